What follows belongs to an exercise in optimizing a design on an open flow for a short achievable clock period and few clock cycles; a production flow would make more cautious choices.
In this exercise RTL edits were held to simulation tests only and were not proved equivalent to the original.
Runs are listed by start time; runs that overlapped did not see each other's results, and the first one shown may already differ from the original design.
Some runs may be left out. An edit can pass the tests and still lose a function that they never use.
No activity file was given, so power comes from the tool's default toggle rates.

**flow/design.v**
```verilog
module mult_core #(parameter SIGNED = 1) (
    input clk,
    input [31:0] a,
    input [31:0] b,
    output reg [63:0] p
    );
    wire [63:0] ax = SIGNED ? {{32{a[31]}}, a} : {32'b0, a};
    wire [63:0] bx = SIGNED ? {{32{b[31]}}, b} : {32'b0, b};
    always @(posedge clk)
        p <= ax * bx;
endmodule
module mult_gen_0 (input clk, input [31:0] a, input [31:0] b, output [63:0] p);
    mult_core #(.SIGNED(1)) u (.clk(clk), .a(a), .b(b), .p(p));
endmodule
module mult_unsigned (input clk, input [31:0] a, input [31:0] b, output [63:0] p);
    mult_core #(.SIGNED(0)) u (.clk(clk), .a(a), .b(b), .p(p));
endmodule
module div_core #(parameter SIGNED = 1) (
    input clk,
    input divisor_tvalid,
    input [31:0] divisor,
    input dividend_tvalid,
    input [31:0] dividend,
    output reg dout_tvalid,
    output [63:0] dout
    );
    reg        busy;
    reg [5:0]  cnt;
    reg [31:0] rem;
    reg [31:0] quo;
    reg [31:0] dsr;
    reg        neg_q, neg_r;
    wire       dd_neg = SIGNED && dividend[31];
    wire       ds_neg = SIGNED && divisor[31];
    wire [32:0] trial = {rem[31:0], quo[31]} - {1'b0, dsr};
    wire [31:0] q_out = neg_q ? (~quo + 32'd1) : quo;
    wire [31:0] r_out = neg_r ? (~rem + 32'd1) : rem;
    assign dout = {q_out, r_out};
    always @(posedge clk) begin
        dout_tvalid <= 1'b0;
        if (divisor_tvalid && dividend_tvalid) begin
            busy  <= 1'b1;
            cnt   <= 6'd0;
            rem   <= 32'b0;
            quo   <= dd_neg ? (~dividend + 32'd1) : dividend;
            dsr   <= ds_neg ? (~divisor + 32'd1) : divisor;
            neg_q <= dd_neg ^ ds_neg;
            neg_r <= dd_neg;
        end else if (busy) begin
            if (trial[32]) begin
                rem <= {rem[30:0], quo[31]};
                quo <= {quo[30:0], 1'b0};
            end else begin
                rem <= trial[31:0];
                quo <= {quo[30:0], 1'b1};
            end
            cnt <= cnt + 6'd1;
            if (cnt == 6'd31) begin
                busy <= 1'b0;
                dout_tvalid <= 1'b1;
            end
        end
    end
endmodule
module div_gen_0 (input clk, input divisor_tvalid, input [31:0] divisor, input dividend_tvalid,
                  input [31:0] dividend, output dout_tvalid, output [63:0] dout);
    div_core #(.SIGNED(1)) u (.clk(clk), .divisor_tvalid(divisor_tvalid), .divisor(divisor),
        .dividend_tvalid(dividend_tvalid), .dividend(dividend), .dout_tvalid(dout_tvalid), .dout(dout));
endmodule
module div_unsigned (input clk, input divisor_tvalid, input [31:0] divisor, input dividend_tvalid,
                     input [31:0] dividend, output dout_tvalid, output [63:0] dout);
    div_core #(.SIGNED(0)) u (.clk(clk), .divisor_tvalid(divisor_tvalid), .divisor(divisor),
        .dividend_tvalid(dividend_tvalid), .dividend(dividend), .dout_tvalid(dout_tvalid), .dout(dout));
endmodule
`timescale 1ns / 1ps
module ALU_57(
    input [31:0] ind1, ind2,
    input [4:0] aluctr,
    output [31:0] alure,
    output ov_ex
    );
    wire signed [31:0] d1_s = ind1;
    wire signed [31:0] d2_s = ind2;
    wire [32:0] add_re = d1_s+d2_s;
    wire [32:0] sub_re = d1_s-d2_s;
    wire [31:0] da1 = d2_s >>> {27'b0,ind1[4:0]};
    wire [31:0] da2 = d2_s >>> {27'b0,ind1[10:6]};
    assign alure = (aluctr==5'b00100) ? d1_s < d2_s :
                    (aluctr==5'b00101) ? ind1 < ind2 :
                    (aluctr==5'b01010) ? ind1&ind2 :
                    (aluctr==5'b01011) ? {{ind2[15:0]}, {16{1'b0}}} :
                    (aluctr==5'b01100) ? ~(ind1|ind2) :
                    (aluctr==5'b01101) ? ind1|ind2 :
                    (aluctr==5'b01110) ? ind1^ind2 :
                    (aluctr==5'b01111) ? ind2<<ind1[4:0] :   
                    (aluctr==5'b10000) ? ind2<<ind1[10:6] :
                    (aluctr==5'b00000 || aluctr==5'b00001) ? add_re[31:0] :
                    (aluctr==5'b00010 || aluctr==5'b00011) ? sub_re[31:0] :
                    (aluctr==5'b10001) ? da1 :
                    (aluctr==5'b10010) ?  da2 :
                    (aluctr==5'b10011) ? ind2>>ind1[4:0] :
                    (aluctr==5'b10100) ? ind2>>ind1[10:6] : 32'b0;
    assign ov_ex = ((aluctr==5'b00000) && add_re[32]!=add_re[31]) ? 1 :
                   ((aluctr==5'b00010) && sub_re[32]!=sub_re[31]) ? 1 : 0; 
endmodule
`timescale 1ns / 1ps
module ALU_for_mux(
            input [31:0] bus,MEM_data,WB_data,
            input [1:0] alusrc,
            output [31:0] dout
    );
            assign dout = (alusrc == 2'b00)     ?       bus     :
                                   (alusrc == 2'b01)     ?       MEM_data   :    WB_data;
endmodule
`timescale 1ns / 1ps
module ALU_forward(
            input [4:0] rs,rt,
            input [4:0] MEM_wbadd,WB_wbadd,
            input MEM_regwrite,WB_regwrite,
            input jback,
            output [1:0] alusrc1,alusrc2
    );
            assign alusrc1 = ( MEM_wbadd == rs  &&  MEM_regwrite == 1'b1)   ?    2'b01  :
                                      ( WB_wbadd == rs && WB_regwrite == 1'b1)      ?       2'b10   :   2'b00;
            assign alusrc2 = (jback == 1'b1)    ?    2'b00  :
                                      ( MEM_wbadd == rt  &&  MEM_regwrite == 1'b1)   ?    2'b01  :
                                      ( WB_wbadd == rt && WB_regwrite == 1'b1)      ?       2'b10   :   2'b00;
endmodule
`timescale 1ns / 1ps
module ALU_func_mux(
            input [31:0] din,imm,
            input alusrc,
            output [31:0] dout
    );
            assign dout = (alusrc == 1'b1)  ?   din     :       imm;
endmodule
`timescale 1ns / 1ps
module Branch_forward(
            input [4:0] EXwbadd,
            input EXregwrite,
            input [4:0] MEMwbadd,
            input MEMregwrite,
            input [4:0] WBwbadd,
            input WBregwrite,
            input [4:0] rs,rt,
            output reg [1:0] cmpsrc1,cmpsrc2
    );
            always@(*)
            begin
                    if(EXregwrite == 1'b1 && EXwbadd == rs)
                    begin
                            cmpsrc1 = 2'b01;
                    end
                    else if(MEMregwrite == 1'b1 && MEMwbadd == rs)
                    begin
                            cmpsrc1 = 2'b10;
                    end
                    else if(WBregwrite == 1'b1 && WBwbadd == rs)
                    begin
                            cmpsrc1 = 2'b11;
                    end
                    else
                    begin
                            cmpsrc1 = 2'b00;
                    end
            end
            always@(*)
            begin
                    if(EXregwrite == 1'b1 && EXwbadd == rt)
                    begin
                            cmpsrc2 = 2'b01;
                    end
                    else if(MEMregwrite == 1'b1 && MEMwbadd == rt)
                    begin
                            cmpsrc2 = 2'b10;
                    end
                    else if(WBregwrite == 1'b1 && WBwbadd == rt)
                    begin
                            cmpsrc2 = 2'b11;
                    end
                    else
                    begin
                            cmpsrc2 = 2'b00;
                    end
            end
endmodule
`timescale 1ns / 1ps
module CMP(
            input [31:0] din1,din2,
            input [2:0] cmpctr,
            output branch_used
    );
            wire signed [31:0] d1,d2;
            assign d1 = din1;
            assign d2 = din2;
            assign branch_used = (cmpctr == 3'b000)     ?      ( (din1 == din2)      ?       1'b1        :      1'b0)       :
                                               (cmpctr == 3'b001)      ?     (  (din1 == din2)      ?       1'b0        :     1'b1)        :
                                               (cmpctr == 3'b010)      ?     (  (d1 < 0)                ?       1'b0        :      1'b1)        :
                                               (cmpctr == 3'b011)       ?     (  (d1 > 0)               ?       1'b1         :       1'b0)      :
                                               (cmpctr == 3'b100)       ?     (  (d1 >0)                ?       1'b0        :       1'b1)       :
                                               (cmpctr == 3'b101)       ?     (  (d1 < 0)               ?        1'b1        :       1'b0)      :
                                               (cmpctr == 3'b110)       ?     (  (d1 < 0)               ?        1'b0       :       1'b1)       :
                                                                                          (  (d1 < 0)               ?         1'b1       :       1'b0) ;
endmodule
`timescale 1ns / 1ps
module CMP_mux(
            input [31:0] register,
            input [31:0] id_ex,
            input [31:0] ex_mem,
            input [31:0] mem_wb,
            input [1:0] cmpsrc,
            output reg [31:0] dout
    );
            always@(*)
            begin
                    case(cmpsrc)
                            2'b00:
                            begin
                                    dout = register;
                            end
                            2'b01:
                            begin
                                    dout = id_ex;
                            end
                            2'b10:
                            begin
                                    dout = ex_mem;
                            end
                            2'b11:
                            begin
                                    dout = mem_wb;
                            end
                    endcase
            end
endmodule
`timescale 1ns / 1ps
module CP0(
            input clk,reset,
            input write,expwrite,
            input [31:0] din,
            input [4:0] rd,
            input [31:0] in_epc,
            input [31:0] in_badvaddr,
            input [31:0] in_status,
            input [31:0] in_cause,
            output reg [31:0] dout,
            output [31:0] out_epc,
            output [31:0] out_badvaddr,
            output [31:0] out_status,
            output [31:0] out_cause,
            output [36:0] out_temp
    );      
            reg delay;
            reg [31:0] CP0_BadVAddr;
            reg [31:0] CP0_Count;
            reg [31:0] CP0_Status;
            reg [31:0] CP0_Cause;
            reg [31:0] CP0_EPC;
            reg [36:0] CP0_temp;
            always @(posedge clk)
            begin
                    delay <= reset;
            end
            always@(posedge clk)
            begin
                    if( reset ==1'b0)
                    begin
                            CP0_BadVAddr<=32'b0;
                            CP0_Count<=32'b0;
                            CP0_Status<={{9'b0},1'b1,{22'b0}};
                            CP0_Cause<=32'b0;
                            CP0_EPC<=32'b0;
                            CP0_temp <= 32'b0;
                    end
                    else if(write == 1'b1)
                    begin
                            case(rd)
                                5'd8    :   CP0_BadVAddr <= din;
                                5'd9    :   CP0_Count <= din;
                                5'd12   :   CP0_Status <= din;
                                5'd13   :   CP0_Cause <= din;
                                5'd14   :   CP0_EPC <= din;
                            endcase
                    end
                    else if(expwrite == 1'b1)
                    begin
                            CP0_BadVAddr <= in_badvaddr;
                            CP0_Status <= in_status;
                            CP0_Cause <= in_cause;
                            CP0_EPC <= in_epc;
                            CP0_temp <= {in_epc,in_cause[6:2]};
                    end
            end
            always@(*)
            begin
                    case (rd)
                            5'd8    :   dout = CP0_BadVAddr;
                            5'd9    :   dout = CP0_Count;
                            5'd12   :   dout = CP0_Status;
                            5'd13   :   dout = CP0_Cause;
                            5'd14   :   dout = CP0_EPC;
                            default :   dout = 32'b0;
                    endcase
            end
            assign out_epc = CP0_EPC;
            assign out_badvaddr = CP0_BadVAddr;
            assign out_status = CP0_Status;
            assign out_cause = CP0_Cause;
            assign out_temp = CP0_temp;
endmodule
`timescale 1ns / 1ps
module	Center_ctr(
	input			[31:0]			instruct,
	input           [8:0]			IFexcept,
	output	reg						regdes,
	output	reg						jump,
	output	reg						branch,
	output	reg						memread,
	output	reg						memwrite,
	output	reg						alusrc1,
	output	reg						alusrc2,
	output	reg						signextend,
	output	reg						regwrite,
	output	reg		[2:0]			branch_ctr,
	output	reg						jr,
	output	reg						hiread,
	output	reg						hiwrite,
	output	reg						loread,
	output	reg						lowrite,
	output	reg						cp0read,
	output	reg						cp0write,
	output	reg						full,
	output	reg						half,
	output	reg						bt,
	output	reg						signload,
	output	reg		[1:0]			T_rs,
	output	reg		[1:0]			T_rt,
	output	reg		[1:0]			T_new,
	output	reg		[8:0]			except,
	output	reg		[4:0]			aluctr,
	output	reg						jback
);
	wire [5:0] op;
	wire [5:0] func;
	wire [4:0] branch_flag;
	assign op = instruct[31:26];
	assign func = instruct[5:0];
	assign branch_flag = instruct[20:16];
	always@(*)
	begin
		case(op)
		6'b000000	:					 
			begin
				case(func)		
				6'b100000	:			 
					begin
					regdes		=	1;
					jump		=	0;
					branch		=	0;
					memread		=	0;
					memwrite	=	0;
					alusrc1		=	1;
					alusrc2		=	1;
					signextend	=	0;
					regwrite	=	1;
					branch_ctr	=	3'b000;
					jr			=	0;
					hiread		=	0;
					hiwrite		=	0;
					loread		=	0;
					lowrite		=	0;
					cp0read		=	0;
					cp0write	=	0;
					full		=	0;
					half		=	0;
					bt			=	0;
					signload	=	0;
					T_rs		=	2'b01;
					T_rt		=	2'b01;
					T_new		=	2'b10;
					except		=	IFexcept;
					aluctr		=	5'b00000;
					jback		=	0;
					end						
				6'b100001	:			 
					begin
					regdes		=	1;
					jump		=	0;
					branch		=	0;
					memread		=	0;
					memwrite	=	0;
					alusrc1		=	1;
					alusrc2		=	1;
					signextend	=	0;
					regwrite	=	1;
					branch_ctr	=	3'b000;
					jr			=	0;
					hiread		=	0;
					hiwrite		=	0;
					loread		=	0;
					lowrite		=	0;
					cp0read		=	0;
					cp0write	=	0;
					full		=	0;
					half		=	0;
					bt			=	0;
					signload	=	0;
					T_rs		=	2'b01;
					T_rt		=	2'b01;
					T_new		=	2'b10;
					except		=	IFexcept;
					aluctr		=	5'b00001;
					jback		=	0;
					end	
				6'b100010	:			 
					begin
					regdes		=	1;
					jump		=	0;
					branch		=	0;
					memread		=	0;
					memwrite	=	0;
					alusrc1		=	1;
					alusrc2		=	1;
					signextend	=	0;
					regwrite	=	1;
					branch_ctr	=	3'b000;
					jr			=	0;
					hiread		=	0;
					hiwrite		=	0;
					loread		=	0;
					lowrite		=	0;
					cp0read		=	0;
					cp0write	=	0;
					full		=	0;
					half		=	0;
					bt			=	0;
					signload	=	0;
					T_rs		=	2'b01;
					T_rt		=	2'b01;
					T_new		=	2'b10;
					except		=	IFexcept;
					aluctr		=	5'b00010;
					jback		=	0;
					end				
				6'b100011	:			 
					begin
					regdes		=	1;
					jump		=	0;
					branch		=	0;
					memread		=	0;
					memwrite	=	0;
					alusrc1		=	1;
					alusrc2		=	1;
					signextend	=	0;
					regwrite	=	1;
					branch_ctr	=	3'b000;
					jr			=	0;
					hiread		=	0;
					hiwrite		=	0;
					loread		=	0;
					lowrite		=	0;
					cp0read		=	0;
					cp0write	=	0;
					full		=	0;
					half		=	0;
					bt			=	0;
					signload	=	0;
					T_rs		=	2'b01;
					T_rt		=	2'b01;
					T_new		=	2'b10;
					except		=	IFexcept;
					aluctr		=	5'b00011;
					jback		=	0;
					end	
				6'b101010	:			 
					begin
					regdes		=	1;
					jump		=	0;
					branch		=	0;
					memread		=	0;
					memwrite	=	0;
					alusrc1		=	1;
					alusrc2		=	1;
					signextend	=	0;
					regwrite	=	1;
					branch_ctr	=	3'b000;
					jr			=	0;
					hiread		=	0;
					hiwrite		=	0;
					loread		=	0;
					lowrite		=	0;
					cp0read		=	0;
					cp0write	=	0;
					full		=	0;
					half		=	0;
					bt			=	0;
					signload	=	0;
					T_rs		=	2'b01;
					T_rt		=	2'b01;
					T_new		=	2'b10;
					except		=	IFexcept;
					aluctr		=	5'b00100;
					jback		=	0;
					end	
				6'b101011	:			 
					begin
					regdes		=	1;
					jump		=	0;
					branch		=	0;
					memread		=	0;
					memwrite	=	0;
					alusrc1		=	1;
					alusrc2		=	1;
					signextend	=	0;
					regwrite	=	1;
					branch_ctr	=	3'b000;
					jr			=	0;
					hiread		=	0;
					hiwrite		=	0;
					loread		=	0;
					lowrite		=	0;
					cp0read		=	0;
					cp0write	=	0;
					full		=	0;
					half		=	0;
					bt			=	0;
					signload	=	0;
					T_rs		=	2'b01;
					T_rt		=	2'b01;
					T_new		=	2'b10;
					except		=	IFexcept;
					aluctr		=	5'b00101;
					jback		=	0;
					end	
				6'b011010	:			 
					begin
					regdes		=	0;
					jump		=	0;
					branch		=	0;
					memread		=	0;
					memwrite	=	0;
					alusrc1		=	1;
					alusrc2		=	1;
					signextend	=	0;
					regwrite	=	0;
					branch_ctr	=	3'b000;
					jr			=	0;
					hiread		=	0;
					hiwrite		=	1;
					loread		=	0;
					lowrite		=	1;
					cp0read		=	0;
					cp0write	=	0;
					full		=	0;
					half		=	0;
					bt			=	0;
					signload	=	0;
					T_rs		=	2'b01;
					T_rt		=	2'b01;
					T_new		=	2'b10;
					except		=	IFexcept;
					aluctr		=	5'b00110;
					jback		=	0;
					end	
				6'b011011	:			 
					begin
					regdes		=	0;
					jump		=	0;
					branch		=	0;
					memread		=	0;
					memwrite	=	0;
					alusrc1		=	1;
					alusrc2		=	1;
					signextend	=	0;
					regwrite	=	0;
					branch_ctr	=	3'b000;
					jr			=	0;
					hiread		=	0;
					hiwrite		=	1;
					loread		=	0;
					lowrite		=	1;
					cp0read		=	0;
					cp0write	=	0;
					full		=	0;
					half		=	0;
					bt			=	0;
					signload	=	0;
					T_rs		=	2'b01;
					T_rt		=	2'b01;
					T_new		=	2'b10;
					except		=	IFexcept;
					aluctr		=	5'b00111;
					jback		=	0;
					end	
				6'b011000	:			 
					begin
					regdes		=	0;
					jump		=	0;
					branch		=	0;
					memread		=	0;
					memwrite	=	0;
					alusrc1		=	1;
					alusrc2		=	1;
					signextend	=	0;
					regwrite	=	0;
					branch_ctr	=	3'b000;
					jr			=	0;
					hiread		=	0;
					hiwrite		=	1;
					loread		=	0;
					lowrite		=	1;
					cp0read		=	0;
					cp0write	=	0;
					full		=	0;
					half		=	0;
					bt			=	0;
					signload	=	0;
					T_rs		=	2'b01;
					T_rt		=	2'b01;
					T_new		=	2'b10;
					except		=	IFexcept;
					aluctr		=	5'b01000;
					jback		=	0;
					end	
				6'b011001	:			 
					begin
					regdes		=	0;
					jump		=	0;
					branch		=	0;
					memread		=	0;
					memwrite	=	0;
					alusrc1		=	1;
					alusrc2		=	1;
					signextend	=	0;
					regwrite	=	0;
					branch_ctr	=	3'b000;
					jr			=	0;
					hiread		=	0;
					hiwrite		=	1;
					loread		=	0;
					lowrite		=	1;
					cp0read		=	0;
					cp0write	=	0;
					full		=	0;
					half		=	0;
					bt			=	0;
					signload	=	0;
					T_rs		=	2'b01;
					T_rt		=	2'b01;
					T_new		=	2'b10;
					except		=	IFexcept;
					aluctr		=	5'b01001;
					jback		=	0;
					end
				6'b100100	:			 
					begin
					regdes		=	1;
					jump		=	0;
					branch		=	0;
					memread		=	0;
					memwrite	=	0;
					alusrc1		=	1;
					alusrc2		=	1;
					signextend	=	0;
					regwrite	=	1;
					branch_ctr	=	3'b000;
					jr			=	0;
					hiread		=	0;
					hiwrite		=	0;
					loread		=	0;
					lowrite		=	0;
					cp0read		=	0;
					cp0write	=	0;
					full		=	0;
					half		=	0;
					bt			=	0;
					signload	=	0;
					T_rs		=	2'b01;
					T_rt		=	2'b01;
					T_new		=	2'b10;
					except		=	IFexcept;
					aluctr		=	5'b01010;
					jback		=	0;
					end
				6'b100111	:			 
					begin
					regdes		=	1;
					jump		=	0;
					branch		=	0;
					memread		=	0;
					memwrite	=	0;
					alusrc1		=	1;
					alusrc2		=	1;
					signextend	=	0;
					regwrite	=	1;
					branch_ctr	=	3'b000;
					jr			=	0;
					hiread		=	0;
					hiwrite		=	0;
					loread		=	0;
					lowrite		=	0;
					cp0read		=	0;
					cp0write	=	0;
					full		=	0;
					half		=	0;
					bt			=	0;
					signload	=	0;
					T_rs		=	2'b01;
					T_rt		=	2'b01;
					T_new		=	2'b10;
					except		=	IFexcept;
					aluctr		=	5'b01100;
					jback		=	0;
					end
				6'b100101	:			 
					begin
					regdes		=	1;
					jump		=	0;
					branch		=	0;
					memread		=	0;
					memwrite	=	0;
					alusrc1		=	1;
					alusrc2		=	1;
					signextend	=	0;
					regwrite	=	1;
					branch_ctr	=	3'b000;
					jr			=	0;
					hiread		=	0;
					hiwrite		=	0;
					loread		=	0;
					lowrite		=	0;
					cp0read		=	0;
					cp0write	=	0;
					full		=	0;
					half		=	0;
					bt			=	0;
					signload	=	0;
					T_rs		=	2'b01;
					T_rt		=	2'b01;
					T_new		=	2'b10;
					except		=	IFexcept;
					aluctr		=	5'b01101;
					jback		=	0;
					end
				6'b100110	:			 
					begin
					regdes		=	1;
					jump		=	0;
					branch		=	0;
					memread		=	0;
					memwrite	=	0;
					alusrc1		=	1;
					alusrc2		=	1;
					signextend	=	0;
					regwrite	=	1;
					branch_ctr	=	3'b000;
					jr			=	0;
					hiread		=	0;
					hiwrite		=	0;
					loread		=	0;
					lowrite		=	0;
					cp0read		=	0;
					cp0write	=	0;
					full		=	0;
					half		=	0;
					bt			=	0;
					signload	=	0;
					T_rs		=	2'b01;
					T_rt		=	2'b01;
					T_new		=	2'b10;
					except		=	IFexcept;
					aluctr		=	5'b01110;
					jback		=	0;
					end
				6'b000100	:			 
					begin
					regdes		=	1;
					jump		=	0;
					branch		=	0;
					memread		=	0;
					memwrite	=	0;
					alusrc1		=	1;
					alusrc2		=	1;
					signextend	=	0;
					regwrite	=	1;
					branch_ctr	=	3'b000;
					jr			=	0;
					hiread		=	0;
					hiwrite		=	0;
					loread		=	0;
					lowrite		=	0;
					cp0read		=	0;
					cp0write	=	0;
					full		=	0;
					half		=	0;
					bt			=	0;
					signload	=	0;
					T_rs		=	2'b01;
					T_rt		=	2'b01;
					T_new		=	2'b10;
					except		=	IFexcept;
					aluctr		=	5'b01111;
					jback		=	0;
					end
				6'b000000	:			 
					begin
					regdes		=	1;
					jump		=	0;
					branch		=	0;
					memread		=	0;
					memwrite	=	0;
					alusrc1		=	0;
					alusrc2		=	1;
					signextend	=	0;
					regwrite	=	1;
					branch_ctr	=	3'b000;
					jr			=	0;
					hiread		=	0;
					hiwrite		=	0;
					loread		=	0;
					lowrite		=	0;
					cp0read		=	0;
					cp0write	=	0;
					full		=	0;
					half		=	0;
					bt			=	0;
					signload	=	0;
					T_rs		=	2'b11;
					T_rt		=	2'b01;
					T_new		=	2'b10;
					except		=	IFexcept;
					aluctr		=	5'b10000;
					jback		=	0;
					end
				6'b000111	:			 
					begin
					regdes		=	1;
					jump		=	0;
					branch		=	0;
					memread		=	0;
					memwrite	=	0;
					alusrc1		=	1;
					alusrc2		=	1;
					signextend	=	0;
					regwrite	=	1;
					branch_ctr	=	3'b000;
					jr			=	0;
					hiread		=	0;
					hiwrite		=	0;
					loread		=	0;
					lowrite		=	0;
					cp0read		=	0;
					cp0write	=	0;
					full		=	0;
					half		=	0;
					bt			=	0;
					signload	=	0;
					T_rs		=	2'b01;
					T_rt		=	2'b01;
					T_new		=	2'b10;
					except		=	IFexcept;
					aluctr		=	5'b10001;
					jback		=	0;
					end
				6'b000011	:			 
					begin
					regdes		=	1;
					jump		=	0;
					branch		=	0;
					memread		=	0;
					memwrite	=	0;
					alusrc1		=	0;
					alusrc2		=	1;
					signextend	=	0;
					regwrite	=	1;
					branch_ctr	=	3'b000;
					jr			=	0;
					hiread		=	0;
					hiwrite		=	0;
					loread		=	0;
					lowrite		=	0;
					cp0read		=	0;
					cp0write	=	0;
					full		=	0;
					half		=	0;
					bt			=	0;
					signload	=	0;
					T_rs		=	2'b11;
					T_rt		=	2'b01;
					T_new		=	2'b10;
					except		=	IFexcept;
					aluctr		=	5'b10010;
					jback		=	0;
					end
				6'b000110	:			 
					begin
					regdes		=	1;
					jump		=	0;
					branch		=	0;
					memread		=	0;
					memwrite	=	0;
					alusrc1		=	1;
					alusrc2		=	1;
					signextend	=	0;
					regwrite	=	1;
					branch_ctr	=	3'b000;
					jr			=	0;
					hiread		=	0;
					hiwrite		=	0;
					loread		=	0;
					lowrite		=	0;
					cp0read		=	0;
					cp0write	=	0;
					full		=	0;
					half		=	0;
					bt			=	0;
					signload	=	0;
					T_rs		=	2'b01;
					T_rt		=	2'b01;
					T_new		=	2'b10;
					except		=	IFexcept;
					aluctr		=	5'b10011;
					jback		=	0;
					end
				6'b000010	:			 
					begin
					regdes		=	1;
					jump		=	0;
					branch		=	0;
					memread		=	0;
					memwrite	=	0;
					alusrc1		=	0;
					alusrc2		=	1;
					signextend	=	0;
					regwrite	=	1;
					branch_ctr	=	3'b000;
					jr			=	0;
					hiread		=	0;
					hiwrite		=	0;
					loread		=	0;
					lowrite		=	0;
					cp0read		=	0;
					cp0write	=	0;
					full		=	0;
					half		=	0;
					bt			=	0;
					signload	=	0;
					T_rs		=	2'b11;
					T_rt		=	2'b01;
					T_new		=	2'b10;
					except		=	IFexcept;
					aluctr		=	5'b10100;
					jback		=	0;
					end
				6'b001000	:			 
					begin
					regdes		=	0;
					jump		=	1;
					branch		=	0;
					memread		=	0;
					memwrite	=	0;
					alusrc1		=	1;
					alusrc2		=	0;
					signextend	=	0;
					regwrite	=	0;
					branch_ctr	=	3'b000;
					jr			=	1;
					hiread		=	0;
					hiwrite		=	0;
					loread		=	0;
					lowrite		=	0;
					cp0read		=	0;
					cp0write	=	0;
					full		=	0;
					half		=	0;
					bt			=	0;
					signload	=	0;
					T_rs		=	2'b00;
					T_rt		=	2'b11;
					T_new		=	2'b01;
					except		=	IFexcept;
					aluctr		=	5'b00000;
					jback		=	0;
					end
				6'b001001	:			 
					begin
					regdes		=	1;
					jump		=	1;
					branch		=	0;
					memread		=	0;
					memwrite	=	0;
					alusrc1		=	1;
					alusrc2		=	0;
					signextend	=	0;
					regwrite	=	1;
					branch_ctr	=	3'b000;
					jr			=	1;
					hiread		=	0;
					hiwrite		=	0;
					loread		=	0;
					lowrite		=	0;
					cp0read		=	0;
					cp0write	=	0;
					full		=	0;
					half		=	0;
					bt			=	0;
					signload	=	0;
					T_rs		=	2'b00;
					T_rt		=	2'b11;
					T_new		=	2'b01;
					except		=	IFexcept;
					aluctr		=	5'b00000;
					jback		=	1;
					end
				6'b010000	:			 
					begin
					regdes		=	1;
					jump		=	0;
					branch		=	0;
					memread		=	0;
					memwrite	=	0;
					alusrc1		=	1;
					alusrc2		=	0;
					signextend	=	0;
					regwrite	=	1;
					branch_ctr	=	3'b000;
					jr			=	0;
					hiread		=	1;
					hiwrite		=	0;
					loread		=	0;
					lowrite		=	0;
					cp0read		=	0;
					cp0write	=	0;
					full		=	0;
					half		=	0;
					bt			=	0;
					signload	=	0;
					T_rs		=	2'b11;
					T_rt		=	2'b11;
					T_new		=	2'b11;
					except		=	IFexcept;
					aluctr		=	5'b00000;
					jback		=	0;
					end
				6'b010010	:			 
					begin
					regdes		=	1;
					jump		=	0;
					branch		=	0;
					memread		=	0;
					memwrite	=	0;
					alusrc1		=	1;
					alusrc2		=	0;
					signextend	=	0;
					regwrite	=	1;
					branch_ctr	=	3'b000;
					jr			=	0;
					hiread		=	0;
					hiwrite		=	0;
					loread		=	1;
					lowrite		=	0;
					cp0read		=	0;
					cp0write	=	0;
					full		=	0;
					half		=	0;
					bt			=	0;
					signload	=	0;
					T_rs		=	2'b11;
					T_rt		=	2'b11;
					T_new		=	2'b11;
					except		=	IFexcept;
					aluctr		=	5'b00000;
					jback		=	0;
					end
				6'b010001	:			 
					begin
					regdes		=	0;
					jump		=	0;
					branch		=	0;
					memread		=	0;
					memwrite	=	0;
					alusrc1		=	1;
					alusrc2		=	0;
					signextend	=	0;
					regwrite	=	0;
					branch_ctr	=	3'b000;
					jr			=	0;
					hiread		=	0;
					hiwrite		=	1;
					loread		=	0;
					lowrite		=	0;
					cp0read		=	0;
					cp0write	=	0;
					full		=	0;
					half		=	0;
					bt			=	0;
					signload	=	0;
					T_rs		=	2'b10;
					T_rt		=	2'b11;
					T_new		=	2'b01;
					except		=	IFexcept;
					aluctr		=	5'b00000;
					jback		=	0;
					end
				6'b010011	:			 
					begin
					regdes		=	0;
					jump		=	0;
					branch		=	0;
					memread		=	0;
					memwrite	=	0;
					alusrc1		=	1;
					alusrc2		=	0;
					signextend	=	0;
					regwrite	=	0;
					branch_ctr	=	3'b000;
					jr			=	0;
					hiread		=	0;
					hiwrite		=	0;
					loread		=	0;
					lowrite		=	1;
					cp0read		=	0;
					cp0write	=	0;
					full		=	0;
					half		=	0;
					bt			=	0;
					signload	=	0;
					T_rs		=	2'b10;
					T_rt		=	2'b11;
					T_new		=	2'b01;
					except		=	IFexcept;
					aluctr		=	5'b00000;
					jback		=	0;
					end
				6'b001101	:			 
					begin
					regdes		=	0;
					jump		=	0;
					branch		=	0;
					memread		=	0;
					memwrite	=	0;
					alusrc1		=	1;
					alusrc2		=	0;
					signextend	=	0;
					regwrite	=	0;
					branch_ctr	=	3'b000;
					jr			=	0;
					hiread		=	0;
					hiwrite		=	0;
					loread		=	0;
					lowrite		=	0;
					cp0read		=	0;
					cp0write	=	0;
					full		=	0;
					half		=	0;
					bt			=	0;
					signload	=	0;
					T_rs		=	2'b11;
					T_rt		=	2'b11;
					T_new		=	2'b00;
					except		=	{1'b1,IFexcept[7:0]};
					aluctr		=	5'b00000;
					jback		=	0;
					end
				6'b001100	:			 
					begin
					regdes		=	0;
					jump		=	0;
					branch		=	0;
					memread		=	0;
					memwrite	=	0;
					alusrc1		=	1;
					alusrc2		=	0;
					signextend	=	0;
					regwrite	=	0;
					branch_ctr	=	3'b000;
					jr			=	0;
					hiread		=	0;
					hiwrite		=	0;
					loread		=	0;
					lowrite		=	0;
					cp0read		=	0;
					cp0write	=	0;
					full		=	0;
					half		=	0;
					bt			=	0;
					signload	=	0;
					T_rs		=	2'b11;
					T_rt		=	2'b11;
					T_new		=	2'b00;
					except		=	{IFexcept[8:4],1'b1,IFexcept[2:0]};
					aluctr		=	5'b00000;
					jback		=	0;
					end
				default	:
					begin
					regdes		=	0;
					jump		=	0;
					branch		=	0;
					memread		=	0;
					memwrite	=	0;
					alusrc1		=	0;
					alusrc2		=	0;
					signextend	=	0;
					regwrite	=	0;
					branch_ctr	=	3'b000;
					jr			=	0;
					hiread		=	0;
					hiwrite		=	0;
					loread		=	0;
					lowrite		=	0;
					cp0read		=	0;
					cp0write	=	0;
					full		=	0;
					half		=	0;
					bt			=	0;
					signload	=	0;
					T_rs		=	2'b11;
					T_rt		=	2'b11;
					T_new		=	2'b00;
					except		=	{IFexcept[8:7],1'b1,IFexcept[5:0]};
					aluctr		=	5'b00000;
					jback		=	0;
					end
			endcase
		end
		6'b001000:					 
			begin
			regdes		=	0;
			jump		=	0;
			branch		=	0;
			memread		=	0;
			memwrite	=	0;
			alusrc1		=	1;
			alusrc2		=	0;
			signextend	=	1;
			regwrite	=	1;
			branch_ctr	=	3'b000;
			jr			=	0;
			hiread		=	0;
			hiwrite		=	0;
			loread		=	0;
			lowrite		=	0;
			cp0read		=	0;
			cp0write	=	0;
			full		=	0;
			half		=	0;
			bt			=	0;
			signload	=	0;
			T_rs		=	2'b01;
			T_rt		=	2'b11;
			T_new		=	2'b10;
			except		=	IFexcept;
			aluctr		=	5'b00000;
			jback		=	0;
			end
		6'b001001:					 
			begin
			regdes		=	0;
			jump		=	0;
			branch		=	0;
			memread		=	0;
			memwrite	=	0;
			alusrc1		=	1;
			alusrc2		=	0;
			signextend	=	1;
			regwrite	=	1;
			branch_ctr	=	3'b000;
			jr			=	0;
			hiread		=	0;
			hiwrite		=	0;
			loread		=	0;
			lowrite		=	0;
			cp0read		=	0;
			cp0write	=	0;
			full		=	0;
			half		=	0;
			bt			=	0;
			signload	=	0;
			T_rs		=	2'b01;
			T_rt		=	2'b11;
			T_new		=	2'b10;
			except		=	IFexcept;
			aluctr		=	5'b00001;
			jback		=	0;
			end
		6'b001010:					 
			begin
			regdes		=	0;
			jump		=	0;
			branch		=	0;
			memread		=	0;
			memwrite	=	0;
			alusrc1		=	1;
			alusrc2		=	0;
			signextend	=	1;
			regwrite	=	1;
			branch_ctr	=	3'b000;
			jr			=	0;
			hiread		=	0;
			hiwrite		=	0;
			loread		=	0;
			lowrite		=	0;
			cp0read		=	0;
			cp0write	=	0;
			full		=	0;
			half		=	0;
			bt			=	0;
			signload	=	0;
			T_rs		=	2'b01;
			T_rt		=	2'b11;
			T_new		=	2'b10;
			except		=	IFexcept;
			aluctr		=	5'b00100;
			jback		=	0;
			end	
		6'b001011:					 
			begin
			regdes		=	0;
			jump		=	0;
			branch		=	0;
			memread		=	0;
			memwrite	=	0;
			alusrc1		=	1;
			alusrc2		=	0;
			signextend	=	1;
			regwrite	=	1;
			branch_ctr	=	3'b000;
			jr			=	0;
			hiread		=	0;
			hiwrite		=	0;
			loread		=	0;
			lowrite		=	0;
			cp0read		=	0;
			cp0write	=	0;
			full		=	0;
			half		=	0;
			bt			=	0;
			signload	=	0;
			T_rs		=	2'b01;
			T_rt		=	2'b11;
			T_new		=	2'b10;
			except		=	IFexcept;
			aluctr		=	5'b00101;
			jback		=	0;
			end	
		6'b001100:					 
			begin
			regdes		=	0;
			jump		=	0;
			branch		=	0;
			memread		=	0;
			memwrite	=	0;
			alusrc1		=	1;
			alusrc2		=	0;
			signextend	=	0;
			regwrite	=	1;
			branch_ctr	=	3'b000;
			jr			=	0;
			hiread		=	0;
			hiwrite		=	0;
			loread		=	0;
			lowrite		=	0;
			cp0read		=	0;
			cp0write	=	0;
			full		=	0;
			half		=	0;
			bt			=	0;
			signload	=	0;
			T_rs		=	2'b01;
			T_rt		=	2'b11;
			T_new		=	2'b10;
			except		=	IFexcept;
			aluctr		=	5'b01010;
			jback		=	0;
			end	
		6'b001111:					 
			begin
			regdes		=	0;
			jump		=	0;
			branch		=	0;
			memread		=	0;
			memwrite	=	0;
			alusrc1		=	1;
			alusrc2		=	0;
			signextend	=	0;                             
			regwrite	=	1;
			branch_ctr	=	3'b000;
			jr			=	0;
			hiread		=	0;
			hiwrite		=	0;
			loread		=	0;
			lowrite		=	0;
			cp0read		=	0;
			cp0write	=	0;
			full		=	0;
			half		=	0;
			bt			=	0;
			signload	=	0;
			T_rs		=	2'b11;
			T_rt		=	2'b11;
			T_new		=	2'b10;
			except		=	IFexcept;
			aluctr		=	5'b01011;
			jback		=	0;
			end	
		6'b001101:					 
			begin
			regdes		=	0;
			jump		=	0;
			branch		=	0;
			memread		=	0;
			memwrite	=	0;
			alusrc1		=	1;
			alusrc2		=	0;
			signextend	=	0;
			regwrite	=	1;
			branch_ctr	=	3'b000;
			jr			=	0;
			hiread		=	0;
			hiwrite		=	0;
			loread		=	0;
			lowrite		=	0;
			cp0read		=	0;
			cp0write	=	0;
			full		=	0;
			half		=	0;
			bt			=	0;
			signload	=	0;
			T_rs		=	2'b01;
			T_rt		=	2'b11;
			T_new		=	2'b10;
			except		=	IFexcept;
			aluctr		=	5'b01101;
			jback		=	0;
			end	
		6'b001110:					 
			begin
			regdes		=	0;
			jump		=	0;
			branch		=	0;
			memread		=	0;
			memwrite	=	0;
			alusrc1		=	1;
			alusrc2		=	0;
			signextend	=	0;
			regwrite	=	1;
			branch_ctr	=	3'b000;
			jr			=	0;
			hiread		=	0;
			hiwrite		=	0;
			loread		=	0;
			lowrite		=	0;
			cp0read		=	0;
			cp0write	=	0;
			full		=	0;
			half		=	0;
			bt			=	0;
			signload	=	0;
			T_rs		=	2'b01;
			T_rt		=	2'b11;
			T_new		=	2'b10;
			except		=	IFexcept;
			aluctr		=	5'b01110;
			jback		=	0;
			end	
		6'b000100:					 
			begin
			regdes		=	0;
			jump		=	0;
			branch		=	1;
			memread		=	0;
			memwrite	=	0;
			alusrc1		=	1;
			alusrc2		=	0;
			signextend	=	0;
			regwrite	=	0;
			branch_ctr	=	3'b000;
			jr			=	0;
			hiread		=	0;
			hiwrite		=	0;
			loread		=	0;
			lowrite		=	0;
			cp0read		=	0;
			cp0write	=	0;
			full		=	0;
			half		=	0;
			bt			=	0;
			signload	=	0;
			T_rs		=	2'b00;
			T_rt		=	2'b00;
			T_new		=	2'b01;
			except		=	IFexcept;
			aluctr		=	5'b00000;
			jback		=	0;
			end
		6'b000101:begin 
				regdes = 0;
				jump = 0;
				branch = 1;
				memread = 0;
				memwrite = 0;
				alusrc1 = 1;
				alusrc2 = 0;
				signextend = 0;
				regwrite = 0;
				branch_ctr = 3'b001;
				hiread = 0;
				hiwrite = 0;
				loread = 0;
				lowrite = 0;
				cp0read = 0;
				cp0write = 0;
				full = 0;
				half = 0;
				bt = 0;
				jr = 0;
				signload = 0;
				T_rs = 2'b00;
				T_rt = 2'b00;
				T_new = 2'b01;
				except = IFexcept;
				aluctr = 5'b00000;
				jback		=	0;
			end
			6'b000001:begin
				case(branch_flag)
					5'b00001:begin 
						regdes = 0;
						jump = 0;
						branch = 1;
						memread = 0;
						memwrite = 0;
						alusrc1 = 1;
						alusrc2 = 0;
						signextend = 0;
						regwrite = 0;
						branch_ctr = 3'b010;
						hiread = 0;
						hiwrite = 0;
						loread = 0;
						lowrite = 0;
						cp0read = 0;
						cp0write = 0;
						full = 0;
						half = 0;
						bt = 0;
						jr = 0;
						signload = 0;
						T_rs = 2'b00;
						T_rt = 2'b11;
						T_new = 2'b01;
						except = IFexcept;
						aluctr = 5'b00000;
						jback		=	0;
					end
					5'b00000:begin 
						regdes = 0;
						jump = 0;
						branch = 1;
						memread = 0;
						memwrite = 0;
						alusrc1 = 1;
						alusrc2 = 0;
						signextend = 0;
						regwrite = 0;
						branch_ctr = 3'b101;
						hiread = 0;
						hiwrite = 0;
						loread = 0;
						lowrite = 0;
						cp0read = 0;
						cp0write = 0;
						full = 0;
						half = 0;
						bt = 0;
						jr = 0;
						signload = 0;
						T_rs = 2'b00;
						T_rt = 2'b11;
						T_new = 2'b01;
						except = IFexcept;
						aluctr = 5'b00000;
						jback		=	0;
					end
					5'b10001:begin 
						regdes = 1;
						jump = 0;
						branch = 1;
						memread = 0;
						memwrite = 0;
						alusrc1 = 1;
						alusrc2 = 0;
						signextend = 0;
						regwrite = 1;
						branch_ctr = 3'b110;
						hiread = 0;
						hiwrite = 0;
						loread = 0;
						lowrite = 0;
						cp0read = 0;
						cp0write = 0;
						full = 0;
						half = 0;
						bt = 0;
						jr = 0;
						signload = 0;
						T_rs = 2'b00;
						T_rt = 2'b11;
						T_new = 2'b01;
						except = IFexcept;
						aluctr = 5'b00000;
						jback		=	1;
					end
					5'b10000:begin 
						regdes = 1;
						jump = 0;
						branch = 1;
						memread = 0;
						memwrite = 0;
						alusrc1 = 1;
						alusrc2 = 0;
						signextend = 0;
						regwrite = 1;
						branch_ctr = 3'b111;
						hiread = 0;
						hiwrite = 0;
						loread = 0;
						lowrite = 0;
						cp0read = 0;
						cp0write = 0;
						full = 0;
						half = 0;
						bt = 0;
						jr = 0;
						signload = 0;
						T_rs = 2'b00;
						T_rt = 2'b11;
						T_new = 2'b01;
						except = IFexcept;
						aluctr = 5'b00000;
						jback		=	1;
					end
					default	:
						begin
							regdes		=	0;
							jump		=	0;
							branch		=	0;
							memread		=	0;
							memwrite	=	0;
							alusrc1		=	0;
							alusrc2		=	0;
							signextend	=	0;
							regwrite	=	0;
							branch_ctr	=	3'b000;
							jr			=	0;
							hiread		=	0;
							hiwrite		=	0;
							loread		=	0;
							lowrite		=	0;
							cp0read		=	0;
							cp0write	=	0;
							full		=	0;
							half		=	0;
							bt			=	0;
							signload	=	0;
							T_rs		=	2'b11;
							T_rt		=	2'b11;
							T_new		=	2'b00;
							except		=	{IFexcept[8:7],1'b1,IFexcept[5:0]};
							aluctr		=	5'b00000;
							jback		=	0;
						end
					endcase
			end
			6'b000111:begin 
				regdes = 0;
				jump = 0;
				branch = 1;
				memread = 0;
				memwrite = 0;
				alusrc1 = 1;
				alusrc2 = 0;
				signextend = 0;
				regwrite = 0;
				branch_ctr = 3'b011;
				hiread = 0;
				hiwrite = 0;
				loread = 0;
				lowrite = 0;
				cp0read = 0;
				cp0write = 0;
				full = 0;
				half = 0;
				bt = 0;
				jr = 0;
				signload = 0;
				T_rs = 2'b00;
				T_rt = 2'b11;
				T_new = 2'b01;
				except = IFexcept;
				aluctr = 5'b00000;
				jback		=	0;
			end
			6'b000110:begin 
				regdes = 0;
				jump = 0;
				branch = 1;
				memread = 0;
				memwrite = 0;
				alusrc1 = 1;
				alusrc2 = 0;
				signextend = 0;
				regwrite = 0;
				branch_ctr = 3'b100;
				hiread = 0;
				hiwrite = 0;
				loread = 0;
				lowrite = 0;
				cp0read = 0;
				cp0write = 0;
				full = 0;
				half = 0;
				bt = 0;
				jr = 0;
				signload = 0;
				T_rs = 2'b00;
				T_rt = 2'b11;
				T_new = 2'b01;
				except = IFexcept;
				aluctr = 5'b00000;
				jback		=	0;
			end
			6'b000010:begin 
				regdes = 0;
				jump = 1;
				branch = 0;
				memread = 0;
				memwrite = 0;
				alusrc1 = 1;
				alusrc2 = 0;
				signextend = 0;
				regwrite = 0;
				branch_ctr = 3'b000;
				hiread = 0;
				hiwrite = 0;
				loread = 0;
				lowrite = 0;
				cp0read = 0;
				cp0write = 0;
				full = 0;
				half = 0;
				bt = 0;
				jr = 0;
				signload = 0;
				T_rs = 2'b11;
				T_rt = 2'b11;
				T_new = 2'b01;
				except = IFexcept;
				aluctr = 5'b00000;
				jback		=	0;
			end
			6'b000011:begin 
				regdes = 1;
				jump = 1;
				branch = 0;
				memread = 0;
				memwrite = 0;
				alusrc1 = 1;
				alusrc2 = 0;
				signextend = 0;
				regwrite = 1;
				branch_ctr = 3'b000;
				hiread = 0;
				hiwrite = 0;
				loread = 0;
				lowrite = 0;
				cp0read = 0;
				cp0write = 0;
				full = 0;
				half = 0;
				bt = 0;
				jr = 0;
				signload = 0;
				T_rs = 2'b11;
				T_rt = 2'b11;
				T_new = 2'b01;
				except = IFexcept;
				aluctr = 5'b00000;
				jback		=	1;
			end
			6'b100000:begin 
				regdes = 0;
				jump = 0;
				branch = 0;
				memread = 1;
				memwrite = 0;
				alusrc1 = 1;
				alusrc2 = 0;
				signextend = 1;
				regwrite = 1;
				branch_ctr = 3'b000;
				hiread = 0;
				hiwrite = 0;
				loread = 0;
				lowrite = 0;
				cp0read = 0;
				cp0write = 0;
				full = 0;
				half = 0;
				bt = 1;
				jr = 0;
				signload = 1;
				T_rs = 2'b01;
				T_rt = 2'b11;
				T_new = 2'b11;
				except = IFexcept;
				aluctr = 5'b00001;
				jback		=	0;
			end
			6'b100100:begin 
				regdes = 0;
				jump = 0;
				branch = 0;
				memread = 1;
				memwrite = 0;
				alusrc1 = 1;
				alusrc2 = 0;
				signextend = 1;
				regwrite = 1;
				branch_ctr = 3'b000;
				hiread = 0;
				hiwrite = 0;
				loread = 0;
				lowrite = 0;
				cp0read = 0;
				cp0write = 0;
				full = 0;
				half = 0;
				bt = 1;
				jr = 0;
				signload = 0;
				T_rs = 2'b01;
				T_rt = 2'b11;
				T_new = 2'b11;
				except = IFexcept;
				aluctr = 5'b00001;
				jback		=	0;
			end
			6'b100001:begin 
				regdes = 0;
				jump = 0;
				branch = 0;
				memread = 1;
				memwrite = 0;
				alusrc1 = 1;
				alusrc2 = 0;
				signextend = 1;
				regwrite = 1;
				branch_ctr = 3'b000;
				hiread = 0;
				hiwrite = 0;
				loread = 0;
				lowrite = 0;
				cp0read = 0;
				cp0write = 0;
				full = 0;
				half = 1;
				bt = 0;
				jr = 0;
				signload = 1;
				T_rs = 2'b01;
				T_rt = 2'b11;
				T_new = 2'b11;
				except = IFexcept;
				aluctr = 5'b00001;
				jback		=	0;
			end
			6'b100101:begin 
				regdes = 0;
				jump = 0;
				branch = 0;
				memread = 1;
				memwrite = 0;
				alusrc1 = 1;
				alusrc2 = 0;
				signextend = 1;
				regwrite = 1;
				branch_ctr = 3'b000;
				hiread = 0;
				hiwrite = 0;
				loread = 0;
				lowrite = 0;
				cp0read = 0;
				cp0write = 0;
				full = 0;
				half = 1;
				bt = 0;
				jr = 0;
				signload = 0;
				T_rs = 2'b01;
				T_rt = 2'b11;
				T_new = 2'b11;
				except = IFexcept;
				aluctr = 5'b00001;
				jback		=	0;
			end
			6'b100011:begin 
				regdes = 0;
				jump = 0;
				branch = 0;
				memread = 1;
				memwrite = 0;
				alusrc1 = 1;
				alusrc2 = 0;
				signextend = 1;
				regwrite = 1;
				branch_ctr = 3'b000;
				hiread = 0;
				hiwrite = 0;
				loread = 0;
				lowrite = 0;
				cp0read = 0;
				cp0write = 0;
				full = 1;
				half = 0;
				bt = 0;
				jr = 0;
				signload = 0;
				T_rs = 2'b01;
				T_rt = 2'b11;
				T_new = 2'b11;
				except = IFexcept;
				aluctr = 5'b00001;
				jback		=	0;
			end
			6'b101000:begin 
				regdes = 0;
				jump = 0;
				branch = 0;
				memread = 0;
				memwrite = 1;
				alusrc1 = 1;
				alusrc2 = 0;
				signextend = 1;
				regwrite = 0;
				branch_ctr = 3'b000;
				hiread = 0;
				hiwrite = 0;
				loread = 0;
				lowrite = 0;
				cp0read = 0;
				cp0write = 0;
				full = 0;
				half = 0;
				bt = 1;
				jr = 0;
				signload = 0;
				T_rs = 2'b01;
				T_rt = 2'b10;
				T_new = 2'b01;
				except = IFexcept;
				aluctr = 5'b00001;
				jback		=	0;
			end
			6'b101001:begin 
				regdes = 0;
				jump = 0;
				branch = 0;
				memread = 0;
				memwrite = 1;
				alusrc1 = 1;
				alusrc2 = 0;
				signextend = 1;
				regwrite = 0;
				branch_ctr = 3'b000;
				hiread = 0;
				hiwrite = 0;
				loread = 0;
				lowrite = 0;
				cp0read = 0;
				cp0write = 0;
				full = 0;
				half = 1;
				bt = 0;
				jr = 0;
				signload = 0;
				T_rs = 2'b01;
				T_rt = 2'b10;
				T_new = 2'b01;
				except = IFexcept;
				aluctr = 5'b00001;
				jback		=	0;
			end
			6'b101011:begin 
				regdes = 0;
				jump = 0;
				branch = 0;
				memread = 0;
				memwrite = 1;
				alusrc1 = 1;
				alusrc2 = 0;
				signextend = 1;
				regwrite = 0;
				branch_ctr = 3'b000;
				hiread = 0;
				hiwrite = 0;
				loread = 0;
				lowrite = 0;
				cp0read = 0;
				cp0write = 0;
				full = 1;
				half = 0;
				bt = 0;
				jr = 0;
				signload = 0;
				T_rs = 2'b01;
				T_rt = 2'b10;
				T_new = 2'b01;
				except = IFexcept;
				aluctr = 5'b00001;
				jback		=	0;
			end
			6'b010000:begin
				case(instruct[25:21])
					5'b10000:begin 
						regdes = 0;
						jump = 0;
						branch = 0;
						memread = 0;
						memwrite = 0;
						alusrc1 = 1;
						alusrc2 = 0;
						signextend = 0;
						regwrite = 0;
						branch_ctr = 3'b000;
						hiread = 0;
						hiwrite = 0;
						loread = 0;
						lowrite = 0;
						cp0read = 0;
						cp0write = 0;
						full = 0;
						half = 0;
						bt = 0;
						jr = 0;
						signload = 0;
						T_rs = 2'b11;
						T_rt = 2'b11;
						T_new = 2'b00;
						except = {IFexcept[8:1],1'b1};
						aluctr = 5'b00000;
						jback		=	0;
					end
					5'b00000:begin 
						regdes = 0;
						jump = 0;
						branch = 0;
						memread = 0;
						memwrite = 0;
						alusrc1 = 1;
						alusrc2 = 0;
						signextend = 0;
						regwrite = 1;
						branch_ctr = 3'b000;
						hiread = 0;
						hiwrite = 0;
						loread = 0;
						lowrite = 0;
						cp0read = 1;
						cp0write = 0;
						full = 0;
						half = 0;
						bt = 0;
						jr = 0;
						signload = 0;
						T_rs = 2'b11;
						T_rt = 2'b11;
						T_new = 2'b11;
						except = IFexcept;
						aluctr = 5'b00000;
						jback		=	0;
					end
					5'b00100:begin 
						regdes = 0;
						jump = 0;
						branch = 0;
						memread = 0;
						memwrite = 0;
						alusrc1 = 1;
						alusrc2 = 0;
						signextend = 0;
						regwrite = 0;
						branch_ctr = 3'b000;
						hiread = 0;
						hiwrite = 0;
						loread = 0;
						lowrite = 0;
						cp0read = 0;
						cp0write = 1;
						full = 0;
						half = 0;
						bt = 0;
						jr = 0;
						signload = 0;
						T_rs = 2'b11;
						T_rt = 2'b10;
						T_new = 2'b01;
						except = IFexcept;
						aluctr = 5'b00000;
						jback		=	0;
					end
					default	:
						begin
							regdes		=	0;
							jump		=	0;
							branch		=	0;
							memread		=	0;
							memwrite	=	0;
							alusrc1		=	0;
							alusrc2		=	0;
							signextend	=	0;
							regwrite	=	0;
							branch_ctr	=	3'b000;
							jr			=	0;
							hiread		=	0;
							hiwrite		=	0;
							loread		=	0;
							lowrite		=	0;
							cp0read		=	0;
							cp0write	=	0;
							full		=	0;
							half		=	0;
							bt			=	0;
							signload	=	0;
							T_rs		=	2'b11;
							T_rt		=	2'b11;
							T_new		=	2'b00;
							except		=	{IFexcept[8:7],1'b1,IFexcept[5:0]};
							aluctr		=	5'b00000;
							jback		=	0;
						end
					endcase
			end
		default	:
			begin
				regdes		=	0;
				jump		=	0;
				branch		=	0;
				memread		=	0;
				memwrite	=	0;
				alusrc1		=	0;
				alusrc2		=	0;
				signextend	=	0;
				regwrite	=	0;
				branch_ctr	=	3'b000;
				jr			=	0;
				hiread		=	0;
				hiwrite		=	0;
				loread		=	0;
				lowrite		=	0;
				cp0read		=	0;
				cp0write	=	0;
				full		=	0;
				half		=	0;
				bt			=	0;
				signload	=	0;
				T_rs		=	2'b11;
				T_rt		=	2'b11;
				T_new		=	2'b00;
				except		=	{IFexcept[8:7],1'b1,IFexcept[5:0]};
				aluctr		=	5'b00000;
				jback		=	0;
			end
			endcase
	end
endmodule
`timescale 1ns / 1ps
module DM_busy(
            input [31:0] pc,
            input clk,reset,
            input memread,memwrite,
            output busy
    );
            reg [31:0] pre_pc;    
            reg delay;
            always@(posedge clk)
                    delay <= reset;
            always@(posedge clk)
            begin
                    if( reset == 1'b0)
                    begin
                            pre_pc <= 32'b0;
                    end
                    else
                    begin
                            pre_pc <= pc;
                    end
            end
            assign busy = (memread == 1'b1 || memwrite == 1'b1)     ?      
                                   ((pre_pc == pc)       ?       1'b0        :       1'b1)      :       1'b0;
endmodule
`timescale 1ns / 1ps
module EX_MEM_Register(
        input clk,reset,
        input stall,flush,
        input EXmemwrite,
        input EXmemread,
        input EXregwrite,
        input EXbds,
        input EXhiwrite,EXhiread,
        input EXlowrite,EXloread,
        input EXcp0write,EXcp0read,
        input EXfull,EXhalf,EXbyte,
        input EXsignload,
        input EXjback,
        input EXalusrc2,
        input [1:0] EXt_new,
        input [8:0] EXexcept,
        input [31:0] EXpc,
        input [31:0] EXhi,
        input [31:0] EXlo,
        input [31:0] EXaluresult,
        input [31:0] EXdata,
        input [4:0] EXwbadd,EXrs,EXrt,EXrd,
        output MEMmemwrite,
        output MEMmemread,
        output MEMregwrite,
        output MEMbds,
        output MEMhiwrite,MEMhiread,
        output MEMlowrite,MEMloread,
        output MEMcp0write,MEMcp0read,
        output MEMfull,MEMhalf,MEMbyte,
        output MEMsignload,
        output MEMjback,
        output MEMalusrc2,
        output [1:0] MEMt_new,
        output [8:0] MEMexcept,
        output [31:0] MEMpc,
        output [31:0] MEMhi,
        output [31:0] MEMlo,
        output [31:0] MEMaluresult,
        output [31:0] MEMdata,
        output [4:0] MEMwbadd,MEMrs,MEMrt,MEMrd
    );
        reg memwrite;
        reg memread;
        reg regwrite;
        reg bds;
        reg hiwrite,hiread;
        reg lowrite,loread;
        reg cp0write,cp0read;
        reg full,half,byte_op;
        reg signload;
        reg jback;
        reg alusrc2;
        reg [1:0]t_new;
        reg [8:0] except;
        reg [31:0] pc;
        reg [31:0] hi;
        reg [31:0] lo;
        reg [31:0] aluresult;
        reg [31:0] data;
        reg [4:0] wbadd,rs,rt,rd;
        reg delay;
        always@(posedge clk)
            delay <= reset;
        always@(posedge clk)
        begin
            if((reset == 1'b0) || flush == 1'b1)
            begin
                memwrite<=1'b0;
                memread<=1'b0;
                regwrite<=1'b0;
                bds<=1'b0;
            hiread<=1'b0;
            hiwrite<=1'b0;
            loread<=1'b0;
            lowrite<=1'b0;
            cp0read<=1'b0;
            cp0write<=1'b0;
            full<=1'b0;
            half<=1'b0;
            byte_op<=1'b0;
            signload<=1'b0;
            jback <= 1'b0;
            alusrc2 <= 1'b0;
            t_new<=2'b0;
            except<=9'b0;
            pc<=32'b0;
            hi<=32'b0;
            lo<=32'b0;
                aluresult<=32'b0;
                data<=32'b0;
                wbadd<=5'b0;
                rs<=5'b0;
                rt<=5'b0;
                rd<=5'b0;
            end
            else if(stall == 1'b0)
            begin
                memwrite <= EXmemwrite;
                memread <= EXmemread;
                regwrite <= EXregwrite;
                bds <= EXbds;
            hiread <= EXhiread;
            hiwrite <= EXhiwrite;
            loread <= EXloread;
            lowrite <= EXlowrite;
            cp0read <= EXcp0read;
            cp0write <= EXcp0write;
            full <= EXfull;
            half <= EXhalf;
            byte_op <= EXbyte;
            signload <= EXsignload;
            jback <= EXjback;
            alusrc2 <= EXalusrc2;
            t_new <= EXt_new;
            except <= EXexcept;
            pc <= EXpc;
            hi <= EXhi;
            lo <= EXlo;
                aluresult <= EXaluresult;
                data <= EXdata;
                wbadd <= EXwbadd;
                rs <= EXrs;
                rt <= EXrt;
                rd <= EXrd;
            end
        end
        assign MEMmemwrite = memwrite;
        assign MEMmemread = memread;
        assign MEMregwrite = regwrite;
        assign MEMbds = bds;
        assign MEMhiread = hiread;
        assign MEMhiwrite = hiwrite;
        assign MEMloread = loread;
        assign MEMlowrite = lowrite;
        assign MEMcp0read = cp0read;
        assign MEMcp0write = cp0write;
        assign MEMfull = full;
        assign MEMhalf = half;
        assign MEMbyte = byte_op;
        assign MEMsignload = signload;
        assign MEMjback = jback;
        assign MEMalusrc2 = alusrc2;
        assign MEMt_new = t_new;
        assign MEMexcept = except;
        assign MEMpc = pc;
        assign MEMhi = hi;
        assign MEMlo = lo;
        assign MEMaluresult = aluresult;
        assign MEMdata = data;
        assign MEMwbadd = wbadd;
        assign MEMrs = rs;
        assign MEMrt = rt;
        assign MEMrd = rd;
endmodule
`timescale 1ns / 1ps
module EX_hi_mux(
            input alusrc2,
            input [31:0] cal,regrs,
            output [31:0] hi
    );
            assign hi = (alusrc2 == 1'b0)       ?       regrs       :       cal;
endmodule
`timescale 1ns / 1ps
module EX_lo_mux(
            input alusrc2,
            input [31:0] cal,regrs,
            output [31:0] lo
    );
            assign lo = (alusrc2 == 1'b0)       ?       regrs       :   cal;
endmodule
`timescale 1ns / 1ps
module EX_of_detect(
            input [8:0] in_except,
            input [31:0] instruct,
            input of,
            output [8:0] out_except
    );
            wire temp;
            assign temp = (of == 1'b0)      ?       1'b0    :
                                    (instruct[31:26] == 6'b0 && instruct [5:0] == 6'b100000)    ?   1'b1    :
                                    (instruct[31:26] == 6'b001000)      ?       1'b1        :
                                    (instruct[31:26] == 6'b0 && instruct [5:0] == 6'b100010)        ?   1'b1   :   1'b0;
            assign out_except = {in_except[8:6],temp,in_except[4:0]};
endmodule
`timescale 1ns / 1ps
module EX_wb_mux(
            input [4:0] rt,rd,
            input regdes,
            output [4:0] wbadd
    );
            assign wbadd = (regdes == 1'b1)     ?       rd      :       rt;
endmodule
`timescale 1ns / 1ps
module Extend(
            input [15:0] imm,
            input src,
            output [31:0] dout
    );
            assign dout = (src == 1'b1)     ?       {{16{imm[15]}},imm[15:0]}         :         {16'b0,imm[15:0]};
endmodule
`timescale 1ns / 1ps
module HI(
            input clk,reset,
            input hiwrite,
            input [31:0] din,
            output [31:0] dout
    );
            reg delay;
            reg [31:0] hi;
            always@(posedge clk)
                    delay <= reset;
            always@(posedge clk)
            begin
                    if( reset ==1'b0)
                    begin
                            hi <= 32'b0;
                    end
                    else if(hiwrite == 1'b1)
                    begin
                            hi <= din;
                    end
            end
            assign dout = hi;
endmodule
`timescale 1ns / 1ps
module HI_LO_mux(
            input [31:0] regdata,fordata,
            input src,
            output [31:0] dout
    );
            assign dout = (src == 1'b0)     ?       regdata     :       fordata;
endmodule
`timescale 1ns / 1ps
module Hazard_detect(
            input [1:0] t_rs,t_rt,EXt_new,MEMt_new,
            input [4:0] rs,rt,
            input [4:0] EX_wbadd,
            input EX_regwrite,
            input [4:0] MEM_wbadd,
            input MEM_regwrite,
            input IM_busy,DM_busy,finish,is_exp,
            output reg PC_stall,IFID_stall,IDEX_stall,EXMEM_stall,MEMWB_stall,
            output reg IFID_flush,IDEX_flush,EXMEM_flush,MEMWB_flush
    );
            always@(*)
            begin
                    if(is_exp == 1'b1)
                    begin
                            PC_stall = 1'b0;
                            IFID_stall = 1'b0;
                            IDEX_stall = 1'b0;
                            EXMEM_stall = 1'b0;
                            MEMWB_stall = 1'b0;
                            IFID_flush = 1'b1;
                            IDEX_flush = 1'b1;
                            EXMEM_flush = 1'b1;
                            MEMWB_flush = 1'b1;
                    end       
                    else if(DM_busy == 1'b1)
                    begin
                            PC_stall = 1'b1;
                            IFID_stall = 1'b1;
                            IDEX_stall = 1'b1;
                            EXMEM_stall = 1'b1;
                            MEMWB_stall = 1'b1;
                            IFID_flush = 1'b0;
                            IDEX_flush = 1'b0;
                            EXMEM_flush = 1'b0;
                            MEMWB_flush = 1'b0;
                    end
                    else if(finish == 1'b0)
                    begin
                            PC_stall = 1'b1;
                            IFID_stall = 1'b1;
                            IDEX_stall = 1'b1;
                            EXMEM_stall = 1'b1;
                            MEMWB_stall = 1'b1;
                            IFID_flush = 1'b0;
                            IDEX_flush = 1'b0;
                            EXMEM_flush = 1'b0;
                            MEMWB_flush = 1'b0;
                    end     
                    else if(  ( (t_rs < EXt_new)&&(rs == EX_wbadd)&&(EX_regwrite == 1'b1) ) ||
                                (  (t_rt < EXt_new)&&(rt == EX_wbadd)&&(EX_regwrite == 1'b1) )    ) 
                    begin
                            PC_stall = 1'b1;
                            IFID_stall = 1'b1;
                            IDEX_stall = 1'b0;
                            EXMEM_stall = 1'b0;
                            MEMWB_stall = 1'b0;
                            IFID_flush = 1'b0;
                            IDEX_flush = 1'b1;
                            EXMEM_flush = 1'b0;
                            MEMWB_flush = 1'b0;
                    end
                    else if(  ( (t_rs < MEMt_new)&&(rs == MEM_wbadd)&&(MEM_regwrite == 1'b1) ) ||
                                (  (t_rt < MEMt_new)&&(rt == MEM_wbadd)&&(MEM_regwrite == 1'b1) )    ) 
                    begin
                            PC_stall = 1'b1;
                            IFID_stall = 1'b1;
                            IDEX_stall = 1'b0;
                            EXMEM_stall = 1'b0;
                            MEMWB_stall = 1'b0;
                            IFID_flush = 1'b0;
                            IDEX_flush = 1'b1;
                            EXMEM_flush = 1'b0;
                            MEMWB_flush = 1'b0;
                    end
                    else if(IM_busy == 1'b1)
                    begin
                            PC_stall = 1'b1;
                            IFID_stall = 1'b1;
                            IDEX_stall = 1'b0;
                            EXMEM_stall = 1'b0;
                            MEMWB_stall = 1'b0;
                            IFID_flush = 1'b0;
                            IDEX_flush = 1'b1;
                            EXMEM_flush = 1'b0;
                            MEMWB_flush = 1'b0;
                    end
                    else
                    begin
                            PC_stall = 1'b0;
                            IFID_stall = 1'b0;
                            IDEX_stall = 1'b0;
                            EXMEM_stall = 1'b0;
                            MEMWB_stall = 1'b0;
                            IFID_flush = 1'b0;
                            IDEX_flush = 1'b0;
                            EXMEM_flush = 1'b0;
                            MEMWB_flush = 1'b0;
                    end            
            end
endmodule
`timescale 1ns / 1ps
module ID_EX_Register(
        input clk,reset,
        input stall,flush,
        input IDalusrc1,IDalusrc2,
        input [4:0] IDaluctr,
        input IDregdes,
        input IDmemwrite,
        input IDmemread,
        input IDregwrite,
        input IDbds,
        input IDhiread,IDhiwrite,
        input IDloread,IDlowrite,
        input IDcp0read,IDcp0write,
        input IDfull,IDhalf,IDbyte,
        input IDsignload,
        input IDjback,
        input [1:0] IDt_new,
        input [8:0] IDexcept,
        input [31:0] IDpc,
        input [31:0] IDinstruct,
        input [31:0] IDbusA,
        input [31:0] IDbusB,
        input [31:0] IDimm,
        input [4:0] IDrs,
        input [4:0] IDrt,
        input [4:0] IDrd, 
        output EXalusrc1,EXalusrc2,
        output [4:0] EXaluctr,
        output EXregdes,
        output EXmemwrite,
        output EXmemread,
        output EXregwrite,
        output EXbds,
        output EXhiread,EXhiwrite,
        output EXloread,EXlowrite,
        output EXcp0read,EXcp0write,
        output EXfull,EXhalf,EXbyte,
        output EXsignload,
        output EXjback,
        output [1:0] EXt_new,
        output [8:0] EXexcept,
        output [31:0] EXpc,
        output [31:0] EXinstruct,
        output [31:0] EXbusA,
        output [31:0] EXbusB,
        output [31:0] EXimm,
        output [4:0] EXrs,
        output [4:0] EXrt,
        output [4:0] EXrd
    );
        reg alusrc1,alusrc2;
        reg [4:0] aluctr;
        reg regdes;
        reg memwrite;
        reg memread;
        reg regwrite;
        reg bds;
        reg hiread,hiwrite;
        reg loread,lowrite;
        reg cp0read,cp0write;
        reg full,half,byte_op;
        reg signload;
        reg jback;
        reg [1:0] t_new;
        reg [8:0] except;
        reg [31:0] pc;
        reg [31:0] instruct;
        reg [31:0] busA,busB,imm;
        reg [4:0]  rs;
        reg [4:0]  rt;
        reg [4:0]  rd;
        reg delay;
        always@(posedge clk)
                delay <= reset;
        always@(posedge clk)
        begin
        if(( reset == 1'b0) || flush == 1'b1)
            begin
            alusrc1<=1'b0;
            alusrc2<=1'b0;
            aluctr<=5'b0;
            regdes<=1'b0;
            memwrite<=1'b0;
            memread<=1'b0;
            regwrite<=1'b0;
            bds<=1'b0;
            hiread<=1'b0;
            hiwrite<=1'b0;
            loread<=1'b0;
            lowrite<=1'b0;
            cp0read<=1'b0;
            cp0write<=1'b0;
            full<=1'b0;
            half<=1'b0;
            byte_op<=1'b0;
            signload<=1'b0;
            jback <= 1'b0;
            t_new<=2'b0;
            except<=9'b0;
            pc<=32'b0;
            instruct <= 32'b0;
            busA<=32'b0;
            busB<=32'b0;
            imm<=32'b0;
            rs<=5'b0;
            rt<=5'b0;
            rd<=5'b0;
            end
        else if (stall == 1'b0)
            begin
            alusrc1          <= IDalusrc1;
            alusrc2         <= IDalusrc2;
            aluctr           <= IDaluctr;
            regdes         <= IDregdes;
            memwrite    <= IDmemwrite;
            memread   <= IDmemread;
            regwrite       <= IDregwrite;
            bds<=IDbds;
            hiread<=IDhiread;
            hiwrite<=IDhiwrite;
            loread<=IDloread;
            lowrite<=IDlowrite;
            cp0read<=IDcp0read;
            cp0write<=IDcp0write;
            full<=IDfull;
            half<=IDhalf;
            byte_op<=IDbyte;
            signload<=IDsignload;
            jback <= IDjback;
            t_new<=IDt_new;
            except<=IDexcept;
            pc<=IDpc;
            instruct <= IDinstruct;
            busA             <= IDbusA;
            busB              <= IDbusB;
            imm              <=  IDimm;
            rs                   <= IDrs;
            rt                    <= IDrt;
            rd                   <= IDrd;
            end
        end
        assign EXalusrc1 = alusrc1;
        assign EXalusrc2 = alusrc2;
        assign EXaluctr = aluctr;
        assign EXregdes = regdes;
        assign EXmemwrite = memwrite;
        assign EXmemread = memread;
        assign EXregwrite = regwrite;
        assign EXbds = bds;
        assign EXhiread = hiread;
        assign EXhiwrite = hiwrite;
        assign EXloread = loread;
        assign EXlowrite = lowrite;
        assign EXcp0read = cp0read;
        assign EXcp0write = cp0write;
        assign EXfull = full;
        assign EXhalf = half;
        assign EXbyte = byte_op;
        assign EXsignload = signload;
        assign EXjback = jback;
        assign EXt_new = t_new;
        assign EXexcept = except;
        assign EXpc = pc;
        assign EXinstruct = instruct;
        assign EXbusA = busA;
        assign EXbusB = busB;
        assign EXimm = imm;
        assign EXrs = rs;
        assign EXrt = rt;
        assign EXrd = rd;
endmodule
`timescale 1ns / 1ps
module ID_bj_mux(
            input [31:0] pc,
            input [31:0] register,
            input [4:0] rd,
            input jump,branch,
            input [2:0] cmpctr,
            input jr,regwrite,
            output [4:0] realrd,
            output [31:0] busB
    );
            assign busB = (jump == 1'b1 || branch == 1'b1)  ?   pc+4    :   register;
            assign realrd = (branch == 1'b1 && cmpctr == 3'b110)    ?   5'd31   :
                                    (branch == 1'b1 && cmpctr == 3'b111)     ?   5'd31   :
                                    (jump == 1'b1 && jr == 1'b0)                   ?    5'd31   :   rd;
endmodule
`timescale 1ns / 1ps
module IF_ID_Register(
    input clk,reset,
    input stall,flush,
    input IDbranch,IDjump,
    input [31:0] IFpc,
    input [31:0] IFinstruct,
    input [8:0] IFexcept,
    output IDbds,
    output [31:0] IDpc,
    output [31:0] IDinstruct,
    output [8:0] IDexcept
    );
    reg [31:0] pc;
    reg [31:0] instruct;    
    reg [8:0]  except;
    reg delay;
    reg bds;
    always@(posedge clk)
            delay <= reset;
    always@(posedge clk)
    begin
        if(( reset == 1'b0) || flush == 1'b1)
        begin
            bds <= 1'b0;
            pc <= 32'b0;
            instruct <= 32'b0;
            except <= 8'b0;
        end
        else if (stall == 1'b0)
        begin
            bds <= (IDbranch==1'b1 || IDjump == 1'b1);
            pc <= IFpc;
            instruct <= IFinstruct;
            except <= IFexcept;
        end
    end
    assign IDbds = bds;
    assign IDpc = pc;
    assign IDinstruct = instruct;
    assign IDexcept = except;
endmodule
`timescale 1ns / 1ps
module IM_busy(
            input [31:0] pc,
            input clk,
            input reset,
            output busy
    );
            reg [31:0] pre_pc;
            reg delay;
            always@(posedge clk)
                    delay <= reset;
            always@(posedge clk)
            begin
                    if(reset == 1'b0)
                    begin
                            pre_pc <= 32'b0; 
                    end
                    else
                    begin
                            pre_pc <= pc;
                    end
            end
            assign busy = (pc == pre_pc)    ?      0       :       1;      
endmodule
`timescale 1ns / 1ps
module LO(
            input clk,reset,
            input lowrite,
            input [31:0] din,
            output [31:0] dout
    );
            reg delay;
            reg [31:0] lo;
            always@(posedge clk)
                    delay <= reset;
            always@(posedge clk)
            begin
                    if(reset ==1'b0)
                    begin
                            lo <= 32'b0;
                    end
                    else if(lowrite == 1'b1)
                    begin
                            lo <= din;
                    end
            end
            assign dout = lo;
endmodule
`timescale 1ns / 1ps
module MEM_WB_Register(
        input clk,reset,
        input flush,stall,
        input MEMregwrite,
        input [31:0] MEMpc,
        input [31:0] MEMwbdata,
        input [4:0] MEMwbadd,
        output WBregwrite,
        output [31:0] WBpc,
        output [31:0] WBwbdata,
        output [4:0] WBwbadd
    );
        reg regwrite;
        reg [31:0] pc;
        reg [31:0] wbdata;
        reg [4:0] wbadd;
        reg delay;
        always@(posedge clk)
            delay <= reset;
        always@(posedge clk)
        begin
            if((reset == 1'b0) || flush == 1'b1)
            begin
                regwrite<=1'b0;
                pc<=32'b0;
                wbdata<=32'b0;
                wbadd<=5'b0;
            end
            else if(stall == 1'b0)
            begin
                regwrite <= MEMregwrite;
                pc<=MEMpc;
                wbdata <= MEMwbdata;
                wbadd <= MEMwbadd;
            end
        end
        assign WBregwrite = regwrite;
        assign WBpc = pc;
        assign WBwbdata = wbdata;
        assign WBwbadd = wbadd;
endmodule
`timescale 1ns / 1ps
module MEM_alu_jb_mux(
            input [31:0] aluresult,data,
            input jback,
            output [31:0] dout
    );
            assign dout = (jback == 1'b1)   ?   data    :   aluresult;
endmodule
`timescale 1ns / 1ps
module MEM_cp0_for_mux(
    );
endmodule
`timescale 1ns / 1ps
module MEM_dm_addr(
            input memwrite,full,half,byte_op,
            input [1:0] addr,
            input [31:0] din,
            output [31:0] dout,
            output [3:0] wen
    );
            assign wen = (memwrite == 1'b0)     ?       4'b0000     :
                                  (full == 1'b1)     ?       4'b1111     :
                                  (half == 1'b1 && addr == 2'b00)    ?       4'b0011    :
                                  (half == 1'b1 && addr == 2'b10)    ?       4'b1100    :
                                   (byte_op == 1'b1 && addr == 2'b00)   ?      4'b0001    :
                                   (byte_op == 1'b1 && addr == 2'b01)   ?      4'b0010    :
                                   (byte_op == 1'b1 && addr == 2'b10)   ?      4'b0100    :
                                   (byte_op == 1'b1 && addr == 2'b11)    ?      4'b1000    :    4'b0000;
            assign dout = (full == 1'b1)    ?   din :
                                   (half == 1'b1 && addr == 2'b00)   ?   {16'b0,din[15:0]}  :
                                   (half == 1'b1 && addr == 2'b10)   ?    {din[15:0],16'b0}  :
                                    (byte_op == 1'b1 && addr == 2'b00)   ?  {24'b0,din[7:0]}    :
                                   (byte_op == 1'b1 && addr == 2'b01)   ?    {16'b0,din[7:0],8'b0}    :
                                   (byte_op == 1'b1 && addr == 2'b10)   ?    {8'b0,din[7:0],16'b0}    :
                                   (byte_op == 1'b1 && addr == 2'b11)    ?    {din[7:0],24'b0}    :    32'b0;
endmodule
`timescale 1ns / 1ps
module MEM_dm_detect(
            input [8:0] in_except,
            input memread,memwrite,
            input [31:0] in_add,
            input full,half,byte_op,
            output [8:0] out_except
    );
            wire wrong;
            assign wrong = (full == 1'b1 && in_add[1:0] != 2'b00)       ?      1'b1     :
                                     (half == 1'b1 && in_add[0] != 1'b0)        ?       1'b1        :       1'b0;
             assign out_except = (wrong == 1'b0)    ?   in_except   :
                                             (memread == 1'b1)      ?       {in_except[8:3],1'b1,in_except[1:0]}     :
                                             (memwrite == 1'b1)     ?       {in_except[8:2],1'b1,in_except[0]}      :   in_except;
endmodule
`timescale 1ns / 1ps
module MEM_dm_dout(
            input [31:0] din,
            input [1:0] addr2,
            input full,half,byte_op,signload,
            output reg [31:0] dout
    );
            always@(*)
            begin
                    dout = din;
                    if(full == 1'b1)
                    begin
                            dout = din;
                    end
                    else if(half == 1'b1)
                    begin
                            case(signload)
                            1'b1    :
                            begin
                                    case(addr2)
                                    2'b10   :
                                    begin
                                            dout = {{16{din[31]}},din[31:16]};
                                    end
                                    2'b00   :
                                    begin
                                            dout = {{16{din[15]}},din[15:0]};
                                    end
                                    default :
                                    begin
                                            dout = 32'b0;
                                    end
                                    endcase
                            end
                            1'b0    :
                            begin
                                    case(addr2)
                                    2'b10   :
                                    begin
                                            dout = {{16'b0},din[31:16]};
                                    end
                                    2'b00   :
                                    begin
                                            dout = {{16'b0},din[15:0]};
                                    end
                                    default :
                                    begin
                                            dout = 32'b0;
                                    end
                                    endcase
                            end
                            endcase
                    end
                    else if(byte_op == 1'b1)
                    begin
                            case(signload)
                            1'b1    :
                            begin
                                    case(addr2)
                                    2'b11   :
                                    begin
                                            dout = {{24{din[31]}},din[31:24]};
                                    end
                                    2'b10   :
                                    begin
                                            dout = {{24{din[23]}},din[23:16]};
                                    end
                                    2'b01   :
                                    begin
                                            dout = {{24{din[15]}},din[15:8]};
                                    end
                                    2'b00   :
                                    begin
                                            dout = {{24{din[7]}},din[7:0]};
                                    end
                                    default :
                                    begin
                                            dout = 32'b0;
                                    end
                                    endcase
                            end
                            1'b0    :
                            begin
                                    case(addr2)
                                    2'b11   :
                                    begin
                                            dout = {{24'b0},din[31:24]};
                                    end
                                    2'b10   :
                                    begin
                                            dout = {{24'b0},din[23:16]};
                                    end
                                    2'b01   :
                                    begin
                                            dout = {{24'b0},din[15:8]};
                                    end
                                    2'b00   :
                                    begin
                                            dout = {{24'b0},din[7:0]};
                                    end
                                    default :
                                    begin
                                            dout = 32'b0;
                                    end
                                    endcase
                            end
                            endcase
                    end
            end
endmodule
`timescale 1ns / 1ps
module MEM_epc_mux(
                input [31:0] epc,
                input [8:0] except,
                output [31:0] realepc
    );
            assign realepc = (except[0] == 1'b1)    ?   epc     :       32'hbfc0_0380;
endmodule
`timescale 1ns / 1ps
module MEM_exp_detect(
            input [31:0] pc,dm_add,
            input [31:0] in_epc,
            input [31:0] in_badvaddr,
            input [31:0] in_status,
            input [31:0] in_cause,
            input [36:0] in_temp,
            input [8:0] in_except,
            input bds,
            output reg is_exp,
            output reg expwrite,
            output reg [31:0] out_epc,
            output reg [31:0] out_badvaddr,
            output reg [31:0] out_status,
            output reg [31:0] out_cause 
    );
            wire status_exl = in_status[1];
            wire status_ie = in_status[0];
            wire status_im1 = in_status[9];
            wire status_im0 = in_status[8];
            wire cause_ip1 = in_cause[9];
            wire cause_ip0 = in_cause[8];
            wire [31:0] realepc;
            assign realepc = (bds == 1'b1)  ?   pc-8    :   pc-4;    
            always@(*)
            begin
                    out_epc = in_epc;
                    out_badvaddr = in_badvaddr;
                    out_status = in_status;
                    out_cause = in_cause;
                    if(status_exl == 1'b0 && status_ie == 1'b1 &&cause_ip1 == 1'b1 &&status_im1 == 1'b1 && pc!=32'b0)
                    begin
                            is_exp = 1'b1;
                            expwrite = 1'b1;
                            out_epc = pc-4;
                            out_badvaddr = in_badvaddr;
                            out_status = {in_status[31:2],1'b1,in_status[0]};
                            out_cause = {1'b0,in_cause[30:7],5'b00000,in_cause[1:0]};
                    end
                    else if(status_exl == 1'b0 && status_ie == 1'b1 &&cause_ip0 == 1'b1 &&status_im0 == 1'b1 && pc!=32'b0)
                    begin
                            is_exp = 1'b1;
                            expwrite = 1'b1;
                            out_epc = pc-4;
                            out_badvaddr = in_badvaddr;
                            out_status = {in_status[31:2],1'b1,in_status[0]};
                            out_cause = {1'b0,in_cause[30:7],5'b00000,in_cause[1:0]};
                    end
                    else if(status_exl == 1'b0 && in_except[7] == 1'b1)    
                    begin
                            is_exp = 1'b1;
                            expwrite = 1'b1;
                            if(bds == 1'b1)
                                    out_epc = pc-8;
                            else
                                    out_epc = pc-4;
                            out_badvaddr = pc-4;
                            out_status = {in_status[31:2],1'b1,in_status[0]};
                            out_cause = {bds,in_cause[30:7],5'b00100,in_cause[1:0]};
                    end
                    else if(status_exl == 1'b0 && in_except[6] == 1'b1)   
                    begin
                            is_exp = 1'b1;
                            expwrite = 1'b1;
                            if(bds == 1'b1)
                                    out_epc = pc-8;
                            else
                                    out_epc = pc-4;
                            out_badvaddr = in_badvaddr;
                            out_status = {in_status[31:2],1'b1,in_status[0]};
                            out_cause = {bds,in_cause[30:7],5'b01010,in_cause[1:0]};
                    end
                    else if(status_exl == 1'b0 && in_except[5] == 1'b1)   
                    begin
                            is_exp = 1'b1;
                            expwrite = 1'b1;
                            if(bds == 1'b1)
                                    out_epc = pc-8;
                            else
                                    out_epc = pc-4;
                            out_badvaddr = in_badvaddr;
                            out_status = {in_status[31:2],1'b1,in_status[0]};
                            out_cause = {bds,in_cause[30:7],5'b01100,in_cause[1:0]};
                    end
                    else if(status_exl == 1'b0 && in_except[3] == 1'b1 ) 
                    begin
                            is_exp = 1'b1;
                            expwrite = 1'b1;
                            if(bds == 1'b1)
                                    out_epc = pc-8;
                            else
                                    out_epc = pc-4;
                            out_badvaddr = in_badvaddr;
                            out_status = {in_status[31:2],1'b1,in_status[0]};
                            out_cause = {bds,in_cause[30:7],5'b01000,in_cause[1:0]};
                    end
                    else if(status_exl == 1'b0 && in_except[8] == 1'b1) 
                    begin
                            is_exp = 1'b1;
                            expwrite = 1'b1;
                            if(bds == 1'b1)
                                    out_epc = pc-8;
                            else
                                    out_epc = pc-4;
                            out_badvaddr = in_badvaddr;
                            out_status = {in_status[31:2],1'b1,in_status[0]};
                            out_cause = {bds,in_cause[30:7],5'b01001,in_cause[1:0]};
                    end
                    else if(status_exl == 1'b0 && in_except[2] == 1'b1) 
                    begin
                            is_exp = 1'b1;
                            expwrite = 1'b1;
                            if(bds == 1'b1)
                                    out_epc = pc-8;
                            else
                                    out_epc = pc-4;
                            out_badvaddr = dm_add;
                            out_status = {in_status[31:2],1'b1,in_status[0]};
                            out_cause = {bds,in_cause[30:7],5'b00100,in_cause[1:0]};
                    end
                    else if(status_exl == 1'b0 && in_except[1] == 1'b1) 
                    begin
                            is_exp = 1'b1;
                            expwrite = 1'b1;
                            if(bds == 1'b1)
                                    out_epc = pc-8;
                            else
                                    out_epc = pc-4;
                            out_badvaddr = dm_add;
                            out_status = {in_status[31:2],1'b1,in_status[0]};
                            out_cause = {bds,in_cause[30:7],5'b00101,in_cause[1:0]};
                    end
                    else if(in_except[0] == 1'b1) 
                    begin
                            is_exp = 1'b1;
                            expwrite = 1'b1;
                            out_epc = in_epc;
                            out_badvaddr = in_badvaddr;
                            out_status = {in_status[31:2],1'b0,in_status[0]};
                            out_cause = in_cause;
                    end
                    else
                    begin
                            is_exp = 1'b0;
                            expwrite = 1'b0;
                    end
            end
endmodule
`timescale 1ns / 1ps
module MEM_exp_flush_mux(
            input EXmemwrite,EXregwrite,EXhiwrite,EXlowrite,EXcp0write,
            input is_exp,
            output rmemwrite,rregwrite,rhiwrite,rlowrite,rcp0write
    );
            assign rmemwrite = (is_exp == 1'b1)     ?       1'b0        :       EXmemwrite;
            assign rregwrite = (is_exp == 1'b1)     ?       1'b0        :       EXregwrite;
            assign rhiwrite = (is_exp == 1'b1)     ?       1'b0        :       EXhiwrite;
            assign rlowrite = (is_exp == 1'b1)     ?       1'b0        :       EXlowrite;
            assign rcp0write = (is_exp == 1'b1)     ?       1'b0        :       EXcp0write;
endmodule
`timescale 1ns / 1ps
module MEM_hi_lo_forward(
            input [4:0] rs,WBwbadd,
            input WBregwrite,alusrc2,
            output src
    );
            assign src = (alusrc2 == 1'b1)      ?       1'b0        :
                                (WBwbadd == rs && WBregwrite == 1'b1)     ?       1'b1       :        1'b0;
endmodule
`timescale 1ns / 1ps
module MEM_rt_for_mux(
            input [31:0] regdata,fordata,
            input [4:0] rt,WBwbadd,WBregwrite,
            output [31:0] dout
    );
            assign dout = (WBwbadd == rt && WBregwrite == 1'b1)     ?       fordata     :       regdata;
endmodule
`timescale 1ns / 1ps
module MEM_wb_mux(
            input [31:0] hi,lo,cp0,dm,jal,aluresult,
            input hiread,loread,cp0read,memread,jback,
            output [31:0] dout
    );
            assign dout = (hiread == 1'b1)      ?      hi       :
                                   (loread == 1'b1)     ?       lo      :
                                   (cp0read == 1'b1)  ?       cp0   :
                                   (memread == 1'b1) ?      dm   :    
                                   (jback == 1'b1)       ?       jal     :      aluresult;
endmodule
`timescale 1ns / 1ps
module M_D(
    input clk, reset,
    input [4:0] aluctr,
    input [31:0] din1, din2,
    input [31:0] pc,
    output [31:0] hi, lo,
    output complete
    );
    wire [63:0] D_S, M_S, D_US, M_US;
    wire divisor_tvalid;
    wire dividend_tvalid;
    wire complete_d_s;
    wire complete_d_u;
    reg [31:0] prepc;
    div_gen_0   d_signed(clk,  divisor_tvalid, din2, dividend_tvalid, din1, complete_d_s, D_S);
    div_unsigned    d_unsigned(clk,  divisor_tvalid, din2, dividend_tvalid, din1, complete_d_u, D_US);
    mult_gen_0      mult_signed(clk, din1, din2, M_S);
    mult_unsigned       m_unsigned(clk, din1, din2, M_US);
    assign hi = (aluctr==5'b00110) ? D_S[31:0] : 
                (aluctr==5'b00111) ? D_US[31:0]:              
                (aluctr==5'b01000) ? M_S[63:32] :       
                M_US[63:32];
    assign lo =  (aluctr==5'b00110) ? D_S[63:32] : 
                (aluctr==5'b00111) ? D_US[63:32]:              
                (aluctr==5'b01000) ? M_S[31:0] :       
                M_US[31:0];
    always @(posedge clk) begin
        if(reset == 1'b0)
            prepc <= 32'b0;
        else
            prepc <= pc;
    end
    assign divisor_tvalid = (prepc!=pc && (aluctr==5'b00110 || aluctr==5'b00111)) ? 1 : 0;
    assign dividend_tvalid = divisor_tvalid;
    assign complete = (aluctr!=5'b00110 && aluctr!=5'b00111 && aluctr!=5'b01000 && aluctr!=5'b01001) ? 1 :
                      ((prepc==pc && aluctr==5'b01000) || (prepc==pc && aluctr==5'b01001)) ? 1 :
                      ((prepc==pc && aluctr==5'b00110 && complete_d_s )|| (prepc==pc && aluctr==5'b00111 && complete_d_u)) ? 1 : 0;
endmodule
`timescale 1ns / 1ps
module NPC(
            input [31:0] instruct,
            input [31:0] pc,
            input [31:0] r31,
            input jump,
            input branch,
            input jr,
            output [31:0] npc
    );
            assign npc = (branch == 1'b1)       ?       pc+{{14{instruct[15]}},instruct[15:0],2'b00}      :
                                  (jump == 1'b0)         ?        pc        :
                                  (jr == 1'b1)                ?        r31      :       {pc[31:28],instruct[25:0],2'b00}     ; 
endmodule
`timescale 1ns / 1ps
module PC(
        input clk,
        input reset,
        input [31:0] npc,
        input busy,
        input pc_stall,
        input is_exp,
        output [31:0] pc
    );
        reg [31:0] mpc;
        reg delay;
        always@(posedge clk)
                delay <= reset;
        always @(posedge clk)
        begin
            if(reset == 1'b0)
                    begin
                        mpc <= 32'hbfc0_0000;
                    end
            else if(is_exp == 1'b1)
                    begin
                        mpc <= npc;
                    end
            else if(pc_stall == 1'b0 && busy == 1'b0)
                    begin
                        mpc <= npc;    
                    end        
        end
        assign pc = mpc;
endmodule
`timescale 1ns / 1ps
module PC_add(
            input [31:0] pc,
            output [31:0] pc4
    );
            assign pc4 = pc + 4;
endmodule
`timescale 1ns / 1ps
module PC_exp_detect(
            input [31:0]  pc,
            output reg [31:0] realpc,
            output reg [8:0] except,
            output reg wen
    );      
            always@(*)
            begin
                    case (pc[1:0])
                        2'b00:
                        begin
                                realpc = {3'b0,pc[28:0]};
                                except = 9'b0;
                                wen = 1'b1;
                        end
                        default:
                        begin
                                realpc = 32'hbfc0_0000;
                                except = 9'b0_1000_0000;
                                wen = 1'b0;
                        end
                    endcase
            end
endmodule
`timescale 1ns / 1ps
module PC_mux(
            input [31:0] npc,
            input [31:0] epc,
            input [31:0] pc4,
            input is_exp,
            input is_branch,
            output [31:0] real_npc
    );
            assign real_npc = (is_exp == 1'b1)      ?       epc         :
                                        (is_branch == 1'b1)  ?      npc         :         pc4;
endmodule
`timescale 1ns / 1ps
module Register(
        input clk,reset,
        input [4:0] read1,read2,
        input [4:0] write,
        input [31:0] wdata,
        input we,
        output  [31:0] busA,busB,r31
        );
        reg[31:0] register[31:0];
        assign busA = (read1 == 5'b00000) ? 32'b0 : register[read1];
        assign busB = (read2 == 5'b00000) ? 32'b0 : register[read2]; 
        assign r31    = register[5'b11111];
        always@(posedge clk)
        begin
            if( we && (write!=5'b00000))
                register[write]<=wdata;
        end
endmodule
`timescale 1ns / 1ps
module WB_rewrite(
            input clk,reset,
            input [31:0] WBpc,
            input WB_regwrite,
            output [3:0] WB_real_regwrite
    );
            reg [31:0] pre_pc;
            always@(posedge clk)
            begin
                    if(reset == 1'b0)
                    begin
                        pre_pc <= 32'b0;
                    end
                    else
                    begin
                        pre_pc <= WBpc;
                    end
            end
            assign WB_real_regwrite = (WBpc == pre_pc)  ?   4'b0    :   {4{WB_regwrite}};
endmodule
`timescale 1ns / 1ps
module mycpu_top(
            input clk,
            input resetn,
            input [5:0] intr,
            output inst_sram_en,
            output [3:0] inst_sram_wen,
            output [31:0] inst_sram_addr,
            output [31:0] inst_sram_wdata,
            input [31:0] inst_sram_rdata,
            output data_sram_en,
            output [3:0] data_sram_wen,
            output [31:0] data_sram_addr,
            output [31:0] data_sram_wdata,
            input [31:0] data_sram_rdata,
            output [31:0] debug_wb_pc,
            output [3:0] debug_wb_rf_wen,
            output [4:0] debug_wb_rf_wnum,
            output [31:0] debug_wb_rf_wdata
    );
            wire flag;
            wire [31:0] IF_pc4;
            wire [31:0] IF_pc;
            wire [31:0] IF_npc;
            wire [31:0] IF_realpc;
            wire IF_busy;
            wire IF_PC_stall;
            wire [8:0] IF_except;
            wire IF_ID_stall;
            wire IF_ID_flush;
            wire [31:0] ID_npc;
            wire ID_is_branch;
            wire ID_branch;
            wire ID_jump;
            wire ID_bds;
            wire [31:0] ID_pc;
            wire [31:0] ID_instruct;
            wire [8:0] ID_except;
            wire ID_regdes,ID_memread,ID_memwrite,ID_alusrc1,ID_alusrc2,ID_signextend,ID_regwrite;
            wire [2:0] ID_branch_ctr;
            wire ID_jr,ID_hiread,ID_hiwrite,ID_loread,ID_lowrite,ID_cp0read,ID_cp0write;
            wire ID_full,ID_half,ID_byte;
            wire ID_signload;
            wire [1:0] ID_T_rs,ID_T_rt,ID_T_new;
            wire [8:0] ID_real_except;
            wire [4:0] ID_aluctr;
            wire ID_jback;
            wire [31:0] ID_busA,ID_busB;
            wire [31:0] ID_imm;
            wire [31:0] ID_r31;
            wire [31:0] ID_cmp_din1,ID_cmp_din2;
            wire ID_branch_used;
            wire [1:0] ID_cmpctr1,ID_cmpctr2;
            wire [4:0] ID_realrd;
            wire [31:0] ID_real_busB;
            wire ID_EX_stall;
            wire ID_EX_flush;
            wire [31:0] EX_busA,EX_busB,EX_imm;
            wire [4:0] EX_wbadd;
            wire EX_regwrite;
            wire EX_alusrc1,EX_alusrc2;
            wire [4:0] EX_aluctr;
            wire EX_regdes,EX_memwrite,EX_memread,EX_bds;
            wire EX_hiread,EX_hiwrite;
            wire EX_loread,EX_lowrite;
            wire EX_cp0read,EX_cp0write;
            wire EX_full,EX_half,EX_byte,EX_signload;
            wire EX_jback;
            wire [1:0] EX_T_new,EX_real_T_new;
            wire [8:0] EX_except,EX_real_except;
            wire [31:0] EX_pc,EX_instruct;
            wire [4:0] EX_rs,EX_rt,EX_rd;
            wire [1:0] EX_mux3_src1,EX_mux3_src2;
            wire [31:0] EX_bridge1,EX_bridge2;
            wire [31:0] EX_alu_din1,EX_alu_din2;
            wire [31:0] EX_aluresult;
            wire EX_of;
            wire [31:0] EX_cal_hi,EX_cal_lo;
            wire EX_finish;
            wire [31:0] EX_hi,EX_lo;
            wire EX_MEM_stall,EX_MEM_flush;
            wire [31:0] MEM_realepc;
            wire MEM_is_exp;
            wire [31:0] MEM_alu_jb_data;
            wire [4:0] MEM_wbadd;
            wire MEM_regwrite; 
            wire MEM_memwrite,MEM_memread,MEM_bds;
            wire MEM_hiwrite,MEM_hiread,MEM_lowrite,MEM_loread,MEM_cp0write,MEM_cp0read;
            wire MEM_full,MEM_half,MEM_byte,MEM_signload;
            wire MEM_jback,MEM_alusrc2;
            wire [1:0] MEM_T_new,MEM_real_T_new;
            wire [8:0] MEM_except,MEM_real_except;
            wire [31:0] MEM_pc,MEM_hi,MEM_lo,MEM_aluresult,MEM_data;
            wire [4:0] MEM_rs,MEM_rt,MEM_rd;    
            wire [31:0] MEM_real_hi,MEM_real_lo;
            wire MEM_src;
            wire [31:0] MEM_hi_read,MEM_lo_read;
            wire MEM_real_memwrite,MEM_real_regwrite,MEM_real_hiwrite,MEM_real_lowrite,MEM_real_cp0write;
            wire [31:0] MEM_real_data;
            wire MEM_exp_write;
            wire [31:0] MEM_in_epc,MEM_in_badv,MEM_in_status,MEM_in_cause;
            wire [31:0] MEM_cp0_read;
            wire [31:0] MEM_out_epc,MEM_out_badv,MEM_out_status,MEM_out_cause;
            wire MEM_busy;
            wire [31:0] MEM_dm_read;
            wire [31:0] MEM_wbdata;
            wire [31:0] MEM_real_sw_data;
            wire [36:0] MEM_cp0_temp;
            wire MEM_WB_stall,MEM_WB_flush;
            wire [4:0] WB_wbadd;
            wire [31:0] WB_wbdata;
            wire [31:0] WB_pc;
            wire WB_regwrite; 
            PC_mux mod1(ID_npc,MEM_realepc,IF_pc4,MEM_is_exp,ID_is_branch,IF_npc);
            PC_add  mod2(IF_pc,IF_pc4);
            PC  mod3(clk,resetn,IF_npc,IF_busy,IF_PC_stall,MEM_is_exp,IF_pc);
            PC_exp_detect  mod4(IF_pc,IF_realpc,IF_except,inst_sram_en);      
            IM_busy   mod5(IF_pc,clk,resetn,IF_busy);
            assign inst_sram_wen = 4'b0;
            assign inst_sram_addr = IF_realpc;
            assign inst_sram_wdata = 32'b0;
            IF_ID_Register  mod6(clk,resetn,IF_ID_stall,IF_ID_flush,ID_branch,ID_jump,
                                                IF_pc4,inst_sram_rdata,IF_except,ID_bds,ID_pc,ID_instruct,ID_except);
            Center_ctr mod7 (ID_instruct,ID_except,ID_regdes,ID_jump,ID_branch,ID_memread,ID_memwrite,
                                        ID_alusrc1,ID_alusrc2,ID_signextend,ID_regwrite,ID_branch_ctr,ID_jr,ID_hiread,ID_hiwrite,
                                        ID_loread,ID_lowrite,ID_cp0read,ID_cp0write,ID_full,ID_half,ID_byte,ID_signload,ID_T_rs,ID_T_rt,
                                        ID_T_new,ID_real_except,ID_aluctr,ID_jback);
            Register  mod8 (clk,resetn,ID_instruct[25:21],ID_instruct[20:16],WB_wbadd,WB_wbdata,WB_regwrite,
                                      ID_busA,ID_busB,ID_r31);  
            Extend  mod9 (ID_instruct[15:0],ID_signextend,ID_imm);
            NPC  mod10  (ID_instruct,ID_pc,ID_cmp_din1,ID_jump,ID_branch,ID_jr,ID_npc);
            CMP  mod11  (ID_cmp_din1,ID_cmp_din2,ID_branch_ctr,ID_branch_used);
            assign ID_is_branch = (ID_jump == 1'b1 || (ID_branch==1'b1&&ID_branch_used == 1'b1) );
            CMP_mux  m1  (ID_busA,EX_busB,MEM_alu_jb_data,WB_wbdata,ID_cmpctr1,ID_cmp_din1);
            CMP_mux  m2  (ID_busB,EX_busB,MEM_alu_jb_data,WB_wbdata,ID_cmpctr2,ID_cmp_din2);
            Branch_forward  mod12 (EX_wbadd,EX_regwrite,MEM_wbadd,MEM_regwrite,WB_wbadd,WB_regwrite,
                                                    ID_instruct[25:21],ID_instruct[20:16],ID_cmpctr1,ID_cmpctr2);
            ID_bj_mux  mod13  (ID_pc,ID_busB,ID_instruct[15:11],ID_jump,ID_branch,ID_branch_ctr,ID_jr,ID_regwrite,ID_realrd,ID_real_busB);
            ID_EX_Register  mod14  (clk,resetn,ID_EX_stall,ID_EX_flush,ID_alusrc1,ID_alusrc2,ID_aluctr,ID_regdes,ID_memwrite,
                                                   ID_memread,ID_regwrite,ID_bds,ID_hiread,ID_hiwrite,ID_loread,ID_lowrite,ID_cp0read,ID_cp0write,
                                                   ID_full,ID_half,ID_byte,ID_signload,ID_jback,ID_T_new,ID_real_except,ID_pc,ID_instruct,ID_busA,ID_real_busB,
                                                   ID_imm,ID_instruct[25:21],ID_instruct[20:16],ID_realrd,EX_alusrc1,EX_alusrc2,EX_aluctr,EX_regdes,EX_memwrite,EX_memread,EX_regwrite,EX_bds,
                                                   EX_hiread,EX_hiwrite,EX_loread,EX_lowrite,EX_cp0read,EX_cp0write,EX_full,EX_half,EX_byte,EX_signload,EX_jback,EX_T_new,EX_except,
                                                   EX_pc,EX_instruct,EX_busA,EX_busB,EX_imm,EX_rs,EX_rt,EX_rd);
            assign EX_real_T_new = (EX_T_new > 2'b01)   ?   EX_T_new - 2'b01    :   2'b00   ;
            EX_wb_mux mod15 (EX_rt,EX_rd,EX_regdes,EX_wbadd);
            ALU_forward  mod16 (EX_rs,EX_rt,MEM_wbadd,WB_wbadd,MEM_regwrite,WB_regwrite,EX_jback,EX_mux3_src1,EX_mux3_src2);
            ALU_for_mux  mm1   (EX_busA,MEM_alu_jb_data,WB_wbdata,EX_mux3_src1,EX_bridge1);
            ALU_for_mux  mm2   (EX_busB,MEM_alu_jb_data,WB_wbdata,EX_mux3_src2,EX_bridge2);
            ALU_func_mux mm3  (EX_bridge1,EX_imm,EX_alusrc1,EX_alu_din1);
            ALU_func_mux mm4  (EX_bridge2,EX_imm,EX_alusrc2,EX_alu_din2);
            ALU_57   mod17  (EX_alu_din1,EX_alu_din2,EX_aluctr,EX_aluresult,EX_of);
            EX_of_detect  mod18 (EX_except,EX_instruct,EX_of,EX_real_except);
            M_D mod19  (clk,resetn,EX_aluctr,EX_alu_din1,EX_alu_din2,EX_pc,EX_cal_hi,EX_cal_lo,EX_finish);
            EX_hi_mux  mod20 (EX_alusrc2,EX_cal_hi,EX_bridge1,EX_hi);
            EX_lo_mux  mod21  (EX_alusrc2,EX_cal_lo,EX_bridge1,EX_lo);
            EX_MEM_Register  mod22 (clk,resetn,EX_MEM_stall,EX_MEM_flush,EX_memwrite,EX_memread,EX_regwrite,EX_bds,
                                                        EX_hiwrite,EX_hiread,EX_lowrite,EX_loread,EX_cp0write,EX_cp0read,EX_full,EX_half,EX_byte,EX_signload,
                                                        EX_jback,EX_alusrc2,EX_real_T_new,EX_real_except,EX_pc,EX_hi,EX_lo,EX_aluresult,EX_bridge2,
                                                        EX_wbadd,EX_rs,EX_rt,EX_rd,
                                                        MEM_memwrite,MEM_memread,MEM_regwrite,MEM_bds,MEM_hiwrite,MEM_hiread,MEM_lowrite,MEM_loread,
                                                        MEM_cp0write,MEM_cp0read,MEM_full,MEM_half,MEM_byte,MEM_signload,MEM_jback,MEM_alusrc2,MEM_T_new,
                                                        MEM_except,MEM_pc,MEM_hi,MEM_lo,MEM_aluresult,MEM_data,MEM_wbadd,MEM_rs,MEM_rt,MEM_rd);
            assign MEM_real_T_new = (MEM_T_new > 2'b01)   ?   MEM_T_new - 2'b01    :   2'b00   ;
            HI_LO_mux n1 (MEM_hi,WB_wbdata,MEM_src,MEM_real_hi);
            HI_LO_mux n2 (MEM_lo,WB_wbdata,MEM_src,MEM_real_lo);
            MEM_hi_lo_forward n3 (MEM_rs,WB_wbadd,WB_regwrite,MEM_alusrc2,MEM_src);
            HI  mod23 (clk,resetn,MEM_real_hiwrite,MEM_real_hi,MEM_hi_read);
            LO mod24 (clk,resetn,MEM_real_lowrite,MEM_real_lo,MEM_lo_read);
            MEM_alu_jb_mux mod25 (MEM_aluresult,MEM_data,MEM_jback,MEM_alu_jb_data);
            MEM_exp_flush_mux mod26 (MEM_memwrite,MEM_regwrite,MEM_hiwrite,MEM_lowrite,MEM_cp0write,MEM_is_exp,
                                                            MEM_real_memwrite,MEM_real_regwrite,MEM_real_hiwrite,MEM_real_lowrite,MEM_real_cp0write);
            MEM_rt_for_mux mod27 (MEM_data,WB_wbdata,MEM_rt,WB_wbadd,WB_regwrite,MEM_real_data);
            CP0  mod28 (clk,resetn,MEM_real_cp0write,MEM_exp_write,MEM_real_data,MEM_rd,
                                 MEM_in_epc,MEM_in_badv,MEM_in_status,MEM_in_cause,MEM_cp0_read,
                                 MEM_out_epc,MEM_out_badv,MEM_out_status,MEM_out_cause,MEM_cp0_temp);
            MEM_exp_detect mod29 (MEM_pc,MEM_aluresult,MEM_out_epc,MEM_out_badv,MEM_out_status,MEM_out_cause,MEM_cp0_temp,
                                                     MEM_real_except,MEM_bds,
                                                     MEM_is_exp,MEM_exp_write,
                                                     MEM_in_epc,MEM_in_badv,MEM_in_status,MEM_in_cause);
            MEM_dm_detect  mod30 (MEM_except,MEM_memread,MEM_memwrite,MEM_aluresult,
                                                      MEM_full,MEM_half,MEM_byte,MEM_real_except);
            DM_busy  mod31 (MEM_pc,clk,resetn,MEM_memread,MEM_real_memwrite,MEM_busy);
            MEM_dm_addr mod32 (MEM_real_memwrite,MEM_full,MEM_half,MEM_byte,MEM_aluresult[1:0],MEM_real_data,MEM_real_sw_data,data_sram_wen);
            assign data_sram_en = 1'b1;
            assign data_sram_addr = {3'b000,MEM_aluresult[28:2],2'b00};
            assign data_sram_wdata = MEM_real_sw_data;
            MEM_dm_dout mod33 (data_sram_rdata,MEM_aluresult[1:0], MEM_full,MEM_half,MEM_byte,MEM_signload,MEM_dm_read);
            MEM_epc_mux mod34 (MEM_out_epc,MEM_real_except,MEM_realepc);
            MEM_wb_mux mod35 (MEM_hi_read,MEM_lo_read,MEM_cp0_read,MEM_dm_read,MEM_data,MEM_aluresult,
                                                 MEM_hiread,MEM_loread,MEM_cp0read,MEM_memread,MEM_jback,MEM_wbdata);
            MEM_WB_Register mod36 (clk,resetn,MEM_WB_flush,MEM_WB_stall,MEM_real_regwrite,MEM_pc,MEM_wbdata,MEM_wbadd,
                                                         WB_regwrite,WB_pc,WB_wbdata,WB_wbadd);
            assign debug_wb_pc = WB_pc-4;
            assign debug_wb_rf_wnum = WB_wbadd;
            assign debug_wb_rf_wdata = WB_wbdata;
            WB_rewrite mn (clk,resetn,debug_wb_pc,WB_regwrite,debug_wb_rf_wen);
            Hazard_detect  mod37 (ID_T_rs,ID_T_rt,EX_real_T_new,MEM_real_T_new,
                                                  ID_instruct[25:21],ID_instruct[20:16],
                                                  EX_wbadd,EX_regwrite,
                                                  MEM_wbadd,MEM_real_regwrite,
                                                  IF_busy,MEM_busy,EX_finish,MEM_is_exp,
                                                  IF_PC_stall,IF_ID_stall,ID_EX_stall,EX_MEM_stall,MEM_WB_stall,
                                                  IF_ID_flush,ID_EX_flush,EX_MEM_flush,MEM_WB_flush);
            assign flag = (MEM_aluresult[15:0] == 16'hf02c)    ?   1'b1    :   1'b0;
endmodule
```
**flow/run.sh**
```bash
#!/bin/bash
# synth_recipe.tcl (not shown) runs the flow's synth.tcl, then flattens the netlist and writes it again
# the make line also repeats each setting of config.mk as NAME=value (left out here)
make -C /OpenROAD-flow-scripts/flow DESIGN_CONFIG=/design/flow/config.mk WORK_HOME=/design/flow/orfs CLKGATE_MAP_FILE= SYNTH_SCRIPT=/design/flow/synth_recipe.tcl finish
```
**flow/config.mk**
```make
export PLATFORM = sky130hd
export DESIGN_NAME = mycpu_top
export DESIGN_NICKNAME = mycpu_top
export VERILOG_FILES = /design/flow/design.v
export SDC_FILE = /design/flow/constraint.sdc
export NUM_CORES = 4
export LEC_CHECK = 0
export CAP_MARGIN = 40
export CORE_MARGIN = 2
export CORE_UTILIZATION = 40
export PLACE_DENSITY = 0.6
export SLEW_MARGIN = 20
```
**flow/constraint.sdc**
```tcl
create_clock -name core_clock -period 16.0 [get_ports {clk}]
set_input_delay 3.2000 -clock core_clock [delete_from_list [all_inputs] [get_ports {clk}]]
set_output_delay 3.2000 -clock core_clock [all_outputs]
set_load 0.01 [all_outputs]
```
==> impl_metrics.ini, run 1 <==
[run_status]
run_status = no timing/DRC/antenna violations

[clock_tree]
cts.sink_count = 2257
insertion_delay_to_the_later_sink_of_the_worst_skew_pair_ps = 980
cts_max_path_buffers = 4
cts-htree-levels = 5
clk_slew_on_worst_s_h_paths_ps = 70
cts_hold_buffers = 0
numCtsBuffers = 264
cts_resized = 0
cts_setup_buffers = 0
tritoncts = done
cts_root_buffer = sky130_fd_sc_hd__clkbuf_16

[place]
finalWeightedCongestion = 1.03
dp_cells = 23483
port_buffers = 231
detailed_placement_wirelength_estimate_um = 582000

[die]
io_pins = 283
floorplan.die_area_mm2 = 0.450
initial_utilization_pct = 40.2
design.core.area_mm2 = 0.442
core.rowCount = 244
die_width_um = 671
die_y_um = 671

[logic_synthesis]
synth_sequential_area_ratio_pct = 31.9
ys_seq_elements = 2257
synth_edf_count = 1153
largest_family_of_logic_cells_by_synthesized_area = adder cells
dominantRegCellSynth = sky130_fd_sc_hd__edfxtp_1
synth_adder_area_share_pct = 20.8
yosys-top-cells-count = 1841 x sky130_fd_sc_hd__nand2_1, 1759 x sky130_fd_sc_hd__inv_1, 1724 x sky130_fd_sc_hd__nor2_1, 1477 x sky130_fd_sc_hd__fa_1, 1153 x sky130_fd_sc_hd__edfxtp_1
syn-cell-area_mm2 = 0.178
synth.top_cell.area_share_pct = 19.5
ys.warnings.count = 25
synth_top_cells_by_area = sky130_fd_sc_hd__edfxtp_1 19%, sky130_fd_sc_hd__fa_1 17%, sky130_fd_sc_hd__dfxtp_1 12%, sky130_fd_sc_hd__mux4_2 7.7%, sky130_fd_sc_hd__ha_1 4.2%
multiplexer_area_fraction_after_synthesis_pct = 12.2
post_synth_xor_area_fraction_pct = 3.44
synth-async-reset-ratio_pct = 0
netlist_instances = 18022
ys_types = 109
synth_compound_gate_area_share_pct = 12.7
synth-simple-area-share_pct = 11.8
synth_most_common_cell = sky130_fd_sc_hd__nand2_1
most_area_hungry_cell_type_in_the_yosys_netlist = sky130_fd_sc_hd__edfxtp_1
syn-mean-instance-area_um2 = 9.87

[route]
num_vias = 150190
top_layer_used = met5
drt_iter0_markers = 21092
met3_wirelength_um = 100000
wl_met2_um = 329000
detailed_route_wl_um = 791000
drcViolationCount = 0
wl_met1_um = 299000
antenna_violating_nets_post_route = 0
route.detailed.vias_per_inst = 6.25
drt_pass1_iterations = 7
wl_per_cell_um = 32.9

[cells_and_area]
largest_registers = mod8.register x1024, mod19.mult_signed.u.p x64, mod19.m_unsigned.u.p x62
instances_no_fill = 24012
layout_cell_share_with_drive_strength_beyond_1_pct = 11.1
largest_register_ffs = 1024
layout-area-overhead-vs-synth_pct = 10.9
design.final.nets = 20015
top_register = mod8.register

[critical_path]
timing.critical_path.slowest_stage_cell = sky130_fd_sc_hd__a22oi_1
r2r_end = mod19.m_unsigned.u.p[62]
crit_arrival_ps = 14340
endpoint_kind = register
regToRegSetupSlack_ps = 2480
critPathMaxFanout = 26
path_delay_family = adder cells
critical_path_class = register to register
worst_r2r_path_depth = 41
critPathRequiredTime_ps = 16820
regToRegStartpoint = mod36.wbadd[2]
critPathLaunchType = register
cpPeakStageDelay_ps = 870
path_common_cell = sky130_fd_sc_hd__fa_1
cp.buffers_inverters = 11

[sta]
maxSlewHeadroom_pct = 24.2
max_clock_freq_mhz = 74.0
grt_setup_unrepaired = false
setup_violations = 0
layout_worst_path_cycle_share_pct = 84.5
final.min_clock_period_ps = 13520
timing_max_transition_violations_final = 0
final.setup_skew_ps = 92.6
timing_worst_slew_pin_value_ps = 1140
finalHoldViolations = 0
setup-tns-final_ps = 0

[global_routing]
grt_overflow_total = 0
antenna_found_initial = 62
global_route_wire_length_before_repair_um = 1110000
grt_use_total_pct = 34.4
pin_count_of_the_biggest_net_entering_global_routing = 140
grt_pass1_vias = 144156

[worst_hold_path]
hold_end = mod14.except[0]
hold_path.startpoint = mod14.except[0]
whs_path_depth = 2
hp-class = register to register

[flow_run]
max_cap_viol_count = 0
## worst max-delay path by stage
stage	from	cells past startpoint	end	slack, ps
2_1_floorplan	mod36.wbadd[0]	38	mod19.mult_signed.u.p[61]	5090
3_3_place_gp	mod36.wbadd[2]	36	mod19.mult_signed.u.p[61]	2860
3_5_place_dp	mod36.wbadd[2]	36	mod19.mult_signed.u.p[61]	2800
4_1_cts	mod36.wbadd[2]	36	mod19.mult_signed.u.p[61]	2660
5_1_grt	mod36.wbadd[4]	35	mod19.mult_signed.u.p[61]	2120
6_report	mod36.wbadd[2]	41	mod19.m_unsigned.u.p[62]	2480
## metal layers
metal,up-vias,GRT usage [%]
met5,-,0
met4,36,21.8
met3,2267,10.3
met2,10321,49.5
met1,75440,45.2
li1,62126,-
## cells by family after synthesis
logic type / count (synthesis)
mux: 1406
xor+xnor: 698
compound gates: 3559
simple gates: 4859
flops: 2257
fa+ha+maj: 2071
buf+inv: 3170
other cells: 2
## area by class of cell
type,instances,area [µm²]
flip-flops and latches,2257,56800
clock buffers,355,7440
inverters,1792,6740
multi-input cells,12670,110000
repair buffers,887,8000
diodes,41,103
well taps,5904,7390
fillers,42309,245000
clock inverters,106,1160
## worst register-to-register path: cells and delay by family, from the launching register on
| family | cells | cell delay, ps |
|---|---|---|
| fa+ha+maj | 10 | 4580 |
| buf+inv | 11 | 3190 |
| compound gates | 8 | 2890 |
| simple gates | 8 | 1600 |
| mux | 2 | 490 |
| flops | 1 | 310 |
| xor+xnor | 2 | 310 |
## layout by cell type, fill, tap and decap left out, types with 49 or more instances in the layout
cell / count
sky130_fd_sc_hd__nand2_1: 1833
sky130_fd_sc_hd__inv_1: 1753
sky130_fd_sc_hd__nor2_1: 1688
sky130_fd_sc_hd__fa_1: 1476
sky130_fd_sc_hd__edfxtp_1: 1153
sky130_fd_sc_hd__a21oi_1: 1079
sky130_fd_sc_hd__dfxtp_1: 1053
sky130_fd_sc_hd__o21ai_0: 748
sky130_fd_sc_hd__mux2i_1: 712
sky130_fd_sc_hd__mux4_2: 606
sky130_fd_sc_hd__ha_1: 594
sky130_fd_sc_hd__buf_4: 576
sky130_fd_sc_hd__xnor2_1: 405
sky130_fd_sc_hd__a211oi_1: 377
sky130_fd_sc_hd__xor2_1: 290
sky130_fd_sc_hd__clkbuf_16: 274
sky130_fd_sc_hd__nor3_1: 263
sky130_fd_sc_hd__nand3_1: 252
sky130_fd_sc_hd__clkdlybuf4s50_1: 230
sky130_fd_sc_hd__o211ai_1: 207
sky130_fd_sc_hd__and2_1: 149
sky130_fd_sc_hd__a21o_1: 146
sky130_fd_sc_hd__a31oi_1: 135
sky130_fd_sc_hd__o22ai_1: 98
sky130_fd_sc_hd__nand4_1: 95
sky130_fd_sc_hd__and3_1: 93
sky130_fd_sc_hd__a221oi_1: 87
sky130_fd_sc_hd__conb_1: 77
sky130_fd_sc_hd__or3_1: 74
sky130_fd_sc_hd__mux2_2: 73
sky130_fd_sc_hd__nor4_1: 73
sky130_fd_sc_hd__nor2b_1: 72
sky130_fd_sc_hd__nand2b_1: 70
sky130_fd_sc_hd__o221ai_1: 67
sky130_fd_sc_hd__o31ai_1: 55
sky130_fd_sc_hd__a22oi_1: 54
sky130_fd_sc_hd__clkbuf_1: 53
sky130_fd_sc_hd__o21bai_1: 49
## metrics by stage
stage | area, µm² | setup slack (ps) | hold WS, ps | utilization, %
CTS | 197000 | 2660 | 452 | 44.5
detailed placement | 188000 | 2800 | 445 | 42.5
global placement | 187000 | 2860 | 435 | 42.3
floorplan | 178000 | 5090 | 427 | -
global route | 197000 | 2120 | 474 | 44.6
finish | 197000 | 2480 | 455 | 44.6
Testbench counts, summed over its fixed seeds: cycles 97,170.
Power of run 1 is not shown: the default activity estimate is doubtful for this run.
==> run 2, diff against run 1 <==
==> flow/design.v (replaced) <==
module mips_mul(
  input clk,
  input [31:0] a, input [31:0] b, input sgn,
  output [63:0] p);
  wire [63:0] a64 = {{32{sgn & a[31]}}, a};
  wire [63:0] pp0 = b[0] ? (a64 << 0) : 64'd0;
  wire [63:0] pp1 = b[1] ? (a64 << 1) : 64'd0;
  wire [63:0] pp2 = b[2] ? (a64 << 2) : 64'd0;
  wire [63:0] pp3 = b[3] ? (a64 << 3) : 64'd0;
  wire [63:0] pp4 = b[4] ? (a64 << 4) : 64'd0;
  wire [63:0] pp5 = b[5] ? (a64 << 5) : 64'd0;
  wire [63:0] pp6 = b[6] ? (a64 << 6) : 64'd0;
  wire [63:0] pp7 = b[7] ? (a64 << 7) : 64'd0;
  wire [63:0] pp8 = b[8] ? (a64 << 8) : 64'd0;
  wire [63:0] pp9 = b[9] ? (a64 << 9) : 64'd0;
  wire [63:0] pp10 = b[10] ? (a64 << 10) : 64'd0;
  wire [63:0] pp11 = b[11] ? (a64 << 11) : 64'd0;
  wire [63:0] pp12 = b[12] ? (a64 << 12) : 64'd0;
  wire [63:0] pp13 = b[13] ? (a64 << 13) : 64'd0;
  wire [63:0] pp14 = b[14] ? (a64 << 14) : 64'd0;
  wire [63:0] pp15 = b[15] ? (a64 << 15) : 64'd0;
  wire [63:0] pp16 = b[16] ? (a64 << 16) : 64'd0;
  wire [63:0] pp17 = b[17] ? (a64 << 17) : 64'd0;
  wire [63:0] pp18 = b[18] ? (a64 << 18) : 64'd0;
  wire [63:0] pp19 = b[19] ? (a64 << 19) : 64'd0;
  wire [63:0] pp20 = b[20] ? (a64 << 20) : 64'd0;
  wire [63:0] pp21 = b[21] ? (a64 << 21) : 64'd0;
  wire [63:0] pp22 = b[22] ? (a64 << 22) : 64'd0;
  wire [63:0] pp23 = b[23] ? (a64 << 23) : 64'd0;
  wire [63:0] pp24 = b[24] ? (a64 << 24) : 64'd0;
  wire [63:0] pp25 = b[25] ? (a64 << 25) : 64'd0;
  wire [63:0] pp26 = b[26] ? (a64 << 26) : 64'd0;
  wire [63:0] pp27 = b[27] ? (a64 << 27) : 64'd0;
  wire [63:0] pp28 = b[28] ? (a64 << 28) : 64'd0;
  wire [63:0] pp29 = b[29] ? (a64 << 29) : 64'd0;
  wire [63:0] pp30 = b[30] ? (a64 << 30) : 64'd0;
  wire [63:0] pp31 = b[31] ? (sgn ? ~(a64 << 31) : (a64 << 31)) : 64'd0;
  wire [63:0] pp32 = {63'd0, b[31] & sgn};
  wire [63:0] l0_s0 = pp0 ^ pp1 ^ pp2;
  wire [63:0] l0_c0 = {((pp0 & pp1) | (pp0 & pp2) | (pp1 & pp2)), 1'b0};
  wire [63:0] l0_s1 = pp3 ^ pp4 ^ pp5;
  wire [63:0] l0_c1 = {((pp3 & pp4) | (pp3 & pp5) | (pp4 & pp5)), 1'b0};
  wire [63:0] l0_s2 = pp6 ^ pp7 ^ pp8;
  wire [63:0] l0_c2 = {((pp6 & pp7) | (pp6 & pp8) | (pp7 & pp8)), 1'b0};
  wire [63:0] l0_s3 = pp9 ^ pp10 ^ pp11;
  wire [63:0] l0_c3 = {((pp9 & pp10) | (pp9 & pp11) | (pp10 & pp11)), 1'b0};
  wire [63:0] l0_s4 = pp12 ^ pp13 ^ pp14;
  wire [63:0] l0_c4 = {((pp12 & pp13) | (pp12 & pp14) | (pp13 & pp14)), 1'b0};
  wire [63:0] l0_s5 = pp15 ^ pp16 ^ pp17;
  wire [63:0] l0_c5 = {((pp15 & pp16) | (pp15 & pp17) | (pp16 & pp17)), 1'b0};
  wire [63:0] l0_s6 = pp18 ^ pp19 ^ pp20;
  wire [63:0] l0_c6 = {((pp18 & pp19) | (pp18 & pp20) | (pp19 & pp20)), 1'b0};
  wire [63:0] l0_s7 = pp21 ^ pp22 ^ pp23;
  wire [63:0] l0_c7 = {((pp21 & pp22) | (pp21 & pp23) | (pp22 & pp23)), 1'b0};
  wire [63:0] l0_s8 = pp24 ^ pp25 ^ pp26;
  wire [63:0] l0_c8 = {((pp24 & pp25) | (pp24 & pp26) | (pp25 & pp26)), 1'b0};
  wire [63:0] l0_s9 = pp27 ^ pp28 ^ pp29;
  wire [63:0] l0_c9 = {((pp27 & pp28) | (pp27 & pp29) | (pp28 & pp29)), 1'b0};
  wire [63:0] l0_s10 = pp30 ^ pp31 ^ pp32;
  wire [63:0] l0_c10 = {((pp30 & pp31) | (pp30 & pp32) | (pp31 & pp32)), 1'b0};
  wire [63:0] l1_s0 = l0_s0 ^ l0_c0 ^ l0_s1;
  wire [63:0] l1_c0 = {((l0_s0 & l0_c0) | (l0_s0 & l0_s1) | (l0_c0 & l0_s1)), 1'b0};
  wire [63:0] l1_s1 = l0_c1 ^ l0_s2 ^ l0_c2;
  wire [63:0] l1_c1 = {((l0_c1 & l0_s2) | (l0_c1 & l0_c2) | (l0_s2 & l0_c2)), 1'b0};
  wire [63:0] l1_s2 = l0_s3 ^ l0_c3 ^ l0_s4;
  wire [63:0] l1_c2 = {((l0_s3 & l0_c3) | (l0_s3 & l0_s4) | (l0_c3 & l0_s4)), 1'b0};
  wire [63:0] l1_s3 = l0_c4 ^ l0_s5 ^ l0_c5;
  wire [63:0] l1_c3 = {((l0_c4 & l0_s5) | (l0_c4 & l0_c5) | (l0_s5 & l0_c5)), 1'b0};
  wire [63:0] l1_s4 = l0_s6 ^ l0_c6 ^ l0_s7;
  wire [63:0] l1_c4 = {((l0_s6 & l0_c6) | (l0_s6 & l0_s7) | (l0_c6 & l0_s7)), 1'b0};
  wire [63:0] l1_s5 = l0_c7 ^ l0_s8 ^ l0_c8;
  wire [63:0] l1_c5 = {((l0_c7 & l0_s8) | (l0_c7 & l0_c8) | (l0_s8 & l0_c8)), 1'b0};
  wire [63:0] l1_s6 = l0_s9 ^ l0_c9 ^ l0_s10;
  wire [63:0] l1_c6 = {((l0_s9 & l0_c9) | (l0_s9 & l0_s10) | (l0_c9 & l0_s10)), 1'b0};
  wire [63:0] l2_s0 = l1_s0 ^ l1_c0 ^ l1_s1;
  wire [63:0] l2_c0 = {((l1_s0 & l1_c0) | (l1_s0 & l1_s1) | (l1_c0 & l1_s1)), 1'b0};
  wire [63:0] l2_s1 = l1_c1 ^ l1_s2 ^ l1_c2;
  wire [63:0] l2_c1 = {((l1_c1 & l1_s2) | (l1_c1 & l1_c2) | (l1_s2 & l1_c2)), 1'b0};
  wire [63:0] l2_s2 = l1_s3 ^ l1_c3 ^ l1_s4;
  wire [63:0] l2_c2 = {((l1_s3 & l1_c3) | (l1_s3 & l1_s4) | (l1_c3 & l1_s4)), 1'b0};
  wire [63:0] l2_s3 = l1_c4 ^ l1_s5 ^ l1_c5;
  wire [63:0] l2_c3 = {((l1_c4 & l1_s5) | (l1_c4 & l1_c5) | (l1_s5 & l1_c5)), 1'b0};
  wire [63:0] l2_s4 = l1_s6 ^ l1_c6 ^ l0_c10;
  wire [63:0] l2_c4 = {((l1_s6 & l1_c6) | (l1_s6 & l0_c10) | (l1_c6 & l0_c10)), 1'b0};
  wire [63:0] l3_s0 = l2_s0 ^ l2_c0 ^ l2_s1;
  wire [63:0] l3_c0 = {((l2_s0 & l2_c0) | (l2_s0 & l2_s1) | (l2_c0 & l2_s1)), 1'b0};
  wire [63:0] l3_s1 = l2_c1 ^ l2_s2 ^ l2_c2;
  wire [63:0] l3_c1 = {((l2_c1 & l2_s2) | (l2_c1 & l2_c2) | (l2_s2 & l2_c2)), 1'b0};
  wire [63:0] l3_s2 = l2_s3 ^ l2_c3 ^ l2_s4;
  wire [63:0] l3_c2 = {((l2_s3 & l2_c3) | (l2_s3 & l2_s4) | (l2_c3 & l2_s4)), 1'b0};
  reg [63:0] r1 [0:6];
  always @(posedge clk) begin
    r1[0] <= l3_s0;
    r1[1] <= l3_c0;
    r1[2] <= l3_s1;
    r1[3] <= l3_c1;
    r1[4] <= l3_s2;
    r1[5] <= l3_c2;
    r1[6] <= l2_c4;
  end
  wire [63:0] l4_s0 = r1[0] ^ r1[1] ^ r1[2];
  wire [63:0] l4_c0 = {((r1[0] & r1[1]) | (r1[0] & r1[2]) | (r1[1] & r1[2])), 1'b0};
  wire [63:0] l4_s1 = r1[3] ^ r1[4] ^ r1[5];
  wire [63:0] l4_c1 = {((r1[3] & r1[4]) | (r1[3] & r1[5]) | (r1[4] & r1[5])), 1'b0};
  wire [63:0] l5_s0 = l4_s0 ^ l4_c0 ^ l4_s1;
  wire [63:0] l5_c0 = {((l4_s0 & l4_c0) | (l4_s0 & l4_s1) | (l4_c0 & l4_s1)), 1'b0};
  wire [63:0] l6_s0 = l5_s0 ^ l5_c0 ^ l4_c1;
  wire [63:0] l6_c0 = {((l5_s0 & l5_c0) | (l5_s0 & l4_c1) | (l5_c0 & l4_c1)), 1'b0};
  wire [63:0] l7_s0 = l6_s0 ^ l6_c0 ^ r1[6];
  wire [63:0] l7_c0 = {((l6_s0 & l6_c0) | (l6_s0 & r1[6]) | (l6_c0 & r1[6])), 1'b0};
  reg [63:0] r2s, r2c;
  always @(posedge clk) begin r2s <= l7_s0; r2c <= l7_c0; end
  assign p = r2s + r2c;
endmodule
module mycpu_top(
    input         clk,
    input         resetn,
    input  [5:0]  intr,
    output        inst_sram_en,
    output [3:0]  inst_sram_wen,
    output [31:0] inst_sram_addr,
    output [31:0] inst_sram_wdata,
    input  [31:0] inst_sram_rdata,
    output        data_sram_en,
    output [3:0]  data_sram_wen,
    output [31:0] data_sram_addr,
    output [31:0] data_sram_wdata,
    input  [31:0] data_sram_rdata,
    output [31:0] debug_wb_pc,
    output [3:0]  debug_wb_rf_wen,
    output [4:0]  debug_wb_rf_wnum,
    output [31:0] debug_wb_rf_wdata
);
    localparam [31:0] RESET_PC = 32'hbfc00000;
    localparam [31:0] EXC_PC   = 32'hbfc00380;
    localparam A_ADD = 0, A_SUB = 1, A_SLT = 2, A_SLTU = 3, A_AND = 4, A_OR = 5,
               A_XOR = 6, A_NOR = 7, A_SLL = 8, A_SRL = 9, A_SRA = 10, A_PB = 11,
               A_HI = 12, A_LO = 13, A_C0 = 14, A_PA = 15;
    reg [31:0] pc_f;
    reg        f2_v;
    reg [31:0] f2_pc;
    reg [1:0]  q_n;
    reg [31:0] q0_ir, q1_ir, q0_pc, q1_pc;
    reg        d_v;
    reg [31:0] d_ir, d_pc;
    reg        prev_br;
    reg        e_v, e_bd, e_we, e_load, e_store, e_ovf, e_exc, e_eret;
    reg [4:0]  e_code;
    reg [31:0] e_pc, e_a, e_b, e_sd;
    reg [1:0]  e_sa_sel, e_sb_sel, e_ss_sel;    
    reg [15:0] e_op;
    reg        e_shv;
    reg [4:0]  e_sa, e_rd, e_c0r;
    reg [1:0]  e_size;                          
    reg        e_lsign;
    reg        e_mthi, e_mtlo, e_md, e_mtc0;
    reg [1:0]  e_mdop;                          
    reg        m_v, m_we, m_load, m_exc, m_eret, m_bd, m_mtc0, m_ade;
    reg [4:0]  m_code, m_rd, m_c0r;
    reg [31:0] m_pc, m_res;
    reg [1:0]  m_size, m_a10;
    reg        m_lsign;
    reg [3:0]  dm_wen;
    reg [31:0] dm_addr, dm_wdata;
    reg        w_we, w_load, w_lsign;
    reg [4:0]  w_rd;
    reg [31:0] w_pc, w_res;
    reg [1:0]  w_size, w_a10;
    reg        r_we;
    reg [4:0]  r_rd;
    reg [31:0] r_pc, r_val;
    reg [31:0] rf [0:31];
    reg [31:0] hi, lo;
    reg [31:0] c0_badv, c0_count, c0_status, c0_cause, c0_epc;
    wire exc_m   = m_v & (m_exc | m_eret);
    wire [31:0] exc_target = m_eret ? c0_epc : EXC_PC;
    wire        i2_v  = (q_n != 2'd0) | f2_v;
    wire [31:0] i2_ir = (q_n != 2'd0) ? q0_ir : inst_sram_rdata;
    wire [31:0] i2_pc = (q_n != 2'd0) ? q0_pc : f2_pc;
    wire [5:0] op = d_ir[31:26];
    wire [4:0] rs = d_ir[25:21];
    wire [4:0] rt = d_ir[20:16];
    wire [4:0] rd = d_ir[15:11];
    wire [4:0] sa = d_ir[10:6];
    wire [5:0] fn = d_ir[5:0];
    wire [15:0] imm = d_ir[15:0];
    wire op_r    = (op == 6'h00);
    wire i_add   = op_r & (fn == 6'h20);
    wire i_addu  = op_r & (fn == 6'h21);
    wire i_sub   = op_r & (fn == 6'h22);
    wire i_subu  = op_r & (fn == 6'h23);
    wire i_slt   = op_r & (fn == 6'h2a);
    wire i_sltu  = op_r & (fn == 6'h2b);
    wire i_and   = op_r & (fn == 6'h24);
    wire i_or    = op_r & (fn == 6'h25);
    wire i_xor   = op_r & (fn == 6'h26);
    wire i_nor   = op_r & (fn == 6'h27);
    wire i_sll   = op_r & (fn == 6'h00);
    wire i_srl   = op_r & (fn == 6'h02);
    wire i_sra   = op_r & (fn == 6'h03);
    wire i_sllv  = op_r & (fn == 6'h04);
    wire i_srlv  = op_r & (fn == 6'h06);
    wire i_srav  = op_r & (fn == 6'h07);
    wire i_jr    = op_r & (fn == 6'h08);
    wire i_jalr  = op_r & (fn == 6'h09);
    wire i_mfhi  = op_r & (fn == 6'h10);
    wire i_mthi  = op_r & (fn == 6'h11);
    wire i_mflo  = op_r & (fn == 6'h12);
    wire i_mtlo  = op_r & (fn == 6'h13);
    wire i_mult  = op_r & (fn == 6'h18);
    wire i_multu = op_r & (fn == 6'h19);
    wire i_div   = op_r & (fn == 6'h1a);
    wire i_divu  = op_r & (fn == 6'h1b);
    wire i_sys   = op_r & (fn == 6'h0c);
    wire i_brk   = op_r & (fn == 6'h0d);
    wire op_ri   = (op == 6'h01);
    wire i_bltz  = op_ri & (rt == 5'h00);
    wire i_bgez  = op_ri & (rt == 5'h01);
    wire i_bltzal= op_ri & (rt == 5'h10);
    wire i_bgezal= op_ri & (rt == 5'h11);
    wire i_j     = (op == 6'h02);
    wire i_jal   = (op == 6'h03);
    wire i_beq   = (op == 6'h04);
    wire i_bne   = (op == 6'h05);
    wire i_blez  = (op == 6'h06);
    wire i_bgtz  = (op == 6'h07);
    wire i_addi  = (op == 6'h08);
    wire i_addiu = (op == 6'h09);
    wire i_slti  = (op == 6'h0a);
    wire i_sltiu = (op == 6'h0b);
    wire i_andi  = (op == 6'h0c);
    wire i_ori   = (op == 6'h0d);
    wire i_xori  = (op == 6'h0e);
    wire i_lui   = (op == 6'h0f);
    wire op_c0   = (op == 6'h10);
    wire i_eret  = op_c0 & (rs == 5'h10);
    wire i_mfc0  = op_c0 & (rs == 5'h00);
    wire i_mtc0  = op_c0 & (rs == 5'h04);
    wire i_lb    = (op == 6'h20);
    wire i_lh    = (op == 6'h21);
    wire i_lw    = (op == 6'h23);
    wire i_lbu   = (op == 6'h24);
    wire i_lhu   = (op == 6'h25);
    wire i_sb    = (op == 6'h28);
    wire i_sh    = (op == 6'h29);
    wire i_sw    = (op == 6'h2b);
    wire r_alu3  = i_add | i_addu | i_sub | i_subu | i_slt | i_sltu | i_and | i_or | i_xor | i_nor;
    wire r_shv   = i_sllv | i_srlv | i_srav;
    wire r_shi   = i_sll | i_srl | i_sra;
    wire r_md    = i_mult | i_multu | i_div | i_divu;
    wire r_valid = r_alu3 | r_shv | r_shi | i_jr | i_jalr | i_mfhi | i_mthi | i_mflo | i_mtlo |
                   r_md | i_sys | i_brk;
    wire i_alui  = i_addi | i_addiu | i_slti | i_sltiu | i_andi | i_ori | i_xori;
    wire i_load  = i_lb | i_lh | i_lw | i_lbu | i_lhu;
    wire i_store = i_sb | i_sh | i_sw;
    wire i_bcmp  = i_beq | i_bne;
    wire i_bz    = i_bltz | i_bgez | i_bltzal | i_bgezal | i_blez | i_bgtz;
    wire i_branch= i_bcmp | i_bz;
    wire i_jump  = i_j | i_jal | i_jr | i_jalr;
    wire i_link  = i_jal | i_jalr | i_bltzal | i_bgezal;
    wire i_rsvd  = op_r ? ~r_valid :
                   op_ri ? ~(i_bltz | i_bgez | i_bltzal | i_bgezal) :
                   op_c0 ? ~(i_eret | i_mfc0 | i_mtc0) :
                   ~(i_j | i_jal | i_beq | i_bne | i_blez | i_bgtz | i_alui | i_lui | i_load | i_store);
    wire [4:0] d_dst = (i_jal | i_bltzal | i_bgezal) ? 5'd31 :
                       (op_r) ? rd : rt;
    wire d_wr = (op_r & (r_alu3 | r_shv | r_shi | i_jalr | i_mfhi | i_mflo)) |
                i_alui | i_lui | i_load | i_mfc0 | i_link;
    wire d_we = d_wr & (d_dst != 5'd0);
    wire [4:0] srcA   = i_mtc0 ? rt : rs;
    wire useA_E = r_alu3 | r_shv | i_mthi | i_mtlo | r_md | i_alui | i_load | i_store | i_mtc0;
    wire useB_E = r_alu3 | r_shv | r_shi | r_md;
    wire useS_E = i_store;
    wire useS_D = i_branch | i_jr | i_jalr;       
    wire useT_D = i_bcmp;                         
    wire hEs = e_v & e_we & (e_rd == rs);
    wire hMs = m_v & m_we & (m_rd == rs);
    wire hWs = w_we & (w_rd == rs);
    wire hRs = r_we & (r_rd == rs);
    wire hEt = e_v & e_we & (e_rd == rt);
    wire hMt = m_v & m_we & (m_rd == rt);
    wire hWt = w_we & (w_rd == rt);
    wire hRt = r_we & (r_rd == rt);
    wire [31:0] rf_s = (rs == 5'd0) ? 32'd0 : rf[rs];
    wire [31:0] rf_t = (rt == 5'd0) ? 32'd0 : rf[rt];
    wire [31:0] v_s = hMs ? m_res : hWs ? w_res : hRs ? r_val : rf_s;
    wire [31:0] v_t = hMt ? m_res : hWt ? w_res : hRt ? r_val : rf_t;
    wire [1:0] sel_s = hEs ? 2'd1 : (~hMs & hWs & w_load) ? 2'd2 : 2'd0;
    wire [1:0] sel_t = hEt ? 2'd1 : (~hMt & hWt & w_load) ? 2'd2 : 2'd0;
    wire lu_s = (hEs & e_load) | (~hEs & hMs & m_load);
    wire lu_t = (hEt & e_load) | (~hEt & hMt & m_load);
    wire dn_s = hEs | (hMs & m_load) | (~hMs & hWs & w_load);
    wire dn_t = hEt | (hMt & m_load) | (~hMt & hWt & w_load);
    wire useAs = useA_E & ~i_mtc0;
    wire useAt = i_mtc0;
    wire stall_data = (useAs & lu_s) | ((useAt | useB_E | useS_E) & lu_t) |
                      (useS_D & dn_s) | (useT_D & dn_t);
    wire md_busy;        
    wire d_mdcls = i_mfhi | i_mflo | i_mthi | i_mtlo | r_md;
    wire stall_md = d_mdcls & (md_busy | (e_v & e_md));
    wire stall_c0 = i_mfc0 & e_v & e_mtc0;
    wire stall_ds = (i_branch | i_jump) & ~i2_v;
    wire stall = stall_data | stall_md | stall_c0 | stall_ds;
    wire d_go  = d_v & ~stall;
    wire eq   = (v_s == v_t);
    wire sz   = (v_s == 32'd0);
    wire neg  = v_s[31];
    wire taken_b = (i_beq & eq) | (i_bne & ~eq) | ((i_bgez | i_bgezal) & ~neg) |
                   ((i_bltz | i_bltzal) & neg) | (i_bgtz & ~neg & ~sz) | (i_blez & (neg | sz));
    wire [31:0] pc4 = d_pc + 32'd4;
    wire [31:0] br_tgt = pc4 + {{14{imm[15]}}, imm, 2'b00};
    wire [31:0] j_tgt  = {pc4[31:28], d_ir[25:0], 2'b00};
    wire d_taken = i_branch ? taken_b : i_jump;
    wire [31:0] d_target = i_branch ? br_tgt : (i_jr | i_jalr) ? v_s : j_tgt;
    wire redirect_d = d_go & d_taken;
    wire [31:0] sext = {{16{imm[15]}}, imm};
    wire [31:0] zext = {16'd0, imm};
    wire [31:0] d_a = i_mtc0 ? v_t : v_s;
    wire [31:0] d_b = i_link ? (d_pc + 32'd8) :
                      i_lui ? {imm, 16'd0} :
                      (i_andi | i_ori | i_xori) ? zext :
                      (i_alui | i_load | i_store) ? sext : v_t;
    wire [1:0] d_sa_sel = useAs ? sel_s : useAt ? sel_t : 2'd0;
    wire [1:0] d_sb_sel = useB_E ? sel_t : 2'd0;
    wire [1:0] d_ss_sel = useS_E ? sel_t : 2'd0;
    wire [15:0] d_op;
    assign d_op[A_ADD]  = i_add | i_addu | i_addi | i_addiu | i_load | i_store;
    assign d_op[A_SUB]  = i_sub | i_subu;
    assign d_op[A_SLT]  = i_slt | i_slti;
    assign d_op[A_SLTU] = i_sltu | i_sltiu;
    assign d_op[A_AND]  = i_and | i_andi;
    assign d_op[A_OR]   = i_or | i_ori;
    assign d_op[A_XOR]  = i_xor | i_xori;
    assign d_op[A_NOR]  = i_nor;
    assign d_op[A_SLL]  = i_sll | i_sllv;
    assign d_op[A_SRL]  = i_srl | i_srlv;
    assign d_op[A_SRA]  = i_sra | i_srav;
    assign d_op[A_PB]   = i_link | i_lui;
    assign d_op[A_HI]   = i_mfhi;
    assign d_op[A_LO]   = i_mflo;
    assign d_op[A_C0]   = i_mfc0;
    assign d_op[A_PA]   = i_mtc0;
    wire d_exc = i_rsvd | i_sys | i_brk;
    wire [4:0] d_code = i_rsvd ? 5'h0a : i_sys ? 5'h08 : 5'h09;
    wire [31:0] a_f = (e_sa_sel == 2'd1) ? m_res : (e_sa_sel == 2'd2) ? r_val : e_a;
    wire [31:0] b_f = (e_sb_sel == 2'd1) ? m_res : (e_sb_sel == 2'd2) ? r_val : e_b;
    wire [31:0] s_f = (e_ss_sel == 2'd1) ? m_res : (e_ss_sel == 2'd2) ? r_val : e_sd;
    wire [32:0] sum  = {1'b0, a_f} + {1'b0, b_f};
    wire [32:0] dif  = {1'b0, a_f} - {1'b0, b_f};
    wire ovf_add = (a_f[31] == b_f[31]) & (sum[31] != a_f[31]);
    wire ovf_sub = (a_f[31] != b_f[31]) & (dif[31] != a_f[31]);
    wire lt_s = (a_f[31] != b_f[31]) ? a_f[31] : dif[31];
    wire lt_u = dif[32];
    wire [4:0] shamt = e_shv ? a_f[4:0] : e_sa;
    wire [31:0] sh_l = b_f << shamt;
    wire [31:0] sh_r = b_f >> shamt;
    wire [31:0] sh_a = sh_r | ({32{b_f[31]}} & ~(32'hffffffff >> shamt));
    reg [31:0] c0_rd;
    always @(*) begin
        case (e_c0r)
            5'd8:    c0_rd = c0_badv;
            5'd9:    c0_rd = c0_count;
            5'd12:   c0_rd = c0_status;
            5'd13:   c0_rd = c0_cause;
            5'd14:   c0_rd = c0_epc;
            default: c0_rd = 32'd0;
        endcase
    end
    wire [31:0] e_res = ({32{e_op[A_ADD]}}  & sum[31:0]) |
                        ({32{e_op[A_SUB]}}  & dif[31:0]) |
                        ({32{e_op[A_SLT]}}  & {31'd0, lt_s}) |
                        ({32{e_op[A_SLTU]}} & {31'd0, lt_u}) |
                        ({32{e_op[A_AND]}}  & (a_f & b_f)) |
                        ({32{e_op[A_OR]}}   & (a_f | b_f)) |
                        ({32{e_op[A_XOR]}}  & (a_f ^ b_f)) |
                        ({32{e_op[A_NOR]}}  & ~(a_f | b_f)) |
                        ({32{e_op[A_SLL]}}  & sh_l) |
                        ({32{e_op[A_SRL]}}  & sh_r) |
                        ({32{e_op[A_SRA]}}  & sh_a) |
                        ({32{e_op[A_PB]}}   & b_f) |
                        ({32{e_op[A_HI]}}   & hi) |
                        ({32{e_op[A_LO]}}   & lo) |
                        ({32{e_op[A_C0]}}   & c0_rd) |
                        ({32{e_op[A_PA]}}   & a_f);
    wire [1:0] ea = sum[1:0];
    wire misal = (e_size == 2'd2) ? (ea != 2'b00) : (e_size == 2'd1) ? ea[0] : 1'b0;
    wire e_ade = (e_load | e_store) & misal;
    wire e_ov  = e_ovf & (e_op[A_SUB] ? ovf_sub : ovf_add);
    wire e_excall = e_exc | e_ade | e_ov;
    wire [4:0] e_codeall = e_exc ? e_code : e_ov ? 5'h0c : e_load ? 5'h04 : 5'h05;
    wire [3:0] be = (e_size == 2'd2) ? 4'b1111 :
                    (e_size == 2'd1) ? (ea[1] ? 4'b1100 : 4'b0011) :
                    (4'b0001 << ea);
    wire [31:0] st_data = (e_size == 2'd2) ? s_f :
                          (e_size == 2'd1) ? {2{s_f[15:0]}} : {4{s_f[7:0]}};
    wire e_live = e_v & ~exc_m;
    localparam MD_IDLE = 3'd0, MD_M1 = 3'd1, MD_M2 = 3'd2, MD_M3 = 3'd3,
               MD_DABS = 3'd4, MD_DNORM = 3'd5, MD_DIT = 3'd6, MD_DFIX = 3'd7;
    reg [2:0]  md_st;
    reg [31:0] md_a, md_b;
    reg        md_sgn;
    reg        md_nq, md_nr, md_bz;
    reg [31:0] dv_r, dv_d, dv_q;
    reg [5:0]  dv_n;
    wire [63:0] mul_p;
    mips_mul u_mul(.clk(clk), .a(md_a), .b(md_b), .sgn(md_sgn), .p(mul_p));
    assign md_busy = (md_st != MD_IDLE) & (md_st != MD_M3) & (md_st != MD_DFIX);
    function [5:0] clz32(input [31:0] x);
        integer k;
        reg done;
        begin
            clz32 = 6'd32;
            done = 1'b0;
            for (k = 31; k >= 0; k = k - 1)
                if (!done && x[k]) begin
                    clz32 = 31 - k;
                    done = 1'b1;
                end
        end
    endfunction
    wire [5:0] clz_a = clz32(md_a);
    wire [5:0] clz_b = clz32(md_b);
    wire [5:0] dshift = clz_b - clz_a;
    wire [32:0] t1 = {1'b0, dv_r} - {1'b0, dv_d};
    wire        g1 = ~t1[32];
    wire [31:0] r1 = g1 ? t1[31:0] : dv_r;
    wire [31:0] d1 = {1'b0, dv_d[31:1]};
    wire [32:0] t2 = {1'b0, r1} - {1'b0, d1};
    wire        g2 = ~t2[32];
    wire [31:0] r2 = g2 ? t2[31:0] : r1;
    wire        two = (dv_n >= 6'd2);
    always @(posedge clk) begin
        if (!resetn) begin
            md_st <= MD_IDLE;
            hi <= 32'd0;
            lo <= 32'd0;
        end else begin
            if (e_live & e_mthi) hi <= a_f;
            if (e_live & e_mtlo) lo <= a_f;
            case (md_st)
                MD_IDLE: if (e_live & e_md) begin
                    md_a   <= a_f;
                    md_b   <= b_f;
                    md_sgn <= ~e_mdop[0];
                    md_st  <= e_mdop[1] ? MD_DABS : MD_M1;
                end
                MD_M1: md_st <= MD_M2;
                MD_M2: md_st <= MD_M3;
                MD_M3: begin
                    hi <= mul_p[63:32];
                    lo <= mul_p[31:0];
                    md_st <= MD_IDLE;
                end
                MD_DABS: begin
                    md_nq <= md_sgn & (md_a[31] ^ md_b[31]);
                    md_nr <= md_sgn & md_a[31];
                    md_bz <= (md_b == 32'd0);
                    md_a  <= (md_sgn & md_a[31]) ? (~md_a + 32'd1) : md_a;
                    md_b  <= (md_sgn & md_b[31]) ? (~md_b + 32'd1) : md_b;
                    md_st <= MD_DNORM;
                end
                MD_DNORM: begin
                    dv_r <= md_a;
                    dv_q <= 32'd0;
                    if (md_bz) begin
                        dv_q  <= 32'hffffffff;
                        md_st <= MD_DFIX;
                    end else if (clz_b < clz_a) begin
                        md_st <= MD_DFIX;
                    end else begin
                        dv_d  <= md_b << dshift[4:0];
                        dv_n  <= dshift + 6'd1;
                        md_st <= MD_DIT;
                    end
                end
                MD_DIT: begin
                    if (two) begin
                        dv_r <= r2;
                        dv_q <= {dv_q[29:0], g1, g2};
                        dv_d <= {1'b0, d1[31:1]};
                        dv_n <= dv_n - 6'd2;
                        if (dv_n == 6'd2) md_st <= MD_DFIX;
                    end else begin
                        dv_r <= r1;
                        dv_q <= {dv_q[30:0], g1};
                        dv_d <= d1;
                        dv_n <= dv_n - 6'd1;
                        md_st <= MD_DFIX;
                    end
                end
                MD_DFIX: begin
                    lo <= md_nq ? (~dv_q + 32'd1) : dv_q;
                    hi <= md_nr ? (~dv_r + 32'd1) : dv_r;
                    md_st <= MD_IDLE;
                end
            endcase
        end
    end
    wire d_accept = ~d_v | d_go;
    wire q_pop  = d_accept & (q_n != 2'd0);
    wire f2_direct = d_accept & (q_n == 2'd0) & f2_v;
    wire q_push = f2_v & ~f2_direct;
    wire [1:0] q_after = q_n - {1'b0, q_pop} + {1'b0, q_push};
    wire issue_ok = (q_after != 2'd2);
    always @(posedge clk) begin
        if (!resetn) begin
            pc_f <= RESET_PC;
            f2_v <= 1'b0;
            f2_pc <= RESET_PC;
            q_n  <= 2'd0;
            d_v  <= 1'b0;
            prev_br <= 1'b0;
        end else if (exc_m) begin
            pc_f <= exc_target;
            f2_v <= 1'b0;
            q_n  <= 2'd0;
            d_v  <= 1'b0;
            prev_br <= 1'b0;
        end else begin
            if (d_go) prev_br <= i_branch | i_jump;
            if (redirect_d) begin
                pc_f <= d_target;
                f2_v <= 1'b0;
                q_n  <= 2'd0;
                d_v  <= 1'b1;
                d_ir <= i2_ir;
                d_pc <= i2_pc;
            end else begin
                f2_v  <= issue_ok;
                f2_pc <= pc_f;
                if (issue_ok) pc_f <= pc_f + 32'd4;
                if (d_accept) begin
                    d_v  <= i2_v;
                    d_ir <= i2_ir;
                    d_pc <= i2_pc;
                end
                if (q_pop) begin
                    q0_ir <= q1_ir;
                    q0_pc <= q1_pc;
                end
                if (q_push) begin
                    if (q_n - {1'b0, q_pop} == 2'd0) begin
                        q0_ir <= inst_sram_rdata;
                        q0_pc <= f2_pc;
                    end else begin
                        q1_ir <= inst_sram_rdata;
                        q1_pc <= f2_pc;
                    end
                end
                q_n <= q_after;
            end
        end
    end
    always @(posedge clk) begin
        if (!resetn) begin
            e_v <= 1'b0;
        end else begin
            e_v <= d_go & ~exc_m;
        end
        e_pc   <= d_pc;
        e_bd   <= prev_br;
        e_we   <= d_we;
        e_rd   <= d_dst;
        e_load <= i_load;
        e_store<= i_store;
        e_ovf  <= i_add | i_sub | i_addi;
        e_exc  <= d_exc;
        e_code <= d_code;
        e_eret <= i_eret;
        e_a    <= d_a;
        e_b    <= d_b;
        e_sd   <= v_t;
        e_sa_sel <= d_sa_sel;
        e_sb_sel <= d_sb_sel;
        e_ss_sel <= d_ss_sel;
        e_op   <= d_op;
        e_shv  <= r_shv;
        e_sa   <= sa;
        e_c0r  <= rd;
        e_size <= (i_lw | i_sw) ? 2'd2 : (i_lh | i_lhu | i_sh) ? 2'd1 : 2'd0;
        e_lsign<= i_lb | i_lh;
        e_mthi <= i_mthi;
        e_mtlo <= i_mtlo;
        e_md   <= r_md;
        e_mtc0 <= i_mtc0;
        e_mdop <= {i_div | i_divu, i_multu | i_divu};
    end
    always @(posedge clk) begin
        if (!resetn) begin
            m_v    <= 1'b0;
            dm_wen <= 4'd0;
        end else begin
            m_v    <= e_live;
            dm_wen <= (e_live & e_store & ~e_ade) ? be : 4'd0;
        end
        m_we   <= e_we & ~e_excall;
        m_load <= e_load;
        m_exc  <= e_excall;
        m_eret <= e_eret;
        m_code <= e_codeall;
        m_ade  <= e_ade;
        m_bd   <= e_bd;
        m_pc   <= e_pc;
        m_rd   <= e_rd;
        m_c0r  <= e_c0r;
        m_mtc0 <= e_mtc0;
        m_res  <= e_res;
        m_size <= e_size;
        m_a10  <= ea;
        m_lsign<= e_lsign;
        dm_addr  <= {3'b000, sum[28:2], 2'b00};
        dm_wdata <= st_data;
    end
    always @(posedge clk) begin
        if (!resetn) begin
            c0_badv   <= 32'd0;
            c0_count  <= 32'd0;
            c0_status <= 32'h00400000;
            c0_cause  <= 32'd0;
            c0_epc    <= 32'd0;
        end else if (m_v & m_mtc0) begin
            case (m_c0r)
                5'd8:  c0_badv   <= m_res;
                5'd9:  c0_count  <= m_res;
                5'd12: c0_status <= m_res;
                5'd13: c0_cause  <= m_res;
                5'd14: c0_epc    <= m_res;
                default: ;
            endcase
        end else if (m_v & m_exc) begin
            c0_epc    <= m_bd ? (m_pc - 32'd4) : m_pc;
            c0_cause  <= {m_bd, c0_cause[30:7], m_code, c0_cause[1:0]};
            c0_status <= {c0_status[31:2], 1'b1, c0_status[0]};
            if (m_ade) c0_badv <= m_res;
        end else if (m_v & m_eret) begin
            c0_status <= {c0_status[31:2], 1'b0, c0_status[0]};
        end
    end
    reg [31:0] ld_val;
    always @(*) begin
        case (w_size)
            2'd2: ld_val = data_sram_rdata;
            2'd1: begin
                if (w_a10[1]) ld_val = {{16{w_lsign & data_sram_rdata[31]}}, data_sram_rdata[31:16]};
                else          ld_val = {{16{w_lsign & data_sram_rdata[15]}}, data_sram_rdata[15:0]};
            end
            default: begin
                case (w_a10)
                    2'd0: ld_val = {{24{w_lsign & data_sram_rdata[7]}},  data_sram_rdata[7:0]};
                    2'd1: ld_val = {{24{w_lsign & data_sram_rdata[15]}}, data_sram_rdata[15:8]};
                    2'd2: ld_val = {{24{w_lsign & data_sram_rdata[23]}}, data_sram_rdata[23:16]};
                    default: ld_val = {{24{w_lsign & data_sram_rdata[31]}}, data_sram_rdata[31:24]};
                endcase
            end
        endcase
    end
    always @(posedge clk) begin
        if (!resetn) begin
            w_we <= 1'b0;
            r_we <= 1'b0;
        end else begin
            w_we <= m_v & m_we & ~(m_exc | m_eret);
            r_we <= w_we;
        end
        w_rd    <= m_rd;
        w_pc    <= m_pc;
        w_res   <= m_res;
        w_load  <= m_load;
        w_size  <= m_size;
        w_a10   <= m_a10;
        w_lsign <= m_lsign;
        r_rd    <= w_rd;
        r_pc    <= w_pc;
        r_val   <= w_load ? ld_val : w_res;
        if (r_we) rf[r_rd] <= r_val;
    end
    assign inst_sram_en    = 1'b1;
    assign inst_sram_wen   = 4'b0000;
    assign inst_sram_addr  = {3'b000, pc_f[28:0]};
    assign inst_sram_wdata = 32'd0;
    assign data_sram_en    = 1'b1;
    assign data_sram_wen   = dm_wen;
    assign data_sram_addr  = dm_addr;
    assign data_sram_wdata = dm_wdata;
    assign debug_wb_pc       = r_pc;
    assign debug_wb_rf_wen   = {4{r_we}};
    assign debug_wb_rf_wnum  = r_rd;
    assign debug_wb_rf_wdata = r_val;
endmodule
==> impl_metrics.ini, run 2 <==
[run_status]
run_status = no timing/DRC/antenna violations

[logic_synthesis]
ys_seq_elements = 2604
synth_sequential_area_ratio_pct = 40.1
syn-cell-area_mm2 = 0.165
ys_types = 103
netlist_instances = 15356
synth-async-reset-ratio_pct = 0
ys.warnings.count = 3
synth_top_cells_by_area = sky130_fd_sc_hd__edfxtp_1 25%, sky130_fd_sc_hd__dfxtp_1 15%, sky130_fd_sc_hd__fa_1 13%, sky130_fd_sc_hd__mux4_2 7.0%, sky130_fd_sc_hd__inv_1 3.6%
yosys-top-cells-count = 1598 x sky130_fd_sc_hd__inv_1, 1386 x sky130_fd_sc_hd__edfxtp_1, 1290 x sky130_fd_sc_hd__nand2_1, 1218 x sky130_fd_sc_hd__dfxtp_1, 1105 x sky130_fd_sc_hd__fa_1
synth_edf_count = 1386
synth_most_common_cell = sky130_fd_sc_hd__inv_1
dominantRegCellSynth = sky130_fd_sc_hd__edfxtp_1
most_area_hungry_cell_type_in_the_yosys_netlist = sky130_fd_sc_hd__edfxtp_1
synth.top_cell.area_share_pct = 25.3
syn-mean-instance-area_um2 = 10.7

[cells_and_area]
layout_cell_share_with_drive_strength_beyond_1_pct = 12.1
fill_cells = 38140
final_common_cell = sky130_fd_sc_hd__inv_1
largest_register_ffs = 1024
largest_registers = rf x1024, u_mul.r1 x303, u_mul.r2s x64
top_register = rf
instances_no_fill = 21089
layout-area-overhead-vs-synth_pct = 12.1
design.final.nets = 16949
layout.cells.most_common_list = 1597 x sky130_fd_sc_hd__inv_1, 1386 x sky130_fd_sc_hd__edfxtp_1, 1285 x sky130_fd_sc_hd__nand2_1

[route]
detailed_route_wl_um = 606000
num_vias = 124586
drcViolationCount = 0
wl_per_cell_um = 28.8
route.detailed.vias_per_inst = 5.91
drt_pass1_iterations = 10
drt_iter0_markers = 16528
antenna_violating_nets_post_route = 0

[sta]
maxSlewHeadroom_pct = 14.8
final.setup_skew_ps = 84.3
setup-tns-final_ps = 0
finalHoldViolations = 0
final.hold.worst_slack_ps = 309
timing_max_transition_violations_final = 0
grt_setup_unrepaired = false
timing_worst_slew_pin_value_ps = 1280
max_clock_freq_mhz = 109
layout_worst_path_cycle_share_pct = 57.1
final.min_clock_period_ps = 9140
setup_violations = 0

[global_routing]
grt_pass1_vias = 120627
grt_overflow_total = 0
pin_count_of_the_biggest_net_entering_global_routing = 144
grt_use_total_pct = 28.6
antenna_found_initial = 53
global_route_wire_length_before_repair_um = 868000

[clock_tree]
cts_setup_buffers = 0
cts-htree-levels = 5
cts_root_buffer = sky130_fd_sc_hd__clkbuf_16
cts.sink_count = 2604
cts_hold_buffers = 0
numCtsBuffers = 305
clk_slew_on_worst_s_h_paths_ps = 60
insertion_delay_to_the_later_sink_of_the_worst_skew_pair_ps = 1000
cts_max_path_buffers = 4
cts_resized = 0
tritoncts = done

[flow_run]
max_cap_viol_count = 0

[place]
finalWeightedCongestion = 1.02
port_buffers = 230
dp_cells = 20492
detailed_placement_wirelength_estimate_um = 428000

[die]
io_pins = 283
initial_utilization_pct = 40.2
die_y_um = 645
design.core.area_mm2 = 0.410
die_width_um = 645
floorplan.die_area_mm2 = 0.416
core.rowCount = 235

[critical_path]
crit_arrival_ps = 9820
critPathLaunchType = register
critPathMaxFanout = 55
critical_path_class = register to register
timing.critical_path.slowest_stage_cell = sky130_fd_sc_hd__a41oi_1
path_common_cell = sky130_fd_sc_hd__a21oi_1
critPathRequiredTime_ps = 16680
path_delay_family = compound AO/OA/AOI/OAI gates
endpoint_kind = register
cpPeakStageDelay_ps = 560
cp.buffers_inverters = 4

[power_and_ir_drop]
power_mw = 36.1
p_per_area_mw_per_mm2 = 196
vdd.ir_drop.worst_mv = 0.131
static-leakage-power_nw = 72.4

[worst_hold_path]
hp-class = register to register
-- run 2: cell count changes in the layout (fill, tap and decap cells not counted), moves of 128 or more --
cell,delta
sky130_fd_sc_hd__fa_1,-372
sky130_fd_sc_hd__a21oi_1,-256
sky130_fd_sc_hd__mux2i_1,-205
sky130_fd_sc_hd__ha_1,-187
sky130_fd_sc_hd__dfxtp_1,+145
sky130_fd_sc_hd__edfxtp_1,+233
sky130_fd_sc_hd__nor2_1,-838
sky130_fd_sc_hd__inv_1,-156
sky130_fd_sc_hd__nand2_1,-548
sky130_fd_sc_hd__and2_1,+743
sky130_fd_sc_hd__o21ai_0,-213
sky130_fd_sc_hd__nor3_1,-140
sky130_fd_sc_hd__a211oi_1,-128
-- run 2: per-layer routing --
layer	global-route usage [%]	share of wire (%)	vias to the layer above
li1	-	-	53297
met5	0	0.044	-
met1	40.1	41	63100
met4	13.2	5.5	34
met3	7.10	11	1354
met2	41.4	42	6801
-- run 2: worst paths after layout --
kind	startpoint	endpoint	slack, ps	cells after the start
setup / recovery	dv_r[0]	dv_r[9]	6860	32
setup reg to reg	dv_r[0]	dv_r[9]	6860	32
hold reg to reg	e_pc[20]	m_pc[20]	310	0
hold / removal	e_pc[20]	m_pc[20]	310	0
-- run 2: area by class of cell --
type	instances	area, µm²	share of cell area [%]
clock inverter	147	1610	0.872
antenna	20	50.0	0.0271
inverter	1611	6050	3.28
sequential	2604	66100	35.8
multi-input combinational	10060	88300	47.9
clock buffer	413	8480	4.60
timing repair buffer	783	7040	3.82
tap	5451	6820	3.70
-- run 2: cells by family after synthesis --
kind of cell	synth area share (%)
simple gates	11.5
mux	11.5
xor+xnor	2.61
fa+ha+maj	16.5
compound gates	11.1
flops	40.1
buf+inv	6.67
other cells	0.00457
-- run 2: per-stage QoR --
stage | worst slack (ps) | util (%) | area, µm²
2_1_floorplan | 5870 | - | 165000
3_3_place_gp | 7260 | 42.3 | 173000
3_5_place_dp | 7190 | 42.5 | 174000
4_1_cts | 7170 | 45.0 | 184000
5_1_grt | 6370 | 45.0 | 184000
6_report | 6860 | 45.0 | 184000
-- run 2: report_power, final --
part	internal, mW	switching (mW)
sequential	8.80	1.01
clock	4.12	3.02
combinational	7.10	12.0
total	20.0	16.1
Testbench counts for the RTL of run 2, summed over its fixed seeds: cycles 48,457.

[static timing again, ports no longer ideal]
Ports are ideal in the flow. The routed layouts listed here were re-timed in OpenROAD. Step 1 assumes that a clkbuf_16 drives the clock port and a buf_2 every other input. Step 2, shift: input delay + t, output delay - t, t = (earliest + latest rising clock arrival at the registers) / 2. This alone moves slack from input paths to output paths. a / b / c = ideal ports / drivers / drivers and shift; a / b = the first two.
run | t (ns) | slack for setup (ns) | hold slack, ns
run 1 | 1.044 | 2.479 / 2.479 / 2.479 | 0.455 / 0.455 / 0.455
run 2 | 1.083 | 6.857 / 6.857 / 6.857 | 0.309 / 0.309 / 0.309
After both steps setup and hold are still met in every run listed.
